From an optimization exercise on the open Yosys and OpenROAD flow, aimed at a short achievable clock period and few clock cycles; shortcuts taken in it are not production practice.
At most, simulation tests tie the RTL to the original design; equivalence was not proved.
Runs are listed by start time; runs that overlapped did not see each other's results, and the first one shown may already differ from the original design.
Not every run is shown, and edits may drop behaviour that the tests do not exercise.
No functional check of the RTL was part of runs 3 and 4.
Power is estimated from default activity; no workload was simulated.

==> design/flow/design.v <==
module ctrlSigRom(
  input  [5:0] io_sel,
  output       io_out_LD_MAR,
  output       io_out_LD_MDR,
  output       io_out_LD_IR,
  output       io_out_LD_BEN,
  output       io_out_LD_REG,
  output       io_out_LD_CC,
  output       io_out_LD_PC,
  output       io_out_LD_PRIV,
  output       io_out_LD_SAVEDSSP,
  output       io_out_LD_SAVEDUSP,
  output       io_out_LD_VECTOR,
  output       io_out_GATE_PC,
  output       io_out_GATE_MDR,
  output       io_out_GATE_ALU,
  output       io_out_GATE_MARMUX,
  output       io_out_GATE_VECTOR,
  output       io_out_GATE_PC1,
  output       io_out_GATE_PSR,
  output       io_out_GATE_SP,
  output [1:0] io_out_PC_MUX,
  output [1:0] io_out_DR_MUX,
  output [1:0] io_out_SR1_MUX,
  output       io_out_ADDR1_MUX,
  output [1:0] io_out_ADDR2_MUX,
  output [1:0] io_out_SP_MUX,
  output       io_out_MAR_MUX,
  output [1:0] io_out_VECTOR_MUX,
  output       io_out_PSR_MUX,
  output [1:0] io_out_ALUK,
  output       io_out_MIO_EN,
  output       io_out_R_W,
  output       io_out_SET_PRIV
);
  wire [38:0] _GEN_1 = 6'h1 == io_sel ? 39'h602004000 : 39'h0;
  wire [38:0] _GEN_2 = 6'h2 == io_sel ? 39'h4001001100 : _GEN_1;
  wire [38:0] _GEN_3 = 6'h3 == io_sel ? 39'h4001001100 : _GEN_2;
  wire [38:0] _GEN_4 = 6'h4 == io_sel ? 39'h408010000 : _GEN_3;
  wire [38:0] _GEN_5 = 6'h5 == io_sel ? 39'h602004008 : _GEN_4;
  wire [38:0] _GEN_6 = 6'h6 == io_sel ? 39'h4001006900 : _GEN_5;
  wire [38:0] _GEN_7 = 6'h7 == io_sel ? 39'h4001006900 : _GEN_6;
  wire [38:0] _GEN_8 = 6'h8 == io_sel ? 39'h4002008018 : _GEN_7;
  wire [38:0] _GEN_9 = 6'h9 == io_sel ? 39'h602004010 : _GEN_8;
  wire [38:0] _GEN_10 = 6'ha == io_sel ? 39'h4001001100 : _GEN_9;
  wire [38:0] _GEN_11 = 6'hb == io_sel ? 39'h4001001100 : _GEN_10;
  wire [38:0] _GEN_12 = 6'hc == io_sel ? 39'h100086000 : _GEN_11;
  wire [38:0] _GEN_13 = 6'hd == io_sel ? 39'h2090200080 : _GEN_12;
  wire [38:0] _GEN_14 = 6'he == io_sel ? 39'h601001100 : _GEN_13;
  wire [38:0] _GEN_15 = 6'hf == io_sel ? 39'h4001000000 : _GEN_14;
  wire [38:0] _GEN_16 = 6'h10 == io_sel ? 39'h6 : _GEN_15;
  wire [38:0] _GEN_17 = 6'h11 == io_sel ? 39'h0 : _GEN_16;
  wire [38:0] _GEN_18 = 6'h12 == io_sel ? 39'h4108000000 : _GEN_17;
  wire [38:0] _GEN_19 = 6'h13 == io_sel ? 39'h0 : _GEN_18;
  wire [38:0] _GEN_20 = 6'h14 == io_sel ? 39'h508096000 : _GEN_19;
  wire [38:0] _GEN_21 = 6'h15 == io_sel ? 39'h100081800 : _GEN_20;
  wire [38:0] _GEN_22 = 6'h16 == io_sel ? 39'h100081000 : _GEN_21;
  wire [38:0] _GEN_23 = 6'h17 == io_sel ? 39'h2002000018 : _GEN_22;
  wire [38:0] _GEN_24 = 6'h18 == io_sel ? 39'h2000000004 : _GEN_23;
  wire [38:0] _GEN_25 = 6'h19 == io_sel ? 39'h2000000004 : _GEN_24;
  wire [38:0] _GEN_26 = 6'h1a == io_sel ? 39'h4004000000 : _GEN_25;
  wire [38:0] _GEN_27 = 6'h1b == io_sel ? 39'h604000000 : _GEN_26;
  wire [38:0] _GEN_28 = 6'h1c == io_sel ? 39'h2408010004 : _GEN_27;
  wire [38:0] _GEN_29 = 6'h1d == io_sel ? 39'h2000000004 : _GEN_28;
  wire [38:0] _GEN_30 = 6'h1e == io_sel ? 39'h104040000 : _GEN_29;
  wire [38:0] _GEN_31 = 6'h1f == io_sel ? 39'h4004000000 : _GEN_30;
  wire [38:0] _GEN_32 = 6'h20 == io_sel ? 39'h800000000 : _GEN_31;
  wire [38:0] _GEN_33 = 6'h21 == io_sel ? 39'h2000000004 : _GEN_32;
  wire [38:0] _GEN_34 = 6'h22 == io_sel ? 39'h400128000 : _GEN_33;
  wire [38:0] _GEN_35 = 6'h23 == io_sel ? 39'h1004000000 : _GEN_34;
  wire [38:0] _GEN_36 = 6'h24 == io_sel ? 39'h2000000004 : _GEN_35;
  wire [38:0] _GEN_37 = 6'h25 == io_sel ? 39'h4400128200 : _GEN_36;
  wire [38:0] _GEN_38 = 6'h26 == io_sel ? 39'h104040000 : _GEN_37;
  wire [38:0] _GEN_39 = 6'h27 == io_sel ? 39'h4400128000 : _GEN_38;
  wire [38:0] _GEN_40 = 6'h28 == io_sel ? 39'h2000000004 : _GEN_39;
  wire [38:0] _GEN_41 = 6'h29 == io_sel ? 39'h26 : _GEN_40;
  wire [38:0] _GEN_42 = 6'h2a == io_sel ? 39'h284000000 : _GEN_41;
  wire [38:0] _GEN_43 = 6'h2b == io_sel ? 39'h2000400000 : _GEN_42;
  wire [38:0] _GEN_44 = 6'h2c == io_sel ? 39'h2090200040 : _GEN_43;
  wire [38:0] _GEN_45 = 6'h2d == io_sel ? 39'h420128400 : _GEN_44;
  wire [38:0] _GEN_46 = 6'h2e == io_sel ? 39'h0 : _GEN_45;
  wire [38:0] _GEN_47 = 6'h2f == io_sel ? 39'h4400128400 : _GEN_46;
  wire [38:0] _GEN_48 = 6'h30 == io_sel ? 39'h6 : _GEN_47;
  wire [38:0] _GEN_49 = 6'h31 == io_sel ? 39'h2090200000 : _GEN_48;
  wire [38:0] _GEN_50 = 6'h32 == io_sel ? 39'h4000800000 : _GEN_49;
  wire [38:0] _GEN_51 = 6'h33 == io_sel ? 39'h0 : _GEN_50;
  wire [38:0] _GEN_52 = 6'h34 == io_sel ? 39'h2000000004 : _GEN_51;
  wire [38:0] _GEN_53 = 6'h35 == io_sel ? 39'h0 : _GEN_52;
  wire [38:0] _GEN_54 = 6'h36 == io_sel ? 39'h104040000 : _GEN_53;
  wire [38:0] _GEN_55 = 6'h37 == io_sel ? 39'h0 : _GEN_54;
  wire [38:0] _GEN_56 = 6'h38 == io_sel ? 39'h0 : _GEN_55;
  wire [38:0] _GEN_57 = 6'h39 == io_sel ? 39'h0 : _GEN_56;
  wire [38:0] _GEN_58 = 6'h3a == io_sel ? 39'h0 : _GEN_57;
  wire [38:0] _GEN_59 = 6'h3b == io_sel ? 39'h440128600 : _GEN_58;
  wire [38:0] _GEN_60 = 6'h3c == io_sel ? 39'h0 : _GEN_59;
  wire [38:0] _GEN_61 = 6'h3d == io_sel ? 39'h0 : _GEN_60;
  wire [38:0] _GEN_62 = 6'h3e == io_sel ? 39'h0 : _GEN_61;
  wire [38:0] _GEN_63 = 6'h3f == io_sel ? 39'h0 : _GEN_62;
  assign io_out_LD_MAR = _GEN_63[38];  
  assign io_out_LD_MDR = _GEN_63[37];  
  assign io_out_LD_IR = _GEN_63[36];  
  assign io_out_LD_BEN = _GEN_63[35];  
  assign io_out_LD_REG = _GEN_63[34];  
  assign io_out_LD_CC = _GEN_63[33];  
  assign io_out_LD_PC = _GEN_63[32];  
  assign io_out_LD_PRIV = _GEN_63[31];  
  assign io_out_LD_SAVEDSSP = _GEN_63[30];  
  assign io_out_LD_SAVEDUSP = _GEN_63[29];  
  assign io_out_LD_VECTOR = _GEN_63[28];  
  assign io_out_GATE_PC = _GEN_63[27];  
  assign io_out_GATE_MDR = _GEN_63[26];  
  assign io_out_GATE_ALU = _GEN_63[25];  
  assign io_out_GATE_MARMUX = _GEN_63[24];  
  assign io_out_GATE_VECTOR = _GEN_63[23];  
  assign io_out_GATE_PC1 = _GEN_63[22];  
  assign io_out_GATE_PSR = _GEN_63[21];  
  assign io_out_GATE_SP = _GEN_63[20];  
  assign io_out_PC_MUX = _GEN_63[19:18];  
  assign io_out_DR_MUX = _GEN_63[17:16];  
  assign io_out_SR1_MUX = _GEN_63[15:14];  
  assign io_out_ADDR1_MUX = _GEN_63[13];  
  assign io_out_ADDR2_MUX = _GEN_63[12:11];  
  assign io_out_SP_MUX = _GEN_63[10:9];  
  assign io_out_MAR_MUX = _GEN_63[8];  
  assign io_out_VECTOR_MUX = _GEN_63[7:6];  
  assign io_out_PSR_MUX = _GEN_63[5];  
  assign io_out_ALUK = _GEN_63[4:3];  
  assign io_out_MIO_EN = _GEN_63[2];  
  assign io_out_R_W = _GEN_63[1];  
  assign io_out_SET_PRIV = _GEN_63[0];  
endmodule
module Controller(
  input        clock,
  input        reset,
  input  [9:0] io_in_sig,
  input        io_in_int,
  input        io_in_r,
  input  [3:0] io_in_ir,
  input        io_in_ben,
  input        io_in_psr,
  output       io_out_LD_MAR,
  output       io_out_LD_MDR,
  output       io_out_LD_IR,
  output       io_out_LD_BEN,
  output       io_out_LD_REG,
  output       io_out_LD_CC,
  output       io_out_LD_PC,
  output       io_out_LD_PRIV,
  output       io_out_LD_SAVEDSSP,
  output       io_out_LD_SAVEDUSP,
  output       io_out_LD_VECTOR,
  output       io_out_GATE_PC,
  output       io_out_GATE_MDR,
  output       io_out_GATE_ALU,
  output       io_out_GATE_MARMUX,
  output       io_out_GATE_VECTOR,
  output       io_out_GATE_PC1,
  output       io_out_GATE_PSR,
  output       io_out_GATE_SP,
  output [1:0] io_out_PC_MUX,
  output [1:0] io_out_DR_MUX,
  output [1:0] io_out_SR1_MUX,
  output       io_out_ADDR1_MUX,
  output [1:0] io_out_ADDR2_MUX,
  output [1:0] io_out_SP_MUX,
  output       io_out_MAR_MUX,
  output [1:0] io_out_VECTOR_MUX,
  output       io_out_PSR_MUX,
  output [1:0] io_out_ALUK,
  output       io_out_MIO_EN,
  output       io_out_R_W,
  output       io_out_SET_PRIV,
  input        io_work,
  input        io_end
);
  wire [5:0] ctrlSigRom_io_sel;  
  wire  ctrlSigRom_io_out_LD_MAR;  
  wire  ctrlSigRom_io_out_LD_MDR;  
  wire  ctrlSigRom_io_out_LD_IR;  
  wire  ctrlSigRom_io_out_LD_BEN;  
  wire  ctrlSigRom_io_out_LD_REG;  
  wire  ctrlSigRom_io_out_LD_CC;  
  wire  ctrlSigRom_io_out_LD_PC;  
  wire  ctrlSigRom_io_out_LD_PRIV;  
  wire  ctrlSigRom_io_out_LD_SAVEDSSP;  
  wire  ctrlSigRom_io_out_LD_SAVEDUSP;  
  wire  ctrlSigRom_io_out_LD_VECTOR;  
  wire  ctrlSigRom_io_out_GATE_PC;  
  wire  ctrlSigRom_io_out_GATE_MDR;  
  wire  ctrlSigRom_io_out_GATE_ALU;  
  wire  ctrlSigRom_io_out_GATE_MARMUX;  
  wire  ctrlSigRom_io_out_GATE_VECTOR;  
  wire  ctrlSigRom_io_out_GATE_PC1;  
  wire  ctrlSigRom_io_out_GATE_PSR;  
  wire  ctrlSigRom_io_out_GATE_SP;  
  wire [1:0] ctrlSigRom_io_out_PC_MUX;  
  wire [1:0] ctrlSigRom_io_out_DR_MUX;  
  wire [1:0] ctrlSigRom_io_out_SR1_MUX;  
  wire  ctrlSigRom_io_out_ADDR1_MUX;  
  wire [1:0] ctrlSigRom_io_out_ADDR2_MUX;  
  wire [1:0] ctrlSigRom_io_out_SP_MUX;  
  wire  ctrlSigRom_io_out_MAR_MUX;  
  wire [1:0] ctrlSigRom_io_out_VECTOR_MUX;  
  wire  ctrlSigRom_io_out_PSR_MUX;  
  wire [1:0] ctrlSigRom_io_out_ALUK;  
  wire  ctrlSigRom_io_out_MIO_EN;  
  wire  ctrlSigRom_io_out_R_W;  
  wire  ctrlSigRom_io_out_SET_PRIV;  
  reg [5:0] state;  
  wire  _T = ~io_end;  
  wire  _T_1 = io_work & _T;  
  wire  _T_2 = 6'h0 == state;  
  wire [4:0] _T_3 = io_in_ben ? 5'h16 : 5'h12;  
  wire  _T_4 = 6'h1 == state;  
  wire  _T_5 = 6'h2 == state;  
  wire  _T_6 = 6'h3 == state;  
  wire  _T_7 = 6'h4 == state;  
  wire [4:0] _T_9 = io_in_ir[0] ? 5'h15 : 5'h14;  
  wire  _T_10 = 6'h5 == state;  
  wire  _T_11 = 6'h6 == state;  
  wire  _T_12 = 6'h7 == state;  
  wire  _T_13 = 6'h8 == state;  
  wire  _T_15 = 6'h9 == state;  
  wire  _T_16 = 6'ha == state;  
  wire  _T_17 = 6'hb == state;  
  wire  _T_18 = 6'hc == state;  
  wire  _T_19 = 6'hd == state;  
  wire  _T_21 = 6'he == state;  
  wire  _T_22 = 6'hf == state;  
  wire  _T_23 = 6'h10 == state;  
  wire [4:0] _T_24 = io_in_r ? 5'h12 : 5'h10;  
  wire  _T_25 = 6'h12 == state;  
  wire  _T_27 = 6'h14 == state;  
  wire  _T_28 = 6'h15 == state;  
  wire  _T_29 = 6'h16 == state;  
  wire  _T_30 = 6'h17 == state;  
  wire  _T_31 = 6'h18 == state;  
  wire [4:0] _T_32 = io_in_r ? 5'h1a : 5'h18;  
  wire  _T_33 = 6'h19 == state;  
  wire [4:0] _T_34 = io_in_r ? 5'h1b : 5'h19;  
  wire  _T_35 = 6'h1a == state;  
  wire  _T_36 = 6'h1b == state;  
  wire  _T_37 = 6'h1c == state;  
  wire [4:0] _T_38 = io_in_r ? 5'h1e : 5'h1c;  
  wire  _T_39 = 6'h1d == state;  
  wire [4:0] _T_40 = io_in_r ? 5'h1f : 5'h1d;  
  wire  _T_41 = 6'h1e == state;  
  wire  _T_42 = 6'h1f == state;  
  wire  _T_43 = 6'h20 == state;  
  wire  _T_44 = 6'h21 == state;  
  wire  _T_46 = 6'h22 == state;  
  wire  _T_48 = 6'h23 == state;  
  wire  _T_49 = 6'h24 == state;  
  wire  _T_51 = 6'h25 == state;  
  wire  _T_52 = 6'h26 == state;  
  wire  _T_53 = 6'h27 == state;  
  wire  _T_54 = 6'h28 == state;  
  wire  _T_56 = 6'h29 == state;  
  wire  _T_58 = 6'h2a == state;  
  wire  _T_59 = 6'h2b == state;  
  wire  _T_60 = 6'h2c == state;  
  wire  _T_61 = 6'h2d == state;  
  wire  _T_62 = 6'h2f == state;  
  wire  _T_63 = 6'h30 == state;  
  wire  _T_65 = 6'h31 == state;  
  wire  _T_67 = 6'h32 == state;  
  wire  _T_68 = 6'h33 == state;  
  wire  _T_69 = 6'h34 == state;  
  wire  _T_71 = 6'h36 == state;  
  wire  _T_72 = 6'h3b == state;  
  ctrlSigRom ctrlSigRom (  
    .io_sel(ctrlSigRom_io_sel),
    .io_out_LD_MAR(ctrlSigRom_io_out_LD_MAR),
    .io_out_LD_MDR(ctrlSigRom_io_out_LD_MDR),
    .io_out_LD_IR(ctrlSigRom_io_out_LD_IR),
    .io_out_LD_BEN(ctrlSigRom_io_out_LD_BEN),
    .io_out_LD_REG(ctrlSigRom_io_out_LD_REG),
    .io_out_LD_CC(ctrlSigRom_io_out_LD_CC),
    .io_out_LD_PC(ctrlSigRom_io_out_LD_PC),
    .io_out_LD_PRIV(ctrlSigRom_io_out_LD_PRIV),
    .io_out_LD_SAVEDSSP(ctrlSigRom_io_out_LD_SAVEDSSP),
    .io_out_LD_SAVEDUSP(ctrlSigRom_io_out_LD_SAVEDUSP),
    .io_out_LD_VECTOR(ctrlSigRom_io_out_LD_VECTOR),
    .io_out_GATE_PC(ctrlSigRom_io_out_GATE_PC),
    .io_out_GATE_MDR(ctrlSigRom_io_out_GATE_MDR),
    .io_out_GATE_ALU(ctrlSigRom_io_out_GATE_ALU),
    .io_out_GATE_MARMUX(ctrlSigRom_io_out_GATE_MARMUX),
    .io_out_GATE_VECTOR(ctrlSigRom_io_out_GATE_VECTOR),
    .io_out_GATE_PC1(ctrlSigRom_io_out_GATE_PC1),
    .io_out_GATE_PSR(ctrlSigRom_io_out_GATE_PSR),
    .io_out_GATE_SP(ctrlSigRom_io_out_GATE_SP),
    .io_out_PC_MUX(ctrlSigRom_io_out_PC_MUX),
    .io_out_DR_MUX(ctrlSigRom_io_out_DR_MUX),
    .io_out_SR1_MUX(ctrlSigRom_io_out_SR1_MUX),
    .io_out_ADDR1_MUX(ctrlSigRom_io_out_ADDR1_MUX),
    .io_out_ADDR2_MUX(ctrlSigRom_io_out_ADDR2_MUX),
    .io_out_SP_MUX(ctrlSigRom_io_out_SP_MUX),
    .io_out_MAR_MUX(ctrlSigRom_io_out_MAR_MUX),
    .io_out_VECTOR_MUX(ctrlSigRom_io_out_VECTOR_MUX),
    .io_out_PSR_MUX(ctrlSigRom_io_out_PSR_MUX),
    .io_out_ALUK(ctrlSigRom_io_out_ALUK),
    .io_out_MIO_EN(ctrlSigRom_io_out_MIO_EN),
    .io_out_R_W(ctrlSigRom_io_out_R_W),
    .io_out_SET_PRIV(ctrlSigRom_io_out_SET_PRIV)
  );
  assign io_out_LD_MAR = ctrlSigRom_io_out_LD_MAR;  
  assign io_out_LD_MDR = ctrlSigRom_io_out_LD_MDR;  
  assign io_out_LD_IR = ctrlSigRom_io_out_LD_IR;  
  assign io_out_LD_BEN = ctrlSigRom_io_out_LD_BEN;  
  assign io_out_LD_REG = ctrlSigRom_io_out_LD_REG;  
  assign io_out_LD_CC = ctrlSigRom_io_out_LD_CC;  
  assign io_out_LD_PC = ctrlSigRom_io_out_LD_PC;  
  assign io_out_LD_PRIV = ctrlSigRom_io_out_LD_PRIV;  
  assign io_out_LD_SAVEDSSP = ctrlSigRom_io_out_LD_SAVEDSSP;  
  assign io_out_LD_SAVEDUSP = ctrlSigRom_io_out_LD_SAVEDUSP;  
  assign io_out_LD_VECTOR = ctrlSigRom_io_out_LD_VECTOR;  
  assign io_out_GATE_PC = ctrlSigRom_io_out_GATE_PC;  
  assign io_out_GATE_MDR = ctrlSigRom_io_out_GATE_MDR;  
  assign io_out_GATE_ALU = ctrlSigRom_io_out_GATE_ALU;  
  assign io_out_GATE_MARMUX = ctrlSigRom_io_out_GATE_MARMUX;  
  assign io_out_GATE_VECTOR = ctrlSigRom_io_out_GATE_VECTOR;  
  assign io_out_GATE_PC1 = ctrlSigRom_io_out_GATE_PC1;  
  assign io_out_GATE_PSR = ctrlSigRom_io_out_GATE_PSR;  
  assign io_out_GATE_SP = ctrlSigRom_io_out_GATE_SP;  
  assign io_out_PC_MUX = ctrlSigRom_io_out_PC_MUX;  
  assign io_out_DR_MUX = ctrlSigRom_io_out_DR_MUX;  
  assign io_out_SR1_MUX = ctrlSigRom_io_out_SR1_MUX;  
  assign io_out_ADDR1_MUX = ctrlSigRom_io_out_ADDR1_MUX;  
  assign io_out_ADDR2_MUX = ctrlSigRom_io_out_ADDR2_MUX;  
  assign io_out_SP_MUX = ctrlSigRom_io_out_SP_MUX;  
  assign io_out_MAR_MUX = ctrlSigRom_io_out_MAR_MUX;  
  assign io_out_VECTOR_MUX = ctrlSigRom_io_out_VECTOR_MUX;  
  assign io_out_PSR_MUX = ctrlSigRom_io_out_PSR_MUX;  
  assign io_out_ALUK = ctrlSigRom_io_out_ALUK;  
  assign io_out_MIO_EN = ctrlSigRom_io_out_MIO_EN;  
  assign io_out_R_W = ctrlSigRom_io_out_R_W;  
  assign io_out_SET_PRIV = ctrlSigRom_io_out_SET_PRIV;  
  assign ctrlSigRom_io_sel = state;  
  always @(posedge clock) begin
    if (reset) begin
      state <= 6'h0;
    end else if (_T_1) begin
      if (_T_2) begin
        state <= {{1'd0}, _T_3};
      end else if (_T_4) begin
        state <= 6'h12;
      end else if (_T_5) begin
        state <= 6'h19;
      end else if (_T_6) begin
        state <= 6'h17;
      end else if (_T_7) begin
        state <= {{1'd0}, _T_9};
      end else if (_T_10) begin
        state <= 6'h12;
      end else if (_T_11) begin
        state <= 6'h19;
      end else if (_T_12) begin
        state <= 6'h17;
      end else if (_T_13) begin
        if (io_in_psr) begin
          state <= 6'h2c;
        end else begin
          state <= 6'h24;
        end
      end else if (_T_15) begin
        state <= 6'h12;
      end else if (_T_16) begin
        state <= 6'h18;
      end else if (_T_17) begin
        state <= 6'h1d;
      end else if (_T_18) begin
        state <= 6'h12;
      end else if (_T_19) begin
        if (io_in_psr) begin
          state <= 6'h2d;
        end else begin
          state <= 6'h25;
        end
      end else if (_T_21) begin
        state <= 6'h12;
      end else if (_T_22) begin
        state <= 6'h1c;
      end else if (_T_23) begin
        state <= {{1'd0}, _T_24};
      end else if (_T_25) begin
        if (io_in_int) begin
          state <= 6'h31;
        end else begin
          state <= 6'h21;
        end
      end else if (_T_27) begin
        state <= 6'h12;
      end else if (_T_28) begin
        state <= 6'h12;
      end else if (_T_29) begin
        state <= 6'h12;
      end else if (_T_30) begin
        state <= 6'h10;
      end else if (_T_31) begin
        state <= {{1'd0}, _T_32};
      end else if (_T_33) begin
        state <= {{1'd0}, _T_34};
      end else if (_T_35) begin
        state <= 6'h19;
      end else if (_T_36) begin
        state <= 6'h12;
      end else if (_T_37) begin
        state <= {{1'd0}, _T_38};
      end else if (_T_39) begin
        state <= {{1'd0}, _T_40};
      end else if (_T_41) begin
        state <= 6'h12;
      end else if (_T_42) begin
        state <= 6'h17;
      end else if (_T_43) begin
        state <= {{2'd0}, io_in_ir};
      end else if (_T_44) begin
        if (io_in_r) begin
          state <= 6'h23;
        end else begin
          state <= 6'h21;
        end
      end else if (_T_46) begin
        if (io_in_psr) begin
          state <= 6'h3b;
        end else begin
          state <= 6'h33;
        end
      end else if (_T_48) begin
        state <= 6'h20;
      end else if (_T_49) begin
        if (io_in_r) begin
          state <= 6'h26;
        end else begin
          state <= 6'h24;
        end
      end else if (_T_51) begin
        state <= 6'h29;
      end else if (_T_52) begin
        state <= 6'h27;
      end else if (_T_53) begin
        state <= 6'h28;
      end else if (_T_54) begin
        if (io_in_r) begin
          state <= 6'h2a;
        end else begin
          state <= 6'h28;
        end
      end else if (_T_56) begin
        if (io_in_r) begin
          state <= 6'h2b;
        end else begin
          state <= 6'h29;
        end
      end else if (_T_58) begin
        state <= 6'h22;
      end else if (_T_59) begin
        state <= 6'h2f;
      end else if (_T_60) begin
        state <= 6'h2d;
      end else if (_T_61) begin
        state <= 6'h25;
      end else if (_T_62) begin
        state <= 6'h30;
      end else if (_T_63) begin
        if (io_in_r) begin
          state <= 6'h32;
        end else begin
          state <= 6'h30;
        end
      end else if (_T_65) begin
        if (io_in_psr) begin
          state <= 6'h2d;
        end else begin
          state <= 6'h25;
        end
      end else if (_T_67) begin
        state <= 6'h34;
      end else if (_T_68) begin
        state <= 6'h12;
      end else if (_T_69) begin
        if (io_in_r) begin
          state <= 6'h36;
        end else begin
          state <= 6'h34;
        end
      end else if (_T_71) begin
        state <= 6'h12;
      end else if (_T_72) begin
        state <= 6'h12;
      end
    end
  end
endmodule
module Regfile(
  input         clock,
  input         reset,
  input         io_wen,
  input  [2:0]  io_wAddr,
  input  [2:0]  io_r1Addr,
  input  [2:0]  io_r2Addr,
  input  [15:0] io_wData,
  output [15:0] io_r1Data,
  output [15:0] io_r2Data
);
  reg [15:0] regfile_0;  
  reg [15:0] regfile_1;  
  reg [15:0] regfile_2;  
  reg [15:0] regfile_3;  
  reg [15:0] regfile_4;  
  reg [15:0] regfile_5;  
  reg [15:0] regfile_6;  
  reg [15:0] regfile_7;  
  wire [15:0] _GEN_17 = 3'h1 == io_r1Addr ? regfile_1 : regfile_0;  
  wire [15:0] _GEN_18 = 3'h2 == io_r1Addr ? regfile_2 : _GEN_17;  
  wire [15:0] _GEN_19 = 3'h3 == io_r1Addr ? regfile_3 : _GEN_18;  
  wire [15:0] _GEN_20 = 3'h4 == io_r1Addr ? regfile_4 : _GEN_19;  
  wire [15:0] _GEN_21 = 3'h5 == io_r1Addr ? regfile_5 : _GEN_20;  
  wire [15:0] _GEN_22 = 3'h6 == io_r1Addr ? regfile_6 : _GEN_21;  
  wire [15:0] _GEN_25 = 3'h1 == io_r2Addr ? regfile_1 : regfile_0;  
  wire [15:0] _GEN_26 = 3'h2 == io_r2Addr ? regfile_2 : _GEN_25;  
  wire [15:0] _GEN_27 = 3'h3 == io_r2Addr ? regfile_3 : _GEN_26;  
  wire [15:0] _GEN_28 = 3'h4 == io_r2Addr ? regfile_4 : _GEN_27;  
  wire [15:0] _GEN_29 = 3'h5 == io_r2Addr ? regfile_5 : _GEN_28;  
  wire [15:0] _GEN_30 = 3'h6 == io_r2Addr ? regfile_6 : _GEN_29;  
  assign io_r1Data = 3'h7 == io_r1Addr ? regfile_7 : _GEN_22;  
  assign io_r2Data = 3'h7 == io_r2Addr ? regfile_7 : _GEN_30;  
  always @(posedge clock) begin
    if (reset) begin
      regfile_0 <= 16'h0;
    end else if (io_wen) begin
      if (3'h0 == io_wAddr) begin
        regfile_0 <= io_wData;
      end
    end
    if (reset) begin
      regfile_1 <= 16'h0;
    end else if (io_wen) begin
      if (3'h1 == io_wAddr) begin
        regfile_1 <= io_wData;
      end
    end
    if (reset) begin
      regfile_2 <= 16'h0;
    end else if (io_wen) begin
      if (3'h2 == io_wAddr) begin
        regfile_2 <= io_wData;
      end
    end
    if (reset) begin
      regfile_3 <= 16'h0;
    end else if (io_wen) begin
      if (3'h3 == io_wAddr) begin
        regfile_3 <= io_wData;
      end
    end
    if (reset) begin
      regfile_4 <= 16'h0;
    end else if (io_wen) begin
      if (3'h4 == io_wAddr) begin
        regfile_4 <= io_wData;
      end
    end
    if (reset) begin
      regfile_5 <= 16'h0;
    end else if (io_wen) begin
      if (3'h5 == io_wAddr) begin
        regfile_5 <= io_wData;
      end
    end
    if (reset) begin
      regfile_6 <= 16'h0;
    end else if (io_wen) begin
      if (3'h6 == io_wAddr) begin
        regfile_6 <= io_wData;
      end
    end
    if (reset) begin
      regfile_7 <= 16'h0;
    end else if (io_wen) begin
      if (3'h7 == io_wAddr) begin
        regfile_7 <= io_wData;
      end
    end
  end
endmodule
module ALU(
  input  [15:0] io_ina,
  input  [15:0] io_inb,
  input  [1:0]  io_op,
  output [15:0] io_out
);
  wire  _T = 2'h0 == io_op;  
  wire [16:0] result = io_ina + io_inb;  
  wire  _T_4 = 2'h1 == io_op;  
  wire [15:0] _T_5 = io_ina & io_inb;  
  wire  _T_6 = 2'h2 == io_op;  
  wire [15:0] _T_7 = ~io_ina;  
  wire [15:0] _GEN_1 = _T_6 ? _T_7 : io_ina;  
  wire [15:0] _GEN_2 = _T_4 ? _T_5 : _GEN_1;  
  assign io_out = _T ? result[15:0] : _GEN_2;  
endmodule
module SimpleBus(
  input  [7:0]  io_GateSig,
  input  [15:0] io_GateData_0,
  input  [15:0] io_GateData_1,
  input  [15:0] io_GateData_2,
  input  [15:0] io_GateData_3,
  input  [15:0] io_GateData_5,
  input  [15:0] io_GateData_7,
  output [15:0] io_out
);
  wire  _T = io_GateSig == 8'h0;  
  wire [7:0] _T_4 = {{4'd0}, io_GateSig[7:4]};  
  wire [7:0] _T_6 = {io_GateSig[3:0], 4'h0};  
  wire [7:0] _T_8 = _T_6 & 8'hf0;  
  wire [7:0] _T_9 = _T_4 | _T_8;  
  wire [7:0] _GEN_8 = {{2'd0}, _T_9[7:2]};  
  wire [7:0] _T_14 = _GEN_8 & 8'h33;  
  wire [7:0] _T_16 = {_T_9[5:0], 2'h0};  
  wire [7:0] _T_18 = _T_16 & 8'hcc;  
  wire [7:0] _T_19 = _T_14 | _T_18;  
  wire [7:0] _GEN_9 = {{1'd0}, _T_19[7:1]};  
  wire [7:0] _T_24 = _GEN_9 & 8'h55;  
  wire [7:0] _T_26 = {_T_19[6:0], 1'h0};  
  wire [7:0] _T_28 = _T_26 & 8'haa;  
  wire [7:0] _T_29 = _T_24 | _T_28;  
  wire  _T_32 = |_T_29[7:4];  
  wire [3:0] _T_33 = _T_29[7:4] | _T_29[3:0];  
  wire  _T_36 = |_T_33[3:2];  
  wire [1:0] _T_37 = _T_33[3:2] | _T_33[1:0];  
  wire [2:0] _T_40 = {_T_32,_T_36,_T_37[1]};  
  wire [15:0] _GEN_1 = 3'h1 == _T_40 ? io_GateData_1 : io_GateData_0;  
  wire [15:0] _GEN_2 = 3'h2 == _T_40 ? io_GateData_2 : _GEN_1;  
  wire [15:0] _GEN_3 = 3'h3 == _T_40 ? io_GateData_3 : _GEN_2;  
  wire [15:0] _GEN_4 = 3'h4 == _T_40 ? 16'h2 : _GEN_3;  
  wire [15:0] _GEN_5 = 3'h5 == _T_40 ? io_GateData_5 : _GEN_4;  
  wire [15:0] _GEN_6 = 3'h6 == _T_40 ? 16'h0 : _GEN_5;  
  wire [15:0] _GEN_7 = 3'h7 == _T_40 ? io_GateData_7 : _GEN_6;  
  assign io_out = _T ? 16'h0 : _GEN_7;  
endmodule
module DataPath(
  input         clock,
  input         reset,
  input         io_signal_LD_MAR,
  input         io_signal_LD_MDR,
  input         io_signal_LD_IR,
  input         io_signal_LD_BEN,
  input         io_signal_LD_REG,
  input         io_signal_LD_CC,
  input         io_signal_LD_PC,
  input         io_signal_LD_PRIV,
  input         io_signal_LD_SAVEDSSP,
  input         io_signal_LD_SAVEDUSP,
  input         io_signal_LD_VECTOR,
  input         io_signal_GATE_PC,
  input         io_signal_GATE_MDR,
  input         io_signal_GATE_ALU,
  input         io_signal_GATE_MARMUX,
  input         io_signal_GATE_VECTOR,
  input         io_signal_GATE_PC1,
  input         io_signal_GATE_PSR,
  input         io_signal_GATE_SP,
  input  [1:0]  io_signal_PC_MUX,
  input  [1:0]  io_signal_DR_MUX,
  input  [1:0]  io_signal_SR1_MUX,
  input         io_signal_ADDR1_MUX,
  input  [1:0]  io_signal_ADDR2_MUX,
  input  [1:0]  io_signal_SP_MUX,
  input         io_signal_MAR_MUX,
  input  [1:0]  io_signal_VECTOR_MUX,
  input         io_signal_PSR_MUX,
  input  [1:0]  io_signal_ALUK,
  input         io_signal_MIO_EN,
  input         io_signal_R_W,
  input         io_signal_SET_PRIV,
  output [15:0] io_mem_raddr,
  input  [15:0] io_mem_rdata,
  output [15:0] io_mem_waddr,
  output [15:0] io_mem_wdata,
  output        io_mem_wen,
  input         io_mem_R,
  output [9:0]  io_out_sig,
  output        io_out_int,
  output        io_out_r,
  output [3:0]  io_out_ir,
  output        io_out_ben,
  output        io_out_psr,
  input         io_initPC_valid,
  input  [15:0] io_initPC_bits,
  output        io_uartRx_ready,
  input         io_uartRx_valid,
  input  [7:0]  io_uartRx_bits,
  input         io_uartTx_ready,
  output        io_uartTx_valid,
  output [7:0]  io_uartTx_bits,
  output        io_end
);
  wire  regfile_clock;  
  wire  regfile_reset;  
  wire  regfile_io_wen;  
  wire [2:0] regfile_io_wAddr;  
  wire [2:0] regfile_io_r1Addr;  
  wire [2:0] regfile_io_r2Addr;  
  wire [15:0] regfile_io_wData;  
  wire [15:0] regfile_io_r1Data;  
  wire [15:0] regfile_io_r2Data;  
  wire [15:0] alu_io_ina;  
  wire [15:0] alu_io_inb;  
  wire [1:0] alu_io_op;  
  wire [15:0] alu_io_out;  
  wire [7:0] bus_io_GateSig;  
  wire [15:0] bus_io_GateData_0;  
  wire [15:0] bus_io_GateData_1;  
  wire [15:0] bus_io_GateData_2;  
  wire [15:0] bus_io_GateData_3;  
  wire [15:0] bus_io_GateData_5;  
  wire [15:0] bus_io_GateData_7;  
  wire [15:0] bus_io_out;  
  reg [63:0] time_;  
  wire [63:0] _T_1 = time_ + 64'h1;  
  reg  BEN;  
  reg  N;  
  reg  P;  
  reg  Z;  
  reg [15:0] PC;  
  reg [15:0] RESET_PC;  
  reg [15:0] IR;  
  reg [15:0] MAR_REG;  
  reg [15:0] MDR;  
  reg [15:0] KBDR;  
  reg [15:0] KBSR;  
  reg [15:0] DDR;  
  reg [15:0] DSR;  
  reg [15:0] PRE_IR;  
  reg  END;  
  wire  _T_2 = IR == 16'h0;  
  wire  _T_3 = PRE_IR != 16'h0;  
  wire  _T_4 = _T_2 & _T_3;  
  wire  _GEN_2 = _T_4 | END;  
  wire [2:0] baseR = IR[8:6];  
  wire  isImm = IR[5];  
  wire [2:0] dst = IR[11:9];  
  wire [10:0] _T_8 = IR[4] ? 11'h7ff : 11'h0;  
  wire [15:0] offset5 = {_T_8,IR[4:0]};  
  wire [9:0] _T_12 = IR[5] ? 10'h3ff : 10'h0;  
  wire [15:0] offset6 = {_T_12,IR[5:0]};  
  wire [6:0] _T_16 = IR[8] ? 7'h7f : 7'h0;  
  wire [15:0] offset9 = {_T_16,IR[8:0]};  
  wire [4:0] _T_20 = IR[10] ? 5'h1f : 5'h0;  
  wire [15:0] offset11 = {_T_20,IR[10:0]};  
  wire [15:0] offset8 = {8'h0,IR[7:0]};  
  wire [15:0] ADDR1MUX = io_signal_ADDR1_MUX ? regfile_io_r1Data : PC;  
  wire  _T_22 = 2'h1 == io_signal_ADDR2_MUX;  
  wire [15:0] _T_23 = _T_22 ? offset6 : 16'h0;  
  wire  _T_24 = 2'h2 == io_signal_ADDR2_MUX;  
  wire [15:0] _T_25 = _T_24 ? offset9 : _T_23;  
  wire  _T_26 = 2'h3 == io_signal_ADDR2_MUX;  
  wire [15:0] ADDR2MUX = _T_26 ? offset11 : _T_25;  
  wire [15:0] addrOut = ADDR1MUX + ADDR2MUX;  
  wire  _T_28 = PC == 16'h0;  
  wire [15:0] _T_30 = PC + 16'h1;  
  wire  _T_32 = 2'h0 == io_signal_PC_MUX;  
  wire  _T_34 = 2'h1 == io_signal_PC_MUX;  
  wire [15:0] BUSOUT = bus_io_out;  
  wire  _T_36 = 2'h2 == io_signal_PC_MUX;  
  wire  _T_39 = 2'h0 == io_signal_DR_MUX;  
  wire [2:0] _T_40 = _T_39 ? dst : dst;  
  wire  _T_41 = 2'h1 == io_signal_DR_MUX;  
  wire [2:0] _T_42 = _T_41 ? 3'h7 : _T_40;  
  wire  _T_43 = 2'h2 == io_signal_DR_MUX;  
  wire  _T_47 = 2'h0 == io_signal_SR1_MUX;  
  wire [2:0] _T_48 = _T_47 ? dst : dst;  
  wire  _T_49 = 2'h1 == io_signal_SR1_MUX;  
  wire [2:0] _T_50 = _T_49 ? baseR : _T_48;  
  wire  _T_51 = 2'h2 == io_signal_SR1_MUX;  
  wire [15:0] _T_53 = regfile_io_r1Data + 16'h1;  
  wire [15:0] _T_57 = regfile_io_r1Data - 16'h1;  
  wire  _T_58 = 2'h1 == io_signal_SP_MUX;  
  wire [15:0] _T_59 = _T_58 ? _T_57 : _T_53;  
  wire  _T_60 = 2'h2 == io_signal_SP_MUX;  
  wire [15:0] _T_61 = _T_60 ? 16'h6 : _T_59;  
  wire  _T_62 = 2'h3 == io_signal_SP_MUX;  
  wire  _T_69 = ~io_signal_R_W;  
  wire  MEM_RD = io_signal_MIO_EN & _T_69;  
  wire [15:0] MAR = io_signal_LD_MAR ? BUSOUT : MAR_REG;  
  wire  _T_70 = MAR < 16'hfe00;  
  wire  MEM_EN = io_signal_MIO_EN & _T_70;  
  wire  _T_71 = MAR == 16'hfe00;  
  wire  _T_72 = MEM_RD & _T_71;  
  wire  _T_73 = MAR == 16'hfe02;  
  wire  _T_74 = MEM_RD & _T_73;  
  wire  _T_75 = MAR == 16'hfe04;  
  wire  _T_76 = MEM_RD & _T_75;  
  wire [15:0] _T_80 = _T_76 ? DSR : io_mem_rdata;  
  wire [15:0] _T_81 = _T_74 ? KBDR : _T_80;  
  wire [15:0] IN_MUX = _T_72 ? KBSR : _T_81;  
  wire  _T_85 = io_uartRx_ready & io_uartRx_valid;  
  wire [15:0] _T_86 = {8'h0,io_uartRx_bits};  
  wire  _T_89 = _T_71 & io_signal_MIO_EN;  
  wire  LD_KBSR = _T_89 & io_signal_R_W;  
  wire  _T_91 = _T_75 & io_signal_MIO_EN;  
  wire  LD_DSR = _T_91 & io_signal_R_W;  
  wire  _T_92 = MAR == 16'hfe06;  
  wire  _T_93 = _T_92 & io_signal_MIO_EN;  
  wire  LD_DDR = _T_93 & io_signal_R_W;  
  wire [15:0] _T_94 = {io_uartTx_ready,15'h0};  
  reg  _T_95;  
  wire [3:0] _T_100 = {io_signal_GATE_VECTOR,io_signal_GATE_PC1,io_signal_GATE_PSR,io_signal_GATE_SP};  
  wire [3:0] _T_103 = {io_signal_GATE_PC,io_signal_GATE_MDR,io_signal_GATE_ALU,io_signal_GATE_MARMUX};  
  wire  _T_112 = IR[11] & N;  
  wire  _T_114 = IR[10] & Z;  
  wire  _T_115 = _T_112 | _T_114;  
  wire  _T_117 = IR[9] & P;  
  wire  _T_118 = _T_115 | _T_117;  
  wire  _T_119 = time_ == 64'h0;  
  wire  _T_120 = io_signal_LD_PC | _T_119;  
  wire [15:0] dstData = regfile_io_wData;
  wire  _T_122 = |dstData;  
  wire  _T_123 = ~_T_122;  
  wire  _T_125 = ~dstData[15];  
  wire  _T_127 = _T_125 & _T_122;  
  wire  _GEN_11 = io_signal_LD_CC ? _T_123 : Z;  
  wire [15:0] in_mux = IN_MUX;  
  wire [15:0] mem_en = {{15'd0}, MEM_EN};  
  Regfile regfile (  
    .clock(regfile_clock),
    .reset(regfile_reset),
    .io_wen(regfile_io_wen),
    .io_wAddr(regfile_io_wAddr),
    .io_r1Addr(regfile_io_r1Addr),
    .io_r2Addr(regfile_io_r2Addr),
    .io_wData(regfile_io_wData),
    .io_r1Data(regfile_io_r1Data),
    .io_r2Data(regfile_io_r2Data)
  );
  ALU alu (  
    .io_ina(alu_io_ina),
    .io_inb(alu_io_inb),
    .io_op(alu_io_op),
    .io_out(alu_io_out)
  );
  SimpleBus bus (  
    .io_GateSig(bus_io_GateSig),
    .io_GateData_0(bus_io_GateData_0),
    .io_GateData_1(bus_io_GateData_1),
    .io_GateData_2(bus_io_GateData_2),
    .io_GateData_3(bus_io_GateData_3),
    .io_GateData_5(bus_io_GateData_5),
    .io_GateData_7(bus_io_GateData_7),
    .io_out(bus_io_out)
  );
  assign io_mem_raddr = io_signal_LD_MAR ? BUSOUT : MAR_REG;  
  assign io_mem_waddr = io_signal_LD_MAR ? BUSOUT : MAR_REG;  
  assign io_mem_wdata = MDR;  
  assign io_mem_wen = io_signal_MIO_EN & io_signal_R_W;  
  assign io_out_sig = 10'h0;
  assign io_out_int = 1'h0;  
  assign io_out_r = io_mem_R;  
  assign io_out_ir = IR[15:12];  
  assign io_out_ben = BEN;  
  assign io_out_psr = 1'h0;  
  assign io_uartRx_ready = ~KBSR[15];  
  assign io_uartTx_valid = _T_95;  
  assign io_uartTx_bits = DDR[7:0];  
  assign io_end = END;  
  assign regfile_clock = clock;
  assign regfile_reset = reset;
  assign regfile_io_wen = io_signal_LD_REG;  
  assign regfile_io_wAddr = _T_43 ? 3'h6 : _T_42;  
  assign regfile_io_r1Addr = _T_51 ? 3'h6 : _T_50;  
  assign regfile_io_r2Addr = IR[2:0];  
  assign regfile_io_wData = bus_io_out;  
  assign alu_io_ina = regfile_io_r1Data;  
  assign alu_io_inb = isImm ? offset5 : regfile_io_r2Data;  
  assign alu_io_op = io_signal_ALUK;  
  assign bus_io_GateSig = {_T_103,_T_100};  
  assign bus_io_GateData_0 = PC;  
  assign bus_io_GateData_1 = MDR;  
  assign bus_io_GateData_2 = alu_io_out;  
  assign bus_io_GateData_3 = io_signal_MAR_MUX ? addrOut : offset8;  
  assign bus_io_GateData_5 = PC - 16'h1;  
  assign bus_io_GateData_7 = _T_62 ? 16'h6 : _T_61;  
  always @(posedge clock) begin
    if (reset) begin
      time_ <= 64'h0;
    end else begin
      time_ <= _T_1;
    end
    if (reset) begin
      BEN <= 1'h0;
    end else if (io_signal_LD_BEN) begin
      BEN <= _T_118;
    end
    if (reset) begin
      N <= 1'h0;
    end else if (io_signal_LD_CC) begin
      N <= dstData[15];
    end
    if (reset) begin
      P <= 1'h0;
    end else if (io_signal_LD_CC) begin
      P <= _T_127;
    end
    Z <= reset | _GEN_11;
    if (reset) begin
      PC <= 16'h3000;
    end else if (_T_120) begin
      if (_T_36) begin
        PC <= addrOut;
      end else if (_T_34) begin
        PC <= BUSOUT;
      end else if (_T_32) begin
        if (_T_28) begin
          PC <= RESET_PC;
        end else begin
          PC <= _T_30;
        end
      end else begin
        PC <= RESET_PC;
      end
    end else if (io_initPC_valid) begin
      PC <= io_initPC_bits;
    end
    if (reset) begin
      RESET_PC <= 16'h3000;
    end else if (io_initPC_valid) begin
      RESET_PC <= io_initPC_bits;
    end
    if (reset) begin
      IR <= 16'h0;
    end else if (io_signal_LD_IR) begin
      IR <= MDR;
    end
    if (reset) begin
      MAR_REG <= 16'h0;
    end else if (io_signal_LD_MAR) begin
      MAR_REG <= BUSOUT;
    end
    if (reset) begin
      MDR <= 16'h0;
    end else if (io_signal_LD_MDR) begin
      if (io_signal_MIO_EN) begin
        if (_T_72) begin
          MDR <= KBSR;
        end else if (_T_74) begin
          MDR <= KBDR;
        end else if (_T_76) begin
          MDR <= DSR;
        end else begin
          MDR <= io_mem_rdata;
        end
      end else begin
        MDR <= BUSOUT;
      end
    end
    if (reset) begin
      KBDR <= 16'h0;
    end else if (_T_85) begin
      KBDR <= _T_86;
    end
    if (reset) begin
      KBSR <= 16'h0;
    end else if (LD_KBSR) begin
      KBSR <= MDR;
    end else if (_T_85) begin
      KBSR <= 16'h8000;
    end
    if (reset) begin
      DDR <= 16'h0;
    end else if (LD_DDR) begin
      DDR <= MDR;
    end
    if (reset) begin
      DSR <= 16'h0;
    end else if (LD_DSR) begin
      DSR <= MDR;
    end else begin
      DSR <= _T_94;
    end
    PRE_IR <= IR;
    if (reset) begin
      END <= 1'h0;
    end else begin
      END <= _GEN_2;
    end
    _T_95 <= _T_93 & io_signal_R_W;
  end
endmodule
module LC3Core(
  input         clock,
  input         reset,
  output [15:0] io_mem_raddr,
  input  [15:0] io_mem_rdata,
  output [15:0] io_mem_waddr,
  output [15:0] io_mem_wdata,
  output        io_mem_wen,
  output        io_kb_ready,
  input         io_kb_valid,
  input  [7:0]  io_kb_bits,
  input         io_disp_ready,
  output        io_disp_valid,
  output [7:0]  io_disp_bits,
  output        io_end
);
  wire  c_LD_MAR, c_LD_MDR, c_LD_IR, c_LD_BEN, c_LD_REG, c_LD_CC, c_LD_PC, c_LD_PRIV;
  wire  c_LD_SAVEDSSP, c_LD_SAVEDUSP, c_LD_VECTOR;
  wire  c_GATE_PC, c_GATE_MDR, c_GATE_ALU, c_GATE_MARMUX, c_GATE_VECTOR, c_GATE_PC1, c_GATE_PSR, c_GATE_SP;
  wire [1:0] c_PC_MUX, c_DR_MUX, c_SR1_MUX, c_ADDR2_MUX, c_SP_MUX, c_VECTOR_MUX, c_ALUK;
  wire  c_ADDR1_MUX, c_MAR_MUX, c_PSR_MUX, c_MIO_EN, c_R_W, c_SET_PRIV;
  wire [9:0] d_sig;
  wire  d_int, d_r, d_ben, d_psr, d_end;
  wire [3:0] d_ir;
  Controller controller (
    .clock(clock), .reset(reset),
    .io_in_sig(d_sig), .io_in_int(d_int), .io_in_r(d_r), .io_in_ir(d_ir),
    .io_in_ben(d_ben), .io_in_psr(d_psr),
    .io_out_LD_MAR(c_LD_MAR), .io_out_LD_MDR(c_LD_MDR), .io_out_LD_IR(c_LD_IR),
    .io_out_LD_BEN(c_LD_BEN), .io_out_LD_REG(c_LD_REG), .io_out_LD_CC(c_LD_CC),
    .io_out_LD_PC(c_LD_PC), .io_out_LD_PRIV(c_LD_PRIV), .io_out_LD_SAVEDSSP(c_LD_SAVEDSSP),
    .io_out_LD_SAVEDUSP(c_LD_SAVEDUSP), .io_out_LD_VECTOR(c_LD_VECTOR),
    .io_out_GATE_PC(c_GATE_PC), .io_out_GATE_MDR(c_GATE_MDR), .io_out_GATE_ALU(c_GATE_ALU),
    .io_out_GATE_MARMUX(c_GATE_MARMUX), .io_out_GATE_VECTOR(c_GATE_VECTOR),
    .io_out_GATE_PC1(c_GATE_PC1), .io_out_GATE_PSR(c_GATE_PSR), .io_out_GATE_SP(c_GATE_SP),
    .io_out_PC_MUX(c_PC_MUX), .io_out_DR_MUX(c_DR_MUX), .io_out_SR1_MUX(c_SR1_MUX),
    .io_out_ADDR1_MUX(c_ADDR1_MUX), .io_out_ADDR2_MUX(c_ADDR2_MUX), .io_out_SP_MUX(c_SP_MUX),
    .io_out_MAR_MUX(c_MAR_MUX), .io_out_VECTOR_MUX(c_VECTOR_MUX), .io_out_PSR_MUX(c_PSR_MUX),
    .io_out_ALUK(c_ALUK), .io_out_MIO_EN(c_MIO_EN), .io_out_R_W(c_R_W),
    .io_out_SET_PRIV(c_SET_PRIV),
    .io_work(1'h1), .io_end(d_end)
  );
  DataPath dataPath (
    .clock(clock), .reset(reset),
    .io_signal_LD_MAR(c_LD_MAR), .io_signal_LD_MDR(c_LD_MDR), .io_signal_LD_IR(c_LD_IR),
    .io_signal_LD_BEN(c_LD_BEN), .io_signal_LD_REG(c_LD_REG), .io_signal_LD_CC(c_LD_CC),
    .io_signal_LD_PC(c_LD_PC), .io_signal_LD_PRIV(c_LD_PRIV),
    .io_signal_LD_SAVEDSSP(c_LD_SAVEDSSP), .io_signal_LD_SAVEDUSP(c_LD_SAVEDUSP),
    .io_signal_LD_VECTOR(c_LD_VECTOR),
    .io_signal_GATE_PC(c_GATE_PC), .io_signal_GATE_MDR(c_GATE_MDR), .io_signal_GATE_ALU(c_GATE_ALU),
    .io_signal_GATE_MARMUX(c_GATE_MARMUX), .io_signal_GATE_VECTOR(c_GATE_VECTOR),
    .io_signal_GATE_PC1(c_GATE_PC1), .io_signal_GATE_PSR(c_GATE_PSR), .io_signal_GATE_SP(c_GATE_SP),
    .io_signal_PC_MUX(c_PC_MUX), .io_signal_DR_MUX(c_DR_MUX), .io_signal_SR1_MUX(c_SR1_MUX),
    .io_signal_ADDR1_MUX(c_ADDR1_MUX), .io_signal_ADDR2_MUX(c_ADDR2_MUX), .io_signal_SP_MUX(c_SP_MUX),
    .io_signal_MAR_MUX(c_MAR_MUX), .io_signal_VECTOR_MUX(c_VECTOR_MUX), .io_signal_PSR_MUX(c_PSR_MUX),
    .io_signal_ALUK(c_ALUK), .io_signal_MIO_EN(c_MIO_EN), .io_signal_R_W(c_R_W),
    .io_signal_SET_PRIV(c_SET_PRIV),
    .io_mem_raddr(io_mem_raddr), .io_mem_rdata(io_mem_rdata), .io_mem_waddr(io_mem_waddr),
    .io_mem_wdata(io_mem_wdata), .io_mem_wen(io_mem_wen), .io_mem_R(1'h1),
    .io_out_sig(d_sig), .io_out_int(d_int), .io_out_r(d_r), .io_out_ir(d_ir),
    .io_out_ben(d_ben), .io_out_psr(d_psr),
    .io_initPC_valid(1'h0), .io_initPC_bits(16'h0),
    .io_uartRx_ready(io_kb_ready), .io_uartRx_valid(io_kb_valid), .io_uartRx_bits(io_kb_bits),
    .io_uartTx_ready(io_disp_ready), .io_uartTx_valid(io_disp_valid), .io_uartTx_bits(io_disp_bits),
    .io_end(d_end)
  );
  assign io_end = d_end;
endmodule
==> design/flow/run.sh <==
#!/bin/bash
# synth_recipe.tcl (not shown) runs the flow's synth.tcl, then flattens the netlist and writes it again
# the make line also repeats each setting of config.mk as NAME=value (left out here)
make -C /OpenROAD-flow-scripts/flow DESIGN_CONFIG=/design/flow/config.mk WORK_HOME=/design/flow/orfs CLKGATE_MAP_FILE= SYNTH_SCRIPT=/design/flow/synth_recipe.tcl finish
==> design/flow/config.mk <==
export PLATFORM = sky130hd
export DESIGN_NAME = LC3Core
export DESIGN_NICKNAME = LC3Core
export VERILOG_FILES = /design/flow/design.v
export SDC_FILE = /design/flow/constraint.sdc
export NUM_CORES = 4
export LEC_CHECK = 0
export CAP_MARGIN = 20
export CORE_MARGIN = 2
export CORE_UTILIZATION = 40
export SLEW_MARGIN = 20
==> design/flow/constraint.sdc <==
create_clock -name core_clock -period 10.0 [get_ports {clock}]
set_input_delay 2.0000 -clock core_clock [delete_from_list [all_inputs] [get_ports {clock}]]
set_output_delay 2.0000 -clock core_clock [all_outputs]
set_load 0.01 [all_outputs]
==> summary.txt, run 1 <==
- First-pass GRT wire length: 160000 um
- Via-to-Cell Ratio: 6.38
- Core Area: 0.0565 mm2
- Grt ovf: 0
- Critical Path AT: 7710 ps
- Layout cells sized above 1: 0.117
- Peak VDD IR: 0.000259 V
- Vias in the first global route: 23000
- Startpoint Class: register
- Post-DP HPWL: 84800 um
- Power Density: 318 mW/mm2
- DRT Pass-1 Iters: 6
- Tot Pwr: 8410 uW
- Commonest cells post-synth: 392 x nand2_1, 391 x nor2_1, 332 x dfxtp_1
- Rel. slew slack: 0.158
- Leak Pwr: 0.00975 uW
- Worst path required time: 8000 ps
- Root Buffer: clkbuf_16
- Synth warn: 3
- CTS Buffer Depth: 3
- Largest net degree at the start of global routing: 90
- Clock Pin Slew Worst Setup and Hold Paths: 60 ps
- GRT Util Overall: 0.363
- Top reg by flops: dataPath.time_
- Count leader, synth: nand2_1
- Post-Synth Simple-Gate Area: 0.257
- Worst setup EP type: output port
- Hold Path Class: register to register
- Max Clock Freq: 103 MHz
- Antenna violations before repair: 3
- Count of final max-slew check failures: 0
- CTS Buf Count: 39
- CTS tree: yes
- Part of the cycle the worst path needs: 0.971
- Post-Synth Adder-Cell Area: 0.0296
- # IOs: 88
- Mapped Area: 0.0229 mm2
- Routability congestion estimate: 1.07
- Largest family of logic cells by synthesized area: simple AND/OR/NAND/NOR gates
- Post-Syn Instances: 3042
- Max FFs per register: 64
- Max cap viols: 0
- Num rows: 87
- Xor/xnor share of the synthesized area: 0.0409
- Clock Skew: 18.3 ps
- Max Fanout on Critical Path: 17
- Vias after detailed routing: 24800
- WL/cell: 28.6 um
- Seq cells post-synth: 332
- Die Y: 243 um
- Synth top area cells: dfxtp_1 29%, nand2_1 6.4%, nor2_1 6.4%, a21oi_1 5.3%, mux2i_1 4.9%
- Least-Margin Pin Slew: 1260 ps
- Compound-Gate Fraction of Synth Area: 0.253
- Routed wire length: 111000 um
- DRC: 0
- H-tree depth: 2
- Die width: 243 um
- Layout Nets: 3188
- RSZ-0062 raised after global routing: no
- Area added between synthesis and finish: 15.5%
- Post-synth top area cell: dfxtp_1
- Post-CTS Hold Buffers: 0
- Clk Latency, worst-skew pair: 590 ps
- WS Path Type: register to output port
- Endpoints failing hold: 0
- Synth unique cells: 109
- Post-synth top area share: 0.290
- Setup TNS: 0 ps
- Post-synth ARST share: 0
- Mux cell area share after synthesis: 0.0711
- Number of synthesized flops with an enable pin: 0
- Initial Util: 0.405
- Status: no timing/DRC/antenna violations
- Final Util: 0.468
- Minimum clock period: 9710 ps
- Syn_area_per_cell: 7.53 um2
- Register area share after synthesis: 0.290
- Syn nets: 3123
- Final setup fails: 0
- Clk sink count: 332
- Drt initial violations: 2873
- Synth Flop Type: dfxtp_1
- Die area: 0.0592 mm2
- Final ANT Viol Nets: 0
- IO Port Bufs: 87
## path summary, 6_finish.rpt
path,cells after the start,slack [ps],from,end
hold reg to reg,0,450,dataPath.IR[14]$_SDFFE_PP0P_,dataPath.PRE_IR[14]$_DFF_P_
hold / removal,0,450,dataPath.IR[14]$_SDFFE_PP0P_,dataPath.PRE_IR[14]$_DFF_P_
setup / recovery,27,290,controller.state[1]$_SDFFE_PP0P_,io_mem_raddr[15]
setup reg to reg,28,1360,controller.state[3]$_SDFFE_PP0P_,dataPath.MDR[15]$_SDFFE_PP0P_
## worst max-delay path, cell delays in order (launching register included)
cell and delay (ps):
dfxtp_1 710, buf_4 270, nor3b_1 80, a2bb2oi_1 280
buf_4 230, nand2_1 60, buf_4 180, a21oi_4 350
buf_4 230, buf_4 200, mux2i_1 100, a211oi_1 600
and2_1 330, buf_4 200, ha_1 270, nor3_1 100
nor3b_1 270, nor2_1 80, o41ai_1 360, buf_4 250
xor2_1 170, nor3_1 70, a311o_1 300, nor3_1 280
o311ai_1 200, and2_1 200, inv_1 160, clkdlybuf4s50_1 580
## metal layers
metal | GRT usage | routed length, um
met1 | 0.504 | 47900
met2 | 0.536 | 46400
met3 | 0.0954 | 12400
met4 | 0.135 | 4700
met5 | 0 | 23
## per-stage QoR
| stage | instance area [um2] | instances | hold WS (ps) | worst slack [ps] |
|---|---|---|---|---|
| 5_1_grt | 26400 | 3890 | 438 | 6.42 |
| 6_report | 26400 | 3892 | 450 | 286 |
| 3_5_place_dp | 25100 | 3820 | 431 | 920 |
| 4_1_cts | 26400 | 3888 | 438 | 265 |
| 2_1_floorplan | 22900 | 3042 | 329 | 2450 |
| 3_3_place_gp | 25000 | 3820 | 421 | 1040 |
## timing repair
action	CTS	global route
endpoints found under the setup margin	0	16
setup buffers	0	0
gates resized for setup	0	3
## layout by cell type (no fill, tap or decap), drive strengths merged, types with 33 or more instances in the layout
cell,netlist,routed
nand2,392,392
nor4,47,47
dfxtp,332,332
clkbuf,151,55
mux2i,112,112
ha,51,51
buf,87,174
a21o,33,33
clkdlybuf4s50,0,86
inv,58,62
or3,38,38
o21ai,161,161
xnor2,46,46
xor2,61,61
nor2,391,391
nor3,85,85
a211oi,79,79
and2,55,55
nand3,87,87
a21oi,252,253
## cells by family (layout without fill, tap and decap cells)
kind of cell	Yosys count	after routing
AOI/OAI and AO/OA	857	858
xor gates and xnor gates	107	107
adders and majority gates	53	53
buffers and inverters	299	390
DFF	332	332
muxes	141	141
other	0	2
and+or+nand+nor	1253	1253
## area by class of cell
cell class | instances | area [um2]
Multi-Input combinational cell | 2412 | 15100
Clock inverter | 14 | 219
Fill cell | 5674 | 30100
Inverter | 61 | 229
Tap cell | 756 | 946
Sequential cell | 332 | 6650
Antenna cell | 2 | 5.00
Timing Repair Buffer | 261 | 2190
Clock buffer | 54 | 1110
## power by group
group | total (uW) | internal (uW) | switching [uW]
registers | 1580 | 1410 | 169
clock network | 1490 | 868 | 620
logic | 5340 | 1780 | 3560
total | 8410 | 4060 | 4350
Testbench counts, summed over its fixed seeds: cycles 173,742.
==> run 2, diff against run 1 <==
==> design/flow/design.v (replaced) <==
module LC3Core(
  input         clock,
  input         reset,
  output [15:0] io_mem_raddr,
  input  [15:0] io_mem_rdata,
  output [15:0] io_mem_waddr,
  output [15:0] io_mem_wdata,
  output        io_mem_wen,
  output        io_kb_ready,
  input         io_kb_valid,
  input  [7:0]  io_kb_bits,
  input         io_disp_ready,
  output        io_disp_valid,
  output [7:0]  io_disp_bits,
  output        io_end
);
  localparam [3:0] S_RUN     = 4'd0,   
                   S_SKIP    = 4'd1,   
                   S_LD_BUF  = 4'd2,   
                   S_LD_DATA = 4'd3,   
                   S_LDI_BUF = 4'd4,   
                   S_LDI_PTR = 4'd5,   
                   S_LDI_W   = 4'd6,   
                   S_STI_W   = 4'd7,   
                   S_STI_PTR = 4'd8,   
                   S_TRAP_W  = 4'd9,   
                   S_TRAP_V  = 4'd10;  
  reg  [3:0]  state;
  reg  [15:0] fa;         
  reg  [15:0] fa_prev;    
  reg  [15:0] pc;         
  reg  [15:0] pcn;        
  reg  [15:0] bir;        
  reg         bstale;     
  reg  [2:0]  pend_dst;   
  reg         dev_q;      
  reg  [15:0] dev_val;
  reg  [15:0] ccv;        
  reg         prev_nz;    
  reg         end1, end2;
  reg         hit_q;      
  reg  [15:0] R0, R1, R2, R3, R4, R5, R6, R7;
  reg  [15:0] waddr_q, wdata_q;
  reg         wen_q;
  reg  [15:0] KBSR, KBDR, DDR, DSR;
  reg         disp_v;
  wire [15:0] rdata_eff = dev_q ? dev_val : io_mem_rdata;    
  wire        ld_data   = (state == S_LD_DATA);
  wire        word_stale = hit_q | (wen_q & (waddr_q == fa_prev));
  wire        from_buf = (state == S_LD_DATA);
  wire [15:0] inst     = from_buf ? bir : io_mem_rdata;
  wire        inst_ok  = (state == S_RUN) | (state == S_LD_DATA);
  wire        stale    = from_buf ? bstale : word_stale;
  wire        ex       = inst_ok & ~stale & ~end1;
  wire        refetch  = inst_ok & stale & ~end1;
  wire [3:0]  op = inst[15:12];
  wire [2:0]  iA = inst[8:6];
  wire [2:0]  iB = inst[2:0];
  wire [2:0]  iC = inst[11:9];
  function [15:0] rsel(input [2:0] i, input [15:0] r0, input [15:0] r1, input [15:0] r2,
                       input [15:0] r3, input [15:0] r4, input [15:0] r5, input [15:0] r6,
                       input [15:0] r7);
    case (i)
      3'd0: rsel = r0; 3'd1: rsel = r1; 3'd2: rsel = r2; 3'd3: rsel = r3;
      3'd4: rsel = r4; 3'd5: rsel = r5; 3'd6: rsel = r6; default: rsel = r7;
    endcase
  endfunction
  wire [15:0] rA = (ld_data & (iA == pend_dst)) ? rdata_eff : rsel(iA, R0, R1, R2, R3, R4, R5, R6, R7);
  wire [15:0] rB = (ld_data & (iB == pend_dst)) ? rdata_eff : rsel(iB, R0, R1, R2, R3, R4, R5, R6, R7);
  wire [15:0] rC = (ld_data & (iC == pend_dst)) ? rdata_eff : rsel(iC, R0, R1, R2, R3, R4, R5, R6, R7);
  wire [15:0] off5  = {{11{inst[4]}}, inst[4:0]};
  wire [15:0] off6  = {{10{inst[5]}}, inst[5:0]};
  wire [15:0] off9  = {{7{inst[8]}}, inst[8:0]};
  wire [15:0] pcoff = pcn + off9;
  wire [15:0] boff  = rA + off6;
  wire [15:0] opb   = inst[5] ? off5 : rB;
  wire [15:0] alu   = (op == 4'h1) ? (rA + opb) :
                      (op == 4'h5) ? (rA & opb) : ~rA;
  wire [15:0] ccs = ld_data ? rdata_eff : ccv;
  wire        cN  = ccs[15];
  wire        cZ  = ~|ccs;
  wire        cP  = ~cN & ~cZ;
  wire        taken = (op == 4'h0) & ((inst[11] & cN) | (inst[10] & cZ) | (inst[9] & cP));
  wire is_alu = (op == 4'h1) | (op == 4'h5) | (op == 4'h9);
  wire is_lea = (op == 4'hE);
  wire is_lnk = (op == 4'h4) | (op == 4'hF);
  wire is_ld  = (op == 4'h2) | (op == 4'h6);
  wire is_ldi = (op == 4'hA);
  wire is_st  = (op == 4'h3) | (op == 4'h7);
  wire is_sti = (op == 4'hB);
  wire is_jmp = (op == 4'hC) | (op == 4'h4);
  wire is_trp = (op == 4'hF);
  wire is_end = (inst == 16'h0) & prev_nz;
  wire        wr_ex  = ex & ~is_end & (is_alu | is_lea | is_lnk);
  wire [2:0]  wr_dst = is_lnk ? 3'd7 : iC;
  wire [15:0] wr_val = is_alu ? alu : is_lea ? pcoff : pcn;
  wire        cc_ex  = ex & ~is_end & (is_alu | is_lea);
  reg  [3:0]  state_n;
  reg  [15:0] fa_n;
  always @(*) begin
    state_n = state;
    fa_n    = fa;
    case (state)
      S_SKIP:    begin state_n = S_RUN; fa_n = fa + 16'd1; end
      S_LD_BUF:  begin state_n = S_LD_DATA; fa_n = pcn; end
      S_LDI_BUF: begin state_n = S_LDI_PTR; end
      S_LDI_PTR: begin state_n = S_LDI_W; fa_n = rdata_eff; end
      S_LDI_W:   begin state_n = S_LD_DATA; fa_n = pcn; end
      S_STI_W:   begin state_n = S_STI_PTR; fa_n = pc; end
      S_STI_PTR: begin state_n = S_RUN; fa_n = fa + 16'd1; end
      S_TRAP_W:  begin state_n = S_TRAP_V; end
      S_TRAP_V:  begin state_n = S_SKIP; fa_n = io_mem_rdata; end
      default:   begin state_n = S_RUN; end
    endcase
    if (refetch) begin
      state_n = S_SKIP; fa_n = pc;
    end else if (ex) begin
      state_n = S_RUN; fa_n = fa + 16'd1;
      if (is_end) begin
        state_n = S_RUN;
      end else if (taken) begin
        state_n = S_SKIP; fa_n = pcoff;
      end else if (is_jmp) begin
        state_n = S_SKIP; fa_n = rA;
      end else if (is_ld) begin
        state_n = S_LD_BUF; fa_n = (op == 4'h2) ? pcoff : boff;
      end else if (is_ldi) begin
        state_n = S_LDI_BUF; fa_n = pcoff;
      end else if (is_sti) begin
        state_n = S_STI_W; fa_n = pcoff;
      end else if (is_trp) begin
        state_n = S_TRAP_W; fa_n = {8'h0, inst[7:0]};
      end
    end
  end
  wire seq_adv = ex & ~is_end & ~taken & ~is_jmp & ~is_trp;    
  always @(posedge clock) begin
    if (reset) begin
      state    <= S_SKIP;
      fa       <= 16'h3001;
      fa_prev  <= 16'h3001;
      pc       <= 16'h3001;
      pcn      <= 16'h3002;
      bir      <= 16'h0;
      bstale   <= 1'b0;
      pend_dst <= 3'd0;
      dev_q    <= 1'b0;
      dev_val  <= 16'h0;
      ccv      <= 16'h0;
      prev_nz  <= 1'b0;
      end1     <= 1'b0;
      end2     <= 1'b0;
      hit_q    <= 1'b0;
      wen_q    <= 1'b0;
      waddr_q  <= 16'h0;
      wdata_q  <= 16'h0;
    end else begin
      state   <= state_n;
      fa      <= fa_n;
      fa_prev <= fa;
      hit_q   <= wen_q & (waddr_q == fa);
      if (state == S_SKIP) begin
        pc  <= fa;
        pcn <= fa + 16'd1;
      end else if (seq_adv) begin
        pc  <= pcn;
        pcn <= pcn + 16'd1;
      end
      if (state == S_LD_BUF || state == S_LDI_BUF) begin
        bir    <= io_mem_rdata;
        bstale <= word_stale;
      end
      if (ex & (is_ld | is_ldi)) pend_dst <= iC;
      dev_q   <= (fa == 16'hFE00) | (fa == 16'hFE02) | (fa == 16'hFE04);
      dev_val <= (fa == 16'hFE00) ? KBSR : (fa == 16'hFE02) ? KBDR : DSR;
      if (cc_ex) ccv <= wr_val;
      else if (ld_data) ccv <= rdata_eff;
      if (ex) prev_nz <= (inst != 16'h0);
      if (ex & is_end) end1 <= 1'b1;
      end2 <= end1;
      wen_q <= 1'b0;
      if (ex & is_st) begin
        wen_q   <= 1'b1;
        waddr_q <= (op == 4'h3) ? pcoff : boff;
        wdata_q <= rC;
      end else if (ex & is_sti) begin
        wdata_q <= rC;
      end else if (state == S_STI_PTR) begin
        wen_q   <= 1'b1;
        waddr_q <= rdata_eff;
      end
    end
  end
  wire ld_w = ld_data;
  always @(posedge clock) begin
    if (reset) begin
      R0 <= 16'h0; R1 <= 16'h0; R2 <= 16'h0; R3 <= 16'h0;
      R4 <= 16'h0; R5 <= 16'h0; R6 <= 16'h0; R7 <= 16'h0;
    end else begin
      if (wr_ex & (wr_dst == 3'd0)) R0 <= wr_val; else if (ld_w & (pend_dst == 3'd0)) R0 <= rdata_eff;
      if (wr_ex & (wr_dst == 3'd1)) R1 <= wr_val; else if (ld_w & (pend_dst == 3'd1)) R1 <= rdata_eff;
      if (wr_ex & (wr_dst == 3'd2)) R2 <= wr_val; else if (ld_w & (pend_dst == 3'd2)) R2 <= rdata_eff;
      if (wr_ex & (wr_dst == 3'd3)) R3 <= wr_val; else if (ld_w & (pend_dst == 3'd3)) R3 <= rdata_eff;
      if (wr_ex & (wr_dst == 3'd4)) R4 <= wr_val; else if (ld_w & (pend_dst == 3'd4)) R4 <= rdata_eff;
      if (wr_ex & (wr_dst == 3'd5)) R5 <= wr_val; else if (ld_w & (pend_dst == 3'd5)) R5 <= rdata_eff;
      if (wr_ex & (wr_dst == 3'd6)) R6 <= wr_val; else if (ld_w & (pend_dst == 3'd6)) R6 <= rdata_eff;
      if (wr_ex & (wr_dst == 3'd7)) R7 <= wr_val; else if (ld_w & (pend_dst == 3'd7)) R7 <= rdata_eff;
    end
  end
  wire kb_fire = io_kb_valid & ~KBSR[15];
  always @(posedge clock) begin
    if (reset) begin
      KBSR   <= 16'h0;
      KBDR   <= 16'h0;
      DDR    <= 16'h0;
      DSR    <= 16'h0;
      disp_v <= 1'b0;
    end else begin
      if (kb_fire) KBDR <= {8'h0, io_kb_bits};
      if (wen_q & (waddr_q == 16'hFE00)) KBSR <= wdata_q;
      else if (kb_fire) KBSR <= 16'h8000;
      if (wen_q & (waddr_q == 16'hFE06)) DDR <= wdata_q;
      disp_v <= wen_q & (waddr_q == 16'hFE06);
      DSR <= {io_disp_ready, 15'h0};
    end
  end
  assign io_mem_raddr  = fa;
  assign io_mem_waddr  = waddr_q;
  assign io_mem_wdata  = wdata_q;
  assign io_mem_wen    = wen_q;
  assign io_kb_ready   = ~KBSR[15];
  assign io_disp_valid = disp_v;
  assign io_disp_bits  = DDR[7:0];
  assign io_end        = end2;
endmodule
==> summary.txt, run 2 <==
- Filler cells: 5581 (-1.6%)
- Hold Path Class: register to register
- Commonest cells post-synth: 391 x nand2_1, 320 x dfxtp_1, 294 x nor2_1
- Leak Pwr: 0.00902 uW (-7.5%)
- Clock Skew: 53.0 ps (+34.7 ps)
- Status: no timing/DRC/antenna violations
- Syn_area_per_cell: 7.46 um2 (-0.86%)
- Register area share after synthesis: 0.285 (-0.00545)
- Clk Latency, worst-skew pair: 610 ps (+20 ps)
- Number of synthesized flops with an enable pin: 0 (unchanged)
- Least-Margin Pin Slew: 1250 ps (-5.22 ps)
- WS Path Type: input pin to register
- Drt initial violations: 3358 (+17%)
- Area added between synthesis and finish: 13.8%
- Post-CTS setup buffers: 0 (unchanged)
- # IOs: 88 (unchanged)
- RSZ-0062 raised after global routing: no
- Largest net degree at the start of global routing: 70 (-22%)
- Final ANT Viol Nets: 0 (unchanged)
- Max Clock Freq: 126 MHz (+22%)
- Antenna violations before repair: 6 (+3)
- Cts repair resizes: 0 (unchanged)
- Post-DP HPWL: 88400 um (+4.1%)
- WL/cell: 32.8 um (+14%)
- Setup TNS: 0 ps (unchanged)
- Peak VDD IR: 0.000159 V (-38%)
- Post-synth ARST share: 0 (unchanged)
- Mapped Area: 0.0225 mm2 (-1.8%)
- Layout Nets: 3057 (-4.1%)
- Syn nets: 3086 (-1.2%)
- Routed wire length: 123000 um (+11%)
- Num rows: 86 (-1.1%)
- Synth warn: 1 (-2)
- Count of final max-slew check failures: 0 (unchanged)
- Worst setup EP type: register
- CTS Buffer Depth: 3 (unchanged)
- Minimum clock period: 7930 ps (-1780 ps)
- Post-CTS Hold Buffers: 0 (unchanged)
- # placed instances: 3690 (-3.4%)
- Count leader, synth: nand2_1
- Synth top area cells: dfxtp_1 28%, nand2_1 6.5%, a21oi_1 6.3%, mux2i_1 5.3%, o21ai_0 5.3%
- Synth Flop Type: dfxtp_1
- Part of the cycle the worst path needs: 0.793 (-0.178)
- Rel. slew slack: 0.162 (+0.00365)
- Seq cells post-synth: 320 (-3.6%)
- Endpoints failing hold: 0 (unchanged)
- Post-route insts no fill: 3768 (-3.2%)
- Vias in the first global route: 23800 (+3.7%)
- Die Y: 241 um (-0.87%)
- Synth unique cells: 98 (-10%)
- Clock Pin Slew Worst Setup and Hold Paths: 60 ps (about the same)
- Startpoint Class: input pin
- Layout cells sized above 1: 0.0932 (-0.0239)
- DRC: 0 (unchanged)
- Root Buffer: clkbuf_16
- Via-to-Cell Ratio: 6.83 (+7.1%)
- Initial Util: 0.407 (+0.00137)
- CTS Buf Count: 40 (+2.6%)
- H-tree depth: 2 (unchanged)
- DRT Pass-1 Iters: 8 (+2)
- Post-Syn Instances: 3014 (-0.92%)
- Die width: 241 um (-0.87%)
- IO Port Bufs: 87 (unchanged)
- Worst path required time: 10450 ps (+2450 ps)
- GRT Util Overall: 0.415 (+0.0527)
- Power Density: 307 mW/mm2 (-3.4%)
- First-pass GRT wire length: 174000 um (+8.9%)
- Grt ovf: 0 (unchanged)
- Vias after detailed routing: 25700 (+3.7%)
- Critical Path AT: 8380 ps (+670 ps)
- Post-synth top area share: 0.285 (-0.00545)
- Core Area: 0.0553 mm2 (-2.1%)
- Max cap viols: 0 (unchanged)
- CTS tree: yes
- Most common cell after layout, fill and taps aside: nand2_1
- Post-synth top area cell: dfxtp_1
- Final setup fails: 0 (unchanged)
- Routability congestion estimate: 1.05 (-1.7%)
- Clk sink count: 320 (-3.6%)
- Die area: 0.0581 mm2 (-1.7%)
- Max Fanout on Critical Path: 13 (-4)
- Most frequent cells in the layout: 391 x nand2_1, 320 x dfxtp_1, 293 x nor2_1
==> run 2: cell types whose count changed after synthesis, sizes merged, moves of 21 or more <==
cell	before	now
a211oi	79	56
a21o	33	12
a21oi	252	290
a221oi	18	39
and2	55	17
clkbuf	151	189
inv	58	26
nor2	391	300
nor3	85	57
nor4	47	23
o211ai	30	94
o21ai	161	258
o22ai	29	108
xnor2	46	75
==> run 2: critical path, cell delays in order <==
cell	delay (ps)
clkdlybuf4s50_1	720
mux2i_2	880
buf_4	430
nand2_1	270
o21ai_0	680
nor2_1	120
o22ai_1	380
ha_1	370
o21ai_0	180
o21bai_1	100
or3_1	360
a211o_1	330
a31oi_1	240
o21ai_0	180
xor2_1	200
a221oi_4	740
o22ai_1	180
==> run 2: area by class of cell <==
type	instances	area (um2)	share of cell area
Antenna cell	4	10.0	0.000391
Clock buffer	53	1110	0.0433
Inverter	27	101	0.00396
Tap cell	748	936	0.0366
Timing Repair Buffer	188	1630	0.0637
Multi-Input combinational cell	2408	15100	0.588
Sequential cell	320	6410	0.250
Clock inverter	20	358	0.0140
==> run 2: cell families after synthesis <==
family | synth area share
muxes | 0.0724
and+or+nand+nor | 0.211
adders and majority gates | 0.0264
xor gates and xnor gates | 0.0462
DFF | 0.285
AOI/OAI and AO/OA | 0.305
buffers and inverters | 0.0545
==> run 2: where the power goes <==
group | leakage [uW] | internal [uW] | switching (uW) | total, uW
sequential | 0.00260 | 1490 | 414 | 1910
clock | 0.000718 | 998 | 649 | 1650
combinational | 0.00570 | 1390 | 2920 | 4310
==> run 2: metrics by stage <==
stage | utilization | power, uW | setup slack [ps] | hold slack, ps | area [um2]
after CTS | 0.462 | 7700 | 2360 | 452 | 25600
after global routing | 0.463 | 8140 | 1930 | 472 | 25600
after detailed placement | 0.436 | 6050 | 1780 | 439 | 24100
final | 0.463 | 7870 | 2070 | 451 | 25600
after floorplan | - | 4400 | 4080 | 429 | 22500
after global placement | 0.436 | 6030 | 1820 | 435 | 24100
==> run 2: worst paths after layout <==
| path | startpoint | to | slack (ps) | depth (start not counted) |
|---|---|---|---|---|
| worst min-delay path | KBSR[10]$_SDFFE_PP0P_ | dev_val[10]$_SDFF_PP0_ | 450 | 1 |
| worst min register to register | KBSR[10]$_SDFFE_PP0P_ | dev_val[10]$_SDFF_PP0_ | 450 | 1 |
| worst max register to register | state[1]$_SDFF_PP0_ | R7[15]$_SDFFE_PP0P_ | 2120 | 18 |
| worst max-delay path | io_mem_rdata[8] | R7[15]$_SDFFE_PP0P_ | 2070 | 17 |
==> run 2: per-layer routing <==
metal  share of wire  global-route usage
met5         0.00011                   0
met4           0.073               0.269
met3            0.11              0.0981
met2            0.43               0.623
met1            0.39               0.533
Testbench counts for the RTL of run 2, summed over its fixed seeds: cycles 45,382.
==> run 3, diff against run 2 <==
==> design/flow/design.v (replaced) <==
module LC3Core(
  input         clock,
  input         reset,
  output [15:0] io_mem_raddr,
  input  [15:0] io_mem_rdata,
  output [15:0] io_mem_waddr,
  output [15:0] io_mem_wdata,
  output        io_mem_wen,
  output        io_kb_ready,
  input         io_kb_valid,
  input  [7:0]  io_kb_bits,
  input         io_disp_ready,
  output        io_disp_valid,
  output [7:0]  io_disp_bits,
  output        io_end
);
  localparam [2:0] T_NONE  = 3'd0,
                   T_INSTR = 3'd1,    
                   T_LDATA = 3'd2,    
                   T_LPTR  = 3'd3,    
                   T_SPTR  = 3'd4,    
                   T_TVEC  = 3'd5;    
  reg  [15:0] ra;           
  reg  [2:0]  tag_p;        
  reg         pt_p;         
  reg  [1:0]  bi_p;         
  reg  [15:0] ra_a;         
  reg  [2:0]  tag_a;
  reg         pt_a;
  reg  [1:0]  bi_a;
  reg         dev_a;        
  reg  [15:0] dev_val;
  reg  [15:0] fp;           
  reg  [2:0]  qv;
  reg  [15:0] qi0, qi1, qi2;    
  reg  [15:0] qa0, qa1, qa2;    
  reg  [15:0] qn0, qn1, qn2;    
  reg  [2:0]  qt;               
  reg  [1:0]  qb0, qb1, qb2;    
  reg  [3:0]  bv;
  reg  [15:0] btag0, btag1, btag2, btag3;
  reg  [15:0] btgt0, btgt1, btgt2, btgt3;
  reg  [1:0]  brr;
  reg  [15:0] R0, R1, R2, R3, R4, R5, R6, R7;
  reg  [15:0] ccv;         
  reg  [15:0] xpc;         
  reg         ldp;         
  reg  [2:0]  pend_dst;
  reg         stip;        
  reg         tvp;         
  reg         prev_nz;     
  reg         end1;
  reg  [15:0] waddr_q, wdata_q;
  reg         wen_q;
  reg  [15:0] KBSR, KBDR, DDR, DSR;
  reg         disp_v;
  wire [15:0] rdata_eff = dev_a ? dev_val : io_mem_rdata;
  wire        arr_instr = (tag_a == T_INSTR);
  wire        arr_ldata = (tag_a == T_LDATA);
  wire [15:0] inst = qi0;
  wire [3:0]  op   = inst[15:12];
  wire [2:0]  iA   = inst[8:6];
  wire [2:0]  iB   = inst[2:0];
  wire [2:0]  iC   = inst[11:9];
  function [15:0] rsel(input [2:0] i, input [15:0] r0, input [15:0] r1, input [15:0] r2,
                       input [15:0] r3, input [15:0] r4, input [15:0] r5, input [15:0] r6,
                       input [15:0] r7);
    case (i)
      3'd0: rsel = r0; 3'd1: rsel = r1; 3'd2: rsel = r2; 3'd3: rsel = r3;
      3'd4: rsel = r4; 3'd5: rsel = r5; 3'd6: rsel = r6; default: rsel = r7;
    endcase
  endfunction
  wire [15:0] rA = rsel(iA, R0, R1, R2, R3, R4, R5, R6, R7);
  wire [15:0] rB = rsel(iB, R0, R1, R2, R3, R4, R5, R6, R7);
  wire [15:0] rC = rsel(iC, R0, R1, R2, R3, R4, R5, R6, R7);
  wire [15:0] off5   = {{11{inst[4]}}, inst[4:0]};
  wire [15:0] off6   = {{10{inst[5]}}, inst[5:0]};
  wire [15:0] off9   = {{7{inst[8]}}, inst[8:0]};
  wire [15:0] pcn    = qn0;
  wire [15:0] pcoff  = qn0 + off9;
  wire [16:0] pcoff1w = {qn0, 1'b1} + {off9, 1'b1};
  wire [15:0] pcoff1 = pcoff1w[16:1];
  wire [15:0] pcn1   = qn0 + 16'd1;
  wire [15:0] rA1    = rA + 16'd1;
  wire [15:0] boff   = rA + off6;
  wire [15:0] opb    = inst[5] ? off5 : rB;
  wire [15:0] alu    = (op == 4'h1) ? (rA + opb) :
                       (op == 4'h5) ? (rA & opb) : ~rA;
  wire        cN = ccv[15];
  wire        cZ = ~|ccv;
  wire        cP = ~cN & ~cZ;
  wire        is_br  = (op == 4'h0);
  wire        taken  = is_br & ((inst[11] & cN) | (inst[10] & cZ) | (inst[9] & cP));
  wire is_alu  = (op == 4'h1) | (op == 4'h5) | (op == 4'h9);
  wire is_lea  = (op == 4'hE);
  wire is_lnk  = (op == 4'h4) | (op == 4'hF);
  wire is_ld   = (op == 4'h2) | (op == 4'h6);
  wire is_ldi  = (op == 4'hA);
  wire is_st   = (op == 4'h3) | (op == 4'h7);
  wire is_sti  = (op == 4'hB);
  wire is_jmp  = (op == 4'hC) | (op == 4'h4);
  wire is_trp  = (op == 4'hF);
  wire is_zero = (inst == 16'h0);
  wire is_end  = is_zero & prev_nz;
  wire is_mem  = is_ld | is_ldi | is_st | is_sti | is_trp | is_zero;
  wire uses_A = is_alu | (op == 4'h6) | (op == 4'h7) | is_jmp;
  wire uses_B = ((op == 4'h1) | (op == 4'h5)) & ~inst[5];
  wire uses_C = is_st | is_sti;
  wire dep_ld = (uses_A & (iA == pend_dst)) | (uses_B & (iB == pend_dst)) |
                (uses_C & (iC == pend_dst)) | is_br;
  reg  sm_hit;
  wire sm_flush = sm_hit;
  wire pt_bad   = qt[0] & ~is_br;      
  wire ld_block  = ldp & ~(arr_ldata & ~dep_ld);
  wire sti_block = stip;
  wire ex        = qv[0] & ~end1 & ~ld_block & ~sti_block & ~sm_flush & ~pt_bad;
  wire refetch   = ~end1 & (sm_flush | (qv[0] & pt_bad));
  wire ex_end    = ex & is_end;
  wire ex_live   = ex & ~is_end;
  wire mispred   = is_br & (taken ^ qt[0]);
  wire redirect  = ex_live & (mispred | is_jmp);
  wire [15:0] rd_tgt  = taken ? pcoff  : is_jmp ? rA  : pcn;
  wire [15:0] rd_tgt1 = taken ? pcoff1 : is_jmp ? rA1 : pcn1;
  wire ex_trap   = ex_live & is_trp;
  wire ex_dreq   = ex_live & (is_ld | is_ldi | is_sti | is_trp);
  wire [15:0] daddr = is_trp ? {8'h0, inst[7:0]} : (op == 4'h6) ? boff : pcoff;
  wire [2:0]  dtag  = is_trp ? T_TVEC : is_sti ? T_SPTR : is_ldi ? T_LPTR : T_LDATA;
  wire flush_q   = refetch | redirect | ex_trap;
  wire        wr_ex  = ex_live & (is_alu | is_lea | is_lnk);
  wire [2:0]  wr_dst = is_lnk ? 3'd7 : iC;
  wire [15:0] wr_val = is_alu ? alu : is_lea ? pcoff : pcn;
  wire        cc_ex  = ex_live & (is_alu | is_lea);
  wire h0 = bv[0] & (btag0 == fp);
  wire h1 = bv[1] & (btag1 == fp);
  wire h2 = bv[2] & (btag2 == fp);
  wire h3 = bv[3] & (btag3 == fp);
  wire bhit = h0 | h1 | h2 | h3;
  wire [1:0]  bidx = h3 ? 2'd3 : h2 ? 2'd2 : h1 ? 2'd1 : 2'd0;
  wire [15:0] btgt = h3 ? btgt3 : h2 ? btgt2 : h1 ? btgt1 : btgt0;
  wire [1:0] qcnt = {1'b0, qv[0]} + {1'b0, qv[1]} + {1'b0, qv[2]};
  wire [2:0] occ  = {1'b0, qcnt} + {2'b0, arr_instr} + {2'b0, (tag_p == T_INSTR)};
  wire room = (occ < 3'd3) | ((occ == 3'd3) & ex);
  reg  [15:0] ra_n, fp_n;
  reg  [2:0]  tag_n;
  reg         pt_n;
  reg  [1:0]  bi_n;
  always @(*) begin
    ra_n  = ra;
    tag_n = T_NONE;
    pt_n  = 1'b0;
    bi_n  = 2'd0;
    fp_n  = refetch ? xpc : fp;
    if (tag_a == T_LPTR) begin
      ra_n = rdata_eff; tag_n = T_LDATA;
    end else if (tag_a == T_TVEC) begin
      ra_n = rdata_eff; tag_n = T_INSTR; fp_n = rdata_eff + 16'd1;
    end else if (ex_dreq) begin
      ra_n = daddr; tag_n = dtag;
    end else if (refetch) begin
      ra_n = xpc; tag_n = T_INSTR; fp_n = xpc + 16'd1;
    end else if (redirect) begin
      ra_n = rd_tgt; tag_n = T_INSTR; fp_n = rd_tgt1;
    end else if (room & ~tvp & ~end1) begin
      ra_n = fp; tag_n = T_INSTR; pt_n = bhit; bi_n = bidx;
      fp_n = bhit ? btgt : fp + 16'd1;
    end
  end
  always @(posedge clock) begin
    if (reset) begin
      ra    <= 16'h3001;
      tag_p <= T_INSTR;
      pt_p  <= 1'b0;
      bi_p  <= 2'd0;
      ra_a  <= 16'h0;
      tag_a <= T_NONE;
      pt_a  <= 1'b0;
      bi_a  <= 2'd0;
      dev_a <= 1'b0;
      dev_val <= 16'h0;
      fp    <= 16'h3002;
    end else begin
      ra    <= ra_n;
      tag_p <= tag_n;
      pt_p  <= pt_n;
      bi_p  <= bi_n;
      fp    <= fp_n;
      ra_a  <= ra;
      tag_a <= (flush_q & (tag_p == T_INSTR)) ? T_NONE : tag_p;
      pt_a  <= pt_p;
      bi_a  <= bi_p;
      dev_a   <= (ra == 16'hFE00) | (ra == 16'hFE02) | (ra == 16'hFE04);
      dev_val <= (ra == 16'hFE00) ? KBSR : (ra == 16'hFE02) ? KBDR : DSR;
    end
  end
  wire [1:0] pos = qcnt - {1'b0, ex};
  wire       app = arr_instr & ~flush_q;
  always @(posedge clock) begin
    if (reset) begin
      qv <= 3'b000;
      qt <= 3'b000;
      qi0 <= 16'h0; qi1 <= 16'h0; qi2 <= 16'h0;
      qa0 <= 16'h0; qa1 <= 16'h0; qa2 <= 16'h0;
      qn0 <= 16'h0; qn1 <= 16'h0; qn2 <= 16'h0;
      qb0 <= 2'd0;  qb1 <= 2'd0;  qb2 <= 2'd0;
    end else if (flush_q) begin
      qv <= 3'b000;
    end else begin
      if (ex) begin
        qv  <= {1'b0, qv[2:1]};
        qt  <= {1'b0, qt[2:1]};
        qi0 <= qi1; qi1 <= qi2;
        qa0 <= qa1; qa1 <= qa2;
        qn0 <= qn1; qn1 <= qn2;
        qb0 <= qb1; qb1 <= qb2;
      end
      if (app) begin
        case (pos)
          2'd0: begin qv[0] <= 1'b1; qt[0] <= pt_a; qi0 <= io_mem_rdata; qa0 <= ra_a; qn0 <= ra_a + 16'd1; qb0 <= bi_a; end
          2'd1: begin qv[1] <= 1'b1; qt[1] <= pt_a; qi1 <= io_mem_rdata; qa1 <= ra_a; qn1 <= ra_a + 16'd1; qb1 <= bi_a; end
          default: begin qv[2] <= 1'b1; qt[2] <= pt_a; qi2 <= io_mem_rdata; qa2 <= ra_a; qn2 <= ra_a + 16'd1; qb2 <= bi_a; end
        endcase
      end
    end
  end
  wire [15:0] br_addr = qa0;
  always @(posedge clock) begin
    if (reset) begin
      bv  <= 4'b0000;
      brr <= 2'd0;
      btag0 <= 16'h0; btag1 <= 16'h0; btag2 <= 16'h0; btag3 <= 16'h0;
      btgt0 <= 16'h0; btgt1 <= 16'h0; btgt2 <= 16'h0; btgt3 <= 16'h0;
    end else begin
      if (wen_q) begin
        if (btag0 == waddr_q) bv[0] <= 1'b0;
        if (btag1 == waddr_q) bv[1] <= 1'b0;
        if (btag2 == waddr_q) bv[2] <= 1'b0;
        if (btag3 == waddr_q) bv[3] <= 1'b0;
      end
      if (refetch & qv[0] & qt[0]) bv[qb0] <= 1'b0;
      if (ex_live & is_br & qt[0] & ~taken) bv[qb0] <= 1'b0;
      if (ex_live & is_br & ~qt[0] & taken) begin
        brr <= brr + 2'd1;
        case (brr)
          2'd0: begin bv[0] <= 1'b1; btag0 <= br_addr; btgt0 <= pcoff; end
          2'd1: begin bv[1] <= 1'b1; btag1 <= br_addr; btgt1 <= pcoff; end
          2'd2: begin bv[2] <= 1'b1; btag2 <= br_addr; btgt2 <= pcoff; end
          default: begin bv[3] <= 1'b1; btag3 <= br_addr; btgt3 <= pcoff; end
        endcase
      end
    end
  end
  wire        st_now  = ex_live & is_st;
  wire [15:0] st_addr = (tag_a == T_SPTR) ? rdata_eff : (op == 4'h3) ? pcoff : boff;
  wire        st_hit  = (st_now | (tag_a == T_SPTR)) &
                        ((st_addr == qa0) | (st_addr == qa1) | (st_addr == qa2) |
                         (st_addr == ra_a) | (st_addr == ra) | (st_addr == fp));
  always @(posedge clock) begin
    if (reset) begin
      ccv      <= 16'h0;
      xpc      <= 16'h3001;
      ldp      <= 1'b0;
      pend_dst <= 3'd0;
      stip     <= 1'b0;
      tvp      <= 1'b0;
      prev_nz  <= 1'b0;
      end1     <= 1'b0;
      sm_hit   <= 1'b0;
      wen_q    <= 1'b0;
      waddr_q  <= 16'h0;
      wdata_q  <= 16'h0;
    end else begin
      if (cc_ex) ccv <= wr_val;
      else if (arr_ldata) ccv <= rdata_eff;
      if (ex_live) xpc <= rd_tgt;
      else if (tag_a == T_TVEC) xpc <= rdata_eff;
      if (arr_ldata) ldp <= 1'b0;
      if (ex_live & (is_ld | is_ldi)) begin
        ldp <= 1'b1;
        pend_dst <= iC;
      end
      if (tag_a == T_SPTR) stip <= 1'b0;
      if (ex_live & is_sti) stip <= 1'b1;
      if (tag_a == T_TVEC) tvp <= 1'b0;
      if (ex_trap) tvp <= 1'b1;
      if (ex) prev_nz <= ~is_zero;
      if (ex_end) end1 <= 1'b1;
      sm_hit <= st_hit;
      wen_q <= 1'b0;
      if (ex_live & is_st) begin
        wen_q   <= 1'b1;
        waddr_q <= (op == 4'h3) ? pcoff : boff;
        wdata_q <= rC;
      end else if (ex_live & is_sti) begin
        wdata_q <= rC;
      end else if (tag_a == T_SPTR) begin
        wen_q   <= 1'b1;
        waddr_q <= rdata_eff;
      end
    end
  end
  always @(posedge clock) begin
    if (reset) begin
      R0 <= 16'h0; R1 <= 16'h0; R2 <= 16'h0; R3 <= 16'h0;
      R4 <= 16'h0; R5 <= 16'h0; R6 <= 16'h0; R7 <= 16'h0;
    end else begin
      if (wr_ex & (wr_dst == 3'd0)) R0 <= wr_val; else if (arr_ldata & (pend_dst == 3'd0)) R0 <= rdata_eff;
      if (wr_ex & (wr_dst == 3'd1)) R1 <= wr_val; else if (arr_ldata & (pend_dst == 3'd1)) R1 <= rdata_eff;
      if (wr_ex & (wr_dst == 3'd2)) R2 <= wr_val; else if (arr_ldata & (pend_dst == 3'd2)) R2 <= rdata_eff;
      if (wr_ex & (wr_dst == 3'd3)) R3 <= wr_val; else if (arr_ldata & (pend_dst == 3'd3)) R3 <= rdata_eff;
      if (wr_ex & (wr_dst == 3'd4)) R4 <= wr_val; else if (arr_ldata & (pend_dst == 3'd4)) R4 <= rdata_eff;
      if (wr_ex & (wr_dst == 3'd5)) R5 <= wr_val; else if (arr_ldata & (pend_dst == 3'd5)) R5 <= rdata_eff;
      if (wr_ex & (wr_dst == 3'd6)) R6 <= wr_val; else if (arr_ldata & (pend_dst == 3'd6)) R6 <= rdata_eff;
      if (wr_ex & (wr_dst == 3'd7)) R7 <= wr_val; else if (arr_ldata & (pend_dst == 3'd7)) R7 <= rdata_eff;
    end
  end
  wire kb_fire = io_kb_valid & ~KBSR[15];
  always @(posedge clock) begin
    if (reset) begin
      KBSR   <= 16'h0;
      KBDR   <= 16'h0;
      DDR    <= 16'h0;
      DSR    <= 16'h0;
      disp_v <= 1'b0;
    end else begin
      if (kb_fire) KBDR <= {8'h0, io_kb_bits};
      if (wen_q & (waddr_q == 16'hFE00)) KBSR <= wdata_q;
      else if (kb_fire) KBSR <= 16'h8000;
      if (wen_q & (waddr_q == 16'hFE06)) DDR <= wdata_q;
      disp_v <= wen_q & (waddr_q == 16'hFE06);
      DSR <= {io_disp_ready, 15'h0};
    end
  end
  assign io_mem_raddr  = ra;
  assign io_mem_waddr  = waddr_q;
  assign io_mem_wdata  = wdata_q;
  assign io_mem_wen    = wen_q;
  assign io_kb_ready   = ~KBSR[15];
  assign io_disp_valid = disp_v;
  assign io_disp_bits  = DDR[7:0];
  assign io_end        = end1;
endmodule
--- a/design/flow/config.mk
+++ b/design/flow/config.mk
@@ -7,2 +7,3 @@
 export LEC_CHECK = 0
+export ABC_CLOCK_PERIOD_IN_PS = 3000
 export CAP_MARGIN = 20
@@ -10,2 +11,3 @@
 export CORE_UTILIZATION = 40
+export SETUP_SLACK_MARGIN = 5
 export SLEW_MARGIN = 20
==> summary.txt, run 3 <==
- Status: no timing/DRC/antenna violations
- Peak VDD IR: 0.000146 V (-8.4%)
- Drt initial violations: 5645 (+68%)
- Post-Synth Simple-Gate Area: 0.231 (+0.0205)
- Power Density: 264 mW/mm2 (-14%)
- GRT Util Overall: 0.353 (-0.0624)
- Hold Crit Depth: 2 (+1)
- Psw: 5660 uW (+42%)
- Rel. slew slack: 0.202 (+0.0400)
- Post-Syn Instances: 5370 (+78%)
- Synth top area cells: dfxtp_1 30%, a21oi_1 8.6%, nor2_1 6.7%, nand2_1 6.2%, xnor2_1 5.2%
- Via-to-Cell Ratio: 6.41 (-6.2%)
- Final setup fails: 0 (unchanged)
- Max cap viols: 0 (unchanged)
- Routed wire length: 188000 um (+52%)
- Pre-CTS setup slack: 3700 ps (+1920 ps)
- Mapped Area: 0.0398 mm2 (+77%)
- Die Y: 319 um (+32%)
- Least-Margin Pin Slew: 1200 ps (-57.3 ps)
- Final ANT Viol Nets: 0 (unchanged)
- Antenna violations before repair: 3 (-3)
- Setup ws final: 4880 ps (+2820 ps)
- Largest net degree at the start of global routing: 96 (+37%)
- Post-DP HPWL: 127000 um (+44%)
- Seq cells post-synth: 603 (+88%)
- Synth unique cells: 108 (+10%)
- CP max stage delay: 510 ps (-370 ps)
- Count of final max-slew check failures: 0 (unchanged)
- Post-synth top area share: 0.303 (+0.0184)
- Synth warn: 1 (unchanged)
- Critical Path AT: 5690 ps (-2690 ps)
- Layout Nets: 5327 (+74%)
- Largest family of logic cells by synthesized area: compound AO/OA/AOI/OAI gates
- RSZ-0062 raised after global routing: yes
- DRC: 0 (unchanged)
- Reg power frac: 0.264 (+0.022)
- Clock Pin Slew Worst Setup and Hold Paths: 60 ps (about the same)
- Clk sink count: 603 (+88%)
- IO Port Bufs: 87 (unchanged)
- Internal power: 6230 uW (+61%)
- Endpoints failing hold: 0 (unchanged)
- Leak Pwr: 0.0159 uW (+76%)
- WS Path Type: input pin to register
- CTS Buf Count: 71 (+78%)
- Layout cells sized above 1: 0.112 (+0.0189)
- H-tree depth: 3 (+1)
- Worst path required time: 10570 ps (+120 ps)
- DRT Pass-1 Iters: 7 (-1)
- CTS Buffer Depth: 3 (unchanged)
- Slowest cell on the critical path: clkdlybuf4s50_1
- Max Fanout on Critical Path: 20 (+7)
- CP delay by family, top: compound AO/OA/AOI/OAI gates
- Clk Latency, worst-skew pair: 660 ps (+50 ps)
- Post-Synth Adder-Cell Area: 0.0212 (-0.00512)
- Setup TNS: 0 ps (unchanged)
- Die width: 319 um (+32%)
- Most common cell on crit path: a2111oi_0
- Die area: 0.102 mm2 (+76%)
- Core Area: 0.0986 mm2 (+78%)
- Vias in the first global route: 38200 (+60%)
- # IOs: 88 (unchanged)
- Worst setup EP type: register
- Count leader, synth: nor2_1
- Commonest cells post-synth: 712 x nor2_1, 681 x a21oi_1, 661 x nand2_1
- Post-synth ARST share: 0 (unchanged)
- CTS tree: yes
- Clock Skew: 27.1 ps (-25.9 ps)
- Area added between synthesis and finish: 13.2%
- Reg2reg path depth: 18 (unchanged)
- Vias after detailed routing: 42200 (+64%)
- Routability congestion estimate: 1.02 (-3.6%)
- Xor/xnor share of the synthesized area: 0.0798 (+0.0337)
- Comb power frac: 0.509 (-0.039)
- Number of synthesized flops with an enable pin: 0 (unchanged)
- Startpoint Class: input pin
- Minimum clock period: 5120 ps (-2820 ps)
- Grt ovf: 0 (unchanged)
- Clock share of power: 0.227 (+0.018)
- Compound-Gate Fraction of Synth Area: 0.248 (-0.0570)
- Most frequent cells in the layout: 704 x nor2_1, 677 x a21oi_1, 660 x nand2_1
- Post-synth top area cell: dfxtp_1
- Syn nets: 5462 (+77%)
- Instance count on the critical path: 13 (-4)
- Net Sw Frac: 0.476 (-0.0306)
- Filler cells: 9861 (+77%)
- Mux cell area share after synthesis: 0.0574 (-0.0151)
- WL/cell: 28.5 um (-13%)
- Initial Util: 0.404 (-0.00280)
- Worst path cell trace: clkdlybuf4s50_1 -> mux2i_4 -> buf_4 -> xnor2_1 -> a2111oi_0 -> nand4_1 -> nor4_1 -> o21ai_0 -> a2111oi_2 -> o211ai_1 -> a2111oi_0 -> a211oi_1 -> a41oi_1
- Max Clock Freq: 195 MHz (+55%)
- Root Buffer: clkbuf_16
- Part of the cycle the worst path needs: 0.512 (-0.282)
- Synth Flop Type: dfxtp_1
- Combined buffer and inverter count along the critical path: 2 (unchanged)
- Register area share after synthesis: 0.303 (+0.0184)
- Most common cell after layout, fill and taps aside: nor2_1
- Num rows: 115 (+34%)
- First-pass GRT wire length: 270000 um (+55%)
- Hold Path Class: register to register
- Syn_area_per_cell: 7.41 um2 (-0.67%)
[run 3: per-stage QoR]
stage | area [um2] | hold WS (ps) | total power, uW | utilization | instances
6_report | 45100 | 451 | 11900 | 0.457 | 6579
5_1_grt | 45100 | 468 | 12300 | 0.457 | 6577
4_1_cts | 44500 | 453 | 11500 | 0.451 | 6543
3_5_place_dp | 41700 | 430 | 8640 | 0.423 | 6399
3_3_place_gp | 41700 | 425 | 8630 | 0.423 | 6399
2_1_floorplan | 39800 | 414 | 6580 | - | 5370
[run 3: cell type report]
type,count,area (um2),area share
clock inverter,28,303,0.00672
antenna,2,5.00,0.000111
clock buffer,100,2090,0.0463
inverter,86,332,0.00736
tap,1287,1610,0.0357
multi-input combinational,4191,26100,0.580
sequential,603,12100,0.268
timing repair buffer,282,2510,0.0557
[run 3: tightest hold or removal path, cell delays in order, from the launching register on]
cell     delay (ps)
dfxtp_1         300
nand2_1          50
a21oi_1          50
[run 3: path summary, 6_finish.rpt]
| check | end | slack (ps) | startpoint |
|---|---|---|---|
| max | sm_hit$_SDFF_PP0_ | 4880 | io_mem_rdata[15] |
| min | btgt0[3]$_SDFFE_PP0P_ | 450 | btgt0[3]$_SDFFE_PP0P_ |
| min reg2reg | btgt0[3]$_SDFFE_PP0P_ | 450 | btgt0[3]$_SDFFE_PP0P_ |
| max reg2reg | sm_hit$_SDFF_PP0_ | 4950 | qi0[8]$_SDFFE_PP0N_ |
[run 3: kinds of logic (layout without fill, tap and decap cells)]
| kind of cell | count (synthesis) | in the layout |
|---|---|---|
| compound gates | 1533 | 1534 |
| xor+xnor | 358 | 358 |
| fa+ha+maj | 64 | 64 |
| buf+inv | 582 | 496 |
| flops | 603 | 603 |
| mux | 190 | 190 |
| other cells | 0 | 2 |
| simple gates | 2040 | 2045 |
[run 3: what timing repair did]
item / 4_1_cts / 5_1_grt
pin swaps: 9 / 11
gates resized for setup: 51 / 62
cloned: 5 / 3
setup endpoints to repair: 251 / 328
hold buffers: 0 / 0
setup buffers: 11 / 31
[run 3: per-layer routing]
metal	global-route usage	vias to the layer above	part of all wire	wire, um
met4	0.242	2	0.084	15700
li1	-	18800	-	-
met5	0	-	0.00011	20
met2	0.527	2678	0.42	78500
met3	0.0679	621	0.10	19600
met1	0.460	20000	0.39	73800
[run 3: power by group through the flow]
stage / combinational [uW] / clock, uW / sequential, uW
after CTS: 5660 / 2720 / 3120
final: 6050 / 2700 / 3140
after floorplan: 3730 / 0 / 2850
after global routing: 6330 / 2810 / 3140
after global placement: 5460 / 0 / 3170
after detailed placement: 5470 / 0 / 3170
==> run 4, diff against run 3 <==
--- a/design/flow/design.v
+++ b/design/flow/design.v
@@ -47,2 +47,4 @@
   reg         ldp;         
+  reg         kill_rf;     
+  reg         kill_cc;     
   reg  [2:0]  pend_dst;
@@ -72,2 +74,37 @@
   endfunction
+  function [15:0] add16(input [15:0] a, input [15:0] b, input ci);
+    reg [15:0] g, p, gg, pp, gn, pn;
+    integer i, d;
+    begin
+      g = a & b;
+      p = a ^ b;
+      gg = g;
+      gg[0] = g[0] | (p[0] & ci);
+      pp = p;
+      for (d = 1; d < 16; d = d * 2) begin
+        gn = gg;
+        pn = pp;
+        for (i = d; i < 16; i = i + 1) begin
+          gn[i] = gg[i] | (pp[i] & gg[i - d]);
+          pn[i] = pp[i] & pp[i - d];
+        end
+        gg = gn;
+        pp = pn;
+      end
+      add16 = p ^ {gg[14:0], ci};
+    end
+  endfunction
+  function sum_eq(input [15:0] a, input [15:0] b, input [15:0] k);
+    reg [15:0] p, g, c, co;
+    begin
+      p = a ^ b;
+      g = a & b;
+      c = p ^ k;                  
+      co = g | (p & c);           
+      sum_eq = ~c[0] & (co[14:0] == c[15:1]);
+    end
+  endfunction
+  function [15:0] inc16(input [15:0] a);
+    inc16 = add16(a, 16'h0, 1'b1);
+  endfunction
   wire [15:0] rA = rsel(iA, R0, R1, R2, R3, R4, R5, R6, R7);
@@ -79,10 +116,9 @@
   wire [15:0] pcn    = qn0;
-  wire [15:0] pcoff  = qn0 + off9;
-  wire [16:0] pcoff1w = {qn0, 1'b1} + {off9, 1'b1};
-  wire [15:0] pcoff1 = pcoff1w[16:1];
-  wire [15:0] pcn1   = qn0 + 16'd1;
-  wire [15:0] rA1    = rA + 16'd1;
-  wire [15:0] boff   = rA + off6;
+  wire [15:0] pcoff  = add16(qn0, off9, 1'b0);
+  wire [15:0] pcoff1 = add16(qn0, off9, 1'b1);
+  wire [15:0] pcn1   = inc16(qn0);
+  wire [15:0] rA1    = inc16(rA);
+  wire [15:0] boff   = add16(rA, off6, 1'b0);
   wire [15:0] opb    = inst[5] ? off5 : rB;
-  wire [15:0] alu    = (op == 4'h1) ? (rA + opb) :
+  wire [15:0] alu    = (op == 4'h1) ? add16(rA, opb, 1'b0) :
                        (op == 4'h5) ? (rA & opb) : ~rA;
@@ -108,4 +144,6 @@
   wire uses_C = is_st | is_sti;
-  wire dep_ld = (uses_A & (iA == pend_dst)) | (uses_B & (iB == pend_dst)) |
-                (uses_C & (iC == pend_dst)) | is_br;
+  wire reads_pd = (uses_A & (iA == pend_dst)) | (uses_B & (iB == pend_dst)) |
+                  (uses_C & (iC == pend_dst));
+  wire dep_ld = (reads_pd & ~kill_rf) | (is_br & ~kill_cc);
+  wire shadow_ok = (is_alu | is_lea) & ~dep_ld;
   reg  sm_hit;
@@ -113,3 +151,3 @@
   wire pt_bad   = qt[0] & ~is_br;      
-  wire ld_block  = ldp & ~(arr_ldata & ~dep_ld);
+  wire ld_block  = ldp & (arr_ldata ? dep_ld : ~shadow_ok);
   wire sti_block = stip;
@@ -155,3 +193,3 @@
     end else if (tag_a == T_TVEC) begin
-      ra_n = rdata_eff; tag_n = T_INSTR; fp_n = rdata_eff + 16'd1;
+      ra_n = rdata_eff; tag_n = T_INSTR; fp_n = inc16(rdata_eff);
     end else if (ex_dreq) begin
@@ -159,3 +197,3 @@
     end else if (refetch) begin
-      ra_n = xpc; tag_n = T_INSTR; fp_n = xpc + 16'd1;
+      ra_n = xpc; tag_n = T_INSTR; fp_n = inc16(xpc);
     end else if (redirect) begin
@@ -164,3 +202,3 @@
       ra_n = fp; tag_n = T_INSTR; pt_n = bhit; bi_n = bidx;
-      fp_n = bhit ? btgt : fp + 16'd1;
+      fp_n = bhit ? btgt : inc16(fp);
     end
@@ -196,2 +234,3 @@
   wire       app = arr_instr & ~flush_q;
+  wire [15:0] ra_a1 = inc16(ra_a);
   always @(posedge clock) begin
@@ -217,5 +256,5 @@
         case (pos)
-          2'd0: begin qv[0] <= 1'b1; qt[0] <= pt_a; qi0 <= io_mem_rdata; qa0 <= ra_a; qn0 <= ra_a + 16'd1; qb0 <= bi_a; end
-          2'd1: begin qv[1] <= 1'b1; qt[1] <= pt_a; qi1 <= io_mem_rdata; qa1 <= ra_a; qn1 <= ra_a + 16'd1; qb1 <= bi_a; end
-          default: begin qv[2] <= 1'b1; qt[2] <= pt_a; qi2 <= io_mem_rdata; qa2 <= ra_a; qn2 <= ra_a + 16'd1; qb2 <= bi_a; end
+          2'd0: begin qv[0] <= 1'b1; qt[0] <= pt_a; qi0 <= io_mem_rdata; qa0 <= ra_a; qn0 <= ra_a1; qb0 <= bi_a; end
+          2'd1: begin qv[1] <= 1'b1; qt[1] <= pt_a; qi1 <= io_mem_rdata; qa1 <= ra_a; qn1 <= ra_a1; qb1 <= bi_a; end
+          default: begin qv[2] <= 1'b1; qt[2] <= pt_a; qi2 <= io_mem_rdata; qa2 <= ra_a; qn2 <= ra_a1; qb2 <= bi_a; end
         endcase
@@ -252,6 +291,10 @@
   wire        st_now  = ex_live & is_st;
-  wire [15:0] st_addr = (tag_a == T_SPTR) ? rdata_eff : (op == 4'h3) ? pcoff : boff;
-  wire        st_hit  = (st_now | (tag_a == T_SPTR)) &
-                        ((st_addr == qa0) | (st_addr == qa1) | (st_addr == qa2) |
-                         (st_addr == ra_a) | (st_addr == ra) | (st_addr == fp));
+  wire        hit_rd = (rdata_eff == qa0) | (rdata_eff == qa1) | (rdata_eff == qa2) |
+                       (rdata_eff == ra_a) | (rdata_eff == ra) | (rdata_eff == fp);
+  wire        hit_pc = sum_eq(qn0, off9, qa0) | sum_eq(qn0, off9, qa1) | sum_eq(qn0, off9, qa2) |
+                       sum_eq(qn0, off9, ra_a) | sum_eq(qn0, off9, ra) | sum_eq(qn0, off9, fp);
+  wire        hit_b  = sum_eq(rA, off6, qa0) | sum_eq(rA, off6, qa1) | sum_eq(rA, off6, qa2) |
+                       sum_eq(rA, off6, ra_a) | sum_eq(rA, off6, ra) | sum_eq(rA, off6, fp);
+  wire        st_hit = ((tag_a == T_SPTR) & hit_rd) |
+                       (st_now & ((op == 4'h3) ? hit_pc : hit_b));
   always @(posedge clock) begin
@@ -261,2 +304,4 @@
       ldp      <= 1'b0;
+      kill_rf  <= 1'b0;
+      kill_cc  <= 1'b0;
       pend_dst <= 3'd0;
@@ -272,3 +317,10 @@
       if (cc_ex) ccv <= wr_val;
-      else if (arr_ldata) ccv <= rdata_eff;
+      else if (arr_ldata & ~kill_cc) ccv <= rdata_eff;
+      if (ex_live & (is_ld | is_ldi)) begin
+        kill_rf <= 1'b0;
+        kill_cc <= 1'b0;
+      end else if (ldp & ~arr_ldata) begin
+        if (wr_ex & (wr_dst == pend_dst)) kill_rf <= 1'b1;
+        if (cc_ex) kill_cc <= 1'b1;
+      end
       if (ex_live) xpc <= rd_tgt;
@@ -300,2 +352,3 @@
   end
+  wire ld_wr = arr_ldata & ~kill_rf;
   always @(posedge clock) begin
@@ -305,10 +358,10 @@
     end else begin
-      if (wr_ex & (wr_dst == 3'd0)) R0 <= wr_val; else if (arr_ldata & (pend_dst == 3'd0)) R0 <= rdata_eff;
-      if (wr_ex & (wr_dst == 3'd1)) R1 <= wr_val; else if (arr_ldata & (pend_dst == 3'd1)) R1 <= rdata_eff;
-      if (wr_ex & (wr_dst == 3'd2)) R2 <= wr_val; else if (arr_ldata & (pend_dst == 3'd2)) R2 <= rdata_eff;
-      if (wr_ex & (wr_dst == 3'd3)) R3 <= wr_val; else if (arr_ldata & (pend_dst == 3'd3)) R3 <= rdata_eff;
-      if (wr_ex & (wr_dst == 3'd4)) R4 <= wr_val; else if (arr_ldata & (pend_dst == 3'd4)) R4 <= rdata_eff;
-      if (wr_ex & (wr_dst == 3'd5)) R5 <= wr_val; else if (arr_ldata & (pend_dst == 3'd5)) R5 <= rdata_eff;
-      if (wr_ex & (wr_dst == 3'd6)) R6 <= wr_val; else if (arr_ldata & (pend_dst == 3'd6)) R6 <= rdata_eff;
-      if (wr_ex & (wr_dst == 3'd7)) R7 <= wr_val; else if (arr_ldata & (pend_dst == 3'd7)) R7 <= rdata_eff;
+      if (wr_ex & (wr_dst == 3'd0)) R0 <= wr_val; else if (ld_wr & (pend_dst == 3'd0)) R0 <= rdata_eff;
+      if (wr_ex & (wr_dst == 3'd1)) R1 <= wr_val; else if (ld_wr & (pend_dst == 3'd1)) R1 <= rdata_eff;
+      if (wr_ex & (wr_dst == 3'd2)) R2 <= wr_val; else if (ld_wr & (pend_dst == 3'd2)) R2 <= rdata_eff;
+      if (wr_ex & (wr_dst == 3'd3)) R3 <= wr_val; else if (ld_wr & (pend_dst == 3'd3)) R3 <= rdata_eff;
+      if (wr_ex & (wr_dst == 3'd4)) R4 <= wr_val; else if (ld_wr & (pend_dst == 3'd4)) R4 <= rdata_eff;
+      if (wr_ex & (wr_dst == 3'd5)) R5 <= wr_val; else if (ld_wr & (pend_dst == 3'd5)) R5 <= rdata_eff;
+      if (wr_ex & (wr_dst == 3'd6)) R6 <= wr_val; else if (ld_wr & (pend_dst == 3'd6)) R6 <= rdata_eff;
+      if (wr_ex & (wr_dst == 3'd7)) R7 <= wr_val; else if (ld_wr & (pend_dst == 3'd7)) R7 <= rdata_eff;
     end
==> design/flow/flow/run.sh (new file) <==
#!/bin/bash
# Standard ORFS layout (standard.sh, unchanged synthesis), with the
# timing repair aiming well below the clock period: repair_timing keeps
# working until the setup slack reaches the margin given here.
set -uo pipefail
bash standard.sh SETUP_SLACK_MARGIN=6.5 finish > standard_flow.log 2>&1
==> design/flow/standard.sh (new file) <==
#!/bin/bash
# synth_recipe.tcl (not shown) runs the flow's synth.tcl, then flattens the netlist and writes it again
# the make line also repeats each setting of config.mk as NAME=value (left out here)
make -C /OpenROAD-flow-scripts/flow DESIGN_CONFIG=/design/flow/config.mk WORK_HOME=/design/flow/orfs CLKGATE_MAP_FILE= SYNTH_SCRIPT=/design/flow/synth_recipe.tcl "${@:-finish}"
--- a/design/flow/config.mk
+++ b/design/flow/config.mk
@@ -11,3 +11,2 @@
 export CORE_UTILIZATION = 40
-export SETUP_SLACK_MARGIN = 5
 export SLEW_MARGIN = 20
removed: design/flow/run.sh
==> summary.txt, run 4 <==
- Routability congestion estimate: 1.05 (+3.1%)
- Num rows: 121 (+5.2%)
- Worst path required time: 10580 ps (about the same)
- Endpoints failing hold: 0 (unchanged)
- Clk sink count: 605 (+0.33%)
- Leak Pwr: 0.0199 uW (+25%)
- Internal power: 7780 uW (+25%)
- Net Sw Frac: 0.484 (+0.00786)
- Comb power frac: 0.600 (+0.091)
- Hold Crit Depth: 1 (-1)
- Vias after detailed routing: 48700 (+16%)
- Reg power frac: 0.209 (-0.055)
- Count of final max-slew check failures: 0 (unchanged)
- Max Fanout on Critical Path: 5 (-75%)
- IO Port Bufs: 87 (unchanged)
- Synth warn: 1 (unchanged)
- Die Y: 336 um (+5.3%)
- Clock share of power: 0.192 (-0.035)
- First-pass GRT wire length: 315000 um (+17%)
- Final setup fails: 0 (unchanged)
- Mapped Area: 0.0442 mm2 (+11%)
- Syn nets: 5987 (+9.6%)
- Least-Margin Pin Slew: 1230 ps (+36.7 ps)
- Clock Pin Slew Worst Setup and Hold Paths: 70 ps (about the same)
- Drt initial violations: 7665 (+36%)
- Synth unique cells: 105 (-2.8%)
- Status: no timing/DRC/antenna violations
- Seq cells post-synth: 605 (+0.33%)
- Slowest cell on the critical path: o41a_1
- Synth top area cells: dfxtp_1 27%, fa_1 8.4%, nand2_1 7.8%, xnor2_1 7.4%, a21oi_1 6.4%
- Count leader, synth: nand2_1
- Peak VDD IR: 0.000178 V (+22%)
- # IOs: 88 (unchanged)
- Filler cells: 10000 (+1.8%)
- Max Clock Freq: 241 MHz (+23%)
- Post-DP HPWL: 142000 um (+12%)
- Power Density: 261 mW/mm2 (-0.93%)
- Post-Syn Instances: 5714 (+6.4%)
- Most common cell after layout, fill and taps aside: nand2_1
- Core Area: 0.109 mm2 (+11%)
- Max cap viols: 0 (unchanged)
- Number of synthesized flops with an enable pin: 0 (unchanged)
- CP max stage delay: 430 ps (-80 ps)
- Grt ovf: 0 (unchanged)
- Die area: 0.113 mm2 (+11%)
- Psw: 7300 uW (+29%)
- Area of the multi-input gates: 0.0340 mm2 (+30%)
- Register area share after synthesis: 0.274 (-0.0291)
- Initial Util: 0.405 (+0.000854)
- Most utilized layer in the global route result: met2
- Vias in the first global route: 43300 (+13%)
- Layout Nets: 6148 (+15%)
- Worst setup EP type: register
- Final Util: 0.528 (+0.0713)
- Commonest cells post-synth: 915 x nand2_1, 605 x dfxtp_1, 585 x nor2_1
- Largest net degree at the start of global routing: 186 (+94%)
- Clock Skew: 84.3 ps (+57.2 ps)
- Final ANT Viol Nets: 0 (unchanged)
- Die width: 336 um (+5.3%)
- Clk Latency, worst-skew pair: 730 ps (+70 ps)
- Post-synth top area cell: dfxtp_1
- Area added between synthesis and finish: 30.6%
- DRC: 0 (unchanged)
- Cell Area, Placed: 0.0471 mm2 (+13%)
- Most frequent cells in the layout: 890 x nand2_1, 548 x dfxtp_1, 465 x nor2_1
- Rel. slew slack: 0.172 (-0.0297)
- Minimum clock period: 4140 ps (-973 ps)
- Via-to-Cell Ratio: 6.57 (+2.5%)
- Post-CTS Hold Buffers: 0 (unchanged)
- Post-synth ARST share: 0 (unchanged)
- Part of the cycle the worst path needs: 0.414 (-0.0973)
- Syn_area_per_cell: 7.73 um2 (+4.3%)
- Pre-CTS setup slack: 4130 ps (+431 ps)
- Storage element area: 0.0123 mm2 (+1.3%)
- WS Path Type: register to register
- Post-synth top area share: 0.274 (-0.0291)
- Cell area after layout: 0.0577 mm2 (+28%)
- Setup TNS: 0 ps (unchanged)
- Layout cells sized above 1: 0.240 (+0.128)
- Synth Flop Type: dfxtp_1
- Root Buffer: clkbuf_16
- GRT met2 Usage: 0.549 (+0.0219)
- H-tree depth: 3 (unchanged)
- RSZ-0062 raised after global routing: yes
- Global routing usage on met1: 0.482 (+0.0217)
- WL/cell: 32.0 um (+12%)
- DRT Pass-1 Iters: 7 (unchanged)
- Critical Path AT: 4720 ps (-970 ps)
- Tot Pwr: 15100 uW (+27%)
- GR Layer Usage met3: 0.120 (+0.0522)
- Worst path cell trace: buf_16 -> mux2_4 -> a221o_1 -> a21oi_4 -> nor2_4 -> ha_4 -> fa_2 -> a21oi_4 -> o22ai_4 -> o41a_1 -> a41oi_2 -> nor2b_4 -> xnor2_2 -> mux2i_1 -> nor3_2 -> o41ai_2 -> o21ai_1
- Most common cell on crit path: a21oi_4
- CTS tree: yes
- GRT Util Overall: 0.382 (+0.0291)
- Startpoint Class: register
- Hold Path Class: register to register
- CTS Buffer Depth: 3 (unchanged)
- CTS Buf Count: 72 (+1.4%)
- Reg2reg path depth: 17 (-1)
- Antenna violations before repair: 9 (+6)
- Setup ws final: 5860 ps (+973 ps)
- Routed wire length: 237000 um (+26%)
-- run 4: cell types whose count changed after synthesis, sizes merged, moves of 88 or more --
cell	delta
xnor2	+138
nor3	-88
fa	+180
nor2	-127
nand2	+258
a21oi	-112
-- run 4: cell type report --
type                       count  area share
sequential                   605       0.212
inverter                     168      0.0122
clock buffer                 101      0.0362
antenna                        7    0.000304
multi-input combinational   4477       0.589
clock inverter                30     0.00787
tap                         1476      0.0320
timing repair buffer         551       0.110
-- run 4: what timing repair did --
action,in CTS,in global routing
pin swaps,80,225
resized for setup,503,647
cloned,20,37
setup buffers,143,109
setup endpoints to repair,584,437
-- run 4: worst max-delay path, delay by kind of cell, from the launching register on --
family,cells,cell delay [ps]
AO/OA/AOI/OAI,8,1900
XOR/XNOR,1,90
adder cells (fa/ha/maj),2,570
buffers and inverters,1,150
flip-flops,1,390
multiplexers,2,510
AND/OR/NAND/NOR,3,380
-- run 4: cells by family after synthesis --
| logic type | count (synthesis) | share of synthesized area |
|---|---|---|
| AOI/OAI and AO/OA | 1444 | 0.207 |
| DFF | 605 | 0.274 |
| buffers and inverters | 640 | 0.0588 |
| and+or+nand+nor | 2067 | 0.207 |
| muxes | 157 | 0.0419 |
| xor gates and xnor gates | 556 | 0.111 |
| adders and majority gates | 245 | 0.101 |
-- run 4: layer usage --
metal | part of all wire | vias up
li1 | - | 20200
met1 | 0.36 | 23300
met2 | 0.40 | 3989
met3 | 0.15 | 1189
met4 | 0.095 | 8
met5 | 0.00027 | -
-- run 4: worst paths after layout --
path / from / end / slack (ps)
worst min register to register: bi_p[1]$_SDFF_PP0_ / bi_a[1]$_SDFF_PP0_ / 440
worst max register to register: qi0[8]$_SDFFE_PP0N_ / ra[12]$_SDFFE_PP1P_ / 5860
worst max-delay path: qi0[8]$_SDFFE_PP0N_ / ra[12]$_SDFFE_PP1P_ / 5860
worst min-delay path: bi_p[1]$_SDFF_PP0_ / bi_a[1]$_SDFF_PP0_ / 440
-- run 4: metrics by stage --
stage | hold slack, ps | instances
finish | 439 | 7415
global route | 460 | 7408
CTS | 440 | 7262
detailed placement | 437 | 6968
global placement | 419 | 6967
floorplan | 414 | 5714
-- run 4: power by group through the flow --
stage	clock, uW	sequential, uW	combinational [uW]
final	2890	3150	9040
after global placement	0	3170	6080
after detailed placement	0	3170	6130
after global routing	3000	3140	9280
after floorplan	0	2960	4170
after CTS	2890	3090	7070
==> run 5, diff against run 4 <==
--- a/design/flow/design.v
+++ b/design/flow/design.v
@@ -33,8 +33,13 @@
   reg  [15:0] fp;           
-  reg  [2:0]  qv;
-  reg  [15:0] qi0, qi1, qi2;    
-  reg  [15:0] qa0, qa1, qa2;    
-  reg  [15:0] qn0, qn1, qn2;    
-  reg  [2:0]  qt;               
-  reg  [1:0]  qb0, qb1, qb2;    
+  localparam QN = 4;                
+  reg  [QN-1:0]    qv;
+  reg  [16*QN-1:0] qi;              
+  reg  [16*QN-1:0] qa;              
+  reg  [16*QN-1:0] qn;              
+  reg  [QN-1:0]    qt;              
+  reg  [2*QN-1:0]  qb;              
+  wire [15:0] qi0 = qi[15:0];
+  wire [15:0] qa0 = qa[15:0];
+  wire [15:0] qn0 = qn[15:0];
+  wire [1:0]  qb0 = qb[1:0];
   reg  [3:0]  bv;
@@ -148,4 +153,5 @@
   wire shadow_ok = (is_alu | is_lea) & ~dep_ld;
-  reg  sm_hit;
-  wire sm_flush = sm_hit;
+  reg  sm_hit;                                     
+  wire sm_now   = wen_q & qv[0] & (waddr_q == qa0);
+  wire sm_flush = sm_hit | sm_now;
   wire pt_bad   = qt[0] & ~is_br;      
@@ -154,3 +160,3 @@
   wire ex        = qv[0] & ~end1 & ~ld_block & ~sti_block & ~sm_flush & ~pt_bad;
-  wire refetch   = ~end1 & (sm_flush | (qv[0] & pt_bad));
+  wire refetch   = ~end1 & ~tvp & (sm_flush | (qv[0] & pt_bad));
   wire ex_end    = ex & is_end;
@@ -177,5 +183,10 @@
   wire [15:0] btgt = h3 ? btgt3 : h2 ? btgt2 : h1 ? btgt1 : btgt0;
-  wire [1:0] qcnt = {1'b0, qv[0]} + {1'b0, qv[1]} + {1'b0, qv[2]};
-  wire [2:0] occ  = {1'b0, qcnt} + {2'b0, arr_instr} + {2'b0, (tag_p == T_INSTR)};
-  wire room = (occ < 3'd3) | ((occ == 3'd3) & ex);
+  reg  [3:0] qcnt;
+  integer ci;
+  always @(*) begin
+    qcnt = 4'd0;
+    for (ci = 0; ci < QN; ci = ci + 1) qcnt = qcnt + {3'b0, qv[ci]};
+  end
+  wire [3:0] occ  = qcnt + {3'b0, arr_instr} + {3'b0, (tag_p == T_INSTR)};
+  wire room = (occ < QN) | ((occ == QN) & ex);
   reg  [15:0] ra_n, fp_n;
@@ -193,3 +204,3 @@
     end else if (tag_a == T_TVEC) begin
-      ra_n = rdata_eff; tag_n = T_INSTR; fp_n = inc16(rdata_eff);
+      fp_n = rdata_eff;             
     end else if (ex_dreq) begin
@@ -232,30 +243,38 @@
   end
-  wire [1:0] pos = qcnt - {1'b0, ex};
-  wire       app = arr_instr & ~flush_q;
+  wire [3:0]  pos = qcnt - {3'b0, ex};
+  wire        app = arr_instr & ~flush_q;
   wire [15:0] ra_a1 = inc16(ra_a);
+  integer qj;
   always @(posedge clock) begin
     if (reset) begin
-      qv <= 3'b000;
-      qt <= 3'b000;
-      qi0 <= 16'h0; qi1 <= 16'h0; qi2 <= 16'h0;
-      qa0 <= 16'h0; qa1 <= 16'h0; qa2 <= 16'h0;
-      qn0 <= 16'h0; qn1 <= 16'h0; qn2 <= 16'h0;
-      qb0 <= 2'd0;  qb1 <= 2'd0;  qb2 <= 2'd0;
+      qv <= {QN{1'b0}};
+      qt <= {QN{1'b0}};
+      qi <= {16*QN{1'b0}};
+      qa <= {16*QN{1'b0}};
+      qn <= {16*QN{1'b0}};
+      qb <= {2*QN{1'b0}};
     end else if (flush_q) begin
-      qv <= 3'b000;
+      qv <= {QN{1'b0}};
     end else begin
-      if (ex) begin
-        qv  <= {1'b0, qv[2:1]};
-        qt  <= {1'b0, qt[2:1]};
-        qi0 <= qi1; qi1 <= qi2;
-        qa0 <= qa1; qa1 <= qa2;
-        qn0 <= qn1; qn1 <= qn2;
-        qb0 <= qb1; qb1 <= qb2;
-      end
-      if (app) begin
-        case (pos)
-          2'd0: begin qv[0] <= 1'b1; qt[0] <= pt_a; qi0 <= io_mem_rdata; qa0 <= ra_a; qn0 <= ra_a1; qb0 <= bi_a; end
-          2'd1: begin qv[1] <= 1'b1; qt[1] <= pt_a; qi1 <= io_mem_rdata; qa1 <= ra_a; qn1 <= ra_a1; qb1 <= bi_a; end
-          default: begin qv[2] <= 1'b1; qt[2] <= pt_a; qi2 <= io_mem_rdata; qa2 <= ra_a; qn2 <= ra_a1; qb2 <= bi_a; end
-        endcase
+      for (qj = 0; qj < QN; qj = qj + 1) begin
+        if (app && pos == qj) begin
+          qv[qj] <= 1'b1;
+          qt[qj] <= pt_a;
+          qi[16*qj +: 16] <= io_mem_rdata;
+          qa[16*qj +: 16] <= ra_a;
+          qn[16*qj +: 16] <= ra_a1;
+          qb[2*qj +: 2]   <= bi_a;
+        end else if (ex) begin
+          if (qj == QN - 1) begin
+            qv[qj] <= 1'b0;
+            qt[qj] <= 1'b0;
+          end else begin
+            qv[qj] <= qv[qj + 1];
+            qt[qj] <= qt[qj + 1];
+            qi[16*qj +: 16] <= qi[16*(qj+1) +: 16];
+            qa[16*qj +: 16] <= qa[16*(qj+1) +: 16];
+            qn[16*qj +: 16] <= qn[16*(qj+1) +: 16];
+            qb[2*qj +: 2]   <= qb[2*(qj+1) +: 2];
+          end
+        end
       end
@@ -290,11 +309,10 @@
   end
-  wire        st_now  = ex_live & is_st;
-  wire        hit_rd = (rdata_eff == qa0) | (rdata_eff == qa1) | (rdata_eff == qa2) |
-                       (rdata_eff == ra_a) | (rdata_eff == ra) | (rdata_eff == fp);
-  wire        hit_pc = sum_eq(qn0, off9, qa0) | sum_eq(qn0, off9, qa1) | sum_eq(qn0, off9, qa2) |
-                       sum_eq(qn0, off9, ra_a) | sum_eq(qn0, off9, ra) | sum_eq(qn0, off9, fp);
-  wire        hit_b  = sum_eq(rA, off6, qa0) | sum_eq(rA, off6, qa1) | sum_eq(rA, off6, qa2) |
-                       sum_eq(rA, off6, ra_a) | sum_eq(rA, off6, ra) | sum_eq(rA, off6, fp);
-  wire        st_hit = ((tag_a == T_SPTR) & hit_rd) |
-                       (st_now & ((op == 4'h3) ? hit_pc : hit_b));
+  integer hj;
+  reg sm_other;
+  always @(*) begin
+    sm_other = (arr_instr & (waddr_q == ra_a)) | ((tag_p == T_INSTR) & (waddr_q == ra));
+    for (hj = 1; hj < QN; hj = hj + 1)
+      sm_other = sm_other | (qv[hj] & (waddr_q == qa[16*hj +: 16]));
+  end
+  wire st_hit = wen_q & sm_other;
   always @(posedge clock) begin
==> summary.txt, run 5 <==
- Rel. slew slack: 0.165 (-0.00736)
- Die width: 322 um (-4.4%)
- Most frequent cells in the layout: 649 x nand2_1, 577 x dfxtp_1, 462 x nor2_1
- Minimum clock period: 4060 ps (-84.6 ps)
- WS Path Type: register to register
- Layout cells sized above 1: 0.292 (+0.0518)
- Clk Latency, worst-skew pair: 670 ps (-60 ps)
- Synth Flop Type: dfxtp_1
- Routability congestion estimate: 0.990 (-5.5%)
- IO Port Bufs: 87 (unchanged)
- Part of the cycle the worst path needs: 0.406 (-0.00846)
- Setup TNS: 0 ps (unchanged)
- Hold Path Class: register to register
- Cell area after layout: 0.0565 mm2 (-2.1%)
- Syn_area_per_cell: 7.86 um2 (+1.7%)
- WL/cell: 30.3 um (-5.3%)
- Worst path required time: 10530 ps (-50 ps)
- Antenna violations before repair: 15 (+6)
- Peak VDD IR: 0.000137 V (-23%)
- Reg-to-reg endpoint: qn[61]$_SDFFE_PP0P_
- Synth warn: 1 (unchanged)
- Leak Pwr: 0.0203 uW (+2.1%)
- Critical Path Start: qi[12]$_SDFFE_PP0P_
- Least-Margin Pin Slew: 1250 ps (+13.8 ps)
- Worst Setup EP: qn[61]$_SDFFE_PP0P_
- CTS Buf Count: 73 (+1.4%)
- Post-synth ARST share: 0 (unchanged)
- Die Y: 322 um (-4.4%)
- Endpoints failing hold: 0 (unchanged)
- Most common cell after layout, fill and taps aside: nand2_1
- Count leader, synth: nand2_1
- Worst setup EP type: register
- # IOs: 88 (unchanged)
- Cell Area, Placed: 0.0429 mm2 (-8.9%)
- Synth unique cells: 88 (-16%)
- Max cap viols: 0 (unchanged)
- Post-Syn Instances: 5134 (-10%)
- Routed wire length: 206000 um (-13%)
- Root Buffer: clkbuf_16
- Critical Path AT: 4580 ps (-140 ps)
- Post-synth top area cell: dfxtp_1
- Clk sink count: 657 (+8.6%)
- Count of final max-slew check failures: 0 (unchanged)
- Max Clock Freq: 246 MHz (+2.1%)
- Max Fanout on Critical Path: 7 (+2)
- Drt initial violations: 6747 (-12%)
- Initial Util: 0.404 (-0.00112)
- Vias in the first global route: 40400 (-6.7%)
- Worst path cell trace: buf_12 -> or4_4 -> a2111o_1 -> nor3_4 -> nand2_4 -> clkinv_4 -> ha_4 -> ha_4 -> xnor2_4 -> nand3_4 -> or3_4 -> nor3_4 -> buf_6 -> buf_16 -> mux2i_1 -> nor2_1
- Reg2reg path depth: 16 (-1)
- Largest net degree at the start of global routing: 157 (-16%)
- Post-DP HPWL: 117000 um (-18%)
- GRT Util Overall: 0.358 (-0.0246)
- CTS tree: yes
- RSZ-0062 raised after global routing: yes
- Num rows: 116 (-4.1%)
- First-pass GRT wire length: 277000 um (-12%)
- Top Registers: qa (64), qi (64), qn (64)
- Register area share after synthesis: 0.326 (+0.0517)
- Clock Pin Slew Worst Setup and Hold Paths: 70 ps (about the same)
- Post-synth top area share: 0.326 (+0.0517)
- Commonest cells post-synth: 678 x nand2_1, 657 x dfxtp_1, 547 x nor2_1
- Mapped Area: 0.0404 mm2 (-8.6%)
- CP max stage delay: 570 ps (+140 ps)
- Core Area: 0.100 mm2 (-8.4%)
- Power Density: 225 mW/mm2 (-14%)
- Seq cells post-synth: 657 (+8.6%)
- H-tree depth: 3 (unchanged)
- Clock Skew: 41.5 ps (-42.8 ps)
- Syn nets: 5231 (-13%)
- Register-to-register setup slack: 5940 ps (+80 ps)
- Grt ovf: 0 (unchanged)
- Startpoint Class: register
- Hold_sp: bi_p[1]$_SDFF_PP0_
- Worst R2R Start: qi[12]$_SDFFE_PP0P_
- Final setup fails: 0 (unchanged)
- Via-to-Cell Ratio: 6.65 (+1.2%)
- CTS Buffer Depth: 3 (unchanged)
- Vias after detailed routing: 45300 (-7.1%)
- DRT Pass-1 Iters: 6 (-1)
- Synth top area cells: dfxtp_1 33%, mux2i_1 7.4%, nand2_1 6.3%, nor2_1 5.1%, a21oi_1 4.9%
- Final ANT Viol Nets: 0 (unchanged)
- Status: no timing/DRC/antenna violations
- Slowest cell on the critical path: or4_4
- DRC: 0 (unchanged)
- Area added between synthesis and finish: 39.9%
- Die area: 0.103 mm2 (-8.5%)
- Layout Nets: 5546 (-9.8%)
- Number of synthesized flops with an enable pin: 0 (unchanged)
## run 5: cell families (layout without fill, tap and decap cells)
kind of cell | count (synthesis) | count (layout) | synth area share
compound gates | 1414 | 1428 | 0.233
xor+xnor | 348 | 348 | 0.0755
fa+ha+maj | 69 | 69 | 0.0227
buf+inv | 508 | 860 | 0.0491
flops | 657 | 657 | 0.326
mux | 372 | 372 | 0.0979
other cells | 0 | 5 | 0
simple gates | 1766 | 1769 | 0.196
## run 5: worst min path at each step
stage          cells past startpoint  slack, ps                   to
2_1_floorplan                      1        410   bi_a[0]$_SDFF_PP0_
3_3_place_gp                       1        420   bi_a[1]$_SDFF_PP0_
3_5_place_dp                       1        430   bi_a[1]$_SDFF_PP0_
4_1_cts                            1        430  tag_a[0]$_SDFF_PP0_
5_1_grt                            1        460  tag_a[0]$_SDFF_PP0_
6_report                           1        450   bi_a[1]$_SDFF_PP0_
## run 5: through the flow
stage / util / total power (uW) / cells / worst slack (ps) / hold slack, ps
floorplan: - / 5710 / 5134 / 6280 / 414
global placement: 0.429 / 6820 / 6212 / 3490 / 418
detailed placement: 0.429 / 6850 / 6212 / 3360 / 428
CTS: 0.515 / 11100 / 6609 / 6180 / 434
global route: 0.565 / 13000 / 6802 / 5880 / 462
finish: 0.565 / 12700 / 6806 / 5940 / 448
## run 5: power by group
part	total, uW	internal (uW)	leakage [uW]	switching [uW]
combinational	6620	2900	0.0138	3710
clock	2820	1600	0.00118	1220
sequential	3300	2860	0.00535	445
## run 5: layer usage
layer / up-vias / GRT usage / routed length (um)
met1: 21600 / 0.453 / 75500
met2: 3466 / 0.529 / 85000
met4: 14 / 0.248 / 18800
met3: 1043 / 0.0922 / 26800
met5: - / 0 / 104
li1: 19200 / - / -
## run 5: cell type report
cell class | instances | area, um2
Sequential cell | 657 | 13300
Clock buffer | 97 | 2050
Clock inverter | 32 | 339
Multi-Input combinational cell | 3986 | 30300
Antenna cell | 5 | 12.5
Inverter | 52 | 223
Timing Repair Buffer | 679 | 8600
Tap cell | 1298 | 1620
Fill cell | 8455 | 43500
## run 5: repair_timing
action	CTS	global route
pin swaps	167	265
gates resized for setup	734	636
endpoints found under the setup margin	639	554
buffers inserted	215	149
cloned	53	43
hold buffers	0	0
## run 5: critical path, delay by kind of cell (launching register included)
kind                       cells  cell delay, ps
buffers and inverters          4             530
DFF                            1             350
and+or+nand+nor                7            1860
muxes                          1             320
adders and majority gates      2             280
xor gates and xnor gates       1             120
AOI/OAI and AO/OA              1             480
Testbench counts for the RTL of run 5, summed over its fixed seeds: cycles 44,737.
==> run 6, diff against run 5 <==
--- a/design/flow/design.v
+++ b/design/flow/design.v
@@ -63,2 +63,4 @@
   reg         disp_v;
+  reg  rst;
+  always @(posedge clock) rst <= reset;
   wire [15:0] rdata_eff = dev_a ? dev_val : io_mem_rdata;
@@ -66,2 +68,3 @@
   wire        arr_ldata = (tag_a == T_LDATA);
+  wire        ld_wr;
   wire [15:0] inst = qi0;
@@ -114,5 +117,4 @@
   endfunction
-  wire [15:0] rA = rsel(iA, R0, R1, R2, R3, R4, R5, R6, R7);
-  wire [15:0] rB = rsel(iB, R0, R1, R2, R3, R4, R5, R6, R7);
-  wire [15:0] rC = rsel(iC, R0, R1, R2, R3, R4, R5, R6, R7);
+  reg  [15:0] rA, rB, rC;
+  reg         opv;         
   wire [15:0] off5   = {{11{inst[4]}}, inst[4:0]};
@@ -126,3 +128,3 @@
   wire [15:0] boff   = add16(rA, off6, 1'b0);
-  wire [15:0] opb    = inst[5] ? off5 : rB;
+  wire [15:0] opb    = rB;
   wire [15:0] alu    = (op == 4'h1) ? add16(rA, opb, 1'b0) :
@@ -149,2 +151,3 @@
   wire uses_C = is_st | is_sti;
+  wire needs_ops = uses_A | uses_B | uses_C;
   wire reads_pd = (uses_A & (iA == pend_dst)) | (uses_B & (iB == pend_dst)) |
@@ -159,3 +162,3 @@
   wire sti_block = stip;
-  wire ex        = qv[0] & ~end1 & ~ld_block & ~sti_block & ~sm_flush & ~pt_bad;
+  wire ex        = qv[0] & (opv | ~needs_ops) & ~end1 & ~ld_block & ~sti_block & ~sm_flush & ~pt_bad;
   wire refetch   = ~end1 & ~tvp & (sm_flush | (qv[0] & pt_bad));
@@ -183,10 +186,7 @@
   wire [15:0] btgt = h3 ? btgt3 : h2 ? btgt2 : h1 ? btgt1 : btgt0;
-  reg  [3:0] qcnt;
-  integer ci;
-  always @(*) begin
-    qcnt = 4'd0;
-    for (ci = 0; ci < QN; ci = ci + 1) qcnt = qcnt + {3'b0, qv[ci]};
-  end
-  wire [3:0] occ  = qcnt + {3'b0, arr_instr} + {3'b0, (tag_p == T_INSTR)};
-  wire room = (occ < QN) | ((occ == QN) & ex);
+  wire w_a = arr_instr, w_p = (tag_p == T_INSTR);
+  wire fr1 = ~qv[QN-1], fr2 = ~qv[QN-2], fr3 = ~qv[QN-3];
+  wire occ_lt = (~w_a & ~w_p & fr1) | ((w_a ^ w_p) & fr2) | (w_a & w_p & fr3);
+  wire occ_eq = (~w_a & ~w_p & ~fr1) | ((w_a ^ w_p) & fr1 & ~fr2) | (w_a & w_p & fr2 & ~fr3);
+  wire room = occ_lt | (occ_eq & ex);
   reg  [15:0] ra_n, fp_n;
@@ -217,3 +217,3 @@
   always @(posedge clock) begin
-    if (reset) begin
+    if (rst) begin
       ra    <= 16'h3001;
@@ -243,8 +243,9 @@
   end
-  wire [3:0]  pos = qcnt - {3'b0, ex};
   wire        app = arr_instr & ~flush_q;
   wire [15:0] ra_a1 = inc16(ra_a);
+  wire [QN:0] qv_x = {1'b0, qv};               
+  wire [QN:0] qv_p = {qv, 1'b1};               
   integer qj;
   always @(posedge clock) begin
-    if (reset) begin
+    if (rst) begin
       qv <= {QN{1'b0}};
@@ -255,19 +256,6 @@
       qb <= {2*QN{1'b0}};
-    end else if (flush_q) begin
-      qv <= {QN{1'b0}};
     end else begin
       for (qj = 0; qj < QN; qj = qj + 1) begin
-        if (app && pos == qj) begin
-          qv[qj] <= 1'b1;
-          qt[qj] <= pt_a;
-          qi[16*qj +: 16] <= io_mem_rdata;
-          qa[16*qj +: 16] <= ra_a;
-          qn[16*qj +: 16] <= ra_a1;
-          qb[2*qj +: 2]   <= bi_a;
-        end else if (ex) begin
-          if (qj == QN - 1) begin
-            qv[qj] <= 1'b0;
-            qt[qj] <= 1'b0;
-          end else begin
-            qv[qj] <= qv[qj + 1];
+        if (ex) begin
+          if (qj < QN - 1 && qv_x[qj + 1]) begin
             qt[qj] <= qt[qj + 1];
@@ -277,3 +265,19 @@
             qb[2*qj +: 2]   <= qb[2*(qj+1) +: 2];
+          end else begin
+            qt[qj] <= pt_a;
+            qi[16*qj +: 16] <= io_mem_rdata;
+            qa[16*qj +: 16] <= ra_a;
+            qn[16*qj +: 16] <= ra_a1;
+            qb[2*qj +: 2]   <= bi_a;
+          end
+          qv[qj] <= ~flush_q & (qv_x[qj + 1] | (arr_instr & qv[qj]));
+        end else begin
+          if (!qv[qj]) begin
+            qt[qj] <= pt_a;
+            qi[16*qj +: 16] <= io_mem_rdata;
+            qa[16*qj +: 16] <= ra_a;
+            qn[16*qj +: 16] <= ra_a1;
+            qb[2*qj +: 2]   <= bi_a;
           end
+          qv[qj] <= ~flush_q & (qv[qj] | (arr_instr & qv_p[qj]));
         end
@@ -284,3 +288,3 @@
   always @(posedge clock) begin
-    if (reset) begin
+    if (rst) begin
       bv  <= 4'b0000;
@@ -318,3 +322,3 @@
   always @(posedge clock) begin
-    if (reset) begin
+    if (rst) begin
       ccv      <= 16'h0;
@@ -370,5 +374,34 @@
   end
-  wire ld_wr = arr_ldata & ~kill_rf;
+  wire [15:0] inst1 = qi[31:16];
+  wire        nxt1  = ex;
+  wire        wr_if = ~is_end & (is_alu | is_lea | is_lnk);    
+  function [15:0] opnd(input [2:0] i, input wfwd, input [15:0] r0, input [15:0] r1,
+                       input [15:0] r2, input [15:0] r3, input [15:0] r4, input [15:0] r5,
+                       input [15:0] r6, input [15:0] r7);
+    opnd = (wfwd & (wr_dst == i)) ? wr_val :
+           (ld_wr & (pend_dst == i)) ? rdata_eff : rsel(i, r0, r1, r2, r3, r4, r5, r6, r7);
+  endfunction
+  wire [15:0] fA = nxt1 ? opnd(inst1[8:6],  wr_if, R0, R1, R2, R3, R4, R5, R6, R7)
+                        : opnd(iA,          1'b0,  R0, R1, R2, R3, R4, R5, R6, R7);
+  wire [15:0] fB = nxt1 ? (inst1[5] ? {{11{inst1[4]}}, inst1[4:0]}
+                                    : opnd(inst1[2:0], wr_if, R0, R1, R2, R3, R4, R5, R6, R7))
+                        : (inst[5] ? off5 : opnd(iB, 1'b0, R0, R1, R2, R3, R4, R5, R6, R7));
+  wire [15:0] fC = nxt1 ? opnd(inst1[11:9], wr_if, R0, R1, R2, R3, R4, R5, R6, R7)
+                        : opnd(iC,          1'b0,  R0, R1, R2, R3, R4, R5, R6, R7);
+  always @(posedge clock) begin
+    if (rst) begin
+      rA  <= 16'h0;
+      rB  <= 16'h0;
+      rC  <= 16'h0;
+      opv <= 1'b0;
+    end else begin
+      rA  <= fA;
+      rB  <= fB;
+      rC  <= fC;
+      opv <= ~flush_q & (nxt1 ? qv[1] : qv[0]);
+    end
+  end
+  assign ld_wr = arr_ldata & ~kill_rf;
   always @(posedge clock) begin
-    if (reset) begin
+    if (rst) begin
       R0 <= 16'h0; R1 <= 16'h0; R2 <= 16'h0; R3 <= 16'h0;
@@ -388,3 +421,3 @@
   always @(posedge clock) begin
-    if (reset) begin
+    if (rst) begin
       KBSR   <= 16'h0;
@@ -407,3 +440,3 @@
   assign io_mem_wen    = wen_q;
-  assign io_kb_ready   = ~KBSR[15];
+  assign io_kb_ready   = ~KBSR[15] & ~rst;
   assign io_disp_valid = disp_v;
--- a/design/flow/flow/run.sh
+++ b/design/flow/flow/run.sh
@@ -5,2 +5,2 @@
 set -uo pipefail
-bash standard.sh SETUP_SLACK_MARGIN=6.5 finish > standard_flow.log 2>&1
+bash standard.sh SETUP_SLACK_MARGIN=7 finish > standard_flow.log 2>&1
--- a/design/flow/config.mk
+++ b/design/flow/config.mk
@@ -10,3 +10,3 @@
 export CORE_MARGIN = 2
-export CORE_UTILIZATION = 40
+export CORE_UTILIZATION = 50
 export SLEW_MARGIN = 20
==> summary.txt, run 6 <==
- Syn nets: 6344 (+21%)
- Power Density: 199 mW/mm2 (-12%)
- Post-DP HPWL: 147000 um (+26%)
- Most utilized layer in the global route result: met2
- Status: no timing/DRC/antenna violations
- Synth Flop Type: dfxtp_1
- Least-Margin Pin Slew: 1120 ps (-128 ps)
- Antenna violations before repair: 12 (-3)
- Most frequent cells in the layout: 796 x nand2_1, 732 x nor2_1, 571 x dfxtp_1
- Grt ovf: 0 (unchanged)
- Max cap viols: 0 (unchanged)
- CTS Buf Count: 83 (+14%)
- Critical Path AT: 1310 ps (-3270 ps)
- # IOs: 88 (unchanged)
- Die area: 0.0968 mm2 (-6.4%)
- Post-Synth Simple-Gate Area: 0.213 (+0.0170)
- WS Path Type: register to output port
- DRC: 0 (unchanged)
- Post-Synth Adder-Cell Area: 0.0173 (-0.00540)
- Cell Area, Placed: 0.0488 mm2 (+14%)
- WL/cell: 32.3 um (+6.7%)
- Max Fanout on Critical Path: 2 (-5)
- Vias after detailed routing: 55300 (+22%)
- Compound-Gate Fraction of Synth Area: 0.256 (+0.0234)
- Routed wire length: 254000 um (+23%)
- Part of the cycle the worst path needs: 0.331 (-0.0744)
- Startpoint Class: register
- Worst path required time: 8000 ps (-2530 ps)
- Via-to-Cell Ratio: 7.02 (+5.5%)
- Clk Latency, worst-skew pair: 720 ps (+50 ps)
- Synth unique cells: 112 (+27%)
- Hold Path Class: register to register
- Mapped Area: 0.0472 mm2 (+17%)
- Num rows: 112 (-3.4%)
- CTS Buffer Depth: 3 (unchanged)
- Number of synthesized flops with an enable pin: 0 (unchanged)
- Drt initial violations: 8873 (+32%)
- Final setup fails: 0 (unchanged)
- Root Buffer: clkbuf_16
- Cell area after layout: 0.0617 mm2 (+9.3%)
- Peak VDD IR: 0.000132 V (-3.5%)
- Xor/xnor share of the synthesized area: 0.0659 (-0.00961)
- CTS tree: yes
- DRT Pass-1 Iters: 9 (+3)
- GR Layer Usage met3: 0.136 (+0.0442)
- Die Y: 311 um (-3.3%)
- Mux cell area share after synthesis: 0.0922 (-0.00569)
- Leak Pwr: 0.0227 uW (+12%)
- Post-synth ARST share: 0 (unchanged)
- Largest family of logic cells by synthesized area: compound AO/OA/AOI/OAI gates
- Rel. slew slack: 0.254 (+0.0895)
- Clock Skew: 51.7 ps (+10.2 ps)
- Initial Util: 0.505 (+0.101)
- Minimum clock period: 3310 ps (-744 ps)
- Post-CTS Hold Buffers: 0 (unchanged)
- Worst path cell trace: buf_12 -> buf_6
- Global routing usage on met1: 0.574 (+0.121)
- Post-synth top area cell: dfxtp_1
- Syn_area_per_cell: 7.54 um2 (-4.0%)
- RSZ-0062 raised after global routing: yes
- Endpoints failing hold: 0 (unchanged)
- Layout cells sized above 1: 0.264 (-0.0281)
- Core Area: 0.0935 mm2 (-6.5%)
- Die width: 311 um (-3.3%)
- Commonest cells post-synth: 836 x nand2_1, 780 x nor2_1, 707 x dfxtp_1
- H-tree depth: 3 (unchanged)
- Hold Slack: 428 ps (-20.1 ps)
- Max Clock Freq: 302 MHz (+22%)
- Largest net degree at the start of global routing: 148 (-5.7%)
- Synth top area cells: dfxtp_1 30%, nand2_1 6.7%, a21oi_1 6.4%, nor2_1 6.2%, mux2i_1 4.7%
- Register area share after synthesis: 0.300 (-0.0259)
- Post-Syn Instances: 6254 (+22%)
- Area added between synthesis and finish: 30.9%
- Count leader, synth: nand2_1
- Layout Nets: 6632 (+20%)
- First-pass GRT wire length: 344000 um (+24%)
- Seq cells post-synth: 707 (+7.6%)
- Routability congestion estimate: 1.02 (+2.7%)
- Count of final max-slew check failures: 0 (unchanged)
- GRT met2 Usage: 0.697 (+0.168)
- Setup TNS: 0 ps (unchanged)
- Clk sink count: 707 (+7.6%)
- IO Port Bufs: 87 (unchanged)
- Top Registers: qa (64), qi (64), qn (64)
- Slowest cell on the critical path: dfxtp_4
- GRT Util Overall: 0.477 (+0.119)
- Worst setup EP type: output port
- Synth warn: 6 (+5)
- CP max stage delay: 360 ps (-210 ps)
- Post-synth top area share: 0.300 (-0.0259)
- Vias in the first global route: 48500 (+20%)
- Tot Pwr: 12300 uW (-3.7%)
- Final ANT Viol Nets: 0 (unchanged)
- Clock Pin Slew Worst Setup and Hold Paths: 60 ps (about the same)
- Most common cell after layout, fill and taps aside: nand2_1
-- run 6: changes by cell type after synthesis, moves of 31 or more --
cell | before | now
a211oi_1 | 163 | 201
a21oi_1 | 398 | 606
a22oi_1 | 23 | 54
buf_2 | 49 | 125
dfxtp_1 | 657 | 707
mux2_2 | 63 | 103
mux2i_1 | 297 | 221
mux4_2 | 12 | 43
nand2_1 | 678 | 836
nor2_1 | 547 | 780
o211ai_1 | 129 | 165
o21ai_0 | 184 | 289
xnor2_1 | 192 | 236
xor2_1 | 156 | 119
-- run 6: path summary, 6_finish.rpt --
| path | start | to | slack [ps] | cells after the start |
|---|---|---|---|---|
| max | waddr_q[1]$_SDFFE_PP0P_ | io_mem_waddr[1] | 6690 | 2 |
| min | rC[15]$_SDFF_PP0_ | wdata_q[15]$_SDFFE_PP0P_ | 430 | 2 |
| max reg2reg | ccv[8]$_SDFFE_PP0P_ | ra[2]$_SDFFE_PP0P_ | 6700 | 10 |
| min reg2reg | rC[15]$_SDFF_PP0_ | wdata_q[15]$_SDFFE_PP0P_ | 430 | 2 |
-- run 6: critical path: cells and delay by family (launching register included) --
| kind | cells | cell delay, ps |
|---|---|---|
| buffers and inverters | 2 | 250 |
| flip-flops | 1 | 360 |
-- run 6: timing repair --
item / 4_1_cts / 5_1_grt
endpoints found under the hold margin: 0 / 0
cloned: 30 / 31
buffers inserted: 235 / 230
setup endpoints to repair: 724 / 566
pin swaps: 102 / 242
gates resized for setup: 925 / 588
-- run 6: power by group --
part / internal, uW / switching [uW]
clock: 1790 / 1350
sequential: 3070 / 481
combinational: 2220 / 3360
-- run 6: cell families after synthesis --
family                   after synthesis
buffers and inverters                627
multiplexers                         368
flip-flops                           707
AND/OR/NAND/NOR                     2256
AO/OA/AOI/OAI                       1878
adder cells (fa/ha/maj)               63
XOR/XNOR                             355
-- run 6: layout make-up --
class                   count  area [um2]
multi-input cells        4942       34000
repair buffers            765        8720
clock buffers             118        2450
clock inverters            33         295
well taps                1254        1570
inverters                  43         193
flip-flops and latches    707       14500
diodes                      9        22.5
fillers                  7933       31700
-- run 6: metrics by stage --
step	util	cells	setup slack, ps
2_1_floorplan	-	6254	6930
3_3_place_gp	0.522	7183	4860
3_5_place_dp	0.522	7184	4760
4_1_cts	0.606	7600	6710
5_1_grt	0.660	7863	6570
6_report	0.661	7871	6690
-- run 6: per-layer routing --
metal  wire [um]  vias to the layer above
li1            -                    23200
met1       87600                    25800
met2      103000                     4645
met3       34400                     1589
met4       29000                       14
met5         178                        -
Testbench counts for the RTL of run 6, summed over its fixed seeds: cycles 46,135.
==> run 7, diff against run 6 <==
--- a/design/flow/design.v
+++ b/design/flow/design.v
@@ -26,2 +26,3 @@
   reg  [1:0]  bi_p;         
+  reg  [15:0] pp_p;         
   reg  [15:0] ra_a;         
@@ -30,2 +31,3 @@
   reg  [1:0]  bi_a;
+  reg  [15:0] pp_a;
   reg         dev_a;        
@@ -40,2 +42,3 @@
   reg  [2*QN-1:0]  qb;              
+  reg  [16*QN-1:0] qp;              
   wire [15:0] qi0 = qi[15:0];
@@ -44,2 +47,3 @@
   wire [1:0]  qb0 = qb[1:0];
+  wire [15:0] qp0 = qp[15:0];
   reg  [3:0]  bv;
@@ -48,2 +52,4 @@
   reg  [1:0]  brr;
+  reg  [3:0]  bret;        
+  reg  [15:0] ras0, ras1;  
   reg  [15:0] R0, R1, R2, R3, R4, R5, R6, R7;
@@ -52,2 +58,3 @@
   reg         ldp;         
+  reg         ldip;        
   reg         kill_rf;     
@@ -145,2 +152,3 @@
   wire is_trp  = (op == 4'hF);
+  wire is_ret  = (op == 4'hC) & (iA == 3'd7);
   wire is_zero = (inst == 16'h0);
@@ -155,3 +163,3 @@
   wire dep_ld = (reads_pd & ~kill_rf) | (is_br & ~kill_cc);
-  wire shadow_ok = (is_alu | is_lea) & ~dep_ld;
+  wire shadow_ok = (is_alu | is_lea | (is_st & ~ldip)) & ~dep_ld;
   reg  sm_hit;                                     
@@ -159,7 +167,15 @@
   wire sm_flush = sm_hit | sm_now;
-  wire pt_bad   = qt[0] & ~is_br;      
+  wire pt_bad   = qt[0] & ~is_br & ~is_ret;      
   wire ld_block  = ldp & (arr_ldata ? dep_ld : ~shadow_ok);
-  wire sti_block = stip;
-  wire ex        = qv[0] & (opv | ~needs_ops) & ~end1 & ~ld_block & ~sti_block & ~sm_flush & ~pt_bad;
-  wire refetch   = ~end1 & ~tvp & (sm_flush | (qv[0] & pt_bad));
+  wire sti_ok    = is_alu | is_lea | (is_br & ~is_zero);
+  wire sti_block = stip & ~sti_ok;
+  reg         u1v, u1w, u1c, u2v, u2w, u2c;
+  reg  [15:0] u1a, u1o, u1co, u2a, u2o, u2co;
+  reg  [2:0]  u1d, u2d;
+  reg         stiw_q;      
+  reg  [1:0]  rs;          
+  wire undo_hit = stiw_q & ((u1v & (u1a == waddr_q)) | (u2v & (u2a == waddr_q)));
+  wire ex        = qv[0] & (opv | ~needs_ops) & ~end1 & ~ld_block & ~sti_block & ~sm_flush & ~pt_bad & ~undo_hit;
+  wire refetch   = ~end1 & ~tvp & (sm_flush | (qv[0] & pt_bad) | undo_hit);
+  wire [15:0] rf_tgt = undo_hit ? u1a : xpc;
   wire ex_end    = ex & is_end;
@@ -167,3 +183,4 @@
   wire mispred   = is_br & (taken ^ qt[0]);
-  wire redirect  = ex_live & (mispred | is_jmp);
+  wire ret_ok    = is_ret & qt[0] & (rA == qp0);    
+  wire redirect  = ex_live & (mispred | (is_jmp & ~ret_ok));
   wire [15:0] rd_tgt  = taken ? pcoff  : is_jmp ? rA  : pcn;
@@ -178,3 +195,4 @@
   wire [15:0] wr_val = is_alu ? alu : is_lea ? pcoff : pcn;
-  wire        cc_ex  = ex_live & (is_alu | is_lea);
+  wire        cc_if  = is_alu | is_lea;
+  wire        cc_ex  = ex_live & cc_if;
   wire h0 = bv[0] & (btag0 == fp);
@@ -185,3 +203,4 @@
   wire [1:0]  bidx = h3 ? 2'd3 : h2 ? 2'd2 : h1 ? 2'd1 : 2'd0;
-  wire [15:0] btgt = h3 ? btgt3 : h2 ? btgt2 : h1 ? btgt1 : btgt0;
+  wire        bisr = h3 ? bret[3] : h2 ? bret[2] : h1 ? bret[1] : bret[0];
+  wire [15:0] btgt = bisr ? ras0 : h3 ? btgt3 : h2 ? btgt2 : h1 ? btgt1 : btgt0;
   wire w_a = arr_instr, w_p = (tag_p == T_INSTR);
@@ -195,2 +214,3 @@
   reg  [1:0]  bi_n;
+  reg  [15:0] pp_n;
   always @(*) begin
@@ -200,3 +220,4 @@
     bi_n  = 2'd0;
-    fp_n  = refetch ? xpc : fp;
+    pp_n  = 16'h0;
+    fp_n  = refetch ? rf_tgt : fp;
     if (tag_a == T_LPTR) begin
@@ -208,3 +229,3 @@
     end else if (refetch) begin
-      ra_n = xpc; tag_n = T_INSTR; fp_n = inc16(xpc);
+      ra_n = rf_tgt; tag_n = T_INSTR; fp_n = inc16(rf_tgt);
     end else if (redirect) begin
@@ -212,3 +233,3 @@
     end else if (room & ~tvp & ~end1) begin
-      ra_n = fp; tag_n = T_INSTR; pt_n = bhit; bi_n = bidx;
+      ra_n = fp; tag_n = T_INSTR; pt_n = bhit; bi_n = bidx; pp_n = btgt;
       fp_n = bhit ? btgt : inc16(fp);
@@ -222,2 +243,3 @@
       bi_p  <= 2'd0;
+      pp_p  <= 16'h0;
       ra_a  <= 16'h0;
@@ -226,2 +248,3 @@
       bi_a  <= 2'd0;
+      pp_a  <= 16'h0;
       dev_a <= 1'b0;
@@ -234,2 +257,3 @@
       bi_p  <= bi_n;
+      pp_p  <= pp_n;
       fp    <= fp_n;
@@ -239,2 +263,3 @@
       bi_a  <= bi_p;
+      pp_a  <= pp_p;
       dev_a   <= (ra == 16'hFE00) | (ra == 16'hFE02) | (ra == 16'hFE04);
@@ -256,2 +281,3 @@
       qb <= {2*QN{1'b0}};
+      qp <= {16*QN{1'b0}};
     end else begin
@@ -265,2 +291,3 @@
             qb[2*qj +: 2]   <= qb[2*(qj+1) +: 2];
+            qp[16*qj +: 16] <= qp[16*(qj+1) +: 16];
           end else begin
@@ -271,2 +298,3 @@
             qb[2*qj +: 2]   <= bi_a;
+            qp[16*qj +: 16] <= pp_a;
           end
@@ -280,2 +308,3 @@
             qb[2*qj +: 2]   <= bi_a;
+            qp[16*qj +: 16] <= pp_a;
           end
@@ -290,2 +319,5 @@
       bv  <= 4'b0000;
+      bret <= 4'b0000;
+      ras0 <= 16'h0;
+      ras1 <= 16'h0;
       brr <= 2'd0;
@@ -302,4 +334,5 @@
       if (ex_live & is_br & qt[0] & ~taken) bv[qb0] <= 1'b0;
-      if (ex_live & is_br & ~qt[0] & taken) begin
+      if (ex_live & ((is_br & taken) | is_ret) & ~qt[0]) begin
         brr <= brr + 2'd1;
+        bret[brr] <= is_ret;
         case (brr)
@@ -311,2 +344,8 @@
       end
+      if (ex_live & ((op == 4'h4) | is_trp)) begin
+        ras0 <= pcn;
+        ras1 <= ras0;
+      end else if (ex_live & is_ret) begin
+        ras0 <= ras1;
+      end
     end
@@ -326,2 +365,3 @@
       ldp      <= 1'b0;
+      ldip     <= 1'b0;
       kill_rf  <= 1'b0;
@@ -340,2 +380,3 @@
       else if (arr_ldata & ~kill_cc) ccv <= rdata_eff;
+      else if (rs_cc) ccv <= rs_ccv;
       if (ex_live & (is_ld | is_ldi)) begin
@@ -347,3 +388,4 @@
       end
-      if (ex_live) xpc <= rd_tgt;
+      if (undo_hit) xpc <= u1a;
+      else if (ex_live) xpc <= rd_tgt;
       else if (tag_a == T_TVEC) xpc <= rdata_eff;
@@ -352,2 +394,3 @@
         ldp <= 1'b1;
+        ldip <= is_ldi;
         pend_dst <= iC;
@@ -374,2 +417,34 @@
   end
+  wire sh_ex = ex_live & stip;
+  always @(posedge clock) begin
+    if (rst) begin
+      u1v <= 1'b0; u2v <= 1'b0; stiw_q <= 1'b0; rs <= 2'd0;
+      u1w <= 1'b0; u1c <= 1'b0; u2w <= 1'b0; u2c <= 1'b0;
+      u1a <= 16'h0; u1o <= 16'h0; u1co <= 16'h0; u1d <= 3'd0;
+      u2a <= 16'h0; u2o <= 16'h0; u2co <= 16'h0; u2d <= 3'd0;
+    end else begin
+      stiw_q <= (tag_a == T_SPTR);
+      if (sh_ex & ~u1v) begin
+        u1v <= 1'b1; u1a <= qa0; u1w <= wr_if; u1d <= wr_dst; u1o <= rC; u1c <= cc_if; u1co <= ccv;
+      end else if (sh_ex) begin
+        u2v <= 1'b1; u2a <= qa0; u2w <= wr_if; u2d <= wr_dst; u2o <= rC; u2c <= cc_if; u2co <= ccv;
+      end
+      if (stiw_q) begin
+        if (undo_hit) rs <= 2'd2;
+        else begin u1v <= 1'b0; u2v <= 1'b0; end
+      end else if (rs == 2'd2) begin
+        rs <= 2'd1; u2v <= 1'b0;
+      end else if (rs == 2'd1) begin
+        rs <= 2'd0; u1v <= 1'b0;
+      end
+    end
+  end
+  wire        rs_wr  = ((rs == 2'd2) & u2v & u2w) | ((rs == 2'd1) & u1v & u1w);
+  wire [2:0]  rs_dst = (rs == 2'd2) ? u2d : u1d;
+  wire [15:0] rs_val = (rs == 2'd2) ? u2o : u1o;
+  wire        rs_cc  = ((rs == 2'd2) & u2v & u2c) | ((rs == 2'd1) & u1v & u1c);
+  wire [15:0] rs_ccv = (rs == 2'd2) ? u2co : u1co;
+  wire        lw_en  = ld_wr | rs_wr;
+  wire [2:0]  lw_dst = rs_wr ? rs_dst : pend_dst;
+  wire [15:0] lw_val = rs_wr ? rs_val : rdata_eff;
   wire [15:0] inst1 = qi[31:16];
@@ -381,11 +456,20 @@
     opnd = (wfwd & (wr_dst == i)) ? wr_val :
-           (ld_wr & (pend_dst == i)) ? rdata_eff : rsel(i, r0, r1, r2, r3, r4, r5, r6, r7);
+           (lw_en & (lw_dst == i)) ? lw_val : rsel(i, r0, r1, r2, r3, r4, r5, r6, r7);
+  endfunction
+  wire [15:0] ird = io_mem_rdata;
+  function [15:0] immb(input [15:0] w);      
+    immb = {{11{w[4]}}, w[4:0]};
   endfunction
-  wire [15:0] fA = nxt1 ? opnd(inst1[8:6],  wr_if, R0, R1, R2, R3, R4, R5, R6, R7)
-                        : opnd(iA,          1'b0,  R0, R1, R2, R3, R4, R5, R6, R7);
-  wire [15:0] fB = nxt1 ? (inst1[5] ? {{11{inst1[4]}}, inst1[4:0]}
-                                    : opnd(inst1[2:0], wr_if, R0, R1, R2, R3, R4, R5, R6, R7))
-                        : (inst[5] ? off5 : opnd(iB, 1'b0, R0, R1, R2, R3, R4, R5, R6, R7));
-  wire [15:0] fC = nxt1 ? opnd(inst1[11:9], wr_if, R0, R1, R2, R3, R4, R5, R6, R7)
-                        : opnd(iC,          1'b0,  R0, R1, R2, R3, R4, R5, R6, R7);
+  wire [15:0] fA = nxt1 ? (qv[1] ? opnd(inst1[8:6], wr_if, R0, R1, R2, R3, R4, R5, R6, R7)
+                                 : opnd(ird[8:6],   wr_if, R0, R1, R2, R3, R4, R5, R6, R7))
+                        : (qv[0] ? opnd(iA,         1'b0,  R0, R1, R2, R3, R4, R5, R6, R7)
+                                 : opnd(ird[8:6],   1'b0,  R0, R1, R2, R3, R4, R5, R6, R7));
+  wire [15:0] fB = nxt1 ? (qv[1] ? (inst1[5] ? immb(inst1) : opnd(inst1[2:0], wr_if, R0, R1, R2, R3, R4, R5, R6, R7))
+                                 : (ird[5]   ? immb(ird)   : opnd(ird[2:0],   wr_if, R0, R1, R2, R3, R4, R5, R6, R7)))
+                        : (qv[0] ? (inst[5]  ? immb(inst)  : opnd(iB,         1'b0,  R0, R1, R2, R3, R4, R5, R6, R7))
+                                 : (ird[5]   ? immb(ird)   : opnd(ird[2:0],   1'b0,  R0, R1, R2, R3, R4, R5, R6, R7)));
+  wire [15:0] fC = nxt1 ? (qv[1] ? opnd(inst1[11:9], wr_if, R0, R1, R2, R3, R4, R5, R6, R7)
+                                 : opnd(ird[11:9],   wr_if, R0, R1, R2, R3, R4, R5, R6, R7))
+                        : (qv[0] ? opnd(iC,          1'b0,  R0, R1, R2, R3, R4, R5, R6, R7)
+                                 : opnd(ird[11:9],   1'b0,  R0, R1, R2, R3, R4, R5, R6, R7));
   always @(posedge clock) begin
@@ -400,3 +484,3 @@
       rC  <= fC;
-      opv <= ~flush_q & (nxt1 ? qv[1] : qv[0]);
+      opv <= ~flush_q & ((nxt1 ? qv[1] : qv[0]) | arr_instr);
     end
@@ -409,16 +493,20 @@
     end else begin
-      if (wr_ex & (wr_dst == 3'd0)) R0 <= wr_val; else if (ld_wr & (pend_dst == 3'd0)) R0 <= rdata_eff;
-      if (wr_ex & (wr_dst == 3'd1)) R1 <= wr_val; else if (ld_wr & (pend_dst == 3'd1)) R1 <= rdata_eff;
-      if (wr_ex & (wr_dst == 3'd2)) R2 <= wr_val; else if (ld_wr & (pend_dst == 3'd2)) R2 <= rdata_eff;
-      if (wr_ex & (wr_dst == 3'd3)) R3 <= wr_val; else if (ld_wr & (pend_dst == 3'd3)) R3 <= rdata_eff;
-      if (wr_ex & (wr_dst == 3'd4)) R4 <= wr_val; else if (ld_wr & (pend_dst == 3'd4)) R4 <= rdata_eff;
-      if (wr_ex & (wr_dst == 3'd5)) R5 <= wr_val; else if (ld_wr & (pend_dst == 3'd5)) R5 <= rdata_eff;
-      if (wr_ex & (wr_dst == 3'd6)) R6 <= wr_val; else if (ld_wr & (pend_dst == 3'd6)) R6 <= rdata_eff;
-      if (wr_ex & (wr_dst == 3'd7)) R7 <= wr_val; else if (ld_wr & (pend_dst == 3'd7)) R7 <= rdata_eff;
+      if (wr_ex & (wr_dst == 3'd0)) R0 <= wr_val; else if (lw_en & (lw_dst == 3'd0)) R0 <= lw_val;
+      if (wr_ex & (wr_dst == 3'd1)) R1 <= wr_val; else if (lw_en & (lw_dst == 3'd1)) R1 <= lw_val;
+      if (wr_ex & (wr_dst == 3'd2)) R2 <= wr_val; else if (lw_en & (lw_dst == 3'd2)) R2 <= lw_val;
+      if (wr_ex & (wr_dst == 3'd3)) R3 <= wr_val; else if (lw_en & (lw_dst == 3'd3)) R3 <= lw_val;
+      if (wr_ex & (wr_dst == 3'd4)) R4 <= wr_val; else if (lw_en & (lw_dst == 3'd4)) R4 <= lw_val;
+      if (wr_ex & (wr_dst == 3'd5)) R5 <= wr_val; else if (lw_en & (lw_dst == 3'd5)) R5 <= lw_val;
+      if (wr_ex & (wr_dst == 3'd6)) R6 <= wr_val; else if (lw_en & (lw_dst == 3'd6)) R6 <= lw_val;
+      if (wr_ex & (wr_dst == 3'd7)) R7 <= wr_val; else if (lw_en & (lw_dst == 3'd7)) R7 <= lw_val;
     end
   end
-  wire kb_fire = io_kb_valid & ~KBSR[15];
+  reg  kbr;
+  wire kb_fire = io_kb_valid & kbr;
+  wire [15:0] kbsr_n = rst ? 16'h0 : (wen_q & (waddr_q == 16'hFE00)) ? wdata_q :
+                       kb_fire ? 16'h8000 : KBSR;
+  always @(posedge clock) kbr <= ~reset & ~kbsr_n[15];
   always @(posedge clock) begin
+    KBSR <= kbsr_n;
     if (rst) begin
-      KBSR   <= 16'h0;
       KBDR   <= 16'h0;
@@ -429,4 +517,2 @@
       if (kb_fire) KBDR <= {8'h0, io_kb_bits};
-      if (wen_q & (waddr_q == 16'hFE00)) KBSR <= wdata_q;
-      else if (kb_fire) KBSR <= 16'h8000;
       if (wen_q & (waddr_q == 16'hFE06)) DDR <= wdata_q;
@@ -440,3 +526,3 @@
   assign io_mem_wen    = wen_q;
-  assign io_kb_ready   = ~KBSR[15] & ~rst;
+  assign io_kb_ready   = kbr;
   assign io_disp_valid = disp_v;
==> summary.txt, run 7 <==
- Status: did not finish
- Fail Step: global routing (5_1_grt)
- Error: [ERROR GRT-0116] Global routing finished with congestion. Check the congestion regions in the DRC Viewer.
- Post-synth ARST share: 0 (unchanged)
- Post-CTS Hold Buffers: 0 (unchanged)
- Grt ovf: 32
- Vias in the first global route: 77700
- Commonest cells post-synth: 1109 x nand2_1, 952 x dfxtp_1, 913 x nor2_1
- Compound-Gate Fraction of Synth Area: 0.241 (-0.0151)
- Num rows: 130 (+16%)
- Post-Synth Adder-Cell Area: 0.0128 (-0.00447)
- Post-Syn Instances: 8243 (+32%)
- Synth warn: 7 (+1)
- Post-Synth Simple-Gate Area: 0.203 (-0.0102)
- Seq cells post-synth: 952 (+35%)
- Clk sink count: 952 (+35%)
- CTS Buffer Depth: 3 (unchanged)
- H-tree depth: 3 (unchanged)
- Routability congestion estimate: 1.14 (+12%)
- Post-synth top area cell: dfxtp_1
- CTS Buf Count: 105 (+27%)
- GRT Util Overall: 0.653
- Post-DP HPWL: 208000 um (+42%)
- Synth unique cells: 104 (-7.1%)
- Xor/xnor share of the synthesized area: 0.0624 (-0.00346)
- Mux cell area share after synthesis: 0.113 (+0.0209)
- # IOs: 88 (unchanged)
- Initial Util: 0.502 (-0.00307)
- Die Y: 359 um (+15%)
- Synth top area cells: dfxtp_1 30%, nand2_1 6.6%, mux2i_1 6.0%, nor2_1 5.5%, a21oi_1 5.0%
- Mapped Area: 0.0628 mm2 (+33%)
- Count leader, synth: nand2_1
- Largest net degree at the start of global routing: 213
- Largest family of logic cells by synthesized area: compound AO/OA/AOI/OAI gates
- First-pass GRT wire length: 609000 um
- Number of synthesized flops with an enable pin: 0 (unchanged)
- Die width: 359 um (+15%)
- Syn nets: 8333 (+31%)
- Synth Flop Type: dfxtp_1
- Root Buffer: clkbuf_16
- Register area share after synthesis: 0.303 (+0.00332)
- Syn_area_per_cell: 7.62 um2 (+1.0%)
- IO Port Bufs: 87 (unchanged)
- Post-synth top area share: 0.303 (+0.00332)
- Cell Area, Placed: 0.0647 mm2 (+33%)
## run 7: cell types whose count changed after synthesis, sizes merged, moves of 52 or more
cell / delta
clkbuf: +292
nand2: +269
dfxtp: +245
a211oi: +179
mux2i: +153
nor2: +134
o21ai: +114
o211ai: -96
xor2: +67
mux2: +53
buf: +52
## run 7: worst min-delay path by stage
stage,endpoint,depth (start not counted),start
floorplan,bi_a[0]$_SDFF_PP0_,1,bi_p[0]$_SDFF_PP0_
global placement,pp_a[7]$_SDFF_PP0_,1,pp_p[7]$_SDFF_PP0_
detailed placement,bi_a[1]$_SDFF_PP0_,1,bi_p[1]$_SDFF_PP0_
CTS,pp_a[6]$_SDFF_PP0_,1,pp_p[6]$_SDFF_PP0_
## run 7: stage by stage
stage	worst slack, ps	hold WS (ps)	util	instances
after floorplan	6340	414	-	8243
after global placement	4430	415	0.516	9301
after detailed placement	4200	427	0.516	9301
after CTS	6580	435	0.697	10400
## run 7: power by group through the flow
stage	logic, uW	clock network [uW]	registers [uW]
global placement	5000	0	4690
CTS	8030	4270	4580
detailed placement	5030	0	4690
floorplan	3350	0	4330
## run 7: per-layer routing
metal / GRT usage / GRT overflow
met1: 0.700 / 0
met2: 0.822 / 20
met3: 0.457 / 0
met4: 0.590 / 10
met5: 0.189 / 2
## run 7: repair_timing
action | in CTS
buffers inserted | 691
cloned | 177
endpoints found under the setup margin | 919
pin swaps | 638
gates resized for setup | 2299
## run 7: cell families after synthesis
| kind of cell | Yosys count |
|---|---|
| AOI/OAI and AO/OA | 2322 |
| xor gates and xnor gates | 448 |
| adders and majority gates | 62 |
| buffers and inverters | 991 |
| DFF | 952 |
| muxes | 602 |
| and+or+nand+nor | 2866 |
Testbench counts for the RTL of run 7, summed over its fixed seeds: cycles 43,710.
==> run 8, diff against run 7 <==
--- a/design/flow/design.v
+++ b/design/flow/design.v
@@ -156,16 +156,17 @@
   wire is_mem  = is_ld | is_ldi | is_st | is_sti | is_trp | is_zero;
-  wire uses_A = is_alu | (op == 4'h6) | (op == 4'h7) | is_jmp;
-  wire uses_B = ((op == 4'h1) | (op == 4'h5)) & ~inst[5];
-  wire uses_C = is_st | is_sti;
-  wire needs_ops = uses_A | uses_B | uses_C;
+  reg  [8:0]  hd;
+  wire uses_A = hd[0];
+  wire uses_B = hd[1];
+  wire uses_C = hd[2];
+  wire needs_ops = hd[0] | hd[1] | hd[2];
   wire reads_pd = (uses_A & (iA == pend_dst)) | (uses_B & (iB == pend_dst)) |
                   (uses_C & (iC == pend_dst));
-  wire dep_ld = (reads_pd & ~kill_rf) | (is_br & ~kill_cc);
-  wire shadow_ok = (is_alu | is_lea | (is_st & ~ldip)) & ~dep_ld;
+  wire dep_ld = (reads_pd & ~kill_rf) | (hd[3] & ~kill_cc);
+  wire shadow_ok = (hd[4] | (hd[5] & ~ldip)) & ~dep_ld;
   reg  sm_hit;                                     
-  wire sm_now   = wen_q & qv[0] & (waddr_q == qa0);
+  reg  sm_now;            
   wire sm_flush = sm_hit | sm_now;
-  wire pt_bad   = qt[0] & ~is_br & ~is_ret;      
+  wire pt_bad   = qt[0] & ~hd[3] & ~hd[7];      
   wire ld_block  = ldp & (arr_ldata ? dep_ld : ~shadow_ok);
-  wire sti_ok    = is_alu | is_lea | (is_br & ~is_zero);
+  wire sti_ok    = hd[6];
   wire sti_block = stip & ~sti_ok;
@@ -176,3 +177,3 @@
   reg  [1:0]  rs;          
-  wire undo_hit = stiw_q & ((u1v & (u1a == waddr_q)) | (u2v & (u2a == waddr_q)));
+  reg  undo_hit;          
   wire ex        = qv[0] & (opv | ~needs_ops) & ~end1 & ~ld_block & ~sti_block & ~sm_flush & ~pt_bad & ~undo_hit;
@@ -315,3 +316,21 @@
   end
-  wire [15:0] br_addr = qa0;
+  reg         ins_v, ins_ret, inv_v, ras_push, ras_pop;
+  reg  [1:0]  inv_i;
+  reg  [15:0] ins_tag, ins_tgt, ras_new;
+  always @(posedge clock) begin
+    if (rst) begin
+      ins_v <= 1'b0; inv_v <= 1'b0; ras_push <= 1'b0; ras_pop <= 1'b0;
+      ins_ret <= 1'b0; inv_i <= 2'd0; ins_tag <= 16'h0; ins_tgt <= 16'h0; ras_new <= 16'h0;
+    end else begin
+      ins_v    <= ex_live & ((is_br & taken) | is_ret) & ~qt[0];
+      ins_ret  <= is_ret;
+      ins_tag  <= qa0;
+      ins_tgt  <= pcoff;
+      inv_v    <= (refetch & qv[0] & qt[0]) | (ex_live & is_br & qt[0] & ~taken);
+      inv_i    <= qb0;
+      ras_push <= ex_live & ((op == 4'h4) | is_trp);
+      ras_pop  <= ex_live & is_ret;
+      ras_new  <= pcn;
+    end
+  end
   always @(posedge clock) begin
@@ -332,18 +351,18 @@
       end
-      if (refetch & qv[0] & qt[0]) bv[qb0] <= 1'b0;
-      if (ex_live & is_br & qt[0] & ~taken) bv[qb0] <= 1'b0;
-      if (ex_live & ((is_br & taken) | is_ret) & ~qt[0]) begin
+      if (inv_v) bv[inv_i] <= 1'b0;
+      if (ins_v) begin
         brr <= brr + 2'd1;
-        bret[brr] <= is_ret;
+        bret[brr] <= ins_ret;
         case (brr)
-          2'd0: begin bv[0] <= 1'b1; btag0 <= br_addr; btgt0 <= pcoff; end
-          2'd1: begin bv[1] <= 1'b1; btag1 <= br_addr; btgt1 <= pcoff; end
-          2'd2: begin bv[2] <= 1'b1; btag2 <= br_addr; btgt2 <= pcoff; end
-          default: begin bv[3] <= 1'b1; btag3 <= br_addr; btgt3 <= pcoff; end
+          2'd0: begin btag0 <= ins_tag; btgt0 <= ins_tgt; end
+          2'd1: begin btag1 <= ins_tag; btgt1 <= ins_tgt; end
+          2'd2: begin btag2 <= ins_tag; btgt2 <= ins_tgt; end
+          default: begin btag3 <= ins_tag; btgt3 <= ins_tgt; end
         endcase
+        bv[brr] <= ~(wen_q & (waddr_q == ins_tag));
       end
-      if (ex_live & ((op == 4'h4) | is_trp)) begin
-        ras0 <= pcn;
+      if (ras_push) begin
+        ras0 <= ras_new;
         ras1 <= ras0;
-      end else if (ex_live & is_ret) begin
+      end else if (ras_pop) begin
         ras0 <= ras1;
@@ -360,2 +379,10 @@
   wire st_hit = wen_q & sm_other;
+  wire [15:0] qa1 = qa[31:16];
+  wire        st_nxt  = (ex_live & is_st) | (tag_a == T_SPTR);
+  wire [15:0] st_addr = (tag_a == T_SPTR) ? rdata_eff : (op == 4'h3) ? pcoff : boff;
+  wire        st_h0   = st_addr == (qv[0] ? qa0 : ra_a);
+  wire        st_h1   = st_addr == (qv[1] ? qa1 : ra_a);
+  wire        sm_now_n = st_nxt & (ex ? st_h1 : st_h0);
+  wire        undo_n  = (tag_a == T_SPTR) & ((u1v & (rdata_eff == u1a)) | (u2v & (rdata_eff == u2a)) |
+                                             (sh_ex & (rdata_eff == qa0)));
   always @(posedge clock) begin
@@ -374,2 +401,4 @@
       sm_hit   <= 1'b0;
+      sm_now   <= 1'b0;
+      undo_hit <= 1'b0;
       wen_q    <= 1'b0;
@@ -404,2 +433,4 @@
       sm_hit <= st_hit;
+      sm_now <= sm_now_n & ~flush_q;
+      undo_hit <= undo_n;
       wen_q <= 1'b0;
@@ -487,2 +518,28 @@
   end
+  function [8:0] hdec(input [15:0] w);
+    reg [3:0] o;
+    reg alu, lea, jmp, st, sti, br, zero, ret;
+    begin
+      o    = w[15:12];
+      alu  = (o == 4'h1) | (o == 4'h5) | (o == 4'h9);
+      lea  = (o == 4'hE);
+      jmp  = (o == 4'hC) | (o == 4'h4);
+      st   = (o == 4'h3) | (o == 4'h7);
+      sti  = (o == 4'hB);
+      br   = (o == 4'h0);
+      zero = (w == 16'h0);
+      ret  = (o == 4'hC) & (w[8:6] == 3'd7);
+      hdec[0] = alu | (o == 4'h6) | (o == 4'h7) | jmp;         
+      hdec[1] = ((o == 4'h1) | (o == 4'h5)) & ~w[5];         
+      hdec[2] = st | sti;                                     
+      hdec[3] = br;
+      hdec[4] = alu | lea;
+      hdec[5] = st;
+      hdec[6] = alu | lea | (br & ~zero);
+      hdec[7] = ret;
+      hdec[8] = 1'b0;
+    end
+  endfunction
+  wire [8:0] hd_n = nxt1 ? (qv[1] ? hdec(inst1) : hdec(ird)) : (qv[0] ? hdec(inst) : hdec(ird));
+  always @(posedge clock) hd <= hd_n;
   assign ld_wr = arr_ldata & ~kill_rf;
--- a/design/flow/config.mk
+++ b/design/flow/config.mk
@@ -10,3 +10,3 @@
 export CORE_MARGIN = 2
-export CORE_UTILIZATION = 50
+export CORE_UTILIZATION = 40
 export SLEW_MARGIN = 20
==> summary.txt, run 8 <==
- Count leader, synth: nand2_1
- Net Sw Frac: 0.421
- Setup TNS: 0 ps
- Die area: 0.165 mm2
- Layout Nets: 8907
- Commonest cells post-synth: 1282 x nand2_1, 1017 x dfxtp_1, 910 x nor2_1
- Die width: 406 um (+13%)
- Seq cells post-synth: 1017 (+6.8%)
- GRT Util Overall: 0.435
- Worst path required time: 10710 ps
- Synth Flop Type: dfxtp_1
- Clk sink count: 1017 (+6.8%)
- Synth warn: 7 (unchanged)
- Tot Pwr: 17500 uW
- CTS Buf Count: 114 (+8.6%)
- Post-synth top area cell: dfxtp_1
- Psw: 7370 uW
- Final setup fails: 0
- WS Path Type: register to register
- Synth top area cells: dfxtp_1 32%, nand2_1 7.4%, a21oi_1 5.8%, nor2_1 5.3%, mux2i_1 4.9%
- Initial Util: 0.403 (-0.0989)
- Worst R2R Start: qi[0]$_SDFFE_PP0P_
- DRC: 0
- Endpoints failing hold: 0
- Startpoint Class: register
- Core Area: 0.160 mm2
- Area added between synthesis and finish: 35.6%
- Num rows: 147 (+13%)
- Reg power frac: 0.291
- Minimum clock period: 3590 ps
- CTS tree: yes
- Peak VDD IR: 0.000161 V
- Least-Margin Pin Slew: 1210 ps
- IO Port Bufs: 87 (unchanged)
- Vias in the first global route: 67500
- Grt ovf: 0
- Syn nets: 8599 (+3.2%)
- Critical Path AT: 4300 ps
- Drt initial violations: 12700
- Status: no timing/DRC/antenna violations
- DRT Pass-1 Iters: 12
- # IOs: 88 (unchanged)
- Final ANT Viol Nets: 0
- CTS Buffer Depth: 3 (unchanged)
- Number of synthesized flops with an enable pin: 0 (unchanged)
- Root Buffer: clkbuf_16
- Routed wire length: 389000 um
- RSZ-0062 raised after global routing: yes
- Max Fanout on Critical Path: 19
- Reg-to-reg endpoint: sm_now$_SDFF_PP0_
- Routability congestion estimate: 1.05 (-7.9%)
- Cell area after layout: 0.0876 mm2
- Hold_sp: pt_p$_SDFF_PP0_
- Internal power: 10100 uW
- Clock Pin Slew Worst Setup and Hold Paths: 60 ps
- Syn_area_per_cell: 7.59 um2 (-0.37%)
- H-tree depth: 3 (unchanged)
- Max cap viols: 0
- Most frequent cells in the layout: 1217 x nand2_1, 876 x dfxtp_1, 789 x nor2_1
- Post-synth top area share: 0.315 (+0.0119)
- Vias after detailed routing: 75700
- Post-DP HPWL: 229000 um (+10%)
- Most common cell after layout, fill and taps aside: nand2_1
- Part of the cycle the worst path needs: 0.359
- Comb power frac: 0.439
- Register-to-register setup slack: 6410 ps
- Leak Pwr: 0.0316 uW
- Clock Skew: 87.1 ps
- Clk Latency, worst-skew pair: 840 ps
- Hold Path Class: register to register
- First-pass GRT wire length: 519000 um
- Hold Crit Depth: 1
- Max Clock Freq: 279 MHz
- Largest net degree at the start of global routing: 106
- Antenna violations before repair: 20
- Synth unique cells: 100 (-3.8%)
- Post-Syn Instances: 8506 (+3.2%)
- Via-to-Cell Ratio: 6.83
- Register area share after synthesis: 0.315 (+0.0119)
- Post-synth ARST share: 0 (unchanged)
- WL/cell: 35.1 um
- Worst setup EP type: register
- Cell Area, Placed: 0.0672 mm2 (+4.0%)
- Clock share of power: 0.269
- Reg2reg path depth: 13
- Layout cells sized above 1: 0.282
- Die Y: 406 um (+13%)
- Power Density: 200 mW/mm2
- Count of final max-slew check failures: 0
- Rel. slew slack: 0.188
- Hold path endpoint: pt_a$_SDFF_PP0_
- Mapped Area: 0.0646 mm2 (+2.8%)
==> run 8: routing by layer <==
metal  vias up  part of all wire  global-route usage
met5         -           0.00049             0.00743
met4        16              0.12               0.404
met3      2417              0.13               0.145
met2      6303              0.40               0.624
met1     35900              0.34               0.510
li1      31100                 -                   -
==> run 8: critical path: stages (launching register included) <==
cell      delay, ps
dfxtp_2         340
buf_12          150
buf_12          140
xnor2_1         120
and4_1          240
o31ai_4         460
nand3_2         280
buf_4           330
o22ai_1         420
o21a_1          210
o211ai_1        150
nor4_4          230
nand4_1         170
nor4_2          270
==> run 8: worst max path at each step <==
stage,to,slack (ps),start,cells after the start
6_report,sm_now$_SDFF_PP0_,6410,qi[0]$_SDFFE_PP0P_,13
5_1_grt,fp[5]$_SDFF_PP0_,6380,fp[11]$_SDFF_PP0_,12
4_1_cts,fp[5]$_SDFF_PP0_,6520,fp[7]$_SDFF_PP0_,12
3_5_place_dp,rA[15]$_SDFF_PP0_,4820,io_mem_rdata[15],9
3_3_place_gp,rA[6]$_SDFF_PP0_,4770,io_mem_rdata[7],8
2_1_floorplan,rB[14]$_SDFF_PP0_,6280,io_mem_rdata[1],10
==> run 8: per-stage QoR <==
step           cells   util  hold slack (ps)  setup slack, ps
5_1_grt        11100  0.546              450             6380
3_5_place_dp   10100  0.419              422             4820
6_report       11100  0.546              431             6410
4_1_cts        10900  0.513              433             6520
2_1_floorplan   8506      -              414             6280
3_3_place_gp   10100  0.419              424             4770
==> run 8: power groups by stage <==
stage          Combinational (uW)  Clock (uW)  Sequential, uW
4_1_cts                      6490        4720            5030
3_3_place_gp                 4960           0            5150
5_1_grt                      7790        4880            5090
2_1_floorplan                3320           0            4700
6_report                     7700        4720            5100
3_5_place_dp                 4980           0            5150
==> run 8: layout make-up <==
type / instances / area (um2)
fillers: 14600 / 72800
inverters: 59 / 293
clock inverters: 50 / 781
clock buffers: 165 / 3410
flip-flops and latches: 1017 / 20700
multi-input cells: 6542 / 46800
repair buffers: 1080 / 12900
well taps: 2160 / 2700
diodes: 12 / 30.0
==> run 8: cells by family (layout without fill, tap and decap cells) <==
family | count (synthesis) | count (layout) | share of synthesized area
AND/OR/NAND/NOR | 2997 | 3014 | 0.204
AO/OA/AOI/OAI | 2423 | 2423 | 0.239
flip-flops | 1017 | 1017 | 0.315
buffers and inverters | 964 | 1354 | 0.0579
multiplexers | 568 | 568 | 0.107
XOR/XNOR | 472 | 472 | 0.0641
adder cells (fa/ha/maj) | 65 | 65 | 0.0131
other | 0 | 12 | 0
==> run 8: repair_timing <==
item                                     CTS  global route
buffers inserted                         505           175
gates resized for setup                 1570           670
cloned                                    59            42
endpoints found under the setup margin   877           502
pin swaps                                271           296
hold buffers                               0             0
Testbench counts for the RTL of run 8, summed over its fixed seeds: cycles 43,710.
==> run 9, diff against run 8 <==
--- a/design/flow/flow/run.sh
+++ b/design/flow/flow/run.sh
@@ -5,2 +5,2 @@
 set -uo pipefail
-bash standard.sh SETUP_SLACK_MARGIN=7 finish > standard_flow.log 2>&1
+bash standard.sh SETUP_SLACK_MARGIN=6.6 finish > standard_flow.log 2>&1
--- a/design/flow/config.mk
+++ b/design/flow/config.mk
@@ -10,3 +10,3 @@
 export CORE_MARGIN = 2
-export CORE_UTILIZATION = 40
+export CORE_UTILIZATION = 45
 export SLEW_MARGIN = 20
==> summary.txt, run 9 <==
- Die area: 0.147 mm2 (-11%)
- Hold Slack: 445 ps (+13.5 ps)
- DRC: 0 (unchanged)
- IO Port Bufs: 87 (unchanged)
- Net Sw Frac: 0.425 (+0.00397)
- CTS Buf Count: 115 (+0.88%)
- Worst setup EP type: register
- Max cap viols: 0 (unchanged)
- Number of synthesized flops with an enable pin: 0 (unchanged)
- H-tree depth: 3 (unchanged)
- Peak VDD IR: 0.000171 V (+6.2%)
- Worst R2R Start: qi[2]$_SDFFE_PP0P_
- Root Buffer: clkbuf_16
- Register-to-register setup slack: 6370 ps (-40 ps)
- Critical Path Start: io_mem_rdata[2]
- Pre-CTS setup slack: 4740 ps (-74.8 ps)
- Syn nets: 8599 (unchanged)
- Clock Skew: 39.9 ps (-47.1 ps)
- Setup ws final: 6340 ps (-71.7 ps)
- Area of the multi-input gates: 0.0434 mm2 (-7.2%)
- Mapped Area: 0.0646 mm2 (unchanged)
- Final ANT Viol Nets: 0 (unchanged)
- Post-DP HPWL: 229000 um (about the same)
- CTS Buffer Depth: 3 (unchanged)
- Seq cells post-synth: 1017 (unchanged)
- DRT Pass-1 Iters: 19 (+7)
- Post-synth ARST share: 0 (unchanged)
- Psw: 6830 uW (-7.4%)
- Critical Path AT: 4350 ps (+50 ps)
- Synth warn: 7 (unchanged)
- Hold path endpoint: bi_a[0]$_SDFF_PP0_
- Post-CTS Hold Buffers: 0 (unchanged)
- Reg power frac: 0.318 (+0.027)
- Initial Util: 0.451 (+0.0485)
- Layout Nets: 8536 (-4.2%)
- Final setup fails: 0 (unchanged)
- First-pass GRT wire length: 495000 um (-4.6%)
- Rel. slew slack: 0.123 (-0.0653)
- Worst path required time: 10690 ps (-20 ps)
- Post-Syn Instances: 8506 (unchanged)
- Comb power frac: 0.401 (-0.038)
- Die Y: 383 um (-5.7%)
- Synth unique cells: 100 (unchanged)
- Clock share of power: 0.280 (+0.011)
- Least-Margin Pin Slew: 1280 ps (+65.9 ps)
- Hold Crit Depth: 1 (unchanged)
- Power Density: 205 mW/mm2 (+2.7%)
- Clk Latency, worst-skew pair: 810 ps (-30 ps)
- Count of final max-slew check failures: 0 (unchanged)
- Synth top area cells: dfxtp_1 32%, nand2_1 7.4%, a21oi_1 5.8%, nor2_1 5.3%, mux2i_1 4.9%
- CTS tree: yes
- Status: no timing/DRC/antenna violations
- # IOs: 88 (unchanged)
- Antenna violations before repair: 35 (+75%)
- Area added between synthesis and finish: 21.2%
- WL/cell: 34.8 um (-0.69%)
- Part of the cycle the worst path needs: 0.366 (+0.00717)
- Storage element area: 0.0206 mm2 (-0.43%)
- # placed instances: 9842 (-2.3%)
- RSZ-0062 raised after global routing: yes
- Synth Flop Type: dfxtp_1
- Internal power: 9250 uW (-8.9%)
- Max Clock Freq: 273 MHz (-2.0%)
- Largest net degree at the start of global routing: 200 (+89%)
- Post-synth top area cell: dfxtp_1
- Core Area: 0.143 mm2 (-11%)
- Count leader, synth: nand2_1
- Routability congestion estimate: 1.05 (+0.68%)
- Vias in the first global route: 65000 (-3.8%)
- Leak Pwr: 0.0282 uW (-11%)
- Clock Pin Slew Worst Setup and Hold Paths: 70 ps (about the same)
- Routed wire length: 364000 um (-6.2%)
- Vias after detailed routing: 73000 (-3.6%)
- GRT Util Overall: 0.465 (+0.0298)
- Filler cells: 13500 (-7.7%)
- Reg-to-reg endpoint: rB[12]$_SDFF_PP0_
- Drt initial violations: 11500 (-9.5%)
- Syn_area_per_cell: 7.59 um2 (unchanged)
- Most common cell after layout, fill and taps aside: nand2_1
- Hold_sp: bi_p[0]$_SDFF_PP0_
- Post-synth top area share: 0.315 (unchanged)
- Endpoints failing hold: 0 (unchanged)
- Die width: 383 um (-5.7%)
- Grt ovf: 0 (unchanged)
- Register area share after synthesis: 0.315 (unchanged)
- Post-route insts no fill: 10500 (-5.6%)
- Max Fanout on Critical Path: 6 (-13)
- Via-to-Cell Ratio: 6.98 (+2.1%)
- Num rows: 139 (-5.4%)
- Setup TNS: 0 ps (unchanged)
- Layout cells sized above 1: 0.199 (-0.0829)
- Startpoint Class: input pin
- Reg2reg path depth: 8 (-5)
- WS Path Type: input pin to register
- Hold Path Class: register to register
- Minimum clock period: 3660 ps (+71.7 ps)
- Commonest cells post-synth: 1282 x nand2_1, 1017 x dfxtp_1, 910 x nor2_1
- Clk sink count: 1017 (unchanged)
- Most frequent cells in the layout: 1247 x nand2_1, 911 x dfxtp_1, 871 x nor2_1
-- run 9: cell counts after synthesis --
Identical to the previous run, type by type.
-- run 9: power groups by stage --
stage                     registers (uW)  clock network, uW  logic, uW
after CTS                           5050               4510       5480
after global routing                5100               4670       6580
after detailed placement            5160                  0       4950
final                               5120               4510       6450
after floorplan                     4700                  0       3290
after global placement              5160                  0       4930
-- run 9: cells by family (layout without fill, tap and decap cells) --
group	count (synthesis)	count (layout)	share of synthesized area
XOR/XNOR	472	472	0.0641
multiplexers	568	568	0.107
other	0	24	0
adder cells (fa/ha/maj)	65	65	0.0131
buffers and inverters	964	993	0.0579
AND/OR/NAND/NOR	2997	3003	0.204
flip-flops	1017	1017	0.315
AO/OA/AOI/OAI	2423	2424	0.239
-- run 9: metrics by stage --
stage	power [uW]	area [um2]	util
6_report	16100	78300	0.547
3_5_place_dp	10100	66900	0.467
2_1_floorplan	7980	65400	-
4_1_cts	15000	74800	0.522
5_1_grt	16300	78300	0.547
3_3_place_gp	10100	66800	0.467
-- run 9: worst max-delay path: stages --
cell and delay, ps:
buf_12 80, buf_16 160, clkinv_16 70, o21ai_4 220, a21oi_4 220, mux2_4 310
mux2_4 260, o211ai_1 490, buf_4 300, o21ai_2 70, o22ai_1 120
-- run 9: timing repair --
| item | in CTS | in global routing |
|---|---|---|
| cloned | 25 | 24 |
| pin swaps | 66 | 128 |
| resized for setup | 753 | 355 |
| setup buffers | 150 | 186 |
| setup endpoints to repair | 741 | 494 |
-- run 9: layout make-up --
cell class                      count  area share
Timing Repair Buffer              718      0.0964
Tap cell                         1903      0.0304
Clock inverter                     49     0.00866
Inverter                           59     0.00376
Clock buffer                      167      0.0421
Multi-Input combinational cell   6532       0.554
Sequential cell                  1017       0.264
Antenna cell                       24    0.000767
-- run 9: per-layer routing --
layer / GRT usage / vias to the layer above / share of wire
li1: - / 30300 / -
met1: 0.543 / 34500 / 0.35
met2: 0.662 / 5989 / 0.40
met3: 0.169 / 2223 / 0.13
met4: 0.422 / 24 / 0.12
met5: 0.00728 / - / 0.00087
-- run 9: worst max-delay path by stage --
stage                        endpoint  cells after the start
CTS                  rC[4]$_SDFF_PP0_                     11
detailed placement  rB[13]$_SDFF_PP0_                      9
global placement     rC[9]$_SDFF_PP0_                      9
global route         rB[2]$_SDFF_PP0_                     11
floorplan           rB[14]$_SDFF_PP0_                     10
finish               rB[2]$_SDFF_PP0_                     11
==> run 10, diff against run 9 <==
--- a/design/flow/design.v
+++ b/design/flow/design.v
@@ -26,3 +26,2 @@
   reg  [1:0]  bi_p;         
-  reg  [15:0] pp_p;         
   reg  [15:0] ra_a;         
@@ -31,4 +30,4 @@
   reg  [1:0]  bi_a;
-  reg  [15:0] pp_a;
   reg         dev_a;        
+  reg  [1:0]  dsel_p;       
   reg  [15:0] dev_val;
@@ -42,3 +41,2 @@
   reg  [2*QN-1:0]  qb;              
-  reg  [16*QN-1:0] qp;              
   wire [15:0] qi0 = qi[15:0];
@@ -47,3 +45,2 @@
   wire [1:0]  qb0 = qb[1:0];
-  wire [15:0] qp0 = qp[15:0];
   reg  [3:0]  bv;
@@ -52,4 +49,2 @@
   reg  [1:0]  brr;
-  reg  [3:0]  bret;        
-  reg  [15:0] ras0, ras1;  
   reg  [15:0] R0, R1, R2, R3, R4, R5, R6, R7;
@@ -152,3 +147,2 @@
   wire is_trp  = (op == 4'hF);
-  wire is_ret  = (op == 4'hC) & (iA == 3'd7);
   wire is_zero = (inst == 16'h0);
@@ -167,16 +161,9 @@
   reg  sm_now;            
-  wire sm_flush = sm_hit | sm_now;
-  wire pt_bad   = qt[0] & ~hd[3] & ~hd[7];      
+  wire sm_flush = sm_hit | sm_hit2 | sm_now;
+  wire pt_bad   = qt[0] & ~hd[3];      
   wire ld_block  = ldp & (arr_ldata ? dep_ld : ~shadow_ok);
-  wire sti_ok    = hd[6];
-  wire sti_block = stip & ~sti_ok;
-  reg         u1v, u1w, u1c, u2v, u2w, u2c;
-  reg  [15:0] u1a, u1o, u1co, u2a, u2o, u2co;
-  reg  [2:0]  u1d, u2d;
-  reg         stiw_q;      
-  reg  [1:0]  rs;          
-  reg  undo_hit;          
-  wire ex        = qv[0] & (opv | ~needs_ops) & ~end1 & ~ld_block & ~sti_block & ~sm_flush & ~pt_bad & ~undo_hit;
-  wire refetch   = ~end1 & ~tvp & (sm_flush | (qv[0] & pt_bad) | undo_hit);
-  wire [15:0] rf_tgt = undo_hit ? u1a : xpc;
+  wire sti_block = stip;
+  wire ex        = qv[0] & (opv | ~needs_ops) & ~end1 & ~ld_block & ~sti_block & ~sm_flush & ~pt_bad;
+  wire refetch   = ~end1 & ~tvp & (sm_flush | (qv[0] & pt_bad));
+  wire [15:0] rf_tgt = xpc;
   wire ex_end    = ex & is_end;
@@ -184,4 +171,3 @@
   wire mispred   = is_br & (taken ^ qt[0]);
-  wire ret_ok    = is_ret & qt[0] & (rA == qp0);    
-  wire redirect  = ex_live & (mispred | (is_jmp & ~ret_ok));
+  wire redirect  = ex_live & (mispred | is_jmp);
   wire [15:0] rd_tgt  = taken ? pcoff  : is_jmp ? rA  : pcn;
@@ -204,4 +190,3 @@
   wire [1:0]  bidx = h3 ? 2'd3 : h2 ? 2'd2 : h1 ? 2'd1 : 2'd0;
-  wire        bisr = h3 ? bret[3] : h2 ? bret[2] : h1 ? bret[1] : bret[0];
-  wire [15:0] btgt = bisr ? ras0 : h3 ? btgt3 : h2 ? btgt2 : h1 ? btgt1 : btgt0;
+  wire [15:0] btgt = h3 ? btgt3 : h2 ? btgt2 : h1 ? btgt1 : btgt0;
   wire w_a = arr_instr, w_p = (tag_p == T_INSTR);
@@ -211,3 +196,7 @@
   wire room = occ_lt | (occ_eq & ex);
+  function [1:0] dsel(input [15:0] a);
+    dsel = (a == 16'hFE00) ? 2'd1 : (a == 16'hFE02) ? 2'd2 : (a == 16'hFE04) ? 2'd3 : 2'd0;
+  endfunction
   reg  [15:0] ra_n, fp_n;
+  reg  [1:0]  dsel_n;
   reg  [2:0]  tag_n;
@@ -215,3 +204,2 @@
   reg  [1:0]  bi_n;
-  reg  [15:0] pp_n;
   always @(*) begin
@@ -221,6 +209,6 @@
     bi_n  = 2'd0;
-    pp_n  = 16'h0;
     fp_n  = refetch ? rf_tgt : fp;
+    dsel_n = 2'd0;
     if (tag_a == T_LPTR) begin
-      ra_n = rdata_eff; tag_n = T_LDATA;
+      ra_n = rdata_eff; tag_n = T_LDATA; dsel_n = dsel(rdata_eff);
     end else if (tag_a == T_TVEC) begin
@@ -228,3 +216,3 @@
     end else if (ex_dreq) begin
-      ra_n = daddr; tag_n = dtag;
+      ra_n = daddr; tag_n = dtag; dsel_n = dsel(daddr);
     end else if (refetch) begin
@@ -234,3 +222,3 @@
     end else if (room & ~tvp & ~end1) begin
-      ra_n = fp; tag_n = T_INSTR; pt_n = bhit; bi_n = bidx; pp_n = btgt;
+      ra_n = fp; tag_n = T_INSTR; pt_n = bhit; bi_n = bidx;
       fp_n = bhit ? btgt : inc16(fp);
@@ -244,3 +232,2 @@
       bi_p  <= 2'd0;
-      pp_p  <= 16'h0;
       ra_a  <= 16'h0;
@@ -249,4 +236,4 @@
       bi_a  <= 2'd0;
-      pp_a  <= 16'h0;
       dev_a <= 1'b0;
+      dsel_p <= 2'd0;
       dev_val <= 16'h0;
@@ -258,3 +245,2 @@
       bi_p  <= bi_n;
-      pp_p  <= pp_n;
       fp    <= fp_n;
@@ -264,5 +250,5 @@
       bi_a  <= bi_p;
-      pp_a  <= pp_p;
-      dev_a   <= (ra == 16'hFE00) | (ra == 16'hFE02) | (ra == 16'hFE04);
-      dev_val <= (ra == 16'hFE00) ? KBSR : (ra == 16'hFE02) ? KBDR : DSR;
+      dsel_p  <= dsel_n;
+      dev_a   <= (dsel_p != 2'd0);
+      dev_val <= (dsel_p == 2'd1) ? KBSR : (dsel_p == 2'd2) ? KBDR : DSR;
     end
@@ -282,3 +268,2 @@
       qb <= {2*QN{1'b0}};
-      qp <= {16*QN{1'b0}};
     end else begin
@@ -292,3 +277,2 @@
             qb[2*qj +: 2]   <= qb[2*(qj+1) +: 2];
-            qp[16*qj +: 16] <= qp[16*(qj+1) +: 16];
           end else begin
@@ -299,3 +283,2 @@
             qb[2*qj +: 2]   <= bi_a;
-            qp[16*qj +: 16] <= pp_a;
           end
@@ -309,3 +292,2 @@
             qb[2*qj +: 2]   <= bi_a;
-            qp[16*qj +: 16] <= pp_a;
           end
@@ -316,12 +298,11 @@
   end
-  reg         ins_v, ins_ret, inv_v, ras_push, ras_pop;
+  reg         ins_v, inv_v;
   reg  [1:0]  inv_i;
-  reg  [15:0] ins_tag, ins_tgt, ras_new;
+  reg  [15:0] ins_tag, ins_tgt;
   always @(posedge clock) begin
     if (rst) begin
-      ins_v <= 1'b0; inv_v <= 1'b0; ras_push <= 1'b0; ras_pop <= 1'b0;
-      ins_ret <= 1'b0; inv_i <= 2'd0; ins_tag <= 16'h0; ins_tgt <= 16'h0; ras_new <= 16'h0;
+      ins_v <= 1'b0; inv_v <= 1'b0;
+      inv_i <= 2'd0; ins_tag <= 16'h0; ins_tgt <= 16'h0;
     end else begin
-      ins_v    <= ex_live & ((is_br & taken) | is_ret) & ~qt[0];
-      ins_ret  <= is_ret;
+      ins_v    <= ex_live & is_br & taken & ~qt[0];
       ins_tag  <= qa0;
@@ -330,5 +311,2 @@
       inv_i    <= qb0;
-      ras_push <= ex_live & ((op == 4'h4) | is_trp);
-      ras_pop  <= ex_live & is_ret;
-      ras_new  <= pcn;
     end
@@ -338,5 +316,2 @@
       bv  <= 4'b0000;
-      bret <= 4'b0000;
-      ras0 <= 16'h0;
-      ras1 <= 16'h0;
       brr <= 2'd0;
@@ -354,3 +329,2 @@
         brr <= brr + 2'd1;
-        bret[brr] <= ins_ret;
         case (brr)
@@ -363,10 +337,7 @@
       end
-      if (ras_push) begin
-        ras0 <= ras_new;
-        ras1 <= ras0;
-      end else if (ras_pop) begin
-        ras0 <= ras1;
-      end
     end
   end
+  wire [15:0] qa1 = qa[31:16];
+  wire        st_nxt  = (ex_live & is_st) | (tag_a == T_SPTR);
+  wire [15:0] st_addr = (tag_a == T_SPTR) ? rdata_eff : (op == 4'h3) ? pcoff : boff;
   integer hj;
@@ -374,10 +345,10 @@
   always @(*) begin
-    sm_other = (arr_instr & (waddr_q == ra_a)) | ((tag_p == T_INSTR) & (waddr_q == ra));
-    for (hj = 1; hj < QN; hj = hj + 1)
-      sm_other = sm_other | (qv[hj] & (waddr_q == qa[16*hj +: 16]));
+    sm_other = (st_addr == ra_a) | (st_addr == ra) | (st_addr == fp);
+    for (hj = 0; hj < QN; hj = hj + 1)
+      sm_other = sm_other | (st_addr == qa[16*hj +: 16]);
   end
-  wire st_hit = wen_q & sm_other;
-  wire [15:0] qa1 = qa[31:16];
-  wire        st_nxt  = (ex_live & is_st) | (tag_a == T_SPTR);
-  wire [15:0] st_addr = (tag_a == T_SPTR) ? rdata_eff : (op == 4'h3) ? pcoff : boff;
+  wire st_hit  = st_nxt & sm_other;
+  wire st_hit2 = wen_q & (tag_p == T_INSTR) & (waddr_q == ra);
+  reg  sm_hit2;
+  reg  w_kb, w_dd;         
   wire        st_h0   = st_addr == (qv[0] ? qa0 : ra_a);
@@ -385,4 +356,2 @@
   wire        sm_now_n = st_nxt & (ex ? st_h1 : st_h0);
-  wire        undo_n  = (tag_a == T_SPTR) & ((u1v & (rdata_eff == u1a)) | (u2v & (rdata_eff == u2a)) |
-                                             (sh_ex & (rdata_eff == qa0)));
   always @(posedge clock) begin
@@ -401,4 +370,6 @@
       sm_hit   <= 1'b0;
+      sm_hit2  <= 1'b0;
+      w_kb     <= 1'b0;
+      w_dd     <= 1'b0;
       sm_now   <= 1'b0;
-      undo_hit <= 1'b0;
       wen_q    <= 1'b0;
@@ -409,3 +380,2 @@
       else if (arr_ldata & ~kill_cc) ccv <= rdata_eff;
-      else if (rs_cc) ccv <= rs_ccv;
       if (ex_live & (is_ld | is_ldi)) begin
@@ -417,4 +387,3 @@
       end
-      if (undo_hit) xpc <= u1a;
-      else if (ex_live) xpc <= rd_tgt;
+      if (ex_live) xpc <= rd_tgt;
       else if (tag_a == T_TVEC) xpc <= rdata_eff;
@@ -433,4 +402,6 @@
       sm_hit <= st_hit;
+      sm_hit2 <= st_hit2;
+      w_kb <= st_nxt & (st_addr == 16'hFE00);
+      w_dd <= st_nxt & (st_addr == 16'hFE06);
       sm_now <= sm_now_n & ~flush_q;
-      undo_hit <= undo_n;
       wen_q <= 1'b0;
@@ -448,34 +419,5 @@
   end
-  wire sh_ex = ex_live & stip;
-  always @(posedge clock) begin
-    if (rst) begin
-      u1v <= 1'b0; u2v <= 1'b0; stiw_q <= 1'b0; rs <= 2'd0;
-      u1w <= 1'b0; u1c <= 1'b0; u2w <= 1'b0; u2c <= 1'b0;
-      u1a <= 16'h0; u1o <= 16'h0; u1co <= 16'h0; u1d <= 3'd0;
-      u2a <= 16'h0; u2o <= 16'h0; u2co <= 16'h0; u2d <= 3'd0;
-    end else begin
-      stiw_q <= (tag_a == T_SPTR);
-      if (sh_ex & ~u1v) begin
-        u1v <= 1'b1; u1a <= qa0; u1w <= wr_if; u1d <= wr_dst; u1o <= rC; u1c <= cc_if; u1co <= ccv;
-      end else if (sh_ex) begin
-        u2v <= 1'b1; u2a <= qa0; u2w <= wr_if; u2d <= wr_dst; u2o <= rC; u2c <= cc_if; u2co <= ccv;
-      end
-      if (stiw_q) begin
-        if (undo_hit) rs <= 2'd2;
-        else begin u1v <= 1'b0; u2v <= 1'b0; end
-      end else if (rs == 2'd2) begin
-        rs <= 2'd1; u2v <= 1'b0;
-      end else if (rs == 2'd1) begin
-        rs <= 2'd0; u1v <= 1'b0;
-      end
-    end
-  end
-  wire        rs_wr  = ((rs == 2'd2) & u2v & u2w) | ((rs == 2'd1) & u1v & u1w);
-  wire [2:0]  rs_dst = (rs == 2'd2) ? u2d : u1d;
-  wire [15:0] rs_val = (rs == 2'd2) ? u2o : u1o;
-  wire        rs_cc  = ((rs == 2'd2) & u2v & u2c) | ((rs == 2'd1) & u1v & u1c);
-  wire [15:0] rs_ccv = (rs == 2'd2) ? u2co : u1co;
-  wire        lw_en  = ld_wr | rs_wr;
-  wire [2:0]  lw_dst = rs_wr ? rs_dst : pend_dst;
-  wire [15:0] lw_val = rs_wr ? rs_val : rdata_eff;
+  wire        lw_en  = ld_wr;
+  wire [2:0]  lw_dst = pend_dst;
+  wire [15:0] lw_val = rdata_eff;
   wire [15:0] inst1 = qi[31:16];
@@ -493,14 +435,8 @@
   endfunction
-  wire [15:0] fA = nxt1 ? (qv[1] ? opnd(inst1[8:6], wr_if, R0, R1, R2, R3, R4, R5, R6, R7)
-                                 : opnd(ird[8:6],   wr_if, R0, R1, R2, R3, R4, R5, R6, R7))
-                        : (qv[0] ? opnd(iA,         1'b0,  R0, R1, R2, R3, R4, R5, R6, R7)
-                                 : opnd(ird[8:6],   1'b0,  R0, R1, R2, R3, R4, R5, R6, R7));
-  wire [15:0] fB = nxt1 ? (qv[1] ? (inst1[5] ? immb(inst1) : opnd(inst1[2:0], wr_if, R0, R1, R2, R3, R4, R5, R6, R7))
-                                 : (ird[5]   ? immb(ird)   : opnd(ird[2:0],   wr_if, R0, R1, R2, R3, R4, R5, R6, R7)))
-                        : (qv[0] ? (inst[5]  ? immb(inst)  : opnd(iB,         1'b0,  R0, R1, R2, R3, R4, R5, R6, R7))
-                                 : (ird[5]   ? immb(ird)   : opnd(ird[2:0],   1'b0,  R0, R1, R2, R3, R4, R5, R6, R7)));
-  wire [15:0] fC = nxt1 ? (qv[1] ? opnd(inst1[11:9], wr_if, R0, R1, R2, R3, R4, R5, R6, R7)
-                                 : opnd(ird[11:9],   wr_if, R0, R1, R2, R3, R4, R5, R6, R7))
-                        : (qv[0] ? opnd(iC,          1'b0,  R0, R1, R2, R3, R4, R5, R6, R7)
-                                 : opnd(ird[11:9],   1'b0,  R0, R1, R2, R3, R4, R5, R6, R7));
+  wire [15:0] fA = nxt1 ? opnd(inst1[8:6], wr_if, R0, R1, R2, R3, R4, R5, R6, R7)
+                        : opnd(iA,         1'b0,  R0, R1, R2, R3, R4, R5, R6, R7);
+  wire [15:0] fB = nxt1 ? (inst1[5] ? immb(inst1) : opnd(inst1[2:0], wr_if, R0, R1, R2, R3, R4, R5, R6, R7))
+                        : (inst[5]  ? immb(inst)  : opnd(iB,         1'b0,  R0, R1, R2, R3, R4, R5, R6, R7));
+  wire [15:0] fC = nxt1 ? opnd(inst1[11:9], wr_if, R0, R1, R2, R3, R4, R5, R6, R7)
+                        : opnd(iC,          1'b0,  R0, R1, R2, R3, R4, R5, R6, R7);
   always @(posedge clock) begin
@@ -515,3 +451,3 @@
       rC  <= fC;
-      opv <= ~flush_q & ((nxt1 ? qv[1] : qv[0]) | arr_instr);
+      opv <= ~flush_q & (nxt1 ? qv[1] : qv[0]);
     end
@@ -520,3 +456,3 @@
     reg [3:0] o;
-    reg alu, lea, jmp, st, sti, br, zero, ret;
+    reg alu, lea, jmp, st, sti, br, zero;
     begin
@@ -530,3 +466,2 @@
       zero = (w == 16'h0);
-      ret  = (o == 4'hC) & (w[8:6] == 3'd7);
       hdec[0] = alu | (o == 4'h6) | (o == 4'h7) | jmp;         
@@ -538,3 +473,3 @@
       hdec[6] = alu | lea | (br & ~zero);
-      hdec[7] = ret;
+      hdec[7] = 1'b0;
       hdec[8] = 1'b0;
@@ -562,3 +497,3 @@
   wire kb_fire = io_kb_valid & kbr;
-  wire [15:0] kbsr_n = rst ? 16'h0 : (wen_q & (waddr_q == 16'hFE00)) ? wdata_q :
+  wire [15:0] kbsr_n = rst ? 16'h0 : w_kb ? wdata_q :
                        kb_fire ? 16'h8000 : KBSR;
@@ -574,4 +509,4 @@
       if (kb_fire) KBDR <= {8'h0, io_kb_bits};
-      if (wen_q & (waddr_q == 16'hFE06)) DDR <= wdata_q;
-      disp_v <= wen_q & (waddr_q == 16'hFE06);
+      if (w_dd) DDR <= wdata_q;
+      disp_v <= w_dd;
       DSR <= {io_disp_ready, 15'h0};
--- a/design/flow/flow/run.sh
+++ b/design/flow/flow/run.sh
@@ -5,2 +5,2 @@
 set -uo pipefail
-bash standard.sh SETUP_SLACK_MARGIN=6.6 finish > standard_flow.log 2>&1
+bash standard.sh SETUP_SLACK_MARGIN=7 finish > standard_flow.log 2>&1
--- a/design/flow/config.mk
+++ b/design/flow/config.mk
@@ -10,3 +10,3 @@
 export CORE_MARGIN = 2
-export CORE_UTILIZATION = 45
+export CORE_UTILIZATION = 50
 export SLEW_MARGIN = 20
==> summary.txt, run 10 <==
- Largest family of logic cells by synthesized area: compound AO/OA/AOI/OAI gates
- Post-Synth Simple-Gate Area: 0.217 (+0.0130)
- Post-CTS Hold Buffers: 0 (unchanged)
- IO Port Bufs: 87 (unchanged)
- Post-synth top area share: 0.293 (-0.0225)
- Seq cells post-synth: 757 (-26%)
- Syn_area_per_cell: 7.36 um2 (-3.1%)
- Post-synth top area cell: dfxtp_1
- Initial Util: 0.502 (+0.0511)
- Number of synthesized flops with an enable pin: 0 (unchanged)
- H-tree depth: 3 (unchanged)
- CTS Buf Count: 87 (-24%)
- Root Buffer: clkbuf_16
- Commonest cells post-synth: 970 x nand2_1, 847 x nor2_1, 779 x a21oi_1
- Syn nets: 7131 (-17%)
- Synth top area cells: dfxtp_1 29%, a21oi_1 7.5%, nand2_1 7.0%, nor2_1 6.1%, xnor2_1 5.0%
- Synth warn: 6 (-1)
- Error: [ERROR GRT-0232] Routing congestion too high. Check the congestion heatmap in the GUI.
- Post-synth ARST share: 0 (unchanged)
- Xor/xnor share of the synthesized area: 0.0712 (+0.00711)
- Largest net degree at the start of global routing: 165
- Post-DP HPWL: 177000 um (-23%)
- Fail Step: global routing (5_1_grt)
- Register area share after synthesis: 0.293 (-0.0225)
- Mapped Area: 0.0518 mm2 (-20%)
- Mux cell area share after synthesis: 0.0792 (-0.0279)
- CTS Buffer Depth: 3 (unchanged)
- Count leader, synth: nand2_1
- Die width: 326 um (-15%)
- Routability congestion estimate: 1.05 (about the same)
- # IOs: 88 (unchanged)
- Synth Flop Type: dfxtp_1
- Status: did not finish
- Post-Synth Adder-Cell Area: 0.0163 (+0.00323)
- Clk sink count: 757 (-26%)
- Die Y: 326 um (-15%)
- Num rows: 118 (-15%)
- Synth unique cells: 98 (-2.0%)
- Compound-Gate Fraction of Synth Area: 0.270 (+0.0309)
- Grt ovf: 2
- Post-Syn Instances: 7038 (-17%)
- GRT Util Overall: 0.611
-- run 10: cells by family after synthesis --
kind of cell	Yosys count
simple gates	2536
compound gates	2187
buf+inv	722
mux	350
fa+ha+maj	65
flops	757
xor+xnor	421
-- run 10: power by group through the flow --
stage	sequential, uW	combinational (uW)	clock [uW]
CTS	3840	6850	3510
detailed placement	3920	4990	0
global placement	3920	4990	0
floorplan	3570	3280	0
-- run 10: layer usage --
layer / overflow / GRT usage
met4: 1 / 0.522
met2: 1 / 0.805
met3: 0 / 0.390
met5: 0 / 0.138
met1: 0 / 0.666
-- run 10: how the worst min path moves through the flow --
stage | from | endpoint | slack (ps) | depth (start not counted)
after floorplan | bi_p[0]$_SDFF_PP0_ | bi_a[0]$_SDFF_PP0_ | 410 | 1
after global placement | bi_p[1]$_SDFF_PP0_ | bi_a[1]$_SDFF_PP0_ | 430 | 1
after detailed placement | bi_p[1]$_SDFF_PP0_ | bi_a[1]$_SDFF_PP0_ | 420 | 1
after CTS | rC[5]$_SDFF_PP0_ | wdata_q[5]$_SDFFE_PP0P_ | 440 | 2
-- run 10: metrics by stage --
step | hold slack (ps) | area [um2] | setup slack [ps] | utilization | std cells
2_1_floorplan | 414 | 52100 | 5620 | - | 7038
3_3_place_gp | 427 | 53900 | 3740 | 0.523 | 8057
3_5_place_dp | 425 | 53900 | 3770 | 0.523 | 8058
4_1_cts | 437 | 65800 | 5720 | 0.638 | 8649
-- run 10: repair_timing --
item	in CTS
cloned	55
endpoints found under the setup margin	615
gates resized for setup	1412
pin swaps	275
setup buffers	377
Testbench counts for the RTL of run 10, summed over its fixed seeds: cycles 46,103.
==> run 11, diff against run 10 <==
--- a/design/flow/design.v
+++ b/design/flow/design.v
@@ -161,3 +161,3 @@
   reg  sm_now;            
-  wire sm_flush = sm_hit | sm_hit2 | sm_now;
+  wire sm_flush = sm_hit | sm_now;
   wire pt_bad   = qt[0] & ~hd[3];      
@@ -196,2 +196,6 @@
   wire room = occ_lt | (occ_eq & ex);
+  function [1:0] dsel_s(input [15:0] a, input [15:0] b);    
+    dsel_s = sum_eq(a, b, 16'hFE00) ? 2'd1 : sum_eq(a, b, 16'hFE02) ? 2'd2 :
+             sum_eq(a, b, 16'hFE04) ? 2'd3 : 2'd0;
+  endfunction
   function [1:0] dsel(input [15:0] a);
@@ -216,3 +220,3 @@
     end else if (ex_dreq) begin
-      ra_n = daddr; tag_n = dtag; dsel_n = dsel(daddr);
+      ra_n = daddr; tag_n = dtag; dsel_n = is_trp ? 2'd0 : (op == 4'h6) ? dsel_s(rA, off6) : dsel_s(qn0, off9);
     end else if (refetch) begin
@@ -341,3 +345,2 @@
   wire        st_nxt  = (ex_live & is_st) | (tag_a == T_SPTR);
-  wire [15:0] st_addr = (tag_a == T_SPTR) ? rdata_eff : (op == 4'h3) ? pcoff : boff;
   integer hj;
@@ -345,12 +348,16 @@
   always @(*) begin
-    sm_other = (st_addr == ra_a) | (st_addr == ra) | (st_addr == fp);
-    for (hj = 0; hj < QN; hj = hj + 1)
-      sm_other = sm_other | (st_addr == qa[16*hj +: 16]);
-  end
-  wire st_hit  = st_nxt & sm_other;
-  wire st_hit2 = wen_q & (tag_p == T_INSTR) & (waddr_q == ra);
-  reg  sm_hit2;
+    sm_other = (arr_instr & (waddr_q == ra_a)) | ((tag_p == T_INSTR) & (waddr_q == ra));
+    for (hj = 1; hj < QN; hj = hj + 1)
+      sm_other = sm_other | (qv[hj] & (waddr_q == qa[16*hj +: 16]));
+  end
+  wire st_hit = wen_q & sm_other;
   reg  w_kb, w_dd;         
-  wire        st_h0   = st_addr == (qv[0] ? qa0 : ra_a);
-  wire        st_h1   = st_addr == (qv[1] ? qa1 : ra_a);
+  wire [15:0] st_b  = (op == 4'h3) ? qn0 : rA;
+  wire [15:0] st_o  = (op == 4'h3) ? off9 : off6;
+  wire        st_p  = (tag_a == T_SPTR);
+  function st_is(input [15:0] k, input p, input [15:0] d, input [15:0] b, input [15:0] o);
+    st_is = p ? (d == k) : sum_eq(b, o, k);
+  endfunction
+  wire        st_h0   = st_is(qv[0] ? qa0 : ra_a, st_p, rdata_eff, st_b, st_o);
+  wire        st_h1   = st_is(qv[1] ? qa1 : ra_a, st_p, rdata_eff, st_b, st_o);
   wire        sm_now_n = st_nxt & (ex ? st_h1 : st_h0);
@@ -370,3 +377,2 @@
       sm_hit   <= 1'b0;
-      sm_hit2  <= 1'b0;
       w_kb     <= 1'b0;
@@ -402,5 +408,4 @@
       sm_hit <= st_hit;
-      sm_hit2 <= st_hit2;
-      w_kb <= st_nxt & (st_addr == 16'hFE00);
-      w_dd <= st_nxt & (st_addr == 16'hFE06);
+      w_kb <= st_nxt & st_is(16'hFE00, st_p, rdata_eff, st_b, st_o);
+      w_dd <= st_nxt & st_is(16'hFE06, st_p, rdata_eff, st_b, st_o);
       sm_now <= sm_now_n & ~flush_q;
==> summary.txt, run 11 <==
- Worst R2R Start: qi[6]$_SDFFE_PP0P_
- Clock share of power: 0.237
- Hold path endpoint: wdata_q[0]$_SDFFE_PP0P_
- CTS tree: yes
- # IOs: 88 (unchanged)
- Die Y: 322 um (-1.1%)
- Psw: 7000 uW
- Post-Syn Instances: 6827 (-3.0%)
- H-tree depth: 3 (unchanged)
- Grt ovf: 0
- Register-to-register setup slack: 6550 ps
- Core Area: 0.100 mm2
- Die area: 0.104 mm2
- Clock Pin Slew Worst Setup and Hold Paths: 60 ps
- WS Path Type: register to register
- Final ANT Viol Nets: 0
- Commonest cells post-synth: 996 x nand2_1, 846 x nor2_1, 756 x dfxtp_1
- Top Registers: qa (64), qi (64), qn (64)
- Post-DP HPWL: 167000 um (-5.6%)
- Clk Latency, worst-skew pair: 740 ps
- Setup TNS: 0 ps
- Leak Pwr: 0.0250 uW
- Synth top area cells: dfxtp_1 30%, nand2_1 7.4%, a21oi_1 6.9%, nor2_1 6.3%, xnor2_1 5.0%
- Syn_area_per_cell: 7.42 um2 (+0.86%)
- Layout Nets: 7336
- Post-synth top area share: 0.299 (+0.00609)
- Root Buffer: clkbuf_16
- Reg-to-reg endpoint: ra[11]$_SDFFE_PP0P_
- Count of final max-slew check failures: 0
- Endpoints failing hold: 0
- Largest net degree at the start of global routing: 94
- Number of synthesized flops with an enable pin: 0 (unchanged)
- Pre-CTS setup slack: 5220 ps (+1460 ps)
- Hold Slack: 435 ps
- Synth Flop Type: dfxtp_1
- Post-synth top area cell: dfxtp_1
- RSZ-0062 raised after global routing: yes
- Post-synth ARST share: 0 (unchanged)
- Register area share after synthesis: 0.299 (+0.00609)
- Clk sink count: 756 (-0.13%)
- Most common cell after layout, fill and taps aside: nand2_1
- IO Port Bufs: 87 (unchanged)
- Power Density: 229 mW/mm2
- Initial Util: 0.505 (+0.00265)
- Drt initial violations: 10600
- Reg power frac: 0.257
- Most frequent cells in the layout: 957 x nand2_1, 745 x nor2_1, 629 x dfxtp_1
- Hold_sp: rC[0]$_SDFF_PP0_
- Die width: 322 um (-1.1%)
- Net Sw Frac: 0.451
- Area added between synthesis and finish: 34.0%
- DRT Pass-1 Iters: 13
- Cell area after layout: 0.0679 mm2
- Comb power frac: 0.506
- Filler cells: 8249
- Routed wire length: 293000 um
- Cell Area, Placed: 0.0528 mm2 (-2.0%)
- Layout cells sized above 1: 0.269
- Routability congestion estimate: 1.05 (about the same)
- Critical Path AT: 4020 ps
- Hold Path Class: register to register
- Clock Skew: 39.3 ps
- Antenna violations before repair: 19
- First-pass GRT wire length: 392000 um
- CTS Buf Count: 87 (unchanged)
- Vias in the first global route: 54100
- GRT Util Overall: 0.520
- Final setup fails: 0
- Status: no timing/DRC/antenna violations
- Minimum clock period: 3450 ps
- CTS Buffer Depth: 3 (unchanged)
- Synth unique cells: 87 (-11%)
- Startpoint Class: register
- Hold Crit Depth: 2
- Worst path required time: 10570 ps
- Setup ws final: 6550 ps
- Num rows: 116 (-1.7%)
- Least-Margin Pin Slew: 1220 ps
- Max cap viols: 0
- DRC: 0
- Mapped Area: 0.0507 mm2 (-2.2%)
- Vias after detailed routing: 61100
- Reg2reg path depth: 13
- Syn nets: 6983 (-2.1%)
- Via-to-Cell Ratio: 7.09
- Rel. slew slack: 0.185
- WL/cell: 34.0 um
- Worst setup EP type: register
- Seq cells post-synth: 756 (-0.13%)
- Post-CTS Hold Buffers: 0 (unchanged)
- Internal power: 8530 uW
- Peak VDD IR: 0.000174 V
- Synth warn: 6 (unchanged)
- Part of the cycle the worst path needs: 0.345
- Max Fanout on Critical Path: 7
- Max Clock Freq: 290 MHz
- Count leader, synth: nand2_1
[run 11: cell types whose count changed after synthesis, sizes merged, moves of 35 or more]
cell    change
xor2       +36
a21oi      -81
clkbuf     -94
a211oi     -97
nor2b      -38
o22ai      +35
[run 11: critical path: stages, from the launching register on]
cell	delay (ps)
dfxtp_4	390
clkinvlp_4	410
ha_4	490
buf_8	160
buf_4	130
nand2_4	80
o21ai_4	160
buf_6	140
a21boi_4	60
xnor2_2	190
buf_6	170
o22ai_1	90
o211ai_1	670
o21ai_1	150
[run 11: power by group through the flow]
stage | combinational, uW | clock, uW | sequential (uW)
after CTS | 6360 | 3660 | 3930
after global routing | 7960 | 3790 | 3980
final | 7860 | 3680 | 3990
after floorplan | 3500 | 0 | 3600
after detailed placement | 5130 | 0 | 4040
after global placement | 5110 | 0 | 4040
[run 11: final cells by class]
cell class / count / area [um2] / area share
sequential: 756 / 15500 / 0.228
antenna: 16 / 40.0 / 0.000590
multi-input combinational: 5393 / 37400 / 0.551
timing repair buffer: 855 / 9540 / 0.140
inverter: 83 / 429 / 0.00632
clock buffer: 115 / 2490 / 0.0367
clock inverter: 47 / 744 / 0.0110
tap: 1357 / 1700 / 0.0250
timing repair inverter: 4 / 32.5 / 0.000479
[run 11: cell families (layout without fill, tap and decap cells)]
kind of cell | Yosys count | count (layout) | share of synthesized area
fa+ha+maj | 128 | 128 | 0.0365
other cells | 0 | 16 | 0
xor+xnor | 453 | 453 | 0.0783
simple gates | 2553 | 2558 | 0.223
buf+inv | 688 | 1104 | 0.0524
compound gates | 1901 | 1904 | 0.231
mux | 348 | 350 | 0.0798
flops | 756 | 756 | 0.299
[run 11: routing by layer]
layer | vias to the layer above | track usage | routed length, um
li1 | 24900 | - | -
met1 | 28400 | 0.572 | 94900
met2 | 5457 | 0.745 | 116000
met3 | 2341 | 0.218 | 42500
met4 | 26 | 0.509 | 38900
met5 | - | 0.0130 | 692
[run 11: what timing repair did]
| action | 4_1_cts | 5_1_grt |
|---|---|---|
| setup endpoints to repair | 571 | 469 |
| gates resized for setup | 1146 | 622 |
| cloned | 43 | 23 |
| pin swaps | 151 | 270 |
| buffers inserted | 293 | 228 |
[run 11: how the worst max path moves through the flow]
stage / cells after the start / end / from / slack (ps)
after detailed placement: 11 / rC[13]$_SDFF_PP0_ / qi[7]$_SDFFE_PP0P_ / 5220
after global placement: 11 / rC[13]$_SDFF_PP0_ / qi[7]$_SDFFE_PP0P_ / 5290
final: 13 / ra[11]$_SDFFE_PP0P_ / qi[6]$_SDFFE_PP0P_ / 6550
after floorplan: 6 / w_dd$_SDFF_PP0_ / io_mem_rdata[3] / 6730
after global routing: 16 / R2[13]$_SDFFE_PP0P_ / qi[0]$_SDFFE_PP0P_ / 6610
after CTS: 2 / io_mem_waddr[4] / waddr_q[4]$_SDFFE_PP0P_ / 6680
[run 11: metrics by stage]
step	total power, uW	utilization	instances
5_1_grt	15700	0.677	8614
3_3_place_gp	9150	0.527	7861
4_1_cts	13900	0.626	8359
6_report	15500	0.677	8626
2_1_floorplan	7100	-	6827
3_5_place_dp	9170	0.527	7861
Testbench counts for the RTL of run 11, summed over its fixed seeds: cycles 46,038.

## afterwards: timing with drivers on the ports
The results above use ideal ports. As a check the final layouts listed here were re-extracted and re-timed, cells and wires unchanged. Step 1 sets driving cells, clkbuf_16 on the clock port and buf_2 on the other inputs (assumed; they add their load-dependent delay and slew). Step 2 also shifts input and output timing later by t, the mid clock arrival at the registers, as if the neighbouring blocks saw the same clock. Three values: ideal, step 1, step 2; two values: the first two.
run	t (ns)	setup WS [ns]	worst setup path at the end
run 1	0.645	0.286 / 0.222 / 0.867	register to output
run 2	0.641	2.065 / 2.099 / 1.458	input to register
run 3	0.718	4.884 / 4.934 / 4.217	input to register
run 4	0.760	5.857 / 5.857 / 5.230	input to register
run 5	0.728	5.942 / 5.942 / 5.665	input to register
run 6	0.772	6.686 / 6.605 / 6.076	input to register
run 8	0.891	6.414 / 6.414 / 5.738	input to register
run 9	0.877	6.343 / 6.371 / 5.495	input to register
run 11	0.801	6.549 / 6.549 / 6.242	input to register
After both steps every run listed still meets setup and hold. The setup slack of run 9, which loses most, moves by +0.028 ns with the drivers and by -0.848 ns with both steps.
